Source: an optimization exercise on an open RTL-to-GDS flow (aim: small area, a short achievable clock period and few clock cycles per item). Production flows keep margins and buffers that such runs may drop. RTL that was checked went through simulation tests only; none was proved equivalent to the original. The runs stand in the order in which they began. Some may have run side by side, so a run need not build on the results above it, and the first need not be the original design. Not every run is shown, and edits may drop behaviour that the tests do not exercise. Function not checked in runs 3, 4 and 12: the RTL went through the layout flow alone. Power figures rest on the tool's default switching activity, not on a simulated workload.

==> flow/config.mk <==
export PLATFORM = sky130hd
export DESIGN_NAME = err_estimat
export DESIGN_NICKNAME = err_estimat
export VERILOG_FILES = /design/flow/design.v
export SDC_FILE = /design/flow/constraint.sdc
export NUM_CORES = 4
export LEC_CHECK = 0
export CAP_MARGIN = 20
export CORE_MARGIN = 2
export CORE_UTILIZATION = 40
export PLACE_DENSITY = 0.6
export SLEW_MARGIN = 20
==> flow/constraint.sdc <==
create_clock -name core_clock -period 10.0 [get_ports {clk}]
set_input_delay 2.0000 -clock core_clock [delete_from_list [all_inputs] [get_ports {clk}]]
set_output_delay 2.0000 -clock core_clock [all_outputs]
set_load 0.01 [all_outputs]
==> flow/design.v <==
`timescale 1ns / 1ps
module qadd
#(
    parameter Q = 23,
    parameter N = 32
)
(
    input  wire         clk        ,
    input  wire         rst        ,
    input  wire         i_start    ,
    input  wire [N-1:0] addend     ,
    input  wire [N-1:0] adder      ,
    output wire [N-1:0] add_res    ,
    output wire         add_res_vld
);
reg [N-1:0] res;
reg         res_vld;
assign add_res = res;
assign add_res_vld = res_vld;
always @(posedge clk) begin
if(rst)begin
    res[N-1:0] <= {N{1'b0}};
    res_vld    <= 1'b0;
end else if(i_start) begin
    res_vld <= 1'b1;
    if(addend[N-1] == adder[N-1]) begin            
        res[N-2:0] = addend[N-2:0] + adder[N-2:0];
        res[N-1] = addend[N-1];
    end else if(addend[N-1] == 0 && adder[N-1] == 1) begin
        if( addend[N-2:0] > adder[N-2:0] ) begin
            res[N-2:0] = addend[N-2:0] - adder[N-2:0];
            res[N-1] = 0;
        end else begin
            res[N-2:0] = adder[N-2:0] - addend[N-2:0];
            if (res[N-2:0] == 0)
                res[N-1] = 0;
            else
                res[N-1] = 1;
        end
    end else begin
        if( addend[N-2:0] > adder[N-2:0] ) begin
            res[N-2:0] = addend[N-2:0] - adder[N-2:0];
            if (res[N-2:0] == 0)
              res[N-1] = 0;
            else
              res[N-1] = 1;
        end else begin
            res[N-2:0] = adder[N-2:0] - addend[N-2:0];
            res[N-1] = 0;
        end
    end
end else begin
    res[N-1:0] <= res[N-1:0]; 
    res_vld    <= 1'b0;
end end
endmodule
`timescale 1ns / 1ps
module qdiv
#(
    parameter Q = 23,
    parameter N = 32
)
(
    input  wire          i_clk         ,
    input  wire          i_rst         ,
    input  wire          i_start       ,
    input  wire  [N-1:0] i_dividend    ,
    input  wire  [N-1:0] i_divisor     ,
    output wire  [N-1:0] o_quotient_out,
    output wire          o_complete    ,
    output wire          o_overflow
);
reg [2*N+Q-3:0] reg_working_quotient;
reg [N-1:0]     reg_quotient;
reg [N-2+Q:0]   reg_working_dividend;
reg [2*N+Q-3:0] reg_working_divisor;
reg [N-1:0]     reg_count;
reg         reg_done;      
reg         reg_sign;      
reg         reg_overflow;    
assign o_quotient_out[N-2:0] = reg_quotient[N-2:0];  
assign o_quotient_out[N-1] = reg_sign;             
assign o_complete = reg_done;
assign o_overflow = reg_overflow;
always @( posedge i_clk ) begin
    if(i_rst)begin
        reg_done <= 1'b1;
        reg_count <= 0; 
        reg_working_quotient <= 0;
        reg_working_dividend <= 0;
        reg_working_divisor <= 0;
        reg_overflow <= 1'b0;
    end else if(   i_start ) begin                    
        reg_done <= 1'b0;
        reg_count <= N+Q-1;                      
        reg_working_quotient <= 0;
        reg_working_dividend <= 0;
        reg_working_divisor <= 0;
        reg_overflow <= 1'b0;
        reg_working_dividend[N+Q-2:Q] <= i_dividend[N-2:0];        
        reg_working_divisor[2*N+Q-3:N+Q-1] <= i_divisor[N-2:0];    
        reg_sign <= i_dividend[N-1] ^ i_divisor[N-1];    
    end else if(!reg_done) begin
        reg_working_divisor <= reg_working_divisor >> 1;   
        reg_count <= reg_count - 1;                
        if(reg_working_dividend >= reg_working_divisor) begin
            reg_working_quotient[reg_count] <= 1'b1;                     
            reg_working_dividend <= reg_working_dividend - reg_working_divisor;  
        end
        if(reg_count == 0) begin
            reg_done <= 1'b1;
            reg_quotient <= reg_working_quotient;
            if (reg_working_quotient[2*N+Q-3:N]>0)
                reg_overflow <= 1'b1;
        end else
            reg_count <= reg_count - 1;
    end
end
endmodule
`timescale 1ns / 1ns
module alt_cal_s1
#(
   parameter s1_coef1 = 32'b1_1100_1100_1101_0010_1010_0001_1110,  
   parameter s1_coef2 = 32'b101_0101_0101_0101_0111_0001,  
   parameter s1_coef3 = 32'b11_0001_0100_1101_0110_0101_0011_0110,  
   parameter recip_s1_amp = 6'd48,
   parameter s1_coef_amp = 6'd22
)
(
   input  wire [00:0] rst      ,
   input  wire [00:0] clk      ,
   input  wire [00:0] i_start  ,
   input wire  [20:0] i_nv     ,
   input wire  [24:0] i_nu     ,
   input wire  [20:0] i_no     ,
   output reg  [00:0] o_s1_busy,
   output reg  [31:0] o_s1     ,
   output reg  [00:0] o_s1_vld ,
   output reg  [00:0] o_s1_error
);
reg [50:0]  k0xnv;
reg [50:0]  k1xnu;
reg [50:0]  k2xno;
reg k0xnv_cpld,k1xnu_cpld,k2xno_cpld;
always@(posedge clk)
    if(rst) k0xnv <= 51'h0;
    else if(i_start) k0xnv[50:0] <= i_nv[20:0]*s1_coef1;
    else k0xnv[50:0] <= k0xnv[50:0];
always@(posedge clk)
    if(rst) k1xnu[50:0] <= 51'h0;
    else if(i_start) k1xnu[50:0] <= i_nu[24:0]*s1_coef2;
    else k1xnu[50:0] <= k1xnu[50:0];
always@(posedge clk)
    if(rst) k2xno[50:0] <= 51'h0;
    else if(i_start) k2xno[50:0] <= i_no[20:0]*s1_coef3;
    else k2xno[50:0] <= k2xno[50:0];
always@(posedge clk)
    if(rst) k0xnv_cpld <= 1'h0;
    else k0xnv_cpld <= i_start;
wire [51:0]add_res0,add_res1;
wire       add_res0_vld,add_res1_vld;
qadd #(.Q(1),.N(52))qadd_inst0
(
    .rst           (rst),
    .clk           (clk),
    .i_start       (k0xnv_cpld),
    .addend        ({1'b0,k0xnv}),
    .adder         ({1'b1,k1xnu}),
    .add_res       (add_res0),
    .add_res_vld   (add_res0_vld)
 );
qadd #(.Q(1),.N(52))qadd_inst1
(
    .rst           (rst),
    .clk           (clk),
    .i_start       (add_res0_vld),
    .addend        (add_res0),
    .adder         ({1'b1,k2xno}),
    .add_res       (add_res1),
    .add_res_vld   (add_res1_vld)
 );
reg [31:0] div,a;
reg        div_vld;
always@(posedge clk)
    if(rst)
        div <= 'h0;
    else if(add_res1_vld)
        div <=  add_res1[51:s1_coef_amp]; 
     else
         div <= div;
always@(posedge clk) div_vld <= add_res1_vld;
reg add_res1_vld_reg;
always@(posedge clk)
    if(rst)begin
    	  o_s1 <= 'h0;
    	  o_s1_vld <= 1'b0;
    end else if(add_res1[51])begin
    	  o_s1 <= 'h0;
    	  o_s1_vld <= div_vld;    	
    end else begin
    	  o_s1 <= div;
    	  o_s1_vld <= div_vld;     	
    end
always@(posedge clk)
    if(rst) o_s1_busy <= 1'b0;
    else if(i_start) o_s1_busy <= 1'b1;
    else if(add_res1_vld) o_s1_busy <= 1'b0;
    else  o_s1_busy <= o_s1_busy;
always@(posedge clk)
    if(rst) o_s1_error <= 1'b0;
    else if(i_start) o_s1_error <= 1'b0;
    else if( (add_res1_vld&&add_res1[51]) || (add_res0_vld&&add_res0[51]))
        o_s1_error <= 1'b1;
    else if(add_res0_vld&&add_res0[50:0]==0)
        o_s1_error <= 1'b1;
    else o_s1_error <= o_s1_error;
endmodule
 `timescale 1ns / 1ns
module alt_cal_e1
#(
    parameter e1_coef1 = 32'b101_1000_0110_1001_1110_0110_1000_0001,  
    parameter e1_coef2 = 33'b1010_0000_0000_0000_0000_0000_0000_0000,  
    parameter recip_s1_amp = 6'd48,
    parameter e1_coef_amp  = 5'd24
)
(
    input  wire [00:0] rst      ,
    input  wire [00:0] clk      ,
    input  wire [00:0] i_start  ,
    input  wire [20:0] i_mv     ,
    input  wire [20:0] i_mo     ,
    input  wire [31:0] i_s1     ,
    input  wire [00:0] i_s1_vld ,
    output reg  [00:0] o_e1_busy,
    output reg  [31:0] o_e1     ,
    output reg  [00:0] o_e1_vld ,
    output reg  [00:0] o_e1_error
);
wire [63:0] CONST0;
wire [63:0] CONST1;  
assign CONST0 = {1'b1 ,{recip_s1_amp{1'b0}}}; 
assign CONST1 = {1'b1 ,{e1_coef_amp{1'b0}}};
reg [52:0] k3xmv,k4xmo;
reg         k3xmv_cpld;
reg [52+recip_s1_amp:0]k3xmv_amp,k4xmo_amp;
reg k3xmv_cpld_amp;
reg [52+recip_s1_amp:0]k3xmv_amp_div,k4xmo_amp_div;
reg k3xmv_vld_amp_div;
always@(posedge clk)
    if(rst) k3xmv <= 53'h0;
    else if(i_start) k3xmv[52:0] <= i_mv[20:0]*e1_coef1;
    else k3xmv[52:0] <= k3xmv[52:0];
always@(posedge clk)
    if(rst) k4xmo[52:0] <= 53'h0;
    else if(i_start) k4xmo[52:0] <= i_mo[20:0]*e1_coef2;
    else k4xmo[52:0] <= k4xmo[52:0];
always@(posedge clk)
    if(rst) k3xmv_cpld <= 1'h0;
    else k3xmv_cpld <= i_start;
always@(posedge clk)
    if(rst) k3xmv_amp <= 'h0;
    else if(k3xmv_cpld) k3xmv_amp <= {k3xmv,{recip_s1_amp{1'b0}}};
    else k3xmv_amp <= k3xmv_amp;
always@(posedge clk)
    if(rst) k4xmo_amp <= 'h0;
    else if(k3xmv_cpld) k4xmo_amp <= {k4xmo,{recip_s1_amp{1'b0}}};
    else k4xmo_amp <= k4xmo_amp;
always@(posedge clk)
    if(rst) k3xmv_cpld_amp <= 1'h0;
    else k3xmv_cpld_amp <= k3xmv_cpld;
wire [53+recip_s1_amp:0]  add_res;
wire         add_res_vld;
qadd
#(
    .Q (0),
    .N (54+recip_s1_amp)
)
qadd_inst0
(
    .rst           (rst),
    .clk           (clk),
    .i_start       (k3xmv_cpld_amp),
    .addend        ({1'b0,k3xmv_amp}),
    .adder         ({1'b1,k4xmo_amp}),
    .add_res       (add_res),
    .add_res_vld   (add_res_vld)
 );
reg [31:0] div;
reg        div_vld;
wire [31:0] qdiv;
wire   qdiv_cpld;
reg    qdiv_cpld_reg;
wire qdiv_vld;
reg [53:0]i_1divs1;
reg i_1divs1_vld;
always@(posedge clk)
    if(rst)
        i_1divs1 <= 'h0;
    else if(i_s1_vld)
        i_1divs1 <= add_res[53+recip_s1_amp:recip_s1_amp];
    else
        i_1divs1 <= i_1divs1;
 always@(posedge clk)begin
     i_1divs1_vld <= i_s1_vld;
     div_vld <= i_1divs1_vld;
 end
qdiv #(.Q (0),.N (54))qdiv_int
(
    .i_clk             (clk),
    .i_rst             (rst),
    .i_start           (i_1divs1_vld),
    .i_dividend        (i_1divs1),
    .i_divisor         ({22'h0,i_s1}),
    .o_quotient_out    (qdiv),
    .o_complete        (qdiv_cpld),
    .o_overflow        ()
);
always@(posedge clk)
    if(rst) qdiv_cpld_reg <= 1'b1;
    else qdiv_cpld_reg <= qdiv_cpld;
assign qdiv_vld = !qdiv_cpld_reg&qdiv_cpld ? 1'b1 : 1'b0;
always@(posedge clk)
    if(rst) begin
         o_e1 <= 'h0;
         o_e1_vld <= 1'b0;
    end else if(i_s1==0)begin
         o_e1 <= 0;
         o_e1_vld <= qdiv_vld;   
    end else if(i_s1==0)begin
         o_e1 <= 0;
         o_e1_vld <= qdiv_vld;         
    end else if(add_res[53+recip_s1_amp])begin
         o_e1 <= 0;
         o_e1_vld <= qdiv_vld;    	
    end else begin
         o_e1 <= qdiv;
         o_e1_vld <= qdiv_vld;
    end
always@(posedge clk)
    if(rst) o_e1_busy <= 1'b0;
    else if(i_start) o_e1_busy <= 1'b1;
    else if(qdiv_vld) o_e1_busy <= 1'b0;
    else  o_e1_busy <= o_e1_busy;
always@(posedge clk)
    if(rst) o_e1_error <= 1'b0;
    else if(i_start) o_e1_error <= 1'b0;
    else if(add_res[53+recip_s1_amp]&&add_res_vld)o_e1_error <= 1'b1;
    else if(add_res[52+recip_s1_amp:0]==0&&add_res_vld)o_e1_error <= 1'b1;
    else if( o_e1_vld && (o_e1>CONST1) || (o_e1<0) )o_e1_error <= 1'b1;
    else o_e1_error <= o_e1_error;
endmodule
`timescale 1ns / 1ns
module err_estimat
#(
   parameter s1_coef1       = 32'b00111001_10011010_01010100_00111101,  
   parameter s1_coef2       = 32'b00000000_01001100_10000001_10010001,  
   parameter s1_coef3       = 32'b01100010_10011010_11001010_01101011,  
   parameter e1_coef1       = 32'b10110000_11010011_11001101_00000010,  
   parameter e1_coef2       = 33'b1_01000000_00000000_00000000_00000000,  
   parameter s1_coef_amp    = 6'd22,
   parameter recip_s1_amp   = 6'd48,
   parameter e1_coef_amp    = 5'd24
)
(
   input wire         clk,
   input wire         rst,
   input wire         i_start,
   input wire  [20:0] i_nv,
   input wire  [24:0] i_nu,
   input wire  [20:0] i_no,
   input wire  [20:0] i_mv,
   input wire  [20:0] i_mo,
   output reg  [31:0] o_s1,
   output reg  [31:0] o_e1,
   output reg         o_vld,
   output reg         o_error
);
reg  [20:0] i_nv_reg    ;
reg  [24:0] i_nu_reg    ;
reg  [20:0] i_no_reg    ;
reg  [20:0] i_mv_reg    ;
reg  [20:0] i_mo_reg    ;
reg         i_start_reg0;
reg         i_start_reg1;
reg         err_cal_start;
always@(posedge clk)i_start_reg0 <= i_start;
always@(posedge clk)i_start_reg1 <= i_start_reg0;
always@(posedge clk)
    if(rst) err_cal_start <= 1'b0;
    else if(~i_start_reg1 & i_start_reg0) err_cal_start <= 1'b1;
    else err_cal_start <= 1'b0;
always@(posedge clk)
    if(rst) begin
         i_nv_reg    <= 'h0;
         i_nu_reg    <= 'h0;
         i_no_reg    <= 'h0;
         i_mv_reg    <= 'h0;
         i_mo_reg    <= 'h0;
    end else if(~i_start_reg0 & i_start)begin
         i_nv_reg    <= i_nv;
         i_nu_reg    <= i_nu;
         i_no_reg    <= i_no;
         i_mv_reg    <= i_mv;
         i_mo_reg    <= i_mo;
    end
wire cal_s1_busy,cal_e1_busy,s1_error;
wire [31:0]s1;
wire       s1_vld;
alt_cal_s1
#(
    .s1_coef1          (s1_coef1),
    .s1_coef2          (s1_coef2),
    .s1_coef3          (s1_coef3),
    .recip_s1_amp      (recip_s1_amp),
    .s1_coef_amp       (s1_coef_amp)
)
cal_s1_inst
(
    .rst               (rst),
    .clk               (clk),
    .i_start           (err_cal_start),
    .i_nv              (i_nv_reg),
    .i_nu              (i_nu_reg),
    .i_no              (i_no_reg),
    .o_s1_busy         (cal_s1_busy),
    .o_s1              (s1),
    .o_s1_vld          (s1_vld),
    .o_s1_error        (s1_error)
);
wire [31:0]e1;
wire e1_vld;
wire e1_error;
alt_cal_e1
#(
    .e1_coef1          (e1_coef1),
    .e1_coef2          (e1_coef2),
    .recip_s1_amp      (recip_s1_amp),
    .e1_coef_amp       (e1_coef_amp)
)
cal_e1_inst
(
    .rst               (rst),
    .clk               (clk),
    .i_start           (err_cal_start),
    .i_mv              (i_mv_reg),
    .i_mo              (i_mo_reg),
    .i_s1              (s1),
    .i_s1_vld          (s1_vld),
    .o_e1_busy         (cal_e1_busy),
    .o_e1              (e1),
    .o_e1_vld          (e1_vld),
    .o_e1_error        (e1_error)
);
wire [31:0] CONST1 = 32'd1 << e1_coef_amp;
always@(posedge clk)
    if(rst) begin
         o_s1    <= 32'h0;
         o_e1    <= 32'h0;
         o_vld   <= 1'b0;
         o_error <= 1'b0;
    end else begin
         o_vld   <= e1_vld;
         if(e1_vld) begin
             o_s1    <= s1;
             o_e1    <= e1;
             o_error <= s1_error | e1_error | (e1 > CONST1);
         end
    end
endmodule
==> flow/run.sh <==
#!/bin/bash
# synth_recipe.tcl (not shown) runs the flow's synth.tcl, then flattens the netlist and writes it again
# the make line also repeats each setting of config.mk as NAME=value (left out here)
make -C /OpenROAD-flow-scripts/flow DESIGN_CONFIG=/design/flow/config.mk WORK_HOME=/design/flow/orfs CLKGATE_MAP_FILE= SYNTH_SCRIPT=/design/flow/synth_recipe.tcl finish
==> flow_summary.yaml, run 1 <==
outcome:
  status: "timing/DRC/antenna clean"
worst_hold_path:
  min_from: "cal_e1_inst.qdiv_cpld_reg"
  hold_class: "register to register"
  holdPathStages: 1
sta:
  slew_violations: 0
  worst_pin_slew_ps: 1090
  finalClockSkew_ps: 61.2
  whs_ps: 382
  hold_viol: 0
  fin_ws_ps: 1740
  tns_ps: 0
  period_needed_ps: 8260
  rsz0062_at_grt: "false"
  slew_headroom: 0.271
  setup_violations: 0
  fin_crit_sh: 0.826
  fmax_mhz: 121
floorplanning:
  core_um2: 240000
  dieArea_um2: 245000
  start_util: 0.401
  num_rows: 180
  die_w_um: 495
  die_h_um: 495
  ios: 178
global_routing:
  grt_overflow: 0
  grt_use_total: 0.257
  grt_max_degree: 136
  grt_pass1_wl_mm: 486
  grt_pass1_vias: 78000
  grt_antenna_before_repair: 7
power_and_ir_drop:
  ir_drop_mv: 0.166
  p_seq_frac: 0.225
  pwr_density_cell_nw_per_um2: 188
  p_switching_uw: 8910
  power_uw: 19800
  switching_share: 0.451
  pwr-share-comb: 0.534
  p_int_uw: 10900
  p_clk_frac: 0.241
  p_leak_uw: 0.0499
detailed_routing:
  wl_per_cell_um: 22.3
  first_pass_iters: 6
  highest_layer: "met4"
  wl_met2_mm: 142
  dr_wl_met3_mm: 16.2
  vias_per_cell: 5.49
  vias: 78300
  met1_length_mm: 153
  dr.first_iter.drc_count: 6309
  route.detailed.drc: 0
  wirelength_mm: 319
  ant_nets: 0
worst_setup_path:
  rrSetupSlack_ps: 1740
  critical_path_class: "register to register"
  cp-startpoint: "i_no_reg[19]"
  max_stage_delay_ps: 770
  path_delay_family: "adder cells"
  critPathSlowestCell: "a2111oi_0"
  cp_data_required_time_ps: 10610
  worst-path-stages: 25
  rr_startpoint: "i_no_reg[19]"
  cp_num_buf_inv: 5
  arrival_ps: 8870
  crit_path_end_kind: "register"
  critPathLaunchType: "register"
  worst_path_most_repeated_cell: "fa_1"
  cp_max_fo: 8
  rr_worst_depth: 25
clock_tree:
  insertion_delay_ps: 820
  h-tree-depth: 3
  cts.path.max_buffers: 3
  hold_buffers: 0
  cts_root_buffer: "clkbuf_16"
  clk_pin_slew_ps: 60
  numCtsBuffers: 121
  post-cts-setup-buffer-count: 0
  clock_sinks: 1020
  cts_resized: 0
  cts_tree: "built"
synthesis:
  synth-edff-count: 32
  avgSynthCellArea_um2: 8.68
  seq_area_frac_synth: 0.215
  synth_top_flop_cell: "dfxtp_1"
  ys_warn_count: 7
  syn_area_um2: 96200
  yosysUniqueCellTypes: 112
  netlist_instances: 11100
  ys_ff_latch: 1020
  async_flop_share: 0
finish:
  reg_top3: "cal_e1_inst.qdiv_int.reg_working_divisor: 83 flops, cal_e1_inst.qdiv_int.reg_count: 54 flops"
  largest_reg_flops: 83
  fillCellCount: 23800
  fin_cells: 14300
  layout-drive-gt1-share: 0.0385
  final-seq-area_um2: 20800
  largest_register: "cal_e1_inst.qdiv_int.reg_working_divisor"
  multiInputGateArea_um2: 68200
  nets: 13100
  syn2layout_area_growth_pct: 9.14
flow_run:
  drv_cap: 0
placed_design:
  place_ws_ps: 1870
  port_buffers: 175
  gp_congestion: 0.979
  dp_cells: 14000
  hpwl_mm: 262
## stage by stage
step	utilization	area, µm²
floorplan	-	96200
global placement	0.420	101000
detailed placement	0.420	101000
CTS	0.438	105000
global route	0.438	105000
finish	0.438	105000
## power by group through the flow
stage,clock (µW),sequential [µW],combinational [µW]
2_1_floorplan,0,4410,7160
3_3_place_gp,0,4540,10300
3_5_place_dp,0,4540,10300
4_1_cts,4890,4450,10400
5_1_grt,5050,4470,11500
6_report,4760,4460,10600
## cells by family (layout without fill, tap and decap cells)
logic type / after synthesis / in the layout / synth area share
fa+ha+maj: 2058 / 2058 / 0.323
buf+inv: 1946 / 1931 / 0.0768
compound gates: 2214 / 2214 / 0.149
other cells: 1 / 3 / 0.0000390
simple gates: 2844 / 2844 / 0.138
xor+xnor: 499 / 499 / 0.0454
flops: 1020 / 1020 / 0.215
mux: 504 / 504 / 0.0526
## cell usage after synthesis (all sizes together), types with 83 or more instances
master | number | area share
xnor2 | 311 | 0.028
a211oi | 153 | 0.012
ha | 1344 | 0.17
inv | 1462 | 0.057
clkbuf | 387 | 0.015
nor2 | 1055 | 0.041
o21bai | 107 | 0.0084
fa | 714 | 0.15
nor3 | 159 | 0.0086
a21o | 250 | 0.020
nand2 | 758 | 0.030
dfxtp | 988 | 0.21
a21oi | 730 | 0.038
xor2 | 188 | 0.017
nor4 | 117 | 0.0083
nor2b | 83 | 0.0054
nand3 | 146 | 0.0076
and2 | 93 | 0.0060
o21ai | 360 | 0.019
buf | 93 | 0.0045
nand4 | 122 | 0.0082
mux2i | 492 | 0.051
## cells in the final DEF, fill, tap and decap left out, types with 21 or more instances in the layout
cell type / count
buf_4: 59
inv_1: 1458
clkdlybuf4s50_1: 174
nor2b_1: 82
nand2_1: 754
xnor2_1: 311
o21ai_0: 345
o21a_1: 70
o21bai_1: 106
nor2_1: 1051
nand2b_1: 59
dfxtp_1: 980
a221oi_1: 29
clkbuf_16: 123
nand4_1: 119
xor2_1: 188
mux2i_1: 492
edfxtp_1: 32
nor3_1: 153
or2_2: 37
o22ai_1: 62
nand3_1: 146
or3_1: 49
clkinv_2: 21
a2111oi_0: 23
nor4_1: 109
a31oi_1: 58
a311oi_1: 57
and2_1: 93
ha_1: 1344
fa_1: 714
a21o_1: 250
and3_1: 60
and4_1: 23
a211oi_1: 151
o211ai_1: 40
o31ai_1: 44
a21oi_1: 729
## path summary, 6_finish.rpt
kind                           end
max          cal_s1_inst.k2xno[49]
max reg2reg  cal_s1_inst.k2xno[49]
min           cal_e1_inst.o_e1_vld
min reg2reg   cal_e1_inst.o_e1_vld
## worst reg2reg max path: stages (launching register included)
cell and delay [ps]:
dfxtp_1 540, inv_1 140, ha_1 340, inv_1 90, fa_1 530, inv_1 60, fa_1 600, fa_1 490
fa_1 530, inv_1 60, fa_1 440, fa_1 520, ha_1 420, a21o_1 220, a21o_1 190, a21o_1 190
a21o_1 180, a211o_1 310, a2111oi_0 770, buf_4 240, nor3_1 70, nor2_1 210, nor2_1 100, a2111oi_0 520
xor2_1 200, o22ai_1 80
## routing by layer
layer	vias up	track usage
li1	37500	-
met1	38300	0.370
met2	2130	0.409
met3	385	0.0280
met4	0	0.0635
met5	-	0
## final cells by class
| type | instances | area share |
|---|---|---|
| inverter | 1466 | 0.0524 |
| antenna | 1 | 0.0000238 |
| clock inverter | 80 | 0.00946 |
| timing repair buffer | 235 | 0.0211 |
| clock buffer | 150 | 0.0321 |
| tap | 3185 | 0.0379 |
| sequential | 1020 | 0.198 |
| multi-input combinational | 8121 | 0.649 |
Testbench counts, summed over its fixed seeds: cycles 78,000, items 1,200.
==> run 2: changes to the inputs <==
==> flow/design.v (replaced) <==
module err_estimat
(
   input wire         clk,
   input wire         rst,
   input wire         i_start,
   input wire  [20:0] i_nv,
   input wire  [24:0] i_nu,
   input wire  [20:0] i_no,
   input wire  [20:0] i_mv,
   input wire  [20:0] i_mo,
   output wire [31:0] o_s1,
   output wire [31:0] o_e1,
   output reg         o_vld,
   output wire        o_error
);
localparam [423:0] TT_l_nv = 424'he098543ec64a1894c64a1894c6da4c2a706cda6c5accaa00e09854fe3ec65accaa;
function [52:0] l_nv;
    input [2:0] d;
    integer j;
    for (j = 0; j < 53; j = j + 1) l_nv[j] = TT_l_nv[j*8 + d];
endfunction
localparam [423:0] TT_l_nu = 424'hfefefefefefefefefefefefefefefefefefefefefefefefefefefe7e8eb294c64a98540e3254fefefe3ec64a98540e3254fe1e66aa;
function [52:0] l_nu;
    input [2:0] d;
    integer j;
    for (j = 0; j < 53; j = j + 1) l_nu[j] = TT_l_nu[j*8 + d];
endfunction
localparam [423:0] TT_l_no = 424'hfefefefefefefefefefefefefefefefefefefe3ec64a98547e8e922492b4e62a706cda6c4a18d48e922492b4e62a706cda6c5accaa;
function [52:0] l_no;
    input [2:0] d;
    integer j;
    for (j = 0; j < 53; j = j + 1) l_no[j] = TT_l_no[j*8 + d];
endfunction
localparam [431:0] TT_l_mv = 432'hc0382492b466aa00e01894c6da6c4a9854fe3ec64a1894c65accaa00000000f0ccaa00;
function [53:0] l_mv;
    input [2:0] d;
    integer j;
    for (j = 0; j < 54; j = j + 1) l_mv[j] = TT_l_mv[j*8 + d];
endfunction
localparam [431:0] TT_l_mo = 432'hfefefefefefefefefefefefefefefefefefe7e8e92b466aa000000000000000000000000000000000000000000000000000000000000;
function [53:0] l_mo;
    input [2:0] d;
    integer j;
    for (j = 0; j < 54; j = j + 1) l_mo[j] = TT_l_mo[j*8 + d];
endfunction
localparam [847:0] TT_l_nutop = 848'hfffefffefffefffefffefffefffefffefffefffefffefffefffefffefffefffefffefffefffefffefffefffefffefffefffefffe3ffec07ec78ec9b2529418c6694a3398aa540f0e33325554fffefffe07fef83e18c6694a3398aa540f0e3332555401fe1e1e6666aaaa;
function [52:0] l_nutop;
    input [3:0] d;
    integer j;
    for (j = 0; j < 53; j = j + 1) l_nutop[j] = TT_l_nutop[j*16 + d];
endfunction
reg         sp;                  
reg         st_mul, st_div;
reg   [2:0] cnt;
reg   [5:0] rows;                
reg  [20:0] rnv, rnu, rno, rmv, rmo;
reg  [52:0] ax;
reg  [53:0] ay;
reg  [28:0] rr;                  
reg         wc, wq, noz, ylez;
wire start = ~rst & i_start & ~sp;
wire        xneg  = ax[52] ^ (ax[51] & wc);
wire        xtopz = wc ? (ax[52:51] == 2'b11) : (ax[52:51] == 2'b00);
wire        xzero = xtopz & (ax[50:0] == 51'd0);
wire        s1err = xneg | (xzero & noz);
wire [28:0] sd    = ax[50:22];
wire        s1z   = xneg | (sd == 29'd0);
wire        yneg  = ay[53] ^ wq;
wire        ylez_now = yneg | (ay[52:0] == 53'd0);
wire        first = st_div & (rows == 6'd52);
wire        ez_now = ylez_now | s1z;
wire        ylez_c = first ? ylez_now : ylez;
wire        ez    = ylez_c | s1z;
wire [52:0] yw = ay[52:0];
wire [30:0] t = {rr, yw[52:51]};
wire [31:0] c1 = {1'b0, t} - {3'b0, sd};
wire [31:0] c2 = {1'b0, t} - {2'b0, sd, 1'b0};
wire [31:0] c3 = {1'b0, t} - {3'b0, sd} - {2'b0, sd, 1'b0};
wire       g1 = ~c1[31], g2 = ~c2[31], g3 = ~c3[31];
wire       q1 = g2;
wire       q2 = g3 | (g1 & ~g2);
wire [28:0] rnext = g3 ? c3[28:0] : g2 ? c2[28:0] : g1 ? c1[28:0] : t[28:0];
wire [36:0] tm = {rr, yw[52:45]};
wire [36:0] hm;
genvar gi;
generate for (gi = 0; gi <= 36; gi = gi + 1) begin : g_hm
    if (gi >= 28) begin : g1
        assign hm[gi] = 1'b1;
    end else begin : g0
        assign hm[gi] = ~|sd[28:gi+1];
    end
end endgenerate
wire sk = (rows >= 6'd8) & ~|(tm & hm);
wire [52:0] ax_h = (ax << 3) + l_nv(rnv[20:18]) + l_nu(rnu[20:18]) + l_no(rno[20:18]);
wire [53:0] ay_h = (ay << 3) + l_mv(rmv[20:18]) + l_mo(rmo[20:18]);
wire last_mul = (cnt == 3'd6);
wire [5:0] rows_n = rows - (sk ? 6'd8 : 6'd2);
wire div_done = st_div & ((first & ez_now) | (rows_n == 6'd0));
always @(posedge clk) begin
    sp <= i_start;
    if (rst) begin
        st_mul <= 1'b0;
        st_div <= 1'b0;
        o_vld  <= 1'b0;
    end else begin
        o_vld  <= div_done & ~start;
        st_mul <= start | (st_mul & ~last_mul);
        st_div <= ~start & ((st_mul & last_mul) | (st_div & ~div_done));
    end
end
always @(posedge clk) begin
    cnt <= st_mul ? cnt + 3'd1 : 3'd0;
    if (st_mul) begin
        rnv <= rnv << 3;
        rnu <= rnu << 3;
        rno <= rno << 3;
        rmv <= rmv << 3;
        rmo <= rmo << 3;
    end else begin
        rnv <= i_nv;
        rnu <= i_nu[20:0];
        rno <= i_no;
        rmv <= i_mv;
        rmo <= i_mo;
    end
    if (st_mul & (cnt == 3'd0)) begin
        wc  <= (rno[20:0] > 21'd1361165);
        wq  <= (rmo[20:0] > 21'd1677721);
        noz <= (rno[20:0] == 21'd0);
    end
    if (st_mul)
        ax <= ax_h;
    else if (~st_div)
        ax <= l_nutop(i_nu[24:21]);
    rows <= st_div ? rows_n : 6'd52;
    if (st_div & first)
        ylez <= ylez_now;
    if (st_mul) begin
        ay <= ay_h;
    end else if (st_div) begin
        if (sk) begin
            ay[52:0] <= {yw[44:0], 8'd0};
        end else begin
            ay[52:0] <= {yw[50:0], q1, q2};
        end
    end else begin
        ay <= 54'd0;
    end
    if (st_div)
        rr <= sk ? tm[28:0] : rnext;
    else
        rr <= 29'd0;
end
wire [31:0] e1 = {ay[30:0], 1'b0};
wire        e1gt = (|e1[31:25]) | (e1[24] & (|e1[23:0]));
assign o_s1    = s1z ? 32'd0 : {3'd0, sd};
assign o_e1    = ez ? 32'd0 : e1;
assign o_error = s1err | ylez_c | (~ez & e1gt);
endmodule
==> flow_summary.yaml, run 2 <==
outcome:
  status: "timing/DRC/antenna clean"
synthesis:
  synth_area_leader_cell: "dfxtp_1"
  syn_area_um2: 24700
  seq_area_frac_synth: 0.232
  synth_top_flop_cell: "dfxtp_1"
  yosys-top-cells-count: "ha_1, inv_1, a21oi_1, dfxtp_1, nand2_1"
  async_flop_share: 0
  synthTopCellsByArea: "dfxtp_1, ha_1, fa_1"
  synth.most_common_cell: "ha_1"
  yosysUniqueCellTypes: 83
  netlist_instances: 2908
  ys_warn_count: 1
  ys_ff_latch: 257
  synth-edff-count: 58
  avgSynthCellArea_um2: 8.48
  synth.top_cell.area_share: 0.162
detailed_routing:
  wl_per_cell_um: 21.2
  first_pass_iters: 6
  vias_per_cell: 5.79
  dr.first_iter.drc_count: 1870
  route.detailed.drc: 0
  vias: 22200
  wirelength_mm: 81.4
  ant_nets: 0
worst_setup_path:
  cp_num_buf_inv: 2
  critPathLaunchType: "register"
  crit_path_end_kind: "register"
  crit_path_cell_trace: "inv_1 > ha_1 > nor2b_1 > o31a_1 > o311ai_0 > nand4_1 > a21o_1 > a21oi_1 > xnor2_1 > ha_1 > nand4_1 > nor2_1 > nand2_1 > o311a_1 > a21o_1 > o31ai_1 > a221oi_4 > xnor2_4 > buf_4 > nand2_1 > o22ai_1 > o221a_1"
  critical_path_class: "register to register"
  cp_data_required_time_ps: 10480
  critPathSlowestCell: "o311ai_0"
  arrival_ps: 7370
  cp_max_fo: 26
  max_stage_delay_ps: 830
  path_delay_family: "compound AO/OA/AOI/OAI gates"
floorplanning:
  num_rows: 91
  die_w_um: 252
  dieArea_um2: 63600
  start_util: 0.402
  die_h_um: 252
  ios: 178
  core_um2: 61400
placed_design:
  gp_congestion: 0.990
  hpwl_mm: 63.3
  port_buffers: 173
  place_ws_ps: 3220
finish:
  fillCellCount: 5923
  reg_top3: "ay: 54 flops, ax: 53 flops, rr: 29 flops"
  largest_register: "ay"
  layout_common_cells: "ha_1, inv_1, a21oi_1, dfxtp_1, nand2_1"
  syn2layout_area_growth_pct: 14.8
  nets: 3517
  postLayoutCoreUtil: 0.461
  layout-drive-gt1-share: 0.0662
  largest_reg_flops: 54
  layout_commonest_cell: "ha_1"
sta:
  slew_headroom: 0.274
  hold_viol: 0
  fmax_mhz: 145
  finalClockSkew_ps: 20.6
  worst_pin_slew_ps: 1090
  tns_ps: 0
  period_needed_ps: 6900
  fin_crit_sh: 0.690
  slew_violations: 0
  fin_ws_ps: 3100
  setup_violations: 0
  rsz0062_at_grt: "false"
clock_tree:
  numCtsBuffers: 34
  post-cts-setup-buffer-count: 0
  cts_tree: "built"
  clock_sinks: 257
  cts_resized: 0
  insertion_delay_ps: 550
  h-tree-depth: 2
  cts_root_buffer: "clkbuf_16"
  clk_pin_slew_ps: 60
  cts.path.max_buffers: 3
  hold_buffers: 0
global_routing:
  grt_pass1_vias: 21600
  grt_antenna_before_repair: 4
  grt_max_degree: 179
  grt_overflow: 0
  grt_pass1_wl_mm: 126
  grt_use_total: 0.252
power_and_ir_drop:
  p_leak_uw: 0.0129
  pwr_density_cell_nw_per_um2: 279
  power_uw: 7910
  ir_drop_mv: 0.180
flow_run:
  drv_cap: 0
worst_hold_path:
  hold_class: "register to register"
==> run 2: cell types whose count changed in the layout (fill, tap and decap cells not counted), moves of 174 or more <==
cell,delta
a21oi_1,-496
nor2_1,-889
xnor2_1,-211
fa_1,-624
dfxtp_1,-782
inv_1,-1184
o21ai_0,-174
nand2_1,-559
ha_1,-1058
mux2i_1,-432
==> run 2: kinds of logic (layout without fill, tap and decap cells) <==
logic type / Yosys count / after routing / synth area share
other: 1 / 5 / 0.000152
adders and majority gates: 376 / 376 / 0.218
buffers and inverters: 384 / 526 / 0.0594
muxes: 159 / 159 / 0.0702
and+or+nand+nor: 702 / 702 / 0.137
DFF: 257 / 257 / 0.232
AOI/OAI and AO/OA: 855 / 855 / 0.221
xor gates and xnor gates: 174 / 174 / 0.0621
==> run 2: final cells by class <==
cell class,count,area [µm²],area share
antenna,1,2.50,0.0000884
clock buffer,45,985,0.0348
clock inverter,15,146,0.00517
inverter,276,1040,0.0366
multi-input combinational,2270,17500,0.620
sequential,257,5730,0.202
tap,790,988,0.0349
timing repair buffer,190,1870,0.0661
==> run 2: path summary, 6_finish.rpt <==
kind              slack (ps)  endpoint  depth (start not counted)    start
setup / recovery        3100    rr[10]                         22   ax[23]
hold / removal           450   rnv[14]                          1  rnv[11]
setup reg to reg        3100    rr[10]                         22   ax[23]
hold reg to reg          450   rnv[14]                          1  rnv[11]
==> run 2: worst register-to-register path: cells and delay by family (launching register included) <==
family,cells,cell delay [ps]
AND/OR/NAND/NOR,6,1220
flip-flops,1,470
XOR/XNOR,2,650
AO/OA/AOI/OAI,10,3100
buffers and inverters,2,710
adder cells (fa/ha/maj),2,690
==> run 2: layer usage <==
metal	track usage	wire length, µm
met5	0	57
met1	0.337	36500
met2	0.416	37300
met3	0.0475	5450
met4	0.0673	2130
==> run 2: power by group <==
group / internal, µW / switching [µW]
clock: 749 / 523
combinational: 2120 / 3090
sequential: 1230 / 182
==> run 2: through the flow <==
step / std cells / hold slack (ps) / cell area (µm²)
2_1_floorplan: 2911 / 417 / 24700
3_3_place_gp: 3783 / 426 / 27200
3_5_place_dp: 3783 / 441 / 27200
4_1_cts: 3843 / 455 / 28300
5_1_grt: 3843 / 461 / 28300
6_report: 3844 / 453 / 28300
Testbench counts for the RTL of run 2, summed over its fixed seeds: cycles 26,307, items 1,200.
==> run 3: changes to the inputs <==
--- a/flow/design.v
+++ b/flow/design.v
@@ -75,7 +75,10 @@
 wire [30:0] t = {rr, yw[52:51]};
 wire [31:0] c1 = {1'b0, t} - {3'b0, sd};
 wire [31:0] c2 = {1'b0, t} - {2'b0, sd, 1'b0};
-wire [31:0] c3 = {1'b0, t} - {3'b0, sd} - {2'b0, sd, 1'b0};
+wire [31:0] na = ~{3'b0, sd}, nb = ~{2'b0, sd, 1'b0}, ta = {1'b0, t};
+wire [31:0] cs_s = ta ^ na ^ nb;
+wire [31:0] cs_c = (ta & na) | (ta & nb) | (na & nb);
+wire [31:0] c3 = cs_s + {cs_c[30:0], 1'b0} + 32'd2;
 wire       g1 = ~c1[31], g2 = ~c2[31], g3 = ~c3[31];
 wire       q1 = g2;
 wire       q2 = g3 | (g1 & ~g2);
==> flow_summary.yaml, run 3 <==
worst_setup_path:
  critPathLaunchType: "register"
  max_stage_delay_ps: 590
  crit_path_end_kind: "register"
  cp_max_fo: 10
  rr_worst_depth: 19
  crit_path_cell_trace: "inv_1 > ha_1 > nand2b_1 > a21boi_0 > fa_1 > inv_1 > fa_1 > inv_1 > ha_1 > o211ai_1 > o211ai_1 > a41o_1 > nor4bb_1 > o21ai_1 > a21oi_1 > o21ai_1 > o21ai_1 > a21oi_1 > or4_1"
  cp_data_required_time_ps: 10270
  critPathSlowestCell: "dfxtp_1"
  arrival_ps: 6270
  rrSetupSlack_ps: 4000
  critical_path_class: "register to register"
  rr_startpoint: "rnv[18]"
  timing.rr.end: "ax[43]"
synthesis:
  synth-edff-count: 58
  async_flop_share: 0
  netlist_instances: 2959
  seq_area_frac_synth: 0.222
  ys_ff_latch: 257
  synthTopCellsByArea: "dfxtp_1, ha_1, fa_1"
  avgSynthCellArea_um2: 8.72
  synthAdderAreaFrac: 0.246
  yosys-top-cells-count: "ha_1, inv_1, a21oi_1, dfxtp_1, nand2_1"
  yosysUniqueCellTypes: 88
  synthXorXnorAreaFrac: 0.0563
  synth_area_leader_cell: "dfxtp_1"
  synth.top_cell.area_share: 0.154
  synth.most_common_cell: "ha_1"
  syn_area_um2: 25800
  synthSimpleGateAreaFrac: 0.131
  synth_mux_area_frac: 0.0642
  synth_top_flop_cell: "dfxtp_1"
  ys_warn_count: 1
  synth_compound_area_frac: 0.218
  synth_top_family_by_area: "adder cells"
global_routing:
  grt_pass1_vias: 23000
  grt_use_total: 0.249
  grt_max_degree: 86
  grt_antenna_before_repair: 1
  grt_pass1_wl_mm: 132
  grt_overflow: 0
sta:
  slew_headroom: 0.293
  fin_crit_sh: 0.600
  period_needed_ps: 6000
  finalClockSkew_ps: 28.3
  worst_pin_slew_ps: 1030
  setup_violations: 0
  rsz0062_at_grt: "false"
  tns_ps: 0
  hold_viol: 0
  fmax_mhz: 167
  slew_violations: 0
detailed_routing:
  wirelength_mm: 84.0
  dr.first_iter.drc_count: 1774
  vias: 22700
  vias_per_cell: 5.76
  wl_per_cell_um: 21.3
  route.detailed.drc: 0
  ant_nets: 0
  first_pass_iters: 7
floorplanning:
  dieArea_um2: 66500
  num_rows: 93
  ios: 178
  die_h_um: 258
  start_util: 0.402
  die_w_um: 258
  core_um2: 64100
placed_design:
  hpwl_mm: 65.1
  gp_congestion: 0.950
  port_buffers: 173
finish:
  largest_register: "ay"
  largest_reg_flops: 54
  reg_top3: "ay: 54 flops, ax: 53 flops, rr: 29 flops"
  nets: 3615
  postLayoutCoreUtil: 0.460
  layout_commonest_cell: "ha_1"
  syn2layout_area_growth_pct: 14.2
  num_antenna_cells: 0
  layout_common_cells: "ha_1, inv_1, a21oi_1, dfxtp_1, nand2_1"
  layout-drive-gt1-share: 0.0708
clock_tree:
  hold_buffers: 0
  cts_root_buffer: "clkbuf_16"
  clock_sinks: 257
  post-cts-setup-buffer-count: 0
  clk_pin_slew_ps: 70
  h-tree-depth: 2
  cts_resized: 0
  insertion_delay_ps: 560
  numCtsBuffers: 34
  cts_tree: "built"
  cts.path.max_buffers: 3
power_and_ir_drop:
  pwr_density_cell_nw_per_um2: 275
  ir_drop_mv: 0.159
  p_leak_uw: 0.0135
outcome:
  status: "timing/DRC/antenna clean"
worst_hold_path:
  hold_end: "cnt[0]"
  hold_class: "register to register"
  holdPathStages: 1
  min_from: "cnt[0]"
flow_run:
  drv_cap: 0
-- run 3: area by class of cell --
class,count,area [µm²]
multi-input combinational,2287,18500
sequential,257,5730
inverter,293,1100
clock inverter,20,285
fill,6255,34700
tap,855,1070
clock buffer,41,888
timing repair buffer,194,1890
-- run 3: per-layer routing --
layer / track usage / wire length (µm)
met4: 0.0776 / 2490
met1: 0.329 / 37000
met2: 0.416 / 39000
met3: 0.0404 / 5440
met5: 0 / 0
-- run 3: cells by family (layout without fill, tap and decap cells) --
kind of cell             count (synthesis)  count (layout)
AO/OA/AOI/OAI                          851             851
AND/OR/NAND/NOR                        679             679
adder cells (fa/ha/maj)                436             436
buffers and inverters                  418             548
flip-flops                             257             257
XOR/XNOR                               165             165
multiplexers                           152             152
other                                    1               4
-- run 3: worst max path at each step --
stage,cells past startpoint,from,end
after global placement,17,rnu[18],ax[43]
after floorplan,19,rnu[18],ax[43]
final,19,rnv[18],ax[43]
after global routing,19,rnv[18],ax[43]
after detailed placement,19,rnv[18],ax[43]
after CTS,19,rnv[18],ax[43]
-- run 3: where the power goes --
| group | switching [µW] | total [µW] | internal [µW] |
|---|---|---|---|
| clock | 534 | 1310 | 778 |
| sequential | 206 | 1440 | 1240 |
| combinational | 3160 | 5340 | 2180 |
-- run 3: worst max-delay path, delay by kind of cell, from the launching register on --
kind                       cells  cell delay [ps]
AOI/OAI and AO/OA              9             2380
adders and majority gates      4             1410
buffers and inverters          3              370
DFF                            1              590
and+or+nand+nor                3              970
-- run 3: through the flow --
step,setup WS (ps),hold WS [ps],area (µm²),power (µW),cells
finish,4000,436,29500,8090,3947
floorplan,4590,402,25800,5250,2962
global route,3610,463,29500,8770,3947
global placement,4310,414,28300,6660,3886
detailed placement,4170,428,28300,6680,3886
CTS,4090,442,29500,8060,3947
==> run 4: changes to the inputs <==
--- a/flow/config.mk
+++ b/flow/config.mk
@@ -9,4 +9,5 @@
 export CORE_MARGIN = 2
 export CORE_UTILIZATION = 40
 export PLACE_DENSITY = 0.6
+export SETUP_SLACK_MARGIN = 5
 export SLEW_MARGIN = 20
==> flow_summary.yaml, run 4 <==
worst_setup_path:
  crit_path_end_kind: "primary output"
  rrSetupSlack_ps: 5100
  critPathLaunchType: "register"
  cp_data_required_time_ps: 8000
  timing.rr.end: "rr[13]"
  rr_startpoint: "ax[26]"
  critical_path_class: "register to primary output"
  rr_worst_depth: 17
  arrival_ps: 3160
  cp_max_fo: 8
synthesis:
  ys_ff_latch: 257
  synthTopCellsByArea: "dfxtp_1, ha_1, fa_1"
  synth-edff-count: 58
  synth_top_flop_cell: "dfxtp_1"
  async_flop_share: 0
  synth.most_common_cell: "ha_1"
  synth.top_cell.area_share: 0.154
  avgSynthCellArea_um2: 8.72
  netlist_instances: 2959
  syn_area_um2: 25800
  yosys-top-cells-count: "ha_1, inv_1, a21oi_1, dfxtp_1, nand2_1"
  yosysUniqueCellTypes: 88
  ys_warn_count: 1
  seq_area_frac_synth: 0.222
  synth_area_leader_cell: "dfxtp_1"
floorplanning:
  ios: 178
  die_h_um: 258
  core_um2: 64100
  die_w_um: 258
  num_rows: 93
  dieArea_um2: 66500
  start_util: 0.402
finish:
  reg_top3: "ay: 54 flops, ax: 53 flops, rr: 29 flops"
  largest_reg_flops: 54
  layout-drive-gt1-share: 0.125
  largest_register: "ay"
  num_antenna_cells: 0
  fillCellCount: 6104
  final-seq-area_um2: 5760
  nets: 3676
  multiInputGateArea_um2: 19100
  fin_cells: 4006
  layout_common_cells: "ha_1, inv_1, a21oi_1, nand2_1, dfxtp_1"
  syn2layout_area_growth_pct: 18.6
  layout_commonest_cell: "ha_1"
  final_area_um2: 30600
clock_tree:
  cts.path.max_buffers: 3
  cts_tree: "built"
  insertion_delay_ps: 570
  clk_pin_slew_ps: 60
  h-tree-depth: 2
  numCtsBuffers: 34
  cts_root_buffer: "clkbuf_16"
  hold_buffers: 0
  clock_sinks: 257
sta:
  finalClockSkew_ps: 32.9
  slew_headroom: 0.369
  setup_violations: 0
  worst_pin_slew_ps: 947
  rsz0062_at_grt: "true"
  hold_viol: 0
  fin_crit_sh: 0.516
  tns_ps: 0
  fin_ws_ps: 4840
  fmax_mhz: 194
  period_needed_ps: 5160
  slew_violations: 0
detailed_routing:
  vias: 23200
  route.detailed.drc: 0
  ant_nets: 0
  wirelength_mm: 84.5
  dr.first_iter.drc_count: 1786
  first_pass_iters: 5
  wl_per_cell_um: 21.1
  vias_per_cell: 5.78
power_and_ir_drop:
  pwr_density_cell_nw_per_um2: 281
  ir_drop_mv: 0.198
  p_leak_uw: 0.0143
global_routing:
  grt_use_total: 0.248
  grt_antenna_before_repair: 0
  grt_max_degree: 72
  grt_overflow: 0
  grt_pass1_vias: 23000
  grt_pass1_wl_mm: 131
outcome:
  status: "timing/DRC/antenna clean"
placed_design:
  hpwl_mm: 64.3
  placedInstanceArea_um2: 28300
  gp_congestion: 0.968
  place_ws_ps: 4140
  port_buffers: 173
  dp_cells: 3886
worst_hold_path:
  hold_class: "register to register"
  holdPathStages: 1
  min_from: "rmv[14]"
  hold_end: "rmv[17]"
flow_run:
  drv_cap: 0
==> run 4: layout make-up <==
cell class / count / area share
timing repair buffer: 254 / 0.0791
sequential: 257 / 0.188
tap: 855 / 0.0350
clock inverter: 13 / 0.00548
multi-input combinational: 2287 / 0.623
timing repair inverter: 1 / 0.000245
inverter: 293 / 0.0373
clock buffer: 46 / 0.0313
==> run 4: report_power, final <==
group          leakage (µW)  internal, µW  switching (µW)
clock              0.000547           730             519
combinational        0.0115          2490            3390
sequential          0.00223          1240             218
total                0.0143          4460            4130
==> run 4: worst max-delay path, cell delays in order, from the launching register on <==
cell	delay, ps
dfxtp_1	460
nor4_4	310
nand4_1	230
o41ai_4	430
mux2_4	250
nor3_2	80
buf_6	180
and2_1	180
clkdlybuf4s50_1	480
==> run 4: what timing repair did <==
item | CTS | global route
setup buffers | 25 | 33
pin swaps | 11 | 22
gates cloned | 1 | 2
gates resized for setup | 78 | 111
setup endpoints to repair | 119 | 104
==> run 4: cell families (layout without fill, tap and decap cells) <==
group           count (synthesis)  in the layout  synth area share
mux                           152            152            0.0642
fa+ha+maj                     436            436             0.246
compound gates                851            851             0.218
xor+xnor                      165            165            0.0563
buf+inv                       418            607            0.0632
flops                         257            257             0.222
other cells                     1              4          0.000145
simple gates                  679            679             0.131
==> run 4: worst max-delay path by stage <==
| stage | startpoint | endpoint | slack (ps) |
|---|---|---|---|
| floorplan | rnu[18] | ax[43] | 4980 |
| global placement | rnv[18] | ax[43] | 4290 |
| detailed placement | rnv[18] | ax[43] | 4140 |
| CTS | ay[50] | o_e1[5] | 4780 |
| global route | ax[36] | o_e1[4] | 4760 |
| finish | ay[46] | o_e1[4] | 4840 |
==> run 4: through the flow <==
| stage | util | power (µW) | hold WS [ps] |
|---|---|---|---|
| global route | 0.477 | 9280 | 466 |
| global placement | 0.441 | 6700 | 413 |
| floorplan | - | 5270 | 402 |
| finish | 0.477 | 8590 | 450 |
| CTS | 0.467 | 8230 | 453 |
| detailed placement | 0.441 | 6710 | 438 |
==> run 4: metal layers <==
layer  global-route usage  part of all wire
met3               0.0392             0.065
met2                0.409              0.46
met5                    0                 0
met4               0.0830             0.035
met1                0.331              0.44
==> run 5: changes to the inputs <==
==> flow/design.v (replaced) <==
module err_estimat
(
   input wire         clk,
   input wire         rst,
   input wire         i_start,
   input wire  [20:0] i_nv,
   input wire  [24:0] i_nu,
   input wire  [20:0] i_no,
   input wire  [20:0] i_mv,
   input wire  [20:0] i_mo,
   output wire [31:0] o_s1,
   output wire [31:0] o_e1,
   output reg         o_vld,
   output wire        o_error
);
localparam [3391:0] TT_l_x6 = 3392'hfe00000000000000fe00000000000000fe00000000000000fe00000000000000fe00000000000000fe00000000000000fe00000000000000fe00000000000000fe00000000000000fe00000000000000fe00000000000000fe00000000000000fe00000000000000fe00000000000000fe00000000000000fe00000000000000fe00000000000000fe00000000000000fe00000000000000feffffff00000000feff0000ffff0000fe00ff00ff00ff00fe000001fffffffffefffffe0000fffffe003ffe00ff003ffe00c0feff0700c0fe1fc07e03f81fc07ee1c78e1c78e1c78e26c9b26c9b26c9b24a5294a5294a5294e318c6318c6318c62d6b5ad6b4a5294a6739cc6319ce739854a5aa5295a94a541ef00f78c33ce10e66333399cccc6632aa5555aa5555aa54ffff00ffff00fffe00ff0f00ff3f00fe007ff001ffc007fe0f81f03e0fc1f83e738e31ce31c639c69496d652525a4a4a313363e6c6cc9c98ad2a52d5a5aa5a547887788ff00ff00e99999b9333333332aaaaa9b5555555540f7ffce000073ffef0873ce10f78c31e3399cc663399cc6655aa55aa55aa55aa;
function [52:0] l_x6;
    input [5:0] d;
    integer j;
    for (j = 0; j < 53; j = j + 1) l_x6[j] = TT_l_x6[j*64 + d];
endfunction
localparam [423:0] TT_l_no = 424'hfefefefefefefefefefefefefefefefefefefe3ec64a98547e8e922492b4e62a706cda6c4a18d48e922492b4e62a706cda6c5accaa;
function [52:0] l_no;
    input [2:0] d;
    integer j;
    for (j = 0; j < 53; j = j + 1) l_no[j] = TT_l_no[j*8 + d];
endfunction
localparam [3455:0] TT_l_y6 = 3456'hf0f0f8f8fcfcfefef0f0f8f8fcfcfefef0f0f8f8fcfcfefef0f0f8f8fcfcfefef0f0f8f8fcfcfefef0f0f8f8fcfcfefef0f0f8f8fcfcfefef0f0f8f8fcfcfefef0f0f8f8fcfcfefef0f0f8f8fcfcfefef0f0f8f8fcfcfefef0f0f8f8fcfcfefef0f0f8f8fcfcfefef0f0f8f8fcfcfefef0f0f8f8fcfcfefef0f0f8f8fcfcfefef0f0f8f8fcfcfefef0f0f8f8fcfcfefef0f0f8f8fcfc7e7ef17138381c1c8e8e3692dbc96d24b6925ab4695ab469d2b43366cc3366cc996655aa5555aa55aaaa00ffff0000ffff00ff00ff00ff00ff000000000000000000ffffff0000000000000000ffff000000ff0000ff00ff0000ffff000000ffff00ffff00ffff00ff0000ffff00ffff000000ff0000ff00ff00ff0000ffff00000000ff00ff00ff0000ffffffffffffff000000ffffffffff00ffff000000ffff0000ff0000ff00ff00000000ffff000000ff0000ff00ff0000ffff000000ffff0000ff00ffff00ff00ffff0000ffff0000ff00ff00ff00ff000000000000000000000000000000000000000000000000000000000000000000ffffffff00000000ffff0000ffff0000ff00ff00ff00ff000000000000000000;
function [53:0] l_y6;
    input [5:0] d;
    integer j;
    for (j = 0; j < 54; j = j + 1) l_y6[j] = TT_l_y6[j*64 + d];
endfunction
localparam [847:0] TT_l_nutop = 848'hfffefffefffefffefffefffefffefffefffefffefffefffefffefffefffefffefffefffefffefffefffefffefffefffefffefffe3ffec07ec78ec9b2529418c6694a3398aa540f0e33325554fffefffe07fef83e18c6694a3398aa540f0e3332555401fe1e1e6666aaaa;
function [52:0] l_nutop;
    input [3:0] d;
    integer j;
    for (j = 0; j < 53; j = j + 1) l_nutop[j] = TT_l_nutop[j*16 + d];
endfunction
reg         sp;                  
reg         st_mul, st_div, dfirst;
reg   [2:0] cnt;
reg   [5:0] rows;                
reg  [20:0] rnv, rnu, rno, rmv, rmo;
reg  [52:0] ax;
reg  [53:0] ay;
reg  [28:0] rr;                  
reg         wc, wq, noz;
reg         f_ylez, f_ez, f_s1z, f_s1err;
wire start = ~rst & i_start & ~sp;
wire [52:0] ox  = ax << 3;
wire [52:0] lx1 = l_x6({rnv[20:18], rnu[20:18]});
wire [52:0] lx2 = l_no(rno[20:18]);
wire [52:0] xa  = ox ^ lx1 ^ lx2;
wire [52:0] xb  = {(ox[51:0] & lx1[51:0]) | (ox[51:0] & lx2[51:0]) | (lx1[51:0] & lx2[51:0]), 1'b0};
wire [52:0] ax_h = xa + xb;
wire [53:0] ay_h = (ay << 3) + l_y6({rmv[20:18], rmo[20:18]});
wire last_mul = (cnt == 3'd6);
wire        xneg  = ax[52] ^ (ax[51] & wc);
wire        xtopz = wc ? (ax[52:51] == 2'b11) : (ax[52:51] == 2'b00);
wire        xzero = xtopz & (ax[50:0] == 51'd0);
wire [28:0] sd    = ax[50:22];
wire        s1z   = xneg | (sd == 29'd0);
wire        yneg  = ay[53] ^ wq;
wire        ylez  = yneg | (ay[52:0] == 53'd0);
wire        ez    = ylez | s1z;
wire [52:0] yw = ay[52:0];
wire [30:0] t  = {rr, yw[52:51]};
wire [31:0] c1 = {1'b0, t} - {3'b0, sd};
wire [31:0] c2 = {1'b0, t} - {2'b0, sd, 1'b0};
wire [31:0] ua = ~{1'b0, t}, ub = {3'b0, sd}, uc = {2'b0, sd, 1'b0};
wire [31:0] us = ua ^ ub ^ uc;
wire [31:0] uk = {(ua[30:0] & ub[30:0]) | (ua[30:0] & uc[30:0]) | (ub[30:0] & uc[30:0]), 1'b0};
wire [31:0] c3 = ~(us + uk);
wire        g1 = ~c1[31], g2 = ~c2[31], g3 = ~c3[31];
wire        q1 = g2;
wire        q0 = g3 | (g1 & ~g2);
wire [28:0] rnext = g3 ? c3[28:0] : g2 ? c2[28:0] : g1 ? c1[28:0] : t[28:0];
wire [44:0] tm = {rr, yw[52:37]};
wire [44:0] hm;
genvar gi;
generate for (gi = 0; gi <= 44; gi = gi + 1) begin : g_hm
    if (gi >= 28) begin : g1
        assign hm[gi] = 1'b1;
    end else begin : g0
        assign hm[gi] = ~|sd[28:gi+1];
    end
end endgenerate
wire sk = (rows >= 6'd16) & ~|(tm & hm);
wire [5:0] rows_n = rows - (sk ? 6'd16 : 6'd2);
wire div_done = st_div & ((dfirst & ez) | (rows_n == 6'd0));
always @(posedge clk) begin
    sp <= i_start;
    if (rst) begin
        st_mul <= 1'b0;
        st_div <= 1'b0;
        o_vld  <= 1'b0;
    end else begin
        o_vld  <= div_done & ~start;
        st_mul <= start | (st_mul & ~last_mul);
        st_div <= ~start & ((st_mul & last_mul) | (st_div & ~div_done));
    end
end
always @(posedge clk) begin
    dfirst <= st_mul & last_mul;
    cnt <= st_mul ? cnt + 3'd1 : 3'd0;
    if (st_mul) begin
        rnv <= rnv << 3;
        rnu <= rnu << 3;
        rno <= rno << 3;
        rmv <= rmv << 3;
        rmo <= rmo << 3;
    end else begin
        rnv <= i_nv;
        rnu <= i_nu[20:0];
        rno <= i_no;
        rmv <= i_mv;
        rmo <= i_mo;
    end
    if (st_mul & (cnt == 3'd0)) begin
        wc  <= (rno > 21'd1361165);
        wq  <= (rmo > 21'd1677721);
        noz <= (rno == 21'd0);
    end
    if (dfirst) begin
        f_ylez  <= ylez;
        f_ez    <= ez;
        f_s1z   <= s1z;
        f_s1err <= xneg | (xzero & noz);
    end
    if (st_mul)
        ax <= ax_h;
    else if (~st_div)
        ax <= l_nutop(i_nu[24:21]);
    if (st_mul) begin
        ay <= ay_h;
    end else if (st_div) begin
        if (sk)
            ay[52:0] <= {yw[36:0], 16'd0};
        else
            ay[52:0] <= {yw[50:0], q1, q0};
    end else begin
        ay <= 54'd0;
    end
    rows <= st_div ? rows_n : 6'd52;
    rr <= ~st_div ? 29'd0 : sk ? tm[28:0] : rnext;
end
wire [31:0] e1   = {ay[30:0], 1'b0};
wire        e1gt = (|e1[31:25]) | (e1[24] & (|e1[23:0]));
assign o_s1    = f_s1z ? 32'd0 : {3'd0, sd};
assign o_e1    = f_ez ? 32'd0 : e1;
assign o_error = f_s1err | f_ylez | (~f_ez & e1gt);
endmodule
==> flow_summary.yaml, run 5 <==
finish:
  syn2layout_area_growth_pct: 16.4
  largest_register: "ay"
  layout-drive-gt1-share: 0.0975
  layout_common_cells: "a21oi_1, nand2_1, nor2_1, inv_1, ha_1"
  nets: 3845
  multiInputGateArea_um2: 19600
  layout_commonest_cell: "a21oi_1"
  reg_top3: "ay: 54 flops, ax: 53 flops, rr: 29 flops"
  fillCellCount: 6545
  postLayoutCoreUtil: 0.469
  final-seq-area_um2: 5850
  largest_reg_flops: 54
  num_antenna_cells: 0
detailed_routing:
  ant_nets: 0
  vias: 25700
  dr.first_iter.drc_count: 2446
  first_pass_iters: 6
  route.detailed.drc: 0
  wl_per_cell_um: 20.9
  wirelength_mm: 90.2
  vias_per_cell: 5.96
global_routing:
  grt.met2_usage: 0.416
  grt.busiest_layer: "met2"
  grt_use_total: 0.254
  grtUsageMet3: 0.0373
  met1_usage: 0.344
  grt_pass1_wl_mm: 138
  grt_overflow: 0
  grt_max_degree: 86
  grt_pass1_vias: 24100
  grt_antenna_before_repair: 1
synthesis:
  ys_warn_count: 1
  synthTopCellsByArea: "dfxtp_1, ha_1, edfxtp_1"
  synth-edff-count: 61
  synth.top_cell.area_share: 0.151
  yosys-top-cells-count: "a21oi_1, nand2_1, nor2_1, inv_1, ha_1"
  netlist_instances: 3321
  synth_top_flop_cell: "dfxtp_1"
  yosysUniqueCellTypes: 93
  async_flop_share: 0
  avgSynthCellArea_um2: 7.99
  seq_area_frac_synth: 0.220
  syn_area_um2: 26500
  ys_ff_latch: 261
  synth.most_common_cell: "a21oi_1"
  synth_area_leader_cell: "dfxtp_1"
placed_design:
  port_buffers: 173
  gp_congestion: 0.989
  hpwl_mm: 66.2
sta:
  hold_viol: 0
  period_needed_ps: 4920
  worst_pin_slew_ps: 1030
  setup_violations: 0
  finalClockSkew_ps: 22.7
  fmax_mhz: 203
  slew_violations: 0
  tns_ps: 0
  fin_crit_sh: 0.492
  rsz0062_at_grt: "true"
  slew_headroom: 0.311
clock_tree:
  h-tree-depth: 1
  numCtsBuffers: 30
  clock_sinks: 261
  cts_root_buffer: "clkbuf_16"
  cts.path.max_buffers: 3
  clk_pin_slew_ps: 60
  insertion_delay_ps: 600
  cts_tree: "built"
worst_setup_path:
  cp_max_fo: 50
  critPathLaunchType: "register"
  path_delay_family: "compound AO/OA/AOI/OAI gates"
  arrival_ps: 5250
  rrSetupSlack_ps: 5080
  critPathSlowestCell: "nor2_1"
  cp_data_required_time_ps: 10330
  crit_path_cell_trace: "buf_4 > nor2_1 > a22o_1 > a21oi_2 > fa_1 > ha_4 > nand2_1 > or3_1 > o21bai_4 > a311oi_4 > o2111a_2 > o2111ai_4 > a2111o_1 > a311o_1"
  critical_path_class: "register to register"
  max_stage_delay_ps: 670
  cp_num_buf_inv: 1
  crit_path_end_kind: "register"
flow_run:
  drv_cap: 0
power_and_ir_drop:
  ir_drop_mv: 0.162
  p_leak_uw: 0.0127
  p_switching_uw: 2930
  p_clk_frac: 0.180
  p_int_uw: 3500
  pwr_density_cell_nw_per_um2: 208
  pwr-share-comb: 0.606
  switching_share: 0.456
  p_seq_frac: 0.214
floorplanning:
  start_util: 0.403
  ios: 178
  core_um2: 65700
  num_rows: 94
  die_w_um: 261
  dieArea_um2: 68400
  die_h_um: 261
outcome:
  status: "timing/DRC/antenna clean"
worst_hold_path:
  hold_class: "register to register"
==> run 5: logic make-up after synthesis <==
family	Yosys count	synth area share
flops	261	0.220
fa+ha+maj	309	0.169
compound gates	1103	0.269
simple gates	927	0.166
other cells	1	0.000141
mux	152	0.0643
xor+xnor	154	0.0509
buf+inv	414	0.0611
==> run 5: layout make-up <==
| class | count | area share |
|---|---|---|
| Multi-Input combinational cell | 2650 | 0.634 |
| Clock buffer | 40 | 0.0276 |
| Timing Repair inverter | 2 | 0.000486 |
| Timing Repair Buffer | 240 | 0.0782 |
| Tap cell | 864 | 0.0350 |
| Inverter | 239 | 0.0298 |
| Clock inverter | 14 | 0.00568 |
| Sequential cell | 261 | 0.190 |
==> run 5: per-layer routing <==
metal / up-vias / routed length (µm) / part of all wire
li1: 12300 / - / -
met1: 12100 / 39500 / 0.44
met2: 1060 / 41000 / 0.45
met3: 195 / 6580 / 0.073
met4: 2 / 3090 / 0.034
met5: - / 13 / 0.00014
==> run 5: worst reg2reg max path, delay by kind of cell, from the launching register on <==
kind | cells | cell delay (ps)
AND/OR/NAND/NOR | 3 | 1180
flip-flops | 1 | 300
adder cells (fa/ha/maj) | 2 | 850
buffers and inverters | 1 | 290
AO/OA/AOI/OAI | 8 | 2040
==> run 5: repair_timing <==
item / in CTS / in global routing
setup buffers: 27 / 12
pin swaps: 11 / 24
hold endpoints to repair: 0 / 0
resized for setup: 61 / 70
endpoints found under the setup margin: 53 / 38
hold buffers: 0 / 0
cloned: 5 / 2
==> run 5: metrics by stage <==
| stage | cell area [µm²] | hold slack (ps) | setup slack, ps | total power [µW] | cells |
|---|---|---|---|---|---|
| 2_1_floorplan | 26500 | 402 | 5030 | 3980 | 3324 |
| 3_3_place_gp | 28800 | 416 | 3840 | 4900 | 4208 |
| 3_5_place_dp | 28800 | 426 | 3850 | 4890 | 4209 |
| 4_1_cts | 30400 | 439 | 4990 | 6180 | 4295 |
| 5_1_grt | 30900 | 457 | 4940 | 6880 | 4310 |
| 6_report | 30900 | 433 | 5080 | 6430 | 4310 |
==> run 5: path summary, 6_finish.rpt <==
kind	startpoint	end	cells past startpoint
max	rnv[20]	ax[52]	14
min	cnt[0]	cnt[0]	1
max reg2reg	rnv[20]	ax[52]	14
min reg2reg	cnt[0]	cnt[0]	1
==> run 5: power groups by stage <==
stage                     logic [µW]  clock network, µW  registers [µW]
after global placement          3500                  0            1400
after global routing            4280               1210            1390
after detailed placement        3490                  0            1400
final                           3900               1160            1380
after CTS                       3630               1180            1370
after floorplan                 2670                  0            1310
Testbench counts for the RTL of run 5, summed over its fixed seeds: cycles 24,000, items 1,200.
==> run 6: changes to the inputs <==
--- a/flow/design.v
+++ b/flow/design.v
@@ -53,8 +53,10 @@
 wire [52:0] lx2 = l_no(rno[20:18]);
 wire [52:0] xa  = ox ^ lx1 ^ lx2;
 wire [52:0] xb  = {(ox[51:0] & lx1[51:0]) | (ox[51:0] & lx2[51:0]) | (lx1[51:0] & lx2[51:0]), 1'b0};
-wire [52:0] ax_h = xa + xb;
-wire [53:0] ay_h = (ay << 3) + l_y6({rmv[20:18], rmo[20:18]});
+wire [52:0] ax_h;
+add53 u_ax (.a(xa), .b(xb), .s(ax_h));
+wire [53:0] ay_h;
+add54 u_ay (.a(ay << 3), .b(l_y6({rmv[20:18], rmo[20:18]})), .s(ay_h));
 wire last_mul = (cnt == 3'd6);
 wire        xneg  = ax[52] ^ (ax[51] & wc);
 wire        xtopz = wc ? (ax[52:51] == 2'b11) : (ax[52:51] == 2'b00);
@@ -66,12 +68,14 @@
 wire        ez    = ylez | s1z;
 wire [52:0] yw = ay[52:0];
 wire [30:0] t  = {rr, yw[52:51]};
-wire [31:0] c1 = {1'b0, t} - {3'b0, sd};
-wire [31:0] c2 = {1'b0, t} - {2'b0, sd, 1'b0};
+wire [31:0] c1, c2, c3x;
+sub32 u_c1 (.a({1'b0, t}), .b(~{3'b0, sd}), .s(c1));
+sub32 u_c2 (.a({1'b0, t}), .b(~{2'b0, sd, 1'b0}), .s(c2));
 wire [31:0] ua = ~{1'b0, t}, ub = {3'b0, sd}, uc = {2'b0, sd, 1'b0};
 wire [31:0] us = ua ^ ub ^ uc;
 wire [31:0] uk = {(ua[30:0] & ub[30:0]) | (ua[30:0] & uc[30:0]) | (ub[30:0] & uc[30:0]), 1'b0};
-wire [31:0] c3 = ~(us + uk);
+add32 u_c3 (.a(us), .b(uk), .s(c3x));
+wire [31:0] c3 = ~c3x;
 wire        g1 = ~c1[31], g2 = ~c2[31], g3 = ~c3[31];
 wire        q1 = g2;
 wire        q0 = g3 | (g1 & ~g2);
@@ -151,3 +155,477 @@
 assign o_e1    = f_ez ? 32'd0 : e1;
 assign o_error = f_s1err | f_ylez | (~f_ez & e1gt);
 endmodule
+module add53 (input wire [52:0] a, input wire [52:0] b, output wire [52:0] s);
+wire [52:0] p = a ^ b;
+wire [52:0] g = a & b;
+wire g_0 = g[1] | (p[1] & g[0]);
+wire g_1 = g[3] | (p[3] & g[2]), p_1 = p[3] & p[2];
+wire g_2 = g[5] | (p[5] & g[4]), p_2 = p[5] & p[4];
+wire g_3 = g[7] | (p[7] & g[6]), p_3 = p[7] & p[6];
+wire g_4 = g[9] | (p[9] & g[8]), p_4 = p[9] & p[8];
+wire g_5 = g[11] | (p[11] & g[10]), p_5 = p[11] & p[10];
+wire g_6 = g[13] | (p[13] & g[12]), p_6 = p[13] & p[12];
+wire g_7 = g[15] | (p[15] & g[14]), p_7 = p[15] & p[14];
+wire g_8 = g[17] | (p[17] & g[16]), p_8 = p[17] & p[16];
+wire g_9 = g[19] | (p[19] & g[18]), p_9 = p[19] & p[18];
+wire g_10 = g[21] | (p[21] & g[20]), p_10 = p[21] & p[20];
+wire g_11 = g[23] | (p[23] & g[22]), p_11 = p[23] & p[22];
+wire g_12 = g[25] | (p[25] & g[24]), p_12 = p[25] & p[24];
+wire g_13 = g[27] | (p[27] & g[26]), p_13 = p[27] & p[26];
+wire g_14 = g[29] | (p[29] & g[28]), p_14 = p[29] & p[28];
+wire g_15 = g[31] | (p[31] & g[30]), p_15 = p[31] & p[30];
+wire g_16 = g[33] | (p[33] & g[32]), p_16 = p[33] & p[32];
+wire g_17 = g[35] | (p[35] & g[34]), p_17 = p[35] & p[34];
+wire g_18 = g[37] | (p[37] & g[36]), p_18 = p[37] & p[36];
+wire g_19 = g[39] | (p[39] & g[38]), p_19 = p[39] & p[38];
+wire g_20 = g[41] | (p[41] & g[40]), p_20 = p[41] & p[40];
+wire g_21 = g[43] | (p[43] & g[42]), p_21 = p[43] & p[42];
+wire g_22 = g[45] | (p[45] & g[44]), p_22 = p[45] & p[44];
+wire g_23 = g[47] | (p[47] & g[46]), p_23 = p[47] & p[46];
+wire g_24 = g[49] | (p[49] & g[48]), p_24 = p[49] & p[48];
+wire g_25 = g[51] | (p[51] & g[50]), p_25 = p[51] & p[50];
+wire g_26 = g[2] | (p[2] & g_0);
+wire g_27 = g_1 | (p_1 & g_0);
+wire g_28 = g[6] | (p[6] & g_2), p_28 = p[6] & p_2;
+wire g_29 = g_3 | (p_3 & g_2), p_29 = p_3 & p_2;
+wire g_30 = g[10] | (p[10] & g_4), p_30 = p[10] & p_4;
+wire g_31 = g_5 | (p_5 & g_4), p_31 = p_5 & p_4;
+wire g_32 = g[14] | (p[14] & g_6), p_32 = p[14] & p_6;
+wire g_33 = g_7 | (p_7 & g_6), p_33 = p_7 & p_6;
+wire g_34 = g[18] | (p[18] & g_8), p_34 = p[18] & p_8;
+wire g_35 = g_9 | (p_9 & g_8), p_35 = p_9 & p_8;
+wire g_36 = g[22] | (p[22] & g_10), p_36 = p[22] & p_10;
+wire g_37 = g_11 | (p_11 & g_10), p_37 = p_11 & p_10;
+wire g_38 = g[26] | (p[26] & g_12), p_38 = p[26] & p_12;
+wire g_39 = g_13 | (p_13 & g_12), p_39 = p_13 & p_12;
+wire g_40 = g[30] | (p[30] & g_14), p_40 = p[30] & p_14;
+wire g_41 = g_15 | (p_15 & g_14), p_41 = p_15 & p_14;
+wire g_42 = g[34] | (p[34] & g_16), p_42 = p[34] & p_16;
+wire g_43 = g_17 | (p_17 & g_16), p_43 = p_17 & p_16;
+wire g_44 = g[38] | (p[38] & g_18), p_44 = p[38] & p_18;
+wire g_45 = g_19 | (p_19 & g_18), p_45 = p_19 & p_18;
+wire g_46 = g[42] | (p[42] & g_20), p_46 = p[42] & p_20;
+wire g_47 = g_21 | (p_21 & g_20), p_47 = p_21 & p_20;
+wire g_48 = g[46] | (p[46] & g_22), p_48 = p[46] & p_22;
+wire g_49 = g_23 | (p_23 & g_22), p_49 = p_23 & p_22;
+wire g_50 = g[50] | (p[50] & g_24), p_50 = p[50] & p_24;
+wire g_51 = g_25 | (p_25 & g_24), p_51 = p_25 & p_24;
+wire g_52 = g[4] | (p[4] & g_27);
+wire g_53 = g_2 | (p_2 & g_27);
+wire g_54 = g_28 | (p_28 & g_27);
+wire g_55 = g_29 | (p_29 & g_27);
+wire g_56 = g[12] | (p[12] & g_31), p_56 = p[12] & p_31;
+wire g_57 = g_6 | (p_6 & g_31), p_57 = p_6 & p_31;
+wire g_58 = g_32 | (p_32 & g_31), p_58 = p_32 & p_31;
+wire g_59 = g_33 | (p_33 & g_31), p_59 = p_33 & p_31;
+wire g_60 = g[20] | (p[20] & g_35), p_60 = p[20] & p_35;
+wire g_61 = g_10 | (p_10 & g_35), p_61 = p_10 & p_35;
+wire g_62 = g_36 | (p_36 & g_35), p_62 = p_36 & p_35;
+wire g_63 = g_37 | (p_37 & g_35), p_63 = p_37 & p_35;
+wire g_64 = g[28] | (p[28] & g_39), p_64 = p[28] & p_39;
+wire g_65 = g_14 | (p_14 & g_39), p_65 = p_14 & p_39;
+wire g_66 = g_40 | (p_40 & g_39), p_66 = p_40 & p_39;
+wire g_67 = g_41 | (p_41 & g_39), p_67 = p_41 & p_39;
+wire g_68 = g[36] | (p[36] & g_43), p_68 = p[36] & p_43;
+wire g_69 = g_18 | (p_18 & g_43), p_69 = p_18 & p_43;
+wire g_70 = g_44 | (p_44 & g_43), p_70 = p_44 & p_43;
+wire g_71 = g_45 | (p_45 & g_43), p_71 = p_45 & p_43;
+wire g_72 = g[44] | (p[44] & g_47), p_72 = p[44] & p_47;
+wire g_73 = g_22 | (p_22 & g_47), p_73 = p_22 & p_47;
+wire g_74 = g_48 | (p_48 & g_47), p_74 = p_48 & p_47;
+wire g_75 = g_49 | (p_49 & g_47), p_75 = p_49 & p_47;
+wire g_76 = g[52] | (p[52] & g_51), p_76 = p[52] & p_51;
+wire g_77 = g[8] | (p[8] & g_55);
+wire g_78 = g_4 | (p_4 & g_55);
+wire g_79 = g_30 | (p_30 & g_55);
+wire g_80 = g_31 | (p_31 & g_55);
+wire g_81 = g_56 | (p_56 & g_55);
+wire g_82 = g_57 | (p_57 & g_55);
+wire g_83 = g_58 | (p_58 & g_55);
+wire g_84 = g_59 | (p_59 & g_55);
+wire g_85 = g[24] | (p[24] & g_63), p_85 = p[24] & p_63;
+wire g_86 = g_12 | (p_12 & g_63), p_86 = p_12 & p_63;
+wire g_87 = g_38 | (p_38 & g_63), p_87 = p_38 & p_63;
+wire g_88 = g_39 | (p_39 & g_63), p_88 = p_39 & p_63;
+wire g_89 = g_64 | (p_64 & g_63), p_89 = p_64 & p_63;
+wire g_90 = g_65 | (p_65 & g_63), p_90 = p_65 & p_63;
+wire g_91 = g_66 | (p_66 & g_63), p_91 = p_66 & p_63;
+wire g_92 = g_67 | (p_67 & g_63), p_92 = p_67 & p_63;
+wire g_93 = g[40] | (p[40] & g_71), p_93 = p[40] & p_71;
+wire g_94 = g_20 | (p_20 & g_71), p_94 = p_20 & p_71;
+wire g_95 = g_46 | (p_46 & g_71), p_95 = p_46 & p_71;
+wire g_96 = g_47 | (p_47 & g_71), p_96 = p_47 & p_71;
+wire g_97 = g_72 | (p_72 & g_71), p_97 = p_72 & p_71;
+wire g_98 = g_73 | (p_73 & g_71), p_98 = p_73 & p_71;
+wire g_99 = g_74 | (p_74 & g_71), p_99 = p_74 & p_71;
+wire g_100 = g_75 | (p_75 & g_71), p_100 = p_75 & p_71;
+wire g_101 = g[16] | (p[16] & g_84);
+wire g_102 = g_8 | (p_8 & g_84);
+wire g_103 = g_34 | (p_34 & g_84);
+wire g_104 = g_35 | (p_35 & g_84);
+wire g_105 = g_60 | (p_60 & g_84);
+wire g_106 = g_61 | (p_61 & g_84);
+wire g_107 = g_62 | (p_62 & g_84);
+wire g_108 = g_63 | (p_63 & g_84);
+wire g_109 = g_85 | (p_85 & g_84);
+wire g_110 = g_86 | (p_86 & g_84);
+wire g_111 = g_87 | (p_87 & g_84);
+wire g_112 = g_88 | (p_88 & g_84);
+wire g_113 = g_89 | (p_89 & g_84);
+wire g_114 = g_90 | (p_90 & g_84);
+wire g_115 = g_91 | (p_91 & g_84);
+wire g_116 = g_92 | (p_92 & g_84);
+wire g_117 = g[48] | (p[48] & g_100), p_117 = p[48] & p_100;
+wire g_118 = g_24 | (p_24 & g_100), p_118 = p_24 & p_100;
+wire g_119 = g_50 | (p_50 & g_100), p_119 = p_50 & p_100;
+wire g_120 = g_51 | (p_51 & g_100), p_120 = p_51 & p_100;
+wire g_121 = g_76 | (p_76 & g_100), p_121 = p_76 & p_100;
+wire g_122 = g[32] | (p[32] & g_116);
+wire g_123 = g_16 | (p_16 & g_116);
+wire g_124 = g_42 | (p_42 & g_116);
+wire g_125 = g_43 | (p_43 & g_116);
+wire g_126 = g_68 | (p_68 & g_116);
+wire g_127 = g_69 | (p_69 & g_116);
+wire g_128 = g_70 | (p_70 & g_116);
+wire g_129 = g_71 | (p_71 & g_116);
+wire g_130 = g_93 | (p_93 & g_116);
+wire g_131 = g_94 | (p_94 & g_116);
+wire g_132 = g_95 | (p_95 & g_116);
+wire g_133 = g_96 | (p_96 & g_116);
+wire g_134 = g_97 | (p_97 & g_116);
+wire g_135 = g_98 | (p_98 & g_116);
+wire g_136 = g_99 | (p_99 & g_116);
+wire g_137 = g_100 | (p_100 & g_116);
+wire g_138 = g_117 | (p_117 & g_116);
+wire g_139 = g_118 | (p_118 & g_116);
+wire g_140 = g_119 | (p_119 & g_116);
+wire g_141 = g_120 | (p_120 & g_116);
+wire g_142 = g_121 | (p_121 & g_116);
+wire [52:0] c = {g_141, g_140, g_139, g_138, g_137, g_136, g_135, g_134, g_133, g_132, g_131, g_130, g_129, g_128, g_127, g_126, g_125, g_124, g_123, g_122, g_116, g_115, g_114, g_113, g_112, g_111, g_110, g_109, g_108, g_107, g_106, g_105, g_104, g_103, g_102, g_101, g_84, g_83, g_82, g_81, g_80, g_79, g_78, g_77, g_55, g_54, g_53, g_52, g_27, g_26, g_0, g[0], 1'b0};
+assign s = p ^ c;
+endmodule
+module add54 (input wire [53:0] a, input wire [53:0] b, output wire [53:0] s);
+wire [53:0] p = a ^ b;
+wire [53:0] g = a & b;
+wire g_0 = g[1] | (p[1] & g[0]);
+wire g_1 = g[3] | (p[3] & g[2]), p_1 = p[3] & p[2];
+wire g_2 = g[5] | (p[5] & g[4]), p_2 = p[5] & p[4];
+wire g_3 = g[7] | (p[7] & g[6]), p_3 = p[7] & p[6];
+wire g_4 = g[9] | (p[9] & g[8]), p_4 = p[9] & p[8];
+wire g_5 = g[11] | (p[11] & g[10]), p_5 = p[11] & p[10];
+wire g_6 = g[13] | (p[13] & g[12]), p_6 = p[13] & p[12];
+wire g_7 = g[15] | (p[15] & g[14]), p_7 = p[15] & p[14];
+wire g_8 = g[17] | (p[17] & g[16]), p_8 = p[17] & p[16];
+wire g_9 = g[19] | (p[19] & g[18]), p_9 = p[19] & p[18];
+wire g_10 = g[21] | (p[21] & g[20]), p_10 = p[21] & p[20];
+wire g_11 = g[23] | (p[23] & g[22]), p_11 = p[23] & p[22];
+wire g_12 = g[25] | (p[25] & g[24]), p_12 = p[25] & p[24];
+wire g_13 = g[27] | (p[27] & g[26]), p_13 = p[27] & p[26];
+wire g_14 = g[29] | (p[29] & g[28]), p_14 = p[29] & p[28];
+wire g_15 = g[31] | (p[31] & g[30]), p_15 = p[31] & p[30];
+wire g_16 = g[33] | (p[33] & g[32]), p_16 = p[33] & p[32];
+wire g_17 = g[35] | (p[35] & g[34]), p_17 = p[35] & p[34];
+wire g_18 = g[37] | (p[37] & g[36]), p_18 = p[37] & p[36];
+wire g_19 = g[39] | (p[39] & g[38]), p_19 = p[39] & p[38];
+wire g_20 = g[41] | (p[41] & g[40]), p_20 = p[41] & p[40];
+wire g_21 = g[43] | (p[43] & g[42]), p_21 = p[43] & p[42];
+wire g_22 = g[45] | (p[45] & g[44]), p_22 = p[45] & p[44];
+wire g_23 = g[47] | (p[47] & g[46]), p_23 = p[47] & p[46];
+wire g_24 = g[49] | (p[49] & g[48]), p_24 = p[49] & p[48];
+wire g_25 = g[51] | (p[51] & g[50]), p_25 = p[51] & p[50];
+wire g_26 = g[53] | (p[53] & g[52]), p_26 = p[53] & p[52];
+wire g_27 = g[2] | (p[2] & g_0);
+wire g_28 = g_1 | (p_1 & g_0);
+wire g_29 = g[6] | (p[6] & g_2), p_29 = p[6] & p_2;
+wire g_30 = g_3 | (p_3 & g_2), p_30 = p_3 & p_2;
+wire g_31 = g[10] | (p[10] & g_4), p_31 = p[10] & p_4;
+wire g_32 = g_5 | (p_5 & g_4), p_32 = p_5 & p_4;
+wire g_33 = g[14] | (p[14] & g_6), p_33 = p[14] & p_6;
+wire g_34 = g_7 | (p_7 & g_6), p_34 = p_7 & p_6;
+wire g_35 = g[18] | (p[18] & g_8), p_35 = p[18] & p_8;
+wire g_36 = g_9 | (p_9 & g_8), p_36 = p_9 & p_8;
+wire g_37 = g[22] | (p[22] & g_10), p_37 = p[22] & p_10;
+wire g_38 = g_11 | (p_11 & g_10), p_38 = p_11 & p_10;
+wire g_39 = g[26] | (p[26] & g_12), p_39 = p[26] & p_12;
+wire g_40 = g_13 | (p_13 & g_12), p_40 = p_13 & p_12;
+wire g_41 = g[30] | (p[30] & g_14), p_41 = p[30] & p_14;
+wire g_42 = g_15 | (p_15 & g_14), p_42 = p_15 & p_14;
+wire g_43 = g[34] | (p[34] & g_16), p_43 = p[34] & p_16;
+wire g_44 = g_17 | (p_17 & g_16), p_44 = p_17 & p_16;
+wire g_45 = g[38] | (p[38] & g_18), p_45 = p[38] & p_18;
+wire g_46 = g_19 | (p_19 & g_18), p_46 = p_19 & p_18;
+wire g_47 = g[42] | (p[42] & g_20), p_47 = p[42] & p_20;
+wire g_48 = g_21 | (p_21 & g_20), p_48 = p_21 & p_20;
+wire g_49 = g[46] | (p[46] & g_22), p_49 = p[46] & p_22;
+wire g_50 = g_23 | (p_23 & g_22), p_50 = p_23 & p_22;
+wire g_51 = g[50] | (p[50] & g_24), p_51 = p[50] & p_24;
+wire g_52 = g_25 | (p_25 & g_24), p_52 = p_25 & p_24;
+wire g_53 = g[4] | (p[4] & g_28);
+wire g_54 = g_2 | (p_2 & g_28);
+wire g_55 = g_29 | (p_29 & g_28);
+wire g_56 = g_30 | (p_30 & g_28);
+wire g_57 = g[12] | (p[12] & g_32), p_57 = p[12] & p_32;
+wire g_58 = g_6 | (p_6 & g_32), p_58 = p_6 & p_32;
+wire g_59 = g_33 | (p_33 & g_32), p_59 = p_33 & p_32;
+wire g_60 = g_34 | (p_34 & g_32), p_60 = p_34 & p_32;
+wire g_61 = g[20] | (p[20] & g_36), p_61 = p[20] & p_36;
+wire g_62 = g_10 | (p_10 & g_36), p_62 = p_10 & p_36;
+wire g_63 = g_37 | (p_37 & g_36), p_63 = p_37 & p_36;
+wire g_64 = g_38 | (p_38 & g_36), p_64 = p_38 & p_36;
+wire g_65 = g[28] | (p[28] & g_40), p_65 = p[28] & p_40;
+wire g_66 = g_14 | (p_14 & g_40), p_66 = p_14 & p_40;
+wire g_67 = g_41 | (p_41 & g_40), p_67 = p_41 & p_40;
+wire g_68 = g_42 | (p_42 & g_40), p_68 = p_42 & p_40;
+wire g_69 = g[36] | (p[36] & g_44), p_69 = p[36] & p_44;
+wire g_70 = g_18 | (p_18 & g_44), p_70 = p_18 & p_44;
+wire g_71 = g_45 | (p_45 & g_44), p_71 = p_45 & p_44;
+wire g_72 = g_46 | (p_46 & g_44), p_72 = p_46 & p_44;
+wire g_73 = g[44] | (p[44] & g_48), p_73 = p[44] & p_48;
+wire g_74 = g_22 | (p_22 & g_48), p_74 = p_22 & p_48;
+wire g_75 = g_49 | (p_49 & g_48), p_75 = p_49 & p_48;
+wire g_76 = g_50 | (p_50 & g_48), p_76 = p_50 & p_48;
+wire g_77 = g[52] | (p[52] & g_52), p_77 = p[52] & p_52;
+wire g_78 = g_26 | (p_26 & g_52), p_78 = p_26 & p_52;
+wire g_79 = g[8] | (p[8] & g_56);
+wire g_80 = g_4 | (p_4 & g_56);
+wire g_81 = g_31 | (p_31 & g_56);
+wire g_82 = g_32 | (p_32 & g_56);
+wire g_83 = g_57 | (p_57 & g_56);
+wire g_84 = g_58 | (p_58 & g_56);
+wire g_85 = g_59 | (p_59 & g_56);
+wire g_86 = g_60 | (p_60 & g_56);
+wire g_87 = g[24] | (p[24] & g_64), p_87 = p[24] & p_64;
+wire g_88 = g_12 | (p_12 & g_64), p_88 = p_12 & p_64;
+wire g_89 = g_39 | (p_39 & g_64), p_89 = p_39 & p_64;
+wire g_90 = g_40 | (p_40 & g_64), p_90 = p_40 & p_64;
+wire g_91 = g_65 | (p_65 & g_64), p_91 = p_65 & p_64;
+wire g_92 = g_66 | (p_66 & g_64), p_92 = p_66 & p_64;
+wire g_93 = g_67 | (p_67 & g_64), p_93 = p_67 & p_64;
+wire g_94 = g_68 | (p_68 & g_64), p_94 = p_68 & p_64;
+wire g_95 = g[40] | (p[40] & g_72), p_95 = p[40] & p_72;
+wire g_96 = g_20 | (p_20 & g_72), p_96 = p_20 & p_72;
+wire g_97 = g_47 | (p_47 & g_72), p_97 = p_47 & p_72;
+wire g_98 = g_48 | (p_48 & g_72), p_98 = p_48 & p_72;
+wire g_99 = g_73 | (p_73 & g_72), p_99 = p_73 & p_72;
+wire g_100 = g_74 | (p_74 & g_72), p_100 = p_74 & p_72;
+wire g_101 = g_75 | (p_75 & g_72), p_101 = p_75 & p_72;
+wire g_102 = g_76 | (p_76 & g_72), p_102 = p_76 & p_72;
+wire g_103 = g[16] | (p[16] & g_86);
+wire g_104 = g_8 | (p_8 & g_86);
+wire g_105 = g_35 | (p_35 & g_86);
+wire g_106 = g_36 | (p_36 & g_86);
+wire g_107 = g_61 | (p_61 & g_86);
+wire g_108 = g_62 | (p_62 & g_86);
+wire g_109 = g_63 | (p_63 & g_86);
+wire g_110 = g_64 | (p_64 & g_86);
+wire g_111 = g_87 | (p_87 & g_86);
+wire g_112 = g_88 | (p_88 & g_86);
+wire g_113 = g_89 | (p_89 & g_86);
+wire g_114 = g_90 | (p_90 & g_86);
+wire g_115 = g_91 | (p_91 & g_86);
+wire g_116 = g_92 | (p_92 & g_86);
+wire g_117 = g_93 | (p_93 & g_86);
+wire g_118 = g_94 | (p_94 & g_86);
+wire g_119 = g[48] | (p[48] & g_102), p_119 = p[48] & p_102;
+wire g_120 = g_24 | (p_24 & g_102), p_120 = p_24 & p_102;
+wire g_121 = g_51 | (p_51 & g_102), p_121 = p_51 & p_102;
+wire g_122 = g_52 | (p_52 & g_102), p_122 = p_52 & p_102;
+wire g_123 = g_77 | (p_77 & g_102), p_123 = p_77 & p_102;
+wire g_124 = g_78 | (p_78 & g_102), p_124 = p_78 & p_102;
+wire g_125 = g[32] | (p[32] & g_118);
+wire g_126 = g_16 | (p_16 & g_118);
+wire g_127 = g_43 | (p_43 & g_118);
+wire g_128 = g_44 | (p_44 & g_118);
+wire g_129 = g_69 | (p_69 & g_118);
+wire g_130 = g_70 | (p_70 & g_118);
+wire g_131 = g_71 | (p_71 & g_118);
+wire g_132 = g_72 | (p_72 & g_118);
+wire g_133 = g_95 | (p_95 & g_118);
+wire g_134 = g_96 | (p_96 & g_118);
+wire g_135 = g_97 | (p_97 & g_118);
+wire g_136 = g_98 | (p_98 & g_118);
+wire g_137 = g_99 | (p_99 & g_118);
+wire g_138 = g_100 | (p_100 & g_118);
+wire g_139 = g_101 | (p_101 & g_118);
+wire g_140 = g_102 | (p_102 & g_118);
+wire g_141 = g_119 | (p_119 & g_118);
+wire g_142 = g_120 | (p_120 & g_118);
+wire g_143 = g_121 | (p_121 & g_118);
+wire g_144 = g_122 | (p_122 & g_118);
+wire g_145 = g_123 | (p_123 & g_118);
+wire g_146 = g_124 | (p_124 & g_118);
+wire [53:0] c = {g_145, g_144, g_143, g_142, g_141, g_140, g_139, g_138, g_137, g_136, g_135, g_134, g_133, g_132, g_131, g_130, g_129, g_128, g_127, g_126, g_125, g_118, g_117, g_116, g_115, g_114, g_113, g_112, g_111, g_110, g_109, g_108, g_107, g_106, g_105, g_104, g_103, g_86, g_85, g_84, g_83, g_82, g_81, g_80, g_79, g_56, g_55, g_54, g_53, g_28, g_27, g_0, g[0], 1'b0};
+assign s = p ^ c;
+endmodule
+module add32 (input wire [31:0] a, input wire [31:0] b, output wire [31:0] s);
+wire [31:0] p = a ^ b;
+wire [31:0] g = a & b;
+wire g_0 = g[1] | (p[1] & g[0]);
+wire g_1 = g[3] | (p[3] & g[2]), p_1 = p[3] & p[2];
+wire g_2 = g[5] | (p[5] & g[4]), p_2 = p[5] & p[4];
+wire g_3 = g[7] | (p[7] & g[6]), p_3 = p[7] & p[6];
+wire g_4 = g[9] | (p[9] & g[8]), p_4 = p[9] & p[8];
+wire g_5 = g[11] | (p[11] & g[10]), p_5 = p[11] & p[10];
+wire g_6 = g[13] | (p[13] & g[12]), p_6 = p[13] & p[12];
+wire g_7 = g[15] | (p[15] & g[14]), p_7 = p[15] & p[14];
+wire g_8 = g[17] | (p[17] & g[16]), p_8 = p[17] & p[16];
+wire g_9 = g[19] | (p[19] & g[18]), p_9 = p[19] & p[18];
+wire g_10 = g[21] | (p[21] & g[20]), p_10 = p[21] & p[20];
+wire g_11 = g[23] | (p[23] & g[22]), p_11 = p[23] & p[22];
+wire g_12 = g[25] | (p[25] & g[24]), p_12 = p[25] & p[24];
+wire g_13 = g[27] | (p[27] & g[26]), p_13 = p[27] & p[26];
+wire g_14 = g[29] | (p[29] & g[28]), p_14 = p[29] & p[28];
+wire g_15 = g[31] | (p[31] & g[30]), p_15 = p[31] & p[30];
+wire g_16 = g[2] | (p[2] & g_0);
+wire g_17 = g_1 | (p_1 & g_0);
+wire g_18 = g[6] | (p[6] & g_2), p_18 = p[6] & p_2;
+wire g_19 = g_3 | (p_3 & g_2), p_19 = p_3 & p_2;
+wire g_20 = g[10] | (p[10] & g_4), p_20 = p[10] & p_4;
+wire g_21 = g_5 | (p_5 & g_4), p_21 = p_5 & p_4;
+wire g_22 = g[14] | (p[14] & g_6), p_22 = p[14] & p_6;
+wire g_23 = g_7 | (p_7 & g_6), p_23 = p_7 & p_6;
+wire g_24 = g[18] | (p[18] & g_8), p_24 = p[18] & p_8;
+wire g_25 = g_9 | (p_9 & g_8), p_25 = p_9 & p_8;
+wire g_26 = g[22] | (p[22] & g_10), p_26 = p[22] & p_10;
+wire g_27 = g_11 | (p_11 & g_10), p_27 = p_11 & p_10;
+wire g_28 = g[26] | (p[26] & g_12), p_28 = p[26] & p_12;
+wire g_29 = g_13 | (p_13 & g_12), p_29 = p_13 & p_12;
+wire g_30 = g[30] | (p[30] & g_14), p_30 = p[30] & p_14;
+wire g_31 = g_15 | (p_15 & g_14), p_31 = p_15 & p_14;
+wire g_32 = g[4] | (p[4] & g_17);
+wire g_33 = g_2 | (p_2 & g_17);
+wire g_34 = g_18 | (p_18 & g_17);
+wire g_35 = g_19 | (p_19 & g_17);
+wire g_36 = g[12] | (p[12] & g_21), p_36 = p[12] & p_21;
+wire g_37 = g_6 | (p_6 & g_21), p_37 = p_6 & p_21;
+wire g_38 = g_22 | (p_22 & g_21), p_38 = p_22 & p_21;
+wire g_39 = g_23 | (p_23 & g_21), p_39 = p_23 & p_21;
+wire g_40 = g[20] | (p[20] & g_25), p_40 = p[20] & p_25;
+wire g_41 = g_10 | (p_10 & g_25), p_41 = p_10 & p_25;
+wire g_42 = g_26 | (p_26 & g_25), p_42 = p_26 & p_25;
+wire g_43 = g_27 | (p_27 & g_25), p_43 = p_27 & p_25;
+wire g_44 = g[28] | (p[28] & g_29), p_44 = p[28] & p_29;
+wire g_45 = g_14 | (p_14 & g_29), p_45 = p_14 & p_29;
+wire g_46 = g_30 | (p_30 & g_29), p_46 = p_30 & p_29;
+wire g_47 = g_31 | (p_31 & g_29), p_47 = p_31 & p_29;
+wire g_48 = g[8] | (p[8] & g_35);
+wire g_49 = g_4 | (p_4 & g_35);
+wire g_50 = g_20 | (p_20 & g_35);
+wire g_51 = g_21 | (p_21 & g_35);
+wire g_52 = g_36 | (p_36 & g_35);
+wire g_53 = g_37 | (p_37 & g_35);
+wire g_54 = g_38 | (p_38 & g_35);
+wire g_55 = g_39 | (p_39 & g_35);
+wire g_56 = g[24] | (p[24] & g_43), p_56 = p[24] & p_43;
+wire g_57 = g_12 | (p_12 & g_43), p_57 = p_12 & p_43;
+wire g_58 = g_28 | (p_28 & g_43), p_58 = p_28 & p_43;
+wire g_59 = g_29 | (p_29 & g_43), p_59 = p_29 & p_43;
+wire g_60 = g_44 | (p_44 & g_43), p_60 = p_44 & p_43;
+wire g_61 = g_45 | (p_45 & g_43), p_61 = p_45 & p_43;
+wire g_62 = g_46 | (p_46 & g_43), p_62 = p_46 & p_43;
+wire g_63 = g_47 | (p_47 & g_43), p_63 = p_47 & p_43;
+wire g_64 = g[16] | (p[16] & g_55);
+wire g_65 = g_8 | (p_8 & g_55);
+wire g_66 = g_24 | (p_24 & g_55);
+wire g_67 = g_25 | (p_25 & g_55);
+wire g_68 = g_40 | (p_40 & g_55);
+wire g_69 = g_41 | (p_41 & g_55);
+wire g_70 = g_42 | (p_42 & g_55);
+wire g_71 = g_43 | (p_43 & g_55);
+wire g_72 = g_56 | (p_56 & g_55);
+wire g_73 = g_57 | (p_57 & g_55);
+wire g_74 = g_58 | (p_58 & g_55);
+wire g_75 = g_59 | (p_59 & g_55);
+wire g_76 = g_60 | (p_60 & g_55);
+wire g_77 = g_61 | (p_61 & g_55);
+wire g_78 = g_62 | (p_62 & g_55);
+wire g_79 = g_63 | (p_63 & g_55);
+wire [31:0] c = {g_78, g_77, g_76, g_75, g_74, g_73, g_72, g_71, g_70, g_69, g_68, g_67, g_66, g_65, g_64, g_55, g_54, g_53, g_52, g_51, g_50, g_49, g_48, g_35, g_34, g_33, g_32, g_17, g_16, g_0, g[0], 1'b0};
+assign s = p ^ c;
+endmodule
+module sub32 (input wire [31:0] a, input wire [31:0] b, output wire [31:0] s);
+wire [31:0] p = a ^ b;
+wire [31:0] g = {a[31:1] & b[31:1], a[0] | b[0]};
+wire g_0 = g[1] | (p[1] & g[0]);
+wire g_1 = g[3] | (p[3] & g[2]), p_1 = p[3] & p[2];
+wire g_2 = g[5] | (p[5] & g[4]), p_2 = p[5] & p[4];
+wire g_3 = g[7] | (p[7] & g[6]), p_3 = p[7] & p[6];
+wire g_4 = g[9] | (p[9] & g[8]), p_4 = p[9] & p[8];
+wire g_5 = g[11] | (p[11] & g[10]), p_5 = p[11] & p[10];
+wire g_6 = g[13] | (p[13] & g[12]), p_6 = p[13] & p[12];
+wire g_7 = g[15] | (p[15] & g[14]), p_7 = p[15] & p[14];
+wire g_8 = g[17] | (p[17] & g[16]), p_8 = p[17] & p[16];
+wire g_9 = g[19] | (p[19] & g[18]), p_9 = p[19] & p[18];
+wire g_10 = g[21] | (p[21] & g[20]), p_10 = p[21] & p[20];
+wire g_11 = g[23] | (p[23] & g[22]), p_11 = p[23] & p[22];
+wire g_12 = g[25] | (p[25] & g[24]), p_12 = p[25] & p[24];
+wire g_13 = g[27] | (p[27] & g[26]), p_13 = p[27] & p[26];
+wire g_14 = g[29] | (p[29] & g[28]), p_14 = p[29] & p[28];
+wire g_15 = g[31] | (p[31] & g[30]), p_15 = p[31] & p[30];
+wire g_16 = g[2] | (p[2] & g_0);
+wire g_17 = g_1 | (p_1 & g_0);
+wire g_18 = g[6] | (p[6] & g_2), p_18 = p[6] & p_2;
+wire g_19 = g_3 | (p_3 & g_2), p_19 = p_3 & p_2;
+wire g_20 = g[10] | (p[10] & g_4), p_20 = p[10] & p_4;
+wire g_21 = g_5 | (p_5 & g_4), p_21 = p_5 & p_4;
+wire g_22 = g[14] | (p[14] & g_6), p_22 = p[14] & p_6;
+wire g_23 = g_7 | (p_7 & g_6), p_23 = p_7 & p_6;
+wire g_24 = g[18] | (p[18] & g_8), p_24 = p[18] & p_8;
+wire g_25 = g_9 | (p_9 & g_8), p_25 = p_9 & p_8;
+wire g_26 = g[22] | (p[22] & g_10), p_26 = p[22] & p_10;
+wire g_27 = g_11 | (p_11 & g_10), p_27 = p_11 & p_10;
+wire g_28 = g[26] | (p[26] & g_12), p_28 = p[26] & p_12;
+wire g_29 = g_13 | (p_13 & g_12), p_29 = p_13 & p_12;
+wire g_30 = g[30] | (p[30] & g_14), p_30 = p[30] & p_14;
+wire g_31 = g_15 | (p_15 & g_14), p_31 = p_15 & p_14;
+wire g_32 = g[4] | (p[4] & g_17);
+wire g_33 = g_2 | (p_2 & g_17);
+wire g_34 = g_18 | (p_18 & g_17);
+wire g_35 = g_19 | (p_19 & g_17);
+wire g_36 = g[12] | (p[12] & g_21), p_36 = p[12] & p_21;
+wire g_37 = g_6 | (p_6 & g_21), p_37 = p_6 & p_21;
+wire g_38 = g_22 | (p_22 & g_21), p_38 = p_22 & p_21;
+wire g_39 = g_23 | (p_23 & g_21), p_39 = p_23 & p_21;
+wire g_40 = g[20] | (p[20] & g_25), p_40 = p[20] & p_25;
+wire g_41 = g_10 | (p_10 & g_25), p_41 = p_10 & p_25;
+wire g_42 = g_26 | (p_26 & g_25), p_42 = p_26 & p_25;
+wire g_43 = g_27 | (p_27 & g_25), p_43 = p_27 & p_25;
+wire g_44 = g[28] | (p[28] & g_29), p_44 = p[28] & p_29;
+wire g_45 = g_14 | (p_14 & g_29), p_45 = p_14 & p_29;
+wire g_46 = g_30 | (p_30 & g_29), p_46 = p_30 & p_29;
+wire g_47 = g_31 | (p_31 & g_29), p_47 = p_31 & p_29;
+wire g_48 = g[8] | (p[8] & g_35);
+wire g_49 = g_4 | (p_4 & g_35);
+wire g_50 = g_20 | (p_20 & g_35);
+wire g_51 = g_21 | (p_21 & g_35);
+wire g_52 = g_36 | (p_36 & g_35);
+wire g_53 = g_37 | (p_37 & g_35);
+wire g_54 = g_38 | (p_38 & g_35);
+wire g_55 = g_39 | (p_39 & g_35);
+wire g_56 = g[24] | (p[24] & g_43), p_56 = p[24] & p_43;
+wire g_57 = g_12 | (p_12 & g_43), p_57 = p_12 & p_43;
+wire g_58 = g_28 | (p_28 & g_43), p_58 = p_28 & p_43;
+wire g_59 = g_29 | (p_29 & g_43), p_59 = p_29 & p_43;
+wire g_60 = g_44 | (p_44 & g_43), p_60 = p_44 & p_43;
+wire g_61 = g_45 | (p_45 & g_43), p_61 = p_45 & p_43;
+wire g_62 = g_46 | (p_46 & g_43), p_62 = p_46 & p_43;
+wire g_63 = g_47 | (p_47 & g_43), p_63 = p_47 & p_43;
+wire g_64 = g[16] | (p[16] & g_55);
+wire g_65 = g_8 | (p_8 & g_55);
+wire g_66 = g_24 | (p_24 & g_55);
+wire g_67 = g_25 | (p_25 & g_55);
+wire g_68 = g_40 | (p_40 & g_55);
+wire g_69 = g_41 | (p_41 & g_55);
+wire g_70 = g_42 | (p_42 & g_55);
+wire g_71 = g_43 | (p_43 & g_55);
+wire g_72 = g_56 | (p_56 & g_55);
+wire g_73 = g_57 | (p_57 & g_55);
+wire g_74 = g_58 | (p_58 & g_55);
+wire g_75 = g_59 | (p_59 & g_55);
+wire g_76 = g_60 | (p_60 & g_55);
+wire g_77 = g_61 | (p_61 & g_55);
+wire g_78 = g_62 | (p_62 & g_55);
+wire g_79 = g_63 | (p_63 & g_55);
+wire [31:0] c = {g_78, g_77, g_76, g_75, g_74, g_73, g_72, g_71, g_70, g_69, g_68, g_67, g_66, g_65, g_64, g_55, g_54, g_53, g_52, g_51, g_50, g_49, g_48, g_35, g_34, g_33, g_32, g_17, g_16, g_0, g[0], 1'b1};
+assign s = {p[31:1] ^ c[31:1], ~p[0]};
+endmodule
==> flow_summary.yaml, run 6 <==
placed_design:
  gp_congestion: 0.948
  port_buffers: 173
  hpwl_mm: 54.6
synthesis:
  avgSynthCellArea_um2: 8.66
  synth_area_leader_cell: "dfxtp_1"
  syn_area_um2: 23500
  synth.top_cell.area_share: 0.170
  yosys-top-cells-count: "ha_1, a21oi_1, inv_1, dfxtp_1, nor2_1"
  yosysUniqueCellTypes: 95
  synth.most_common_cell: "ha_1"
  seq_area_frac_synth: 0.248
  async_flop_share: 0
  synthTopCellsByArea: "dfxtp_1, ha_1, fa_1"
  synth-edff-count: 61
  ys_ff_latch: 261
  ys_warn_count: 1
  synth_top_flop_cell: "dfxtp_1"
  netlist_instances: 2715
finish:
  multiInputGateArea_um2: 16800
  fillCellCount: 5582
  num_antenna_cells: 0
  syn2layout_area_growth_pct: 18.6
  largest_register: "ay"
  largest_reg_flops: 54
  layout_commonest_cell: "a21oi_1"
  layout-drive-gt1-share: 0.120
  final-seq-area_um2: 5850
  layout_common_cells: "a21oi_1, ha_1, inv_1, dfxtp_1, nor2_1"
  reg_top3: "ay: 54 flops, ax: 53 flops, rr: 29 flops"
  nets: 3294
floorplanning:
  num_rows: 88
  die_w_um: 247
  start_util: 0.406
  dieArea_um2: 60800
  die_h_um: 247
  core_um2: 57900
  ios: 178
worst_setup_path:
  rrSetupSlack_ps: 5080
  max_stage_delay_ps: 640
  rr_startpoint: "rnu[19]"
  arrival_ps: 5250
  timing.rr.end: "ax[27]"
  cp_max_fo: 8
  crit_path_cell_trace: "buf_6 > clkinvlp_4 > ha_4 > buf_6 > nor3_2 > o21ai_1 > o221a_2 > o21ai_4 > fa_2 > ha_4 > o211a_1 > a211o_1 > a211o_4 > a21boi_4 > o21ai_4 > a2111oi_4 > nor2_2 > a21o_1 > xor2_1 > a21o_1"
  rr_worst_depth: 20
  cp_num_buf_inv: 3
  crit_path_end_kind: "register"
  critical_path_class: "register to register"
  critPathSlowestCell: "fa_2"
  path_delay_family: "compound AO/OA/AOI/OAI gates"
  critPathLaunchType: "register"
  cp_data_required_time_ps: 10330
sta:
  slew_violations: 0
  tns_ps: 0
  hold_viol: 0
  period_needed_ps: 4920
  worst_pin_slew_ps: 1080
  finalClockSkew_ps: 45.9
  fmax_mhz: 203
  slew_headroom: 0.282
  rsz0062_at_grt: "true"
  fin_crit_sh: 0.492
  whs_ps: 447
  setup_violations: 0
clock_tree:
  numCtsBuffers: 31
  insertion_delay_ps: 610
  cts.path.max_buffers: 3
  cts_tree: "built"
  h-tree-depth: 1
  clock_sinks: 261
  cts_root_buffer: "clkbuf_16"
  clk_pin_slew_ps: 60
  hold_buffers: 0
global_routing:
  grt_max_degree: 93
  grt_pass1_wl_mm: 116
  grt_antenna_before_repair: 1
  grt_overflow: 0
  grt_pass1_vias: 21100
  grt_use_total: 0.239
power_and_ir_drop:
  ir_drop_mv: 0.144
  p_seq_frac: 0.247
  p_clk_frac: 0.213
  power_uw: 5570
  p_int_uw: 3260
  p_switching_uw: 2320
  p_leak_uw: 0.0118
  switching_share: 0.415
  pwr_density_cell_nw_per_um2: 200
  pwr-share-comb: 0.540
worst_hold_path:
  min_from: "cnt[0]"
  hold_class: "register to register"
  holdPathStages: 1
  hold_end: "cnt[0]"
detailed_routing:
  vias: 21200
  first_pass_iters: 6
  ant_nets: 0
  vias_per_cell: 5.81
  wirelength_mm: 74.7
  route.detailed.drc: 0
  wl_per_cell_um: 20.5
  dr.first_iter.drc_count: 1474
flow_run:
  drv_cap: 0
outcome:
  status: "timing/DRC/antenna clean"
## run 6: per-stage QoR
stage                     worst slack (ps)   util  cell area, µm²  std cells
after floorplan                       5040      -           23500       2718
after global placement                3850  0.447           25900       3548
after detailed placement              3830  0.447           25900       3548
after CTS                             5000  0.472           27300       3628
after global routing                  4910  0.482           27900       3648
final                                 5080  0.482           27900       3648
## run 6: logic make-up after synthesis
| logic type | Yosys count | share of synthesized area |
|---|---|---|
| AO/OA/AOI/OAI | 782 | 0.216 |
| other | 1 | 0.000159 |
| flip-flops | 261 | 0.248 |
| XOR/XNOR | 172 | 0.0640 |
| AND/OR/NAND/NOR | 674 | 0.137 |
| adder cells (fa/ha/maj) | 324 | 0.204 |
| multiplexers | 155 | 0.0737 |
| buffers and inverters | 346 | 0.0573 |
## run 6: timing repair
action	CTS	global route
cloned	5	1
pin swaps	4	36
setup buffers	17	18
gates resized for setup	47	87
endpoints found under the setup margin	44	26
## run 6: metal layers
layer	global-route usage	up-vias	share of wire	routed length [µm]
met5	0	-	0.00017	13
met4	0.0730	2	0.030	2210
met3	0.0383	157	0.072	5350
met2	0.404	779	0.47	34900
met1	0.313	10200	0.43	32100
li1	-	10000	-	-
## run 6: worst max-delay path by stage
stage / start / endpoint / slack, ps / depth (start not counted)
after global placement: rnv[19] / ax[52] / 3850 / 19
after CTS: rnu[19] / ax[39] / 5000 / 20
after global routing: rnu[19] / ax[29] / 4910 / 21
after detailed placement: rnv[19] / ax[52] / 3830 / 19
final: rnu[19] / ax[27] / 5080 / 20
after floorplan: rnu[20] / ax[27] / 5040 / 19
## run 6: power by group through the flow
stage / combinational, µW / clock, µW / sequential [µW]
floorplan: 2070 / 0 / 1310
global placement: 2670 / 0 / 1390
detailed placement: 2710 / 0 / 1400
CTS: 2790 / 1210 / 1370
global route: 3330 / 1250 / 1390
finish: 3010 / 1190 / 1370
## run 6: final cells by class
type | instances | share of cell area
multi-input combinational | 2111 | 0.603
sequential | 261 | 0.210
timing repair buffer | 236 | 0.0848
tap | 765 | 0.0343
clock buffer | 42 | 0.0327
inverter | 215 | 0.0298
clock inverter | 16 | 0.00533
timing repair inverter | 2 | 0.000538
Testbench counts for the RTL of run 6, summed over its fixed seeds: cycles 24,000, items 1,200.
==> run 7: changes to the inputs <==
--- a/flow/design.v
+++ b/flow/design.v
@@ -25,11 +25,11 @@
     integer j;
     for (j = 0; j < 53; j = j + 1) l_no[j] = TT_l_no[j*8 + d];
 endfunction
-localparam [3455:0] TT_l_y6 = 3456'hf0f0f8f8fcfcfefef0f0f8f8fcfcfefef0f0f8f8fcfcfefef0f0f8f8fcfcfefef0f0f8f8fcfcfefef0f0f8f8fcfcfefef0f0f8f8fcfcfefef0f0f8f8fcfcfefef0f0f8f8fcfcfefef0f0f8f8fcfcfefef0f0f8f8fcfcfefef0f0f8f8fcfcfefef0f0f8f8fcfcfefef0f0f8f8fcfcfefef0f0f8f8fcfcfefef0f0f8f8fcfcfefef0f0f8f8fcfcfefef0f0f8f8fcfcfefef0f0f8f8fcfc7e7ef17138381c1c8e8e3692dbc96d24b6925ab4695ab469d2b43366cc3366cc996655aa5555aa55aaaa00ffff0000ffff00ff00ff00ff00ff000000000000000000ffffff0000000000000000ffff000000ff0000ff00ff0000ffff000000ffff00ffff00ffff00ff0000ffff00ffff000000ff0000ff00ff00ff0000ffff00000000ff00ff00ff0000ffffffffffffff000000ffffffffff00ffff000000ffff0000ff0000ff00ff00000000ffff000000ff0000ff00ff0000ffff000000ffff0000ff00ffff00ff00ffff0000ffff0000ff00ff00ff00ff000000000000000000000000000000000000000000000000000000000000000000ffffffff00000000ffff0000ffff0000ff00ff00ff00ff000000000000000000;
-function [53:0] l_y6;
+localparam [2367:0] TT_l_y6 = 2368'hf0f0f8f8fcfcfefef0f0f8f8fcfc7e7ef17138381c1c8e8e3692dbc96d24b6925ab4695ab469d2b43366cc3366cc996655aa5555aa55aaaa00ffff0000ffff00ff00ff00ff00ff000000000000000000ffffff0000000000000000ffff000000ff0000ff00ff0000ffff000000ffff00ffff00ffff00ff0000ffff00ffff000000ff0000ff00ff00ff0000ffff00000000ff00ff00ff0000ffffffffffffff000000ffffffffff00ffff000000ffff0000ff0000ff00ff00000000ffff000000ff0000ff00ff0000ffff000000ffff0000ff00ffff00ff00ffff0000ffff0000ff00ff00ff00ff000000000000000000000000000000000000000000000000000000000000000000ffffffff00000000ffff0000ffff0000ff00ff00ff00ff000000000000000000;
+function [36:0] l_y6;
     input [5:0] d;
     integer j;
-    for (j = 0; j < 54; j = j + 1) l_y6[j] = TT_l_y6[j*64 + d];
+    for (j = 0; j < 37; j = j + 1) l_y6[j] = TT_l_y6[j*64 + d];
 endfunction
 localparam [847:0] TT_l_nutop = 848'hfffefffefffefffefffefffefffefffefffefffefffefffefffefffefffefffefffefffefffefffefffefffefffefffefffefffe3ffec07ec78ec9b2529418c6694a3398aa540f0e33325554fffefffe07fef83e18c6694a3398aa540f0e3332555401fe1e1e6666aaaa;
 function [52:0] l_nutop;
@@ -43,7 +43,7 @@
 reg   [5:0] rows;                
 reg  [20:0] rnv, rnu, rno, rmv, rmo;
 reg  [52:0] ax;
-reg  [53:0] ay;
+reg  [33:0] hy;
 reg  [28:0] rr;                  
 reg         wc, wq, noz;
 reg         f_ylez, f_ez, f_s1z, f_s1err;
@@ -55,18 +55,19 @@
 wire [52:0] xb  = {(ox[51:0] & lx1[51:0]) | (ox[51:0] & lx2[51:0]) | (lx1[51:0] & lx2[51:0]), 1'b0};
 wire [52:0] ax_h;
 add53 u_ax (.a(xa), .b(xb), .s(ax_h));
-wire [53:0] ay_h;
-add54 u_ay (.a(ay << 3), .b(l_y6({rmv[20:18], rmo[20:18]})), .s(ay_h));
+wire [36:0] ly = l_y6({rmv[2:0], rmo[2:0]});
+wire [36:0] sy;
+add37 u_sy (.a({{3{hy[33]}}, hy}), .b(ly), .s(sy));
 wire last_mul = (cnt == 3'd6);
 wire        xneg  = ax[52] ^ (ax[51] & wc);
 wire        xtopz = wc ? (ax[52:51] == 2'b11) : (ax[52:51] == 2'b00);
 wire        xzero = xtopz & (ax[50:0] == 51'd0);
 wire [28:0] sd    = ax[50:22];
 wire        s1z   = xneg | (sd == 29'd0);
-wire        yneg  = ay[53] ^ wq;
-wire        ylez  = yneg | (ay[52:0] == 53'd0);
+wire [52:0] yw = {hy[31:0], rmv};
+wire        yneg  = hy[32] ^ wq;
+wire        ylez  = yneg | (yw == 53'd0);
 wire        ez    = ylez | s1z;
-wire [52:0] yw = ay[52:0];
 wire [30:0] t  = {rr, yw[52:51]};
 wire [31:0] c1, c2, c3x;
 sub32 u_c1 (.a({1'b0, t}), .b(~{3'b0, sd}), .s(c1));
@@ -80,18 +81,18 @@
 wire        q1 = g2;
 wire        q0 = g3 | (g1 & ~g2);
 wire [28:0] rnext = g3 ? c3[28:0] : g2 ? c2[28:0] : g1 ? c1[28:0] : t[28:0];
-wire [44:0] tm = {rr, yw[52:37]};
-wire [44:0] hm;
+wire [31:0] tm = yw[52:21];
+wire [31:0] hm;
 genvar gi;
-generate for (gi = 0; gi <= 44; gi = gi + 1) begin : g_hm
+generate for (gi = 0; gi <= 31; gi = gi + 1) begin : g_hm
     if (gi >= 28) begin : g1
         assign hm[gi] = 1'b1;
     end else begin : g0
         assign hm[gi] = ~|sd[28:gi+1];
     end
 end endgenerate
-wire sk = (rows >= 6'd16) & ~|(tm & hm);
-wire [5:0] rows_n = rows - (sk ? 6'd16 : 6'd2);
+wire sk = dfirst & ~|(tm & hm);
+wire [5:0] rows_n = rows - (sk ? 6'd32 : 6'd2);
 wire div_done = st_div & ((dfirst & ez) | (rows_n == 6'd0));
 always @(posedge clk) begin
     sp <= i_start;
@@ -112,13 +113,11 @@
         rnv <= rnv << 3;
         rnu <= rnu << 3;
         rno <= rno << 3;
-        rmv <= rmv << 3;
-        rmo <= rmo << 3;
+        rmo <= rmo >> 3;
     end else begin
         rnv <= i_nv;
         rnu <= i_nu[20:0];
         rno <= i_no;
-        rmv <= i_mv;
         rmo <= i_mo;
     end
     if (st_mul & (cnt == 3'd0)) begin
@@ -137,19 +136,21 @@
     else if (~st_div)
         ax <= l_nutop(i_nu[24:21]);
     if (st_mul) begin
-        ay <= ay_h;
+        hy  <= sy[36:3];
+        rmv <= {sy[2:0], rmv[20:3]};
     end else if (st_div) begin
         if (sk)
-            ay[52:0] <= {yw[36:0], 16'd0};
+            {hy[31:0], rmv} <= {yw[20:0], 32'd0};
         else
-            ay[52:0] <= {yw[50:0], q1, q0};
+            {hy[31:0], rmv} <= {yw[50:0], q1, q0};
     end else begin
-        ay <= 54'd0;
+        hy  <= 34'd0;
+        rmv <= i_mv;
     end
     rows <= st_div ? rows_n : 6'd52;
     rr <= ~st_div ? 29'd0 : sk ? tm[28:0] : rnext;
 end
-wire [31:0] e1   = {ay[30:0], 1'b0};
+wire [31:0] e1   = {yw[30:0], 1'b0};
 wire        e1gt = (|e1[31:25]) | (e1[24] & (|e1[23:0]));
 assign o_s1    = f_s1z ? 32'd0 : {3'd0, sd};
 assign o_e1    = f_ez ? 32'd0 : e1;
@@ -304,9 +305,9 @@
 wire [52:0] c = {g_141, g_140, g_139, g_138, g_137, g_136, g_135, g_134, g_133, g_132, g_131, g_130, g_129, g_128, g_127, g_126, g_125, g_124, g_123, g_122, g_116, g_115, g_114, g_113, g_112, g_111, g_110, g_109, g_108, g_107, g_106, g_105, g_104, g_103, g_102, g_101, g_84, g_83, g_82, g_81, g_80, g_79, g_78, g_77, g_55, g_54, g_53, g_52, g_27, g_26, g_0, g[0], 1'b0};
 assign s = p ^ c;
 endmodule
-module add54 (input wire [53:0] a, input wire [53:0] b, output wire [53:0] s);
-wire [53:0] p = a ^ b;
-wire [53:0] g = a & b;
+module add37 (input wire [36:0] a, input wire [36:0] b, output wire [36:0] s);
+wire [36:0] p = a ^ b;
+wire [36:0] g = a & b;
 wire g_0 = g[1] | (p[1] & g[0]);
 wire g_1 = g[3] | (p[3] & g[2]), p_1 = p[3] & p[2];
 wire g_2 = g[5] | (p[5] & g[4]), p_2 = p[5] & p[4];
@@ -325,136 +326,79 @@
 wire g_15 = g[31] | (p[31] & g[30]), p_15 = p[31] & p[30];
 wire g_16 = g[33] | (p[33] & g[32]), p_16 = p[33] & p[32];
 wire g_17 = g[35] | (p[35] & g[34]), p_17 = p[35] & p[34];
-wire g_18 = g[37] | (p[37] & g[36]), p_18 = p[37] & p[36];
-wire g_19 = g[39] | (p[39] & g[38]), p_19 = p[39] & p[38];
-wire g_20 = g[41] | (p[41] & g[40]), p_20 = p[41] & p[40];
-wire g_21 = g[43] | (p[43] & g[42]), p_21 = p[43] & p[42];
-wire g_22 = g[45] | (p[45] & g[44]), p_22 = p[45] & p[44];
-wire g_23 = g[47] | (p[47] & g[46]), p_23 = p[47] & p[46];
-wire g_24 = g[49] | (p[49] & g[48]), p_24 = p[49] & p[48];
-wire g_25 = g[51] | (p[51] & g[50]), p_25 = p[51] & p[50];
-wire g_26 = g[53] | (p[53] & g[52]), p_26 = p[53] & p[52];
-wire g_27 = g[2] | (p[2] & g_0);
-wire g_28 = g_1 | (p_1 & g_0);
-wire g_29 = g[6] | (p[6] & g_2), p_29 = p[6] & p_2;
-wire g_30 = g_3 | (p_3 & g_2), p_30 = p_3 & p_2;
-wire g_31 = g[10] | (p[10] & g_4), p_31 = p[10] & p_4;
-wire g_32 = g_5 | (p_5 & g_4), p_32 = p_5 & p_4;
-wire g_33 = g[14] | (p[14] & g_6), p_33 = p[14] & p_6;
-wire g_34 = g_7 | (p_7 & g_6), p_34 = p_7 & p_6;
-wire g_35 = g[18] | (p[18] & g_8), p_35 = p[18] & p_8;
-wire g_36 = g_9 | (p_9 & g_8), p_36 = p_9 & p_8;
-wire g_37 = g[22] | (p[22] & g_10), p_37 = p[22] & p_10;
-wire g_38 = g_11 | (p_11 & g_10), p_38 = p_11 & p_10;
-wire g_39 = g[26] | (p[26] & g_12), p_39 = p[26] & p_12;
-wire g_40 = g_13 | (p_13 & g_12), p_40 = p_13 & p_12;
-wire g_41 = g[30] | (p[30] & g_14), p_41 = p[30] & p_14;
-wire g_42 = g_15 | (p_15 & g_14), p_42 = p_15 & p_14;
-wire g_43 = g[34] | (p[34] & g_16), p_43 = p[34] & p_16;
-wire g_44 = g_17 | (p_17 & g_16), p_44 = p_17 & p_16;
-wire g_45 = g[38] | (p[38] & g_18), p_45 = p[38] & p_18;
-wire g_46 = g_19 | (p_19 & g_18), p_46 = p_19 & p_18;
-wire g_47 = g[42] | (p[42] & g_20), p_47 = p[42] & p_20;
-wire g_48 = g_21 | (p_21 & g_20), p_48 = p_21 & p_20;
-wire g_49 = g[46] | (p[46] & g_22), p_49 = p[46] & p_22;
-wire g_50 = g_23 | (p_23 & g_22), p_50 = p_23 & p_22;
-wire g_51 = g[50] | (p[50] & g_24), p_51 = p[50] & p_24;
-wire g_52 = g_25 | (p_25 & g_24), p_52 = p_25 & p_24;
-wire g_53 = g[4] | (p[4] & g_28);
-wire g_54 = g_2 | (p_2 & g_28);
-wire g_55 = g_29 | (p_29 & g_28);
-wire g_56 = g_30 | (p_30 & g_28);
-wire g_57 = g[12] | (p[12] & g_32), p_57 = p[12] & p_32;
-wire g_58 = g_6 | (p_6 & g_32), p_58 = p_6 & p_32;
-wire g_59 = g_33 | (p_33 & g_32), p_59 = p_33 & p_32;
-wire g_60 = g_34 | (p_34 & g_32), p_60 = p_34 & p_32;
-wire g_61 = g[20] | (p[20] & g_36), p_61 = p[20] & p_36;
-wire g_62 = g_10 | (p_10 & g_36), p_62 = p_10 & p_36;
-wire g_63 = g_37 | (p_37 & g_36), p_63 = p_37 & p_36;
-wire g_64 = g_38 | (p_38 & g_36), p_64 = p_38 & p_36;
-wire g_65 = g[28] | (p[28] & g_40), p_65 = p[28] & p_40;
-wire g_66 = g_14 | (p_14 & g_40), p_66 = p_14 & p_40;
-wire g_67 = g_41 | (p_41 & g_40), p_67 = p_41 & p_40;
-wire g_68 = g_42 | (p_42 & g_40), p_68 = p_42 & p_40;
-wire g_69 = g[36] | (p[36] & g_44), p_69 = p[36] & p_44;
-wire g_70 = g_18 | (p_18 & g_44), p_70 = p_18 & p_44;
-wire g_71 = g_45 | (p_45 & g_44), p_71 = p_45 & p_44;
-wire g_72 = g_46 | (p_46 & g_44), p_72 = p_46 & p_44;
-wire g_73 = g[44] | (p[44] & g_48), p_73 = p[44] & p_48;
-wire g_74 = g_22 | (p_22 & g_48), p_74 = p_22 & p_48;
-wire g_75 = g_49 | (p_49 & g_48), p_75 = p_49 & p_48;
-wire g_76 = g_50 | (p_50 & g_48), p_76 = p_50 & p_48;
-wire g_77 = g[52] | (p[52] & g_52), p_77 = p[52] & p_52;
-wire g_78 = g_26 | (p_26 & g_52), p_78 = p_26 & p_52;
-wire g_79 = g[8] | (p[8] & g_56);
-wire g_80 = g_4 | (p_4 & g_56);
-wire g_81 = g_31 | (p_31 & g_56);
-wire g_82 = g_32 | (p_32 & g_56);
-wire g_83 = g_57 | (p_57 & g_56);
-wire g_84 = g_58 | (p_58 & g_56);
-wire g_85 = g_59 | (p_59 & g_56);
-wire g_86 = g_60 | (p_60 & g_56);
-wire g_87 = g[24] | (p[24] & g_64), p_87 = p[24] & p_64;
-wire g_88 = g_12 | (p_12 & g_64), p_88 = p_12 & p_64;
-wire g_89 = g_39 | (p_39 & g_64), p_89 = p_39 & p_64;
-wire g_90 = g_40 | (p_40 & g_64), p_90 = p_40 & p_64;
-wire g_91 = g_65 | (p_65 & g_64), p_91 = p_65 & p_64;
-wire g_92 = g_66 | (p_66 & g_64), p_92 = p_66 & p_64;
-wire g_93 = g_67 | (p_67 & g_64), p_93 = p_67 & p_64;
-wire g_94 = g_68 | (p_68 & g_64), p_94 = p_68 & p_64;
-wire g_95 = g[40] | (p[40] & g_72), p_95 = p[40] & p_72;
-wire g_96 = g_20 | (p_20 & g_72), p_96 = p_20 & p_72;
-wire g_97 = g_47 | (p_47 & g_72), p_97 = p_47 & p_72;
-wire g_98 = g_48 | (p_48 & g_72), p_98 = p_48 & p_72;
-wire g_99 = g_73 | (p_73 & g_72), p_99 = p_73 & p_72;
-wire g_100 = g_74 | (p_74 & g_72), p_100 = p_74 & p_72;
-wire g_101 = g_75 | (p_75 & g_72), p_101 = p_75 & p_72;
-wire g_102 = g_76 | (p_76 & g_72), p_102 = p_76 & p_72;
-wire g_103 = g[16] | (p[16] & g_86);
-wire g_104 = g_8 | (p_8 & g_86);
-wire g_105 = g_35 | (p_35 & g_86);
-wire g_106 = g_36 | (p_36 & g_86);
-wire g_107 = g_61 | (p_61 & g_86);
-wire g_108 = g_62 | (p_62 & g_86);
-wire g_109 = g_63 | (p_63 & g_86);
-wire g_110 = g_64 | (p_64 & g_86);
-wire g_111 = g_87 | (p_87 & g_86);
-wire g_112 = g_88 | (p_88 & g_86);
-wire g_113 = g_89 | (p_89 & g_86);
-wire g_114 = g_90 | (p_90 & g_86);
-wire g_115 = g_91 | (p_91 & g_86);
-wire g_116 = g_92 | (p_92 & g_86);
-wire g_117 = g_93 | (p_93 & g_86);
-wire g_118 = g_94 | (p_94 & g_86);
-wire g_119 = g[48] | (p[48] & g_102), p_119 = p[48] & p_102;
-wire g_120 = g_24 | (p_24 & g_102), p_120 = p_24 & p_102;
-wire g_121 = g_51 | (p_51 & g_102), p_121 = p_51 & p_102;
-wire g_122 = g_52 | (p_52 & g_102), p_122 = p_52 & p_102;
-wire g_123 = g_77 | (p_77 & g_102), p_123 = p_77 & p_102;
-wire g_124 = g_78 | (p_78 & g_102), p_124 = p_78 & p_102;
-wire g_125 = g[32] | (p[32] & g_118);
-wire g_126 = g_16 | (p_16 & g_118);
-wire g_127 = g_43 | (p_43 & g_118);
-wire g_128 = g_44 | (p_44 & g_118);
-wire g_129 = g_69 | (p_69 & g_118);
-wire g_130 = g_70 | (p_70 & g_118);
-wire g_131 = g_71 | (p_71 & g_118);
-wire g_132 = g_72 | (p_72 & g_118);
-wire g_133 = g_95 | (p_95 & g_118);
-wire g_134 = g_96 | (p_96 & g_118);
-wire g_135 = g_97 | (p_97 & g_118);
-wire g_136 = g_98 | (p_98 & g_118);
-wire g_137 = g_99 | (p_99 & g_118);
-wire g_138 = g_100 | (p_100 & g_118);
-wire g_139 = g_101 | (p_101 & g_118);
-wire g_140 = g_102 | (p_102 & g_118);
-wire g_141 = g_119 | (p_119 & g_118);
-wire g_142 = g_120 | (p_120 & g_118);
-wire g_143 = g_121 | (p_121 & g_118);
-wire g_144 = g_122 | (p_122 & g_118);
-wire g_145 = g_123 | (p_123 & g_118);
-wire g_146 = g_124 | (p_124 & g_118);
-wire [53:0] c = {g_145, g_144, g_143, g_142, g_141, g_140, g_139, g_138, g_137, g_136, g_135, g_134, g_133, g_132, g_131, g_130, g_129, g_128, g_127, g_126, g_125, g_118, g_117, g_116, g_115, g_114, g_113, g_112, g_111, g_110, g_109, g_108, g_107, g_106, g_105, g_104, g_103, g_86, g_85, g_84, g_83, g_82, g_81, g_80, g_79, g_56, g_55, g_54, g_53, g_28, g_27, g_0, g[0], 1'b0};
+wire g_18 = g[2] | (p[2] & g_0);
+wire g_19 = g_1 | (p_1 & g_0);
+wire g_20 = g[6] | (p[6] & g_2), p_20 = p[6] & p_2;
+wire g_21 = g_3 | (p_3 & g_2), p_21 = p_3 & p_2;
+wire g_22 = g[10] | (p[10] & g_4), p_22 = p[10] & p_4;
+wire g_23 = g_5 | (p_5 & g_4), p_23 = p_5 & p_4;
+wire g_24 = g[14] | (p[14] & g_6), p_24 = p[14] & p_6;
+wire g_25 = g_7 | (p_7 & g_6), p_25 = p_7 & p_6;
+wire g_26 = g[18] | (p[18] & g_8), p_26 = p[18] & p_8;
+wire g_27 = g_9 | (p_9 & g_8), p_27 = p_9 & p_8;
+wire g_28 = g[22] | (p[22] & g_10), p_28 = p[22] & p_10;
+wire g_29 = g_11 | (p_11 & g_10), p_29 = p_11 & p_10;
+wire g_30 = g[26] | (p[26] & g_12), p_30 = p[26] & p_12;
+wire g_31 = g_13 | (p_13 & g_12), p_31 = p_13 & p_12;
+wire g_32 = g[30] | (p[30] & g_14), p_32 = p[30] & p_14;
+wire g_33 = g_15 | (p_15 & g_14), p_33 = p_15 & p_14;
+wire g_34 = g[34] | (p[34] & g_16), p_34 = p[34] & p_16;
+wire g_35 = g_17 | (p_17 & g_16), p_35 = p_17 & p_16;
+wire g_36 = g[4] | (p[4] & g_19);
+wire g_37 = g_2 | (p_2 & g_19);
+wire g_38 = g_20 | (p_20 & g_19);
+wire g_39 = g_21 | (p_21 & g_19);
+wire g_40 = g[12] | (p[12] & g_23), p_40 = p[12] & p_23;
+wire g_41 = g_6 | (p_6 & g_23), p_41 = p_6 & p_23;
+wire g_42 = g_24 | (p_24 & g_23), p_42 = p_24 & p_23;
+wire g_43 = g_25 | (p_25 & g_23), p_43 = p_25 & p_23;
+wire g_44 = g[20] | (p[20] & g_27), p_44 = p[20] & p_27;
+wire g_45 = g_10 | (p_10 & g_27), p_45 = p_10 & p_27;
+wire g_46 = g_28 | (p_28 & g_27), p_46 = p_28 & p_27;
+wire g_47 = g_29 | (p_29 & g_27), p_47 = p_29 & p_27;
+wire g_48 = g[28] | (p[28] & g_31), p_48 = p[28] & p_31;
+wire g_49 = g_14 | (p_14 & g_31), p_49 = p_14 & p_31;
+wire g_50 = g_32 | (p_32 & g_31), p_50 = p_32 & p_31;
+wire g_51 = g_33 | (p_33 & g_31), p_51 = p_33 & p_31;
+wire g_52 = g[36] | (p[36] & g_35), p_52 = p[36] & p_35;
+wire g_53 = g[8] | (p[8] & g_39);
+wire g_54 = g_4 | (p_4 & g_39);
+wire g_55 = g_22 | (p_22 & g_39);
+wire g_56 = g_23 | (p_23 & g_39);
+wire g_57 = g_40 | (p_40 & g_39);
+wire g_58 = g_41 | (p_41 & g_39);
+wire g_59 = g_42 | (p_42 & g_39);
+wire g_60 = g_43 | (p_43 & g_39);
+wire g_61 = g[24] | (p[24] & g_47), p_61 = p[24] & p_47;
+wire g_62 = g_12 | (p_12 & g_47), p_62 = p_12 & p_47;
+wire g_63 = g_30 | (p_30 & g_47), p_63 = p_30 & p_47;
+wire g_64 = g_31 | (p_31 & g_47), p_64 = p_31 & p_47;
+wire g_65 = g_48 | (p_48 & g_47), p_65 = p_48 & p_47;
+wire g_66 = g_49 | (p_49 & g_47), p_66 = p_49 & p_47;
+wire g_67 = g_50 | (p_50 & g_47), p_67 = p_50 & p_47;
+wire g_68 = g_51 | (p_51 & g_47), p_68 = p_51 & p_47;
+wire g_69 = g[16] | (p[16] & g_60);
+wire g_70 = g_8 | (p_8 & g_60);
+wire g_71 = g_26 | (p_26 & g_60);
+wire g_72 = g_27 | (p_27 & g_60);
+wire g_73 = g_44 | (p_44 & g_60);
+wire g_74 = g_45 | (p_45 & g_60);
+wire g_75 = g_46 | (p_46 & g_60);
+wire g_76 = g_47 | (p_47 & g_60);
+wire g_77 = g_61 | (p_61 & g_60);
+wire g_78 = g_62 | (p_62 & g_60);
+wire g_79 = g_63 | (p_63 & g_60);
+wire g_80 = g_64 | (p_64 & g_60);
+wire g_81 = g_65 | (p_65 & g_60);
+wire g_82 = g_66 | (p_66 & g_60);
+wire g_83 = g_67 | (p_67 & g_60);
+wire g_84 = g_68 | (p_68 & g_60);
+wire g_85 = g[32] | (p[32] & g_84);
+wire g_86 = g_16 | (p_16 & g_84);
+wire g_87 = g_34 | (p_34 & g_84);
+wire g_88 = g_35 | (p_35 & g_84);
+wire g_89 = g_52 | (p_52 & g_84);
+wire [36:0] c = {g_88, g_87, g_86, g_85, g_84, g_83, g_82, g_81, g_80, g_79, g_78, g_77, g_76, g_75, g_74, g_73, g_72, g_71, g_70, g_69, g_60, g_59, g_58, g_57, g_56, g_55, g_54, g_53, g_39, g_38, g_37, g_36, g_19, g_18, g_0, g[0], 1'b0};
 assign s = p ^ c;
 endmodule
 module add32 (input wire [31:0] a, input wire [31:0] b, output wire [31:0] s);
==> flow_summary.yaml, run 7 <==
outcome:
  status: "timing/DRC/antenna clean"
synthesis:
  async_flop_share: 0
  synth_compound_area_frac: 0.221
  ys_warn_count: 1
  synthSimpleGateAreaFrac: 0.148
  synth.most_common_cell: "nand2_1"
  synth.top_cell.area_share: 0.161
  netlist_instances: 2632
  synthXorXnorAreaFrac: 0.0602
  seq_area_frac_synth: 0.244
  synthAdderAreaFrac: 0.207
  syn_area_um2: 22300
  yosys-top-cells-count: "nand2_1, ha_1, inv_1, a21oi_1, nor2_1"
  synth-edff-count: 62
  synth_top_flop_cell: "dfxtp_1"
  synth_mux_area_frac: 0.0564
  ys_ff_latch: 241
  avgSynthCellArea_um2: 8.46
  synthTopCellsByArea: "dfxtp_1, ha_1, fa_1"
  yosysUniqueCellTypes: 90
  synth_top_family_by_area: "compound AO/OA/AOI/OAI gates"
  synth_area_leader_cell: "dfxtp_1"
sta:
  period_needed_ps: 5080
  rsz0062_at_grt: "true"
  fin_crit_sh: 0.508
  finalClockSkew_ps: 16.2
  hold_viol: 0
  fin_ws_ps: 4920
  slew_violations: 0
  whs_ps: 438
  worst_pin_slew_ps: 1090
  slew_headroom: 0.270
  fmax_mhz: 197
  setup_violations: 0
  tns_ps: 0
detailed_routing:
  vias_per_cell: 5.76
  ant_nets: 0
  first_pass_iters: 6
  route.detailed.drc: 0
  dr.first_iter.drc_count: 1543
  vias: 20500
  wirelength_mm: 73.8
  wl_per_cell_um: 20.8
global_routing:
  grt.busiest_layer: "met2"
  grt_use_total: 0.247
  grt_pass1_wl_mm: 112
  grt.met2_usage: 0.428
  met1_usage: 0.313
  grt_overflow: 0
  grtUsageMet3: 0.0292
  grt_max_degree: 69
  grt_antenna_before_repair: 0
  grt_pass1_vias: 20200
placed_design:
  gp_congestion: 0.943
  place_ws_ps: 3240
  port_buffers: 173
  hpwl_mm: 54.0
  dp_cells: 3442
finish:
  syn2layout_area_growth_pct: 20.2
  fin_cells: 3555
  multiInputGateArea_um2: 15900
  reg_top3: "ax: 53 flops, hy: 34 flops, rr: 29 flops"
  largest_register: "ax"
  fillCellCount: 5290
  final-seq-area_um2: 5460
  layout_common_cells: "nand2_1, inv_1, a21oi_1, ha_1, nor2_1"
  layout_commonest_cell: "nand2_1"
  num_antenna_cells: 0
  layout-drive-gt1-share: 0.119
  nets: 3207
  largest_reg_flops: 53
flow_run:
  drv_cap: 0
floorplanning:
  ios: 178
  core_um2: 55100
  die_w_um: 240
  dieArea_um2: 57600
  num_rows: 86
  start_util: 0.404
  die_h_um: 240
clock_tree:
  cts_tree: "built"
  insertion_delay_ps: 580
  h-tree-depth: 1
  clock_sinks: 241
  numCtsBuffers: 29
  cts_root_buffer: "clkbuf_16"
  cts.path.max_buffers: 3
  clk_pin_slew_ps: 60
power_and_ir_drop:
  p_int_uw: 3090
  ir_drop_mv: 0.134
  p_clk_frac: 0.208
  p_leak_uw: 0.0112
  p_seq_frac: 0.241
  p_switching_uw: 2220
  switching_share: 0.418
  power_uw: 5310
  pwr-share-comb: 0.551
  pwr_density_cell_nw_per_um2: 198
worst_setup_path:
  cp_max_fo: 5
  cp_data_required_time_ps: 10340
  critical_path_class: "register to register"
  crit_path_end_kind: "register"
  rrSetupSlack_ps: 4920
  arrival_ps: 5420
  critPathLaunchType: "register"
worst_hold_path:
  hold_class: "register to register"
==> run 7: final timing paths <==
kind | start | endpoint | cells after the start
worst min register to register | cnt[0] | cnt[0] | 1
worst min-delay path | cnt[0] | cnt[0] | 1
worst max-delay path | rnu[19] | ax[42] | 20
worst max register to register | rnu[19] | ax[42] | 20
==> run 7: area by class of cell <==
type | instances | share of cell area
Clock buffer | 47 | 0.0342
Inverter | 217 | 0.0323
Clock inverter | 5 | 0.00308
Sequential cell | 241 | 0.204
Multi-Input combinational cell | 2041 | 0.594
Timing Repair Buffer | 254 | 0.0967
Timing Repair inverter | 2 | 0.000561
Tap cell | 748 | 0.0350
==> run 7: power groups by stage <==
stage                     clock network (µW)  logic (µW)  registers (µW)
after global routing                    1170        3210            1290
after floorplan                            0        1950            1210
after global placement                     0        2510            1300
after detailed placement                   0        2570            1300
final                                   1110        2930            1280
after CTS                               1130        2700            1280
==> run 7: worst max-delay path: stages (launching register included) <==
cell and delay [ps]:
dfxtp_4 430, clkinv_8 90, ha_4 320, nand2b_4 160
o21ai_4 60, mux4_2 520, a21oi_2 190, fa_1 460
ha_4 290, a211oi_4 280, o21ai_1 80, o211ai_1 250
nand3b_1 170, o221ai_4 260, o21bai_4 90, a221o_1 430
buf_4 160, a21o_1 180, a21oi_2 150, xnor2_1 80
a21o_1 170
==> run 7: cell families (layout without fill, tap and decap cells) <==
| family | after synthesis | count (layout) |
|---|---|---|
| AO/OA/AOI/OAI | 759 | 759 |
| XOR/XNOR | 153 | 153 |
| adder cells (fa/ha/maj) | 310 | 310 |
| buffers and inverters | 353 | 525 |
| flip-flops | 241 | 241 |
| multiplexers | 112 | 112 |
| other | 1 | 4 |
| AND/OR/NAND/NOR | 703 | 703 |
==> run 7: routing by layer <==
layer  vias to the layer above  wire (µm)
met4                         0       3070
li1                       9684          -
met1                      9911      30900
met2                       705      35900
met3                       173       3900
met5                         -          0
==> run 7: metrics by stage <==
stage	cell area [µm²]	utilization
global placement	24600	0.447
global route	26800	0.486
CTS	26100	0.474
finish	26800	0.486
floorplan	22400	-
detailed placement	24600	0.447
==> run 7: timing repair <==
action,4_1_cts,5_1_grt
hold buffers,0,0
cloned,4,3
gates resized for setup,63,62
hold endpoints to repair,0,0
pin swaps,7,31
endpoints found under the setup margin,49,37
buffers inserted,20,32
Testbench counts for the RTL of run 7, summed over its fixed seeds: cycles 22,800, items 1,200.
==> run 8: changes to the inputs <==
--- a/flow/design.v
+++ b/flow/design.v
@@ -13,17 +13,17 @@
    output reg         o_vld,
    output wire        o_error
 );
-localparam [3391:0] TT_l_x6 = 3392'hfe00000000000000fe00000000000000fe00000000000000fe00000000000000fe00000000000000fe00000000000000fe00000000000000fe00000000000000fe00000000000000fe00000000000000fe00000000000000fe00000000000000fe00000000000000fe00000000000000fe00000000000000fe00000000000000fe00000000000000fe00000000000000fe00000000000000feffffff00000000feff0000ffff0000fe00ff00ff00ff00fe000001fffffffffefffffe0000fffffe003ffe00ff003ffe00c0feff0700c0fe1fc07e03f81fc07ee1c78e1c78e1c78e26c9b26c9b26c9b24a5294a5294a5294e318c6318c6318c62d6b5ad6b4a5294a6739cc6319ce739854a5aa5295a94a541ef00f78c33ce10e66333399cccc6632aa5555aa5555aa54ffff00ffff00fffe00ff0f00ff3f00fe007ff001ffc007fe0f81f03e0fc1f83e738e31ce31c639c69496d652525a4a4a313363e6c6cc9c98ad2a52d5a5aa5a547887788ff00ff00e99999b9333333332aaaaa9b5555555540f7ffce000073ffef0873ce10f78c31e3399cc663399cc6655aa55aa55aa55aa;
-function [52:0] l_x6;
+localparam [2239:0] TT_l_x6 = 2240'hfe00000000000000feffff7f00000000fe1f0080ffff0000fee03f80ff00ff00fee0c08103071f3f7ee1c78e1c78e1c78e26c9b26c9b26c9b24a5294a5294a52946318c6318c6318c6a5294a5294a5294acc6398e631cc63982a5a5495a92a5a548ff01ec33c87f00e933366cccc993332a555aa5555aa5554f0ff0000ff7f00fef000ff00ff800ffef0ff7f0f0080f0fef01f83f01f83f03e31e79c31e79c31c6526ba5d26ba5d64ae6318c6739cc639895a94a54b5ab5a54c33ce31ee11ef10ecc4c6c666666363255d5a5aaaaaa5a540780f0ff0f00f0fe7887f00ff00ff01e9999333333333366aaaa5555555555aaffff000000ffff0000ff00ffff00ff00ffff0000ffff0000ff00ff00ff00ff00;
+function [34:0] l_x6;
     input [5:0] d;
     integer j;
-    for (j = 0; j < 53; j = j + 1) l_x6[j] = TT_l_x6[j*64 + d];
+    for (j = 0; j < 35; j = j + 1) l_x6[j] = TT_l_x6[j*64 + d];
 endfunction
-localparam [423:0] TT_l_no = 424'hfefefefefefefefefefefefefefefefefefefe3ec64a98547e8e922492b4e62a706cda6c4a18d48e922492b4e62a706cda6c5accaa;
-function [52:0] l_no;
+localparam [279:0] TT_l_no = 280'hfe3ec64a98547e8e922492b4e62a706cda6c4a18d48e922492b4e62a706cda6c5accaa;
+function [34:0] l_no;
     input [2:0] d;
     integer j;
-    for (j = 0; j < 53; j = j + 1) l_no[j] = TT_l_no[j*8 + d];
+    for (j = 0; j < 35; j = j + 1) l_no[j] = TT_l_no[j*8 + d];
 endfunction
 localparam [2367:0] TT_l_y6 = 2368'hf0f0f8f8fcfcfefef0f0f8f8fcfc7e7ef17138381c1c8e8e3692dbc96d24b6925ab4695ab469d2b43366cc3366cc996655aa5555aa55aaaa00ffff0000ffff00ff00ff00ff00ff000000000000000000ffffff0000000000000000ffff000000ff0000ff00ff0000ffff000000ffff00ffff00ffff00ff0000ffff00ffff000000ff0000ff00ff00ff0000ffff00000000ff00ff00ff0000ffffffffffffff000000ffffffffff00ffff000000ffff0000ff0000ff00ff00000000ffff000000ff0000ff00ff0000ffff000000ffff0000ff00ffff00ff00ffff0000ffff0000ff00ff00ff00ff000000000000000000000000000000000000000000000000000000000000000000ffffffff00000000ffff0000ffff0000ff00ff00ff00ff000000000000000000;
 function [36:0] l_y6;
@@ -31,38 +31,39 @@
     integer j;
     for (j = 0; j < 37; j = j + 1) l_y6[j] = TT_l_y6[j*64 + d];
 endfunction
-localparam [847:0] TT_l_nutop = 848'hfffefffefffefffefffefffefffefffefffefffefffefffefffefffefffefffefffefffefffefffefffefffefffefffefffefffe3ffec07ec78ec9b2529418c6694a3398aa540f0e33325554fffefffe07fef83e18c6694a3398aa540f0e3332555401fe1e1e6666aaaa;
-function [52:0] l_nutop;
+localparam [511:0] TT_l_nulo = 512'hfffefffefffefffefffe3ffec07ec78ec9b2529418c6694a3398aa540f0e33325554fffefffe07fef83e18c6694a3398aa540f0e3332555401fe1e1e6666aaaa;
+function [31:0] l_nulo;
     input [3:0] d;
     integer j;
-    for (j = 0; j < 53; j = j + 1) l_nutop[j] = TT_l_nutop[j*16 + d];
+    for (j = 0; j < 32; j = j + 1) l_nulo[j] = TT_l_nulo[j*16 + d];
 endfunction
 reg         sp;                  
 reg         st_mul, st_div, dfirst;
 reg   [2:0] cnt;
 reg   [5:0] rows;                
 reg  [20:0] rnv, rnu, rno, rmv, rmo;
-reg  [52:0] ax;
+reg  [31:0] hx;
+reg         xlz;
 reg  [33:0] hy;
 reg  [28:0] rr;                  
 reg         wc, wq, noz;
 reg         f_ylez, f_ez, f_s1z, f_s1err;
 wire start = ~rst & i_start & ~sp;
-wire [52:0] ox  = ax << 3;
-wire [52:0] lx1 = l_x6({rnv[20:18], rnu[20:18]});
-wire [52:0] lx2 = l_no(rno[20:18]);
-wire [52:0] xa  = ox ^ lx1 ^ lx2;
-wire [52:0] xb  = {(ox[51:0] & lx1[51:0]) | (ox[51:0] & lx2[51:0]) | (lx1[51:0] & lx2[51:0]), 1'b0};
-wire [52:0] ax_h;
-add53 u_ax (.a(xa), .b(xb), .s(ax_h));
+wire [34:0] ox  = {{3{hx[31]}}, hx};
+wire [34:0] lx1 = l_x6({rnv[2:0], rnu[2:0]});
+wire [34:0] lx2 = l_no(rno[2:0]);
+wire [34:0] xa  = ox ^ lx1 ^ lx2;
+wire [34:0] xb  = {(ox[33:0] & lx1[33:0]) | (ox[33:0] & lx2[33:0]) | (lx1[33:0] & lx2[33:0]), 1'b0};
+wire [34:0] sx;
+add35 u_sx (.a(xa), .b(xb), .s(sx));
 wire [36:0] ly = l_y6({rmv[2:0], rmo[2:0]});
 wire [36:0] sy;
 add37 u_sy (.a({{3{hy[33]}}, hy}), .b(ly), .s(sy));
 wire last_mul = (cnt == 3'd6);
-wire        xneg  = ax[52] ^ (ax[51] & wc);
-wire        xtopz = wc ? (ax[52:51] == 2'b11) : (ax[52:51] == 2'b00);
-wire        xzero = xtopz & (ax[50:0] == 51'd0);
-wire [28:0] sd    = ax[50:22];
+wire        xneg  = hx[31] ^ (hx[30] & wc);
+wire        xtopz = wc ? (hx[31:30] == 2'b11) : (hx[31:30] == 2'b00);
+wire        xzero = xtopz & (hx[29:0] == 30'd0) & xlz;
+wire [28:0] sd    = hx[29:1];
 wire        s1z   = xneg | (sd == 29'd0);
 wire [52:0] yw = {hy[31:0], rmv};
 wire        yneg  = hy[32] ^ wq;
@@ -110,13 +111,13 @@
     dfirst <= st_mul & last_mul;
     cnt <= st_mul ? cnt + 3'd1 : 3'd0;
     if (st_mul) begin
-        rnv <= rnv << 3;
-        rnu <= rnu << 3;
-        rno <= rno << 3;
+        rnv <= rnv >> 3;
+        rnu <= rnu >> 3;
+        rno <= rno >> 3;
         rmo <= rmo >> 3;
     end else begin
         rnv <= i_nv;
-        rnu <= i_nu[20:0];
+        rnu <= i_nu[24:4];
         rno <= i_no;
         rmo <= i_mo;
     end
@@ -132,9 +133,15 @@
         f_s1err <= xneg | (xzero & noz);
     end
     if (st_mul)
-        ax <= ax_h;
+    begin
+        hx  <= sx[34:3];
+        xlz <= xlz & (sx[2:0] == 3'd0);
+    end
     else if (~st_div)
-        ax <= l_nutop(i_nu[24:21]);
+    begin
+        hx  <= l_nulo(i_nu[3:0]);
+        xlz <= 1'b1;
+    end
     if (st_mul) begin
         hy  <= sy[36:3];
         rmv <= {sy[2:0], rmv[20:3]};
@@ -156,9 +163,9 @@
 assign o_e1    = f_ez ? 32'd0 : e1;
 assign o_error = f_s1err | f_ylez | (~f_ez & e1gt);
 endmodule
-module add53 (input wire [52:0] a, input wire [52:0] b, output wire [52:0] s);
-wire [52:0] p = a ^ b;
-wire [52:0] g = a & b;
+module add35 (input wire [34:0] a, input wire [34:0] b, output wire [34:0] s);
+wire [34:0] p = a ^ b;
+wire [34:0] g = a & b;
 wire g_0 = g[1] | (p[1] & g[0]);
 wire g_1 = g[3] | (p[3] & g[2]), p_1 = p[3] & p[2];
 wire g_2 = g[5] | (p[5] & g[4]), p_2 = p[5] & p[4];
@@ -176,133 +183,75 @@
 wire g_14 = g[29] | (p[29] & g[28]), p_14 = p[29] & p[28];
 wire g_15 = g[31] | (p[31] & g[30]), p_15 = p[31] & p[30];
 wire g_16 = g[33] | (p[33] & g[32]), p_16 = p[33] & p[32];
-wire g_17 = g[35] | (p[35] & g[34]), p_17 = p[35] & p[34];
-wire g_18 = g[37] | (p[37] & g[36]), p_18 = p[37] & p[36];
-wire g_19 = g[39] | (p[39] & g[38]), p_19 = p[39] & p[38];
-wire g_20 = g[41] | (p[41] & g[40]), p_20 = p[41] & p[40];
-wire g_21 = g[43] | (p[43] & g[42]), p_21 = p[43] & p[42];
-wire g_22 = g[45] | (p[45] & g[44]), p_22 = p[45] & p[44];
-wire g_23 = g[47] | (p[47] & g[46]), p_23 = p[47] & p[46];
-wire g_24 = g[49] | (p[49] & g[48]), p_24 = p[49] & p[48];
-wire g_25 = g[51] | (p[51] & g[50]), p_25 = p[51] & p[50];
-wire g_26 = g[2] | (p[2] & g_0);
-wire g_27 = g_1 | (p_1 & g_0);
-wire g_28 = g[6] | (p[6] & g_2), p_28 = p[6] & p_2;
-wire g_29 = g_3 | (p_3 & g_2), p_29 = p_3 & p_2;
-wire g_30 = g[10] | (p[10] & g_4), p_30 = p[10] & p_4;
-wire g_31 = g_5 | (p_5 & g_4), p_31 = p_5 & p_4;
-wire g_32 = g[14] | (p[14] & g_6), p_32 = p[14] & p_6;
-wire g_33 = g_7 | (p_7 & g_6), p_33 = p_7 & p_6;
-wire g_34 = g[18] | (p[18] & g_8), p_34 = p[18] & p_8;
-wire g_35 = g_9 | (p_9 & g_8), p_35 = p_9 & p_8;
-wire g_36 = g[22] | (p[22] & g_10), p_36 = p[22] & p_10;
-wire g_37 = g_11 | (p_11 & g_10), p_37 = p_11 & p_10;
-wire g_38 = g[26] | (p[26] & g_12), p_38 = p[26] & p_12;
-wire g_39 = g_13 | (p_13 & g_12), p_39 = p_13 & p_12;
-wire g_40 = g[30] | (p[30] & g_14), p_40 = p[30] & p_14;
-wire g_41 = g_15 | (p_15 & g_14), p_41 = p_15 & p_14;
-wire g_42 = g[34] | (p[34] & g_16), p_42 = p[34] & p_16;
-wire g_43 = g_17 | (p_17 & g_16), p_43 = p_17 & p_16;
-wire g_44 = g[38] | (p[38] & g_18), p_44 = p[38] & p_18;
-wire g_45 = g_19 | (p_19 & g_18), p_45 = p_19 & p_18;
-wire g_46 = g[42] | (p[42] & g_20), p_46 = p[42] & p_20;
-wire g_47 = g_21 | (p_21 & g_20), p_47 = p_21 & p_20;
-wire g_48 = g[46] | (p[46] & g_22), p_48 = p[46] & p_22;
-wire g_49 = g_23 | (p_23 & g_22), p_49 = p_23 & p_22;
-wire g_50 = g[50] | (p[50] & g_24), p_50 = p[50] & p_24;
-wire g_51 = g_25 | (p_25 & g_24), p_51 = p_25 & p_24;
-wire g_52 = g[4] | (p[4] & g_27);
-wire g_53 = g_2 | (p_2 & g_27);
-wire g_54 = g_28 | (p_28 & g_27);
-wire g_55 = g_29 | (p_29 & g_27);
-wire g_56 = g[12] | (p[12] & g_31), p_56 = p[12] & p_31;
-wire g_57 = g_6 | (p_6 & g_31), p_57 = p_6 & p_31;
-wire g_58 = g_32 | (p_32 & g_31), p_58 = p_32 & p_31;
-wire g_59 = g_33 | (p_33 & g_31), p_59 = p_33 & p_31;
-wire g_60 = g[20] | (p[20] & g_35), p_60 = p[20] & p_35;
-wire g_61 = g_10 | (p_10 & g_35), p_61 = p_10 & p_35;
-wire g_62 = g_36 | (p_36 & g_35), p_62 = p_36 & p_35;
-wire g_63 = g_37 | (p_37 & g_35), p_63 = p_37 & p_35;
-wire g_64 = g[28] | (p[28] & g_39), p_64 = p[28] & p_39;
-wire g_65 = g_14 | (p_14 & g_39), p_65 = p_14 & p_39;
-wire g_66 = g_40 | (p_40 & g_39), p_66 = p_40 & p_39;
-wire g_67 = g_41 | (p_41 & g_39), p_67 = p_41 & p_39;
-wire g_68 = g[36] | (p[36] & g_43), p_68 = p[36] & p_43;
-wire g_69 = g_18 | (p_18 & g_43), p_69 = p_18 & p_43;
-wire g_70 = g_44 | (p_44 & g_43), p_70 = p_44 & p_43;
-wire g_71 = g_45 | (p_45 & g_43), p_71 = p_45 & p_43;
-wire g_72 = g[44] | (p[44] & g_47), p_72 = p[44] & p_47;
-wire g_73 = g_22 | (p_22 & g_47), p_73 = p_22 & p_47;
-wire g_74 = g_48 | (p_48 & g_47), p_74 = p_48 & p_47;
-wire g_75 = g_49 | (p_49 & g_47), p_75 = p_49 & p_47;
-wire g_76 = g[52] | (p[52] & g_51), p_76 = p[52] & p_51;
-wire g_77 = g[8] | (p[8] & g_55);
-wire g_78 = g_4 | (p_4 & g_55);
-wire g_79 = g_30 | (p_30 & g_55);
-wire g_80 = g_31 | (p_31 & g_55);
-wire g_81 = g_56 | (p_56 & g_55);
-wire g_82 = g_57 | (p_57 & g_55);
-wire g_83 = g_58 | (p_58 & g_55);
-wire g_84 = g_59 | (p_59 & g_55);
-wire g_85 = g[24] | (p[24] & g_63), p_85 = p[24] & p_63;
-wire g_86 = g_12 | (p_12 & g_63), p_86 = p_12 & p_63;
-wire g_87 = g_38 | (p_38 & g_63), p_87 = p_38 & p_63;
-wire g_88 = g_39 | (p_39 & g_63), p_88 = p_39 & p_63;
-wire g_89 = g_64 | (p_64 & g_63), p_89 = p_64 & p_63;
-wire g_90 = g_65 | (p_65 & g_63), p_90 = p_65 & p_63;
-wire g_91 = g_66 | (p_66 & g_63), p_91 = p_66 & p_63;
-wire g_92 = g_67 | (p_67 & g_63), p_92 = p_67 & p_63;
-wire g_93 = g[40] | (p[40] & g_71), p_93 = p[40] & p_71;
-wire g_94 = g_20 | (p_20 & g_71), p_94 = p_20 & p_71;
-wire g_95 = g_46 | (p_46 & g_71), p_95 = p_46 & p_71;
-wire g_96 = g_47 | (p_47 & g_71), p_96 = p_47 & p_71;
-wire g_97 = g_72 | (p_72 & g_71), p_97 = p_72 & p_71;
-wire g_98 = g_73 | (p_73 & g_71), p_98 = p_73 & p_71;
-wire g_99 = g_74 | (p_74 & g_71), p_99 = p_74 & p_71;
-wire g_100 = g_75 | (p_75 & g_71), p_100 = p_75 & p_71;
-wire g_101 = g[16] | (p[16] & g_84);
-wire g_102 = g_8 | (p_8 & g_84);
-wire g_103 = g_34 | (p_34 & g_84);
-wire g_104 = g_35 | (p_35 & g_84);
-wire g_105 = g_60 | (p_60 & g_84);
-wire g_106 = g_61 | (p_61 & g_84);
-wire g_107 = g_62 | (p_62 & g_84);
-wire g_108 = g_63 | (p_63 & g_84);
-wire g_109 = g_85 | (p_85 & g_84);
-wire g_110 = g_86 | (p_86 & g_84);
-wire g_111 = g_87 | (p_87 & g_84);
-wire g_112 = g_88 | (p_88 & g_84);
-wire g_113 = g_89 | (p_89 & g_84);
-wire g_114 = g_90 | (p_90 & g_84);
-wire g_115 = g_91 | (p_91 & g_84);
-wire g_116 = g_92 | (p_92 & g_84);
-wire g_117 = g[48] | (p[48] & g_100), p_117 = p[48] & p_100;
-wire g_118 = g_24 | (p_24 & g_100), p_118 = p_24 & p_100;
-wire g_119 = g_50 | (p_50 & g_100), p_119 = p_50 & p_100;
-wire g_120 = g_51 | (p_51 & g_100), p_120 = p_51 & p_100;
-wire g_121 = g_76 | (p_76 & g_100), p_121 = p_76 & p_100;
-wire g_122 = g[32] | (p[32] & g_116);
-wire g_123 = g_16 | (p_16 & g_116);
-wire g_124 = g_42 | (p_42 & g_116);
-wire g_125 = g_43 | (p_43 & g_116);
-wire g_126 = g_68 | (p_68 & g_116);
-wire g_127 = g_69 | (p_69 & g_116);
-wire g_128 = g_70 | (p_70 & g_116);
-wire g_129 = g_71 | (p_71 & g_116);
-wire g_130 = g_93 | (p_93 & g_116);
-wire g_131 = g_94 | (p_94 & g_116);
-wire g_132 = g_95 | (p_95 & g_116);
-wire g_133 = g_96 | (p_96 & g_116);
-wire g_134 = g_97 | (p_97 & g_116);
-wire g_135 = g_98 | (p_98 & g_116);
-wire g_136 = g_99 | (p_99 & g_116);
-wire g_137 = g_100 | (p_100 & g_116);
-wire g_138 = g_117 | (p_117 & g_116);
-wire g_139 = g_118 | (p_118 & g_116);
-wire g_140 = g_119 | (p_119 & g_116);
-wire g_141 = g_120 | (p_120 & g_116);
-wire g_142 = g_121 | (p_121 & g_116);
-wire [52:0] c = {g_141, g_140, g_139, g_138, g_137, g_136, g_135, g_134, g_133, g_132, g_131, g_130, g_129, g_128, g_127, g_126, g_125, g_124, g_123, g_122, g_116, g_115, g_114, g_113, g_112, g_111, g_110, g_109, g_108, g_107, g_106, g_105, g_104, g_103, g_102, g_101, g_84, g_83, g_82, g_81, g_80, g_79, g_78, g_77, g_55, g_54, g_53, g_52, g_27, g_26, g_0, g[0], 1'b0};
+wire g_17 = g[2] | (p[2] & g_0);
+wire g_18 = g_1 | (p_1 & g_0);
+wire g_19 = g[6] | (p[6] & g_2), p_19 = p[6] & p_2;
+wire g_20 = g_3 | (p_3 & g_2), p_20 = p_3 & p_2;
+wire g_21 = g[10] | (p[10] & g_4), p_21 = p[10] & p_4;
+wire g_22 = g_5 | (p_5 & g_4), p_22 = p_5 & p_4;
+wire g_23 = g[14] | (p[14] & g_6), p_23 = p[14] & p_6;
+wire g_24 = g_7 | (p_7 & g_6), p_24 = p_7 & p_6;
+wire g_25 = g[18] | (p[18] & g_8), p_25 = p[18] & p_8;
+wire g_26 = g_9 | (p_9 & g_8), p_26 = p_9 & p_8;
+wire g_27 = g[22] | (p[22] & g_10), p_27 = p[22] & p_10;
+wire g_28 = g_11 | (p_11 & g_10), p_28 = p_11 & p_10;
+wire g_29 = g[26] | (p[26] & g_12), p_29 = p[26] & p_12;
+wire g_30 = g_13 | (p_13 & g_12), p_30 = p_13 & p_12;
+wire g_31 = g[30] | (p[30] & g_14), p_31 = p[30] & p_14;
+wire g_32 = g_15 | (p_15 & g_14), p_32 = p_15 & p_14;
+wire g_33 = g[34] | (p[34] & g_16), p_33 = p[34] & p_16;
+wire g_34 = g[4] | (p[4] & g_18);
+wire g_35 = g_2 | (p_2 & g_18);
+wire g_36 = g_19 | (p_19 & g_18);
+wire g_37 = g_20 | (p_20 & g_18);
+wire g_38 = g[12] | (p[12] & g_22), p_38 = p[12] & p_22;
+wire g_39 = g_6 | (p_6 & g_22), p_39 = p_6 & p_22;
+wire g_40 = g_23 | (p_23 & g_22), p_40 = p_23 & p_22;
+wire g_41 = g_24 | (p_24 & g_22), p_41 = p_24 & p_22;
+wire g_42 = g[20] | (p[20] & g_26), p_42 = p[20] & p_26;
+wire g_43 = g_10 | (p_10 & g_26), p_43 = p_10 & p_26;
+wire g_44 = g_27 | (p_27 & g_26), p_44 = p_27 & p_26;
+wire g_45 = g_28 | (p_28 & g_26), p_45 = p_28 & p_26;
+wire g_46 = g[28] | (p[28] & g_30), p_46 = p[28] & p_30;
+wire g_47 = g_14 | (p_14 & g_30), p_47 = p_14 & p_30;
+wire g_48 = g_31 | (p_31 & g_30), p_48 = p_31 & p_30;
+wire g_49 = g_32 | (p_32 & g_30), p_49 = p_32 & p_30;
+wire g_50 = g[8] | (p[8] & g_37);
+wire g_51 = g_4 | (p_4 & g_37);
+wire g_52 = g_21 | (p_21 & g_37);
+wire g_53 = g_22 | (p_22 & g_37);
+wire g_54 = g_38 | (p_38 & g_37);
+wire g_55 = g_39 | (p_39 & g_37);
+wire g_56 = g_40 | (p_40 & g_37);
+wire g_57 = g_41 | (p_41 & g_37);
+wire g_58 = g[24] | (p[24] & g_45), p_58 = p[24] & p_45;
+wire g_59 = g_12 | (p_12 & g_45), p_59 = p_12 & p_45;
+wire g_60 = g_29 | (p_29 & g_45), p_60 = p_29 & p_45;
+wire g_61 = g_30 | (p_30 & g_45), p_61 = p_30 & p_45;
+wire g_62 = g_46 | (p_46 & g_45), p_62 = p_46 & p_45;
+wire g_63 = g_47 | (p_47 & g_45), p_63 = p_47 & p_45;
+wire g_64 = g_48 | (p_48 & g_45), p_64 = p_48 & p_45;
+wire g_65 = g_49 | (p_49 & g_45), p_65 = p_49 & p_45;
+wire g_66 = g[16] | (p[16] & g_57);
+wire g_67 = g_8 | (p_8 & g_57);
+wire g_68 = g_25 | (p_25 & g_57);
+wire g_69 = g_26 | (p_26 & g_57);
+wire g_70 = g_42 | (p_42 & g_57);
+wire g_71 = g_43 | (p_43 & g_57);
+wire g_72 = g_44 | (p_44 & g_57);
+wire g_73 = g_45 | (p_45 & g_57);
+wire g_74 = g_58 | (p_58 & g_57);
+wire g_75 = g_59 | (p_59 & g_57);
+wire g_76 = g_60 | (p_60 & g_57);
+wire g_77 = g_61 | (p_61 & g_57);
+wire g_78 = g_62 | (p_62 & g_57);
+wire g_79 = g_63 | (p_63 & g_57);
+wire g_80 = g_64 | (p_64 & g_57);
+wire g_81 = g_65 | (p_65 & g_57);
+wire g_82 = g[32] | (p[32] & g_81);
+wire g_83 = g_16 | (p_16 & g_81);
+wire g_84 = g_33 | (p_33 & g_81);
+wire [34:0] c = {g_83, g_82, g_81, g_80, g_79, g_78, g_77, g_76, g_75, g_74, g_73, g_72, g_71, g_70, g_69, g_68, g_67, g_66, g_57, g_56, g_55, g_54, g_53, g_52, g_51, g_50, g_37, g_36, g_35, g_34, g_18, g_17, g_0, g[0], 1'b0};
 assign s = p ^ c;
 endmodule
 module add37 (input wire [36:0] a, input wire [36:0] b, output wire [36:0] s);
==> flow_summary.yaml, run 8 <==
outcome:
  status: "timing/DRC/antenna clean"
clock_tree:
  hold_buffers: 0
  numCtsBuffers: 26
  clk_pin_slew_ps: 70
  cts_tree: "built"
  clock_sinks: 221
  insertion_delay_ps: 560
  cts.path.max_buffers: 3
  h-tree-depth: 1
  cts_root_buffer: "clkbuf_16"
floorplanning:
  start_util: 0.404
  core_um2: 50000
  die_h_um: 229
  dieArea_um2: 52300
  ios: 178
  die_w_um: 229
  num_rows: 82
finish:
  nets: 2940
  reg_top3: "hy: 34 flops, hx: 32 flops, rr: 29 flops"
  layout-drive-gt1-share: 0.0974
  largest_register: "hy"
  syn2layout_area_growth_pct: 18.0
  largest_reg_flops: 34
  fillCellCount: 4780
  num_antenna_cells: 0
  layout_common_cells: "a21oi_1, nand2_1, o21ai_0, ha_1, nor2_1"
  layout_commonest_cell: "a21oi_1"
  final_area_um2: 23800
sta:
  hold_viol: 0
  worst_pin_slew_ps: 1200
  slew_violations: 0
  rsz0062_at_grt: "true"
  fin_crit_sh: 0.488
  setup_violations: 0
  slew_headroom: 0.197
  period_needed_ps: 4880
  fmax_mhz: 205
  tns_ps: 0
  finalClockSkew_ps: 9.57
worst_setup_path:
  cp_max_fo: 52
  path_delay_family: "compound AO/OA/AOI/OAI gates"
  crit_path_cell_trace: "buf_6 > clkinvlp_4 > buf_4 > nor2_1 > nor3_1 > a21oi_1 > fa_1 > ha_1 > a21oi_1 > nand2_1 > o211ai_1 > o21ai_4 > a22oi_2 > o21ai_2 > a31oi_4 > o21bai_1 > fa_1 > xor2_1 > a21o_1"
  cp_num_buf_inv: 3
  max_stage_delay_ps: 480
  arrival_ps: 5200
  crit_path_end_kind: "register"
  critical_path_class: "register to register"
  critPathSlowestCell: "fa_1"
  critPathLaunchType: "register"
  cp_data_required_time_ps: 10320
detailed_routing:
  vias_per_cell: 5.82
  ant_nets: 0
  dr.first_iter.drc_count: 1816
  first_pass_iters: 6
  wl_per_cell_um: 20.7
  wirelength_mm: 67.1
  route.detailed.drc: 0
  vias: 18900
synthesis:
  async_flop_share: 0
  netlist_instances: 2431
  synth-edff-count: 42
  yosysUniqueCellTypes: 78
  avgSynthCellArea_um2: 8.30
  synth_top_flop_cell: "dfxtp_1"
  seq_area_frac_synth: 0.240
  synth.top_cell.area_share: 0.178
  yosys-top-cells-count: "a21oi_1, nand2_1, o21ai_0, ha_1, dfxtp_1"
  syn_area_um2: 20200
  ys_ff_latch: 221
  synth_area_leader_cell: "dfxtp_1"
  synth.most_common_cell: "a21oi_1"
  synthTopCellsByArea: "dfxtp_1, ha_1, fa_1"
  ys_warn_count: 1
power_and_ir_drop:
  p_seq_frac: 0.222
  switching_share: 0.447
  p_clk_frac: 0.188
  pwr_density_cell_nw_per_um2: 229
  pwr-share-comb: 0.590
  p_int_uw: 3010
  p_switching_uw: 2440
  p_leak_uw: 0.00990
  ir_drop_mv: 0.156
global_routing:
  grt_max_degree: 94
  grt_use_total: 0.246
  grt_antenna_before_repair: 0
  grt_pass1_vias: 17900
  grt_overflow: 0
  grt_pass1_wl_mm: 103
placed_design:
  gp_congestion: 0.976
  port_buffers: 173
  hpwl_mm: 49.9
  placedInstanceArea_um2: 22400
worst_hold_path:
  hold_class: "register to register"
flow_run:
  drv_cap: 0
-- run 8: per-layer routing --
layer | track usage | up-vias | share of wire
met2 | 0.406 | 753 | 0.46
met1 | 0.333 | 9080 | 0.44
met3 | 0.0297 | 141 | 0.063
met5 | 0 | - | 0
li1 | - | 8927 | -
met4 | 0.0837 | 0 | 0.036
-- run 8: kinds of logic (layout without fill, tap and decap cells) --
logic type | count (synthesis) | in the layout | synth area share
simple gates | 661 | 661 | 0.155
other cells | 1 | 4 | 0.000186
mux | 110 | 110 | 0.0631
xor+xnor | 131 | 131 | 0.0569
flops | 221 | 221 | 0.240
buf+inv | 301 | 443 | 0.0589
fa+ha+maj | 272 | 272 | 0.200
compound gates | 734 | 734 | 0.226
-- run 8: metrics by stage --
stage	std cells	util	total power [µW]	hold WS [ps]	worst slack, ps
final	3248	0.476	5450	438	5120
after global routing	3248	0.476	5870	464	4860
after CTS	3237	0.472	5370	445	4930
after detailed placement	3168	0.448	4280	420	3580
after global placement	3168	0.448	4220	417	3670
after floorplan	2434	-	3430	402	5050
-- run 8: power by group through the flow --
| stage | clock [µW] | sequential, µW | combinational, µW |
|---|---|---|---|
| after floorplan | 0 | 1120 | 2300 |
| after global placement | 0 | 1220 | 3000 |
| after CTS | 1050 | 1200 | 3120 |
| after global routing | 1080 | 1220 | 3570 |
| after detailed placement | 0 | 1220 | 3050 |
| final | 1030 | 1210 | 3220 |
-- run 8: final cells by class --
type | count | area, µm² | share of cell area
Clock inverter | 13 | 168 | 0.00704
Timing Repair inverter | 2 | 12.5 | 0.000526
Timing Repair Buffer | 222 | 2190 | 0.0919
Clock buffer | 35 | 766 | 0.0322
Tap cell | 672 | 841 | 0.0353
Inverter | 171 | 671 | 0.0282
Multi-Input combinational cell | 1912 | 14300 | 0.601
Sequential cell | 221 | 4860 | 0.204
-- run 8: final timing paths --
path / cells after the start / to / startpoint / slack, ps
hold reg to reg: 1 / cnt[0] / cnt[0] / 440
setup reg to reg: 19 / hx[30] / rnv[2] / 5120
hold / removal: 1 / cnt[0] / cnt[0] / 440
setup / recovery: 19 / hx[30] / rnv[2] / 5120
-- run 8: what timing repair did --
| item | in CTS | in global routing |
|---|---|---|
| cloned | 2 | 2 |
| setup endpoints to repair | 49 | 33 |
| gates resized for setup | 40 | 26 |
| setup buffers | 19 | 8 |
| pin swaps | 2 | 5 |
Testbench counts for the RTL of run 8, summed over its fixed seeds: cycles 22,800, items 1,200.
==> run 9: changes to the inputs <==
--- a/flow/design.v
+++ b/flow/design.v
@@ -40,11 +40,12 @@
 reg         sp;                  
 reg         st_mul, st_div, dfirst;
 reg   [2:0] cnt;
-reg   [5:0] rows;                
+reg   [4:0] steps;               
+reg         pha;
 reg  [20:0] rnv, rnu, rno, rmv, rmo;
 reg  [31:0] hx;
 reg         xlz;
-reg  [33:0] hy;
+reg   [4:0] hy;
 reg  [28:0] rr;                  
 reg         wc, wq, noz;
 reg         f_ylez, f_ez, f_s1z, f_s1err;
@@ -58,18 +59,19 @@
 add35 u_sx (.a(xa), .b(xb), .s(sx));
 wire [36:0] ly = l_y6({rmv[2:0], rmo[2:0]});
 wire [36:0] sy;
-add37 u_sy (.a({{3{hy[33]}}, hy}), .b(ly), .s(sy));
+add37 u_sy (.a({{3{hy[4]}}, hy, rr}), .b(ly), .s(sy));
 wire last_mul = (cnt == 3'd6);
 wire        xneg  = hx[31] ^ (hx[30] & wc);
 wire        xtopz = wc ? (hx[31:30] == 2'b11) : (hx[31:30] == 2'b00);
 wire        xzero = xtopz & (hx[29:0] == 30'd0) & xlz;
 wire [28:0] sd    = hx[29:1];
 wire        s1z   = xneg | (sd == 29'd0);
-wire [52:0] yw = {hy[31:0], rmv};
-wire        yneg  = hy[32] ^ wq;
+wire [52:0] yw = {hy[2:0], rr, rmv};
+wire        yneg  = hy[3] ^ wq;
 wire        ylez  = yneg | (yw == 53'd0);
 wire        ez    = ylez | s1z;
-wire [30:0] t  = {rr, yw[52:51]};
+wire [31:0] qa = {rnv, rnu[20:10]};
+wire [30:0] t  = {rr, pha ? qa[31:30] : rmv[20:19]};
 wire [31:0] c1, c2, c3x;
 sub32 u_c1 (.a({1'b0, t}), .b(~{3'b0, sd}), .s(c1));
 sub32 u_c2 (.a({1'b0, t}), .b(~{2'b0, sd, 1'b0}), .s(c2));
@@ -82,7 +84,6 @@
 wire        q1 = g2;
 wire        q0 = g3 | (g1 & ~g2);
 wire [28:0] rnext = g3 ? c3[28:0] : g2 ? c2[28:0] : g1 ? c1[28:0] : t[28:0];
-wire [31:0] tm = yw[52:21];
 wire [31:0] hm;
 genvar gi;
 generate for (gi = 0; gi <= 31; gi = gi + 1) begin : g_hm
@@ -92,9 +93,10 @@
         assign hm[gi] = ~|sd[28:gi+1];
     end
 end endgenerate
-wire sk = dfirst & ~|(tm & hm);
-wire [5:0] rows_n = rows - (sk ? 6'd32 : 6'd2);
-wire div_done = st_div & ((dfirst & ez) | (rows_n == 6'd0));
+wire yhsmall = ~|(yw[52:21] & hm);
+wire bstep    = st_div & ~pha & (~dfirst | yhsmall);    
+wire to_pha   = dfirst & ~ez & ~yhsmall;
+wire div_done = st_div & ((dfirst & ez) | (bstep & (steps == 5'd1)));
 always @(posedge clk) begin
     sp <= i_start;
     if (rst) begin
@@ -106,6 +108,7 @@
         st_mul <= start | (st_mul & ~last_mul);
         st_div <= ~start & ((st_mul & last_mul) | (st_div & ~div_done));
     end
+    pha <= st_div & ~start & (to_pha | (pha & (steps != 5'd1)));
 end
 always @(posedge clk) begin
     dfirst <= st_mul & last_mul;
@@ -115,6 +118,11 @@
         rnu <= rnu >> 3;
         rno <= rno >> 3;
         rmo <= rmo >> 3;
+    end else if (st_div) begin
+        if (to_pha)
+            {rnv, rnu[20:10]} <= yw[52:21];
+        else if (pha)
+            {rnv, rnu[20:10]} <= {qa[29:0], q1, q0};
     end else begin
         rnv <= i_nv;
         rnu <= i_nu[24:4];
@@ -143,21 +151,22 @@
         xlz <= 1'b1;
     end
     if (st_mul) begin
-        hy  <= sy[36:3];
+        {hy, rr} <= sy[36:3];
         rmv <= {sy[2:0], rmv[20:3]};
     end else if (st_div) begin
-        if (sk)
-            {hy[31:0], rmv} <= {yw[20:0], 32'd0};
-        else
-            {hy[31:0], rmv} <= {yw[50:0], q1, q0};
+        if (to_pha)
+            rr <= 29'd0;
+        else if (pha | bstep)
+            rr <= rnext;
+        if (bstep)
+            rmv <= {rmv[18:0], q1, q0};
     end else begin
-        hy  <= 34'd0;
+        {hy, rr} <= 34'd0;
         rmv <= i_mv;
     end
-    rows <= st_div ? rows_n : 6'd52;
-    rr <= ~st_div ? 29'd0 : sk ? tm[28:0] : rnext;
+    steps <= ~st_div ? 5'd10 : to_pha ? 5'd16 : (pha & (steps == 5'd1)) ? 5'd10 : (pha | bstep) ? steps - 5'd1 : steps;
 end
-wire [31:0] e1   = {yw[30:0], 1'b0};
+wire [31:0] e1   = {rnu[20:10], rmv[19:0], 1'b0};
 wire        e1gt = (|e1[31:25]) | (e1[24] & (|e1[23:0]));
 assign o_s1    = f_s1z ? 32'd0 : {3'd0, sd};
 assign o_e1    = f_ez ? 32'd0 : e1;
==> flow_summary.yaml, run 9 <==
clock_tree:
  cts.path.max_buffers: 2
  h-tree-depth: 4
  clock_sinks: 193
  cts_tree: "built"
  insertion_delay_ps: 470
  cts_root_buffer: "clkbuf_16"
  hold_buffers: 0
  clk_pin_slew_ps: 80
  numCtsBuffers: 17
sta:
  setup_violations: 0
  hold_viol: 0
  rsz0062_at_grt: "true"
  finalClockSkew_ps: 12.0
  worst_pin_slew_ps: 1170
  whs_ps: 480
  fmax_mhz: 196
  period_needed_ps: 5110
  tns_ps: 0
  slew_headroom: 0.218
  fin_crit_sh: 0.511
  slew_violations: 0
outcome:
  status: "timing/DRC/antenna clean"
synthesis:
  async_flop_share: 0
  synthTopCellsByArea: "edfxtp_1, ha_1, fa_1"
  seq_area_frac_synth: 0.257
  synth.most_common_cell: "nor2_1"
  ys_ff_latch: 193
  synth-edff-count: 167
  synth_top_flop_cell: "edfxtp_1"
  synth_area_leader_cell: "edfxtp_1"
  yosys-top-cells-count: "nor2_1, a21oi_1, ha_1, inv_1, nand2_1"
  netlist_instances: 2470
  synth.top_cell.area_share: 0.233
  avgSynthCellArea_um2: 8.73
  yosysUniqueCellTypes: 92
  ys_warn_count: 1
  syn_area_um2: 21600
worst_setup_path:
  critPathLaunchType: "register"
  rr_startpoint: "rnu[1]"
  rrSetupSlack_ps: 4890
  timing.rr.end: "hx[30]"
  rr_worst_depth: 22
  crit_path_end_kind: "register"
  cp_max_fo: 5
  arrival_ps: 5330
  critical_path_class: "register to register"
  cp_data_required_time_ps: 10230
floorplanning:
  core_um2: 53500
  dieArea_um2: 55800
  ios: 178
  num_rows: 85
  start_util: 0.403
  die_h_um: 236
  die_w_um: 236
global_routing:
  grt_antenna_before_repair: 1
  grt_pass1_wl_mm: 117
  grt_overflow: 0
  grt_pass1_vias: 19200
  grt_max_degree: 103
  grt_use_total: 0.272
finish:
  layout_commonest_cell: "nor2_1"
  largest_register: "hx"
  layout_common_cells: "nor2_1, ha_1, a21oi_1, inv_1, nand2_1"
  syn2layout_area_growth_pct: 18.3
  reg_top3: "hx: 32 flops, rr: 29 flops"
  nets: 3030
  largest_reg_flops: 32
  layout-drive-gt1-share: 0.109
detailed_routing:
  vias: 20300
  dr.first_iter.drc_count: 2148
  route.detailed.drc: 0
  first_pass_iters: 6
  wl_per_cell_um: 23.2
  vias_per_cell: 6.05
  wirelength_mm: 77.7
  ant_nets: 0
power_and_ir_drop:
  ir_drop_mv: 0.160
  pwr_density_cell_nw_per_um2: 234
  p_leak_uw: 0.0108
worst_hold_path:
  min_from: "cnt[0]"
  holdPathStages: 1
  hold_end: "cnt[0]"
  hold_class: "register to register"
flow_run:
  drv_cap: 0
placed_design:
  gp_congestion: 0.927
  hpwl_mm: 57.8
  port_buffers: 173
[run 9: cell count changes in the layout (fill, tap and decap cells not counted), moves of 22 or more]
cell | before | now
a211oi_1 | 24 | 68
a21o_1 | 49 | 87
a21oi_1 | 215 | 184
buf_4 | 40 | 89
dfxtp_1 | 171 | 23
edfxtp_1 | 42 | 167
mux2i_1 | 27 | 73
nand2_1 | 210 | 177
nor2_1 | 173 | 219
o211ai_1 | 51 | 23
o21ai_0 | 188 | 166
[run 9: critical path, cell delays in order, from the launching register on]
cell and delay, ps:
edfxtp_1 430, buf_12 180, ha_4 170, buf_4 150, buf_4 150, nor2_4 170
nor2_1 60, a211oi_1 270, o21ai_0 130, nand3_1 90, nand2_1 160, fa_1 480
ha_1 350, and3_1 210, a221oi_1 230, o21ai_1 130, a21o_1 190, nand3_1 130
a21oi_2 100, or3_4 380, fa_2 360, xor2_1 150, a21o_1 180
[run 9: how the worst max path moves through the flow]
stage           start      to
2_1_floorplan  rnu[1]  hx[30]
3_3_place_gp   rnu[1]  hx[30]
3_5_place_dp   rnu[1]  hx[30]
4_1_cts        rnu[1]  hx[30]
5_1_grt        rnu[1]  hx[30]
6_report       rnu[1]  hx[30]
[run 9: layout make-up]
type                    instances  area (µm²)
diodes                          1        2.50
multi-input cells            1963       15100
clock buffers                  19         433
fillers                      5111       28000
repair buffers                276        2690
well taps                     696         871
clock inverters                13         135
flip-flops and latches        193        5540
repair inverters                2        18.8
inverters                     188         753
[run 9: cell families after synthesis]
family	share of synthesized area
multiplexers	0.0698
AND/OR/NAND/NOR	0.147
XOR/XNOR	0.0475
other	0.000174
buffers and inverters	0.0597
AO/OA/AOI/OAI	0.229
flip-flops	0.257
adder cells (fa/ha/maj)	0.190
[run 9: what timing repair did]
| item | 4_1_cts | 5_1_grt |
|---|---|---|
| gates resized for setup | 79 | 19 |
| pin swaps | 18 | 20 |
| gates cloned | 5 | 1 |
| setup endpoints to repair | 45 | 23 |
| setup buffers | 41 | 34 |
[run 9: per-layer routing]
layer	GRT usage	vias up	share of wire
li1	-	9353	-
met1	0.385	9858	0.45
met2	0.416	913	0.44
met3	0.0516	135	0.083
met4	0.0919	0	0.034
met5	0	-	0
[run 9: through the flow]
step,cells,area [µm²],util,setup WS (ps),power [µW]
floorplan,2473,21700,-,5000,3900
global placement,3237,23900,0.446,3920,4930
detailed placement,3237,23900,0.446,3900,4990
CTS,3315,25200,0.470,4910,5830
global route,3350,25500,0.477,4730,6410
finish,3351,25500,0.477,4890,5970
[run 9: power by group]
group | internal [µW] | switching (µW)
Combinational | 1680 | 2360
Clock | 334 | 367
Sequential | 1010 | 213
Testbench counts for the RTL of run 9, summed over its fixed seeds: cycles 21,600, items 1,200.
==> run 10: changes to the inputs <==
--- a/flow/config.mk
+++ b/flow/config.mk
@@ -7,7 +7,7 @@
 export LEC_CHECK = 0
 export CAP_MARGIN = 20
 export CORE_MARGIN = 2
-export CORE_UTILIZATION = 40
-export PLACE_DENSITY = 0.6
+export CORE_UTILIZATION = 65
+export PLACE_DENSITY = 0.75
 export SETUP_SLACK_MARGIN = 5
 export SLEW_MARGIN = 20
==> flow_summary.yaml, run 10 <==
clock_tree:
  clk_pin_slew_ps: 90
  insertion_delay_ps: 460
  numCtsBuffers: 17
  clock_sinks: 193
  cts_root_buffer: "clkbuf_16"
  cts.path.max_buffers: 2
  cts_tree: "built"
  h-tree-depth: 4
worst_setup_path:
  critPathSlowestCell: "edfxtp_1"
  rrSetupSlack_ps: 4830
  critical_path_class: "register to register"
  cp_data_required_time_ps: 10220
  max_stage_delay_ps: 500
  critPathLaunchType: "register"
  rr_worst_depth: 20
  rr_startpoint: "rnu[0]"
  cp_max_fo: 6
  crit_path_end_kind: "register"
  timing.rr.end: "hx[30]"
  arrival_ps: 5390
  worst_path_most_repeated_cell: "a21o_1"
  crit_path_cell_trace: "inv_4 > ha_4 > or2_4 > buf_4 > buf_4 > o21ai_0 > mux4_2 > mux2i_2 > fa_1 > ha_1 > inv_1 > o21bai_1 > a21o_1 > a21o_1 > a21o_1 > a22o_1 > or3_4 > fa_2 > xor2_2 > a21o_1"
detailed_routing:
  route.detailed.drc: 0
  first_pass_iters: 8
  wl_per_cell_um: 24.1
  vias: 21200
  ant_nets: 0
  dr.first_iter.drc_count: 2720
  vias_per_cell: 6.87
  wirelength_mm: 74.6
synthesis:
  ys_warn_count: 1
  synthTopCellsByArea: "edfxtp_1, ha_1, fa_1"
  synth-edff-count: 167
  syn_area_um2: 21600
  async_flop_share: 0
  netlist_instances: 2470
  ys_ff_latch: 193
  synth.top_cell.area_share: 0.233
  avgSynthCellArea_um2: 8.73
  seq_area_frac_synth: 0.257
  synth.most_common_cell: "nor2_1"
  synth_top_flop_cell: "edfxtp_1"
  yosys-top-cells-count: "nor2_1, a21oi_1, ha_1, inv_1, nand2_1"
  yosysUniqueCellTypes: 92
  synth_area_leader_cell: "edfxtp_1"
power_and_ir_drop:
  pwr_density_cell_nw_per_um2: 241
  p_int_uw: 3060
  p_switching_uw: 3030
  switching_share: 0.497
  pwr-share-comb: 0.674
  p_seq_frac: 0.197
  p_clk_frac: 0.129
  ir_drop_mv: 0.199
  p_leak_uw: 0.0108
flow_run:
  drv_cap: 0
finish:
  reg_top3: "hx: 32 flops, rr: 29 flops"
  layout_commonest_cell: "nor2_1"
  layout_common_cells: "nor2_1, a21oi_1, ha_1, nand2_1, inv_1"
  syn2layout_area_growth_pct: 17.3
  nets: 3028
  layout-drive-gt1-share: 0.109
  largest_reg_flops: 32
  largest_register: "hx"
  num_antenna_cells: 0
sta:
  rsz0062_at_grt: "true"
  fin_crit_sh: 0.517
  setup_violations: 0
  worst_pin_slew_ps: 1160
  slew_headroom: 0.226
  slew_violations: 0
  fmax_mhz: 193
  hold_viol: 0
  finalClockSkew_ps: 15.4
  whs_ps: 467
  tns_ps: 0
  period_needed_ps: 5170
worst_hold_path:
  hold_end: "cnt[0]"
  min_from: "cnt[0]"
  holdPathStages: 1
  hold_class: "register to register"
placed_design:
  gp_congestion: 0.997
  hpwl_mm: 52.5
  port_buffers: 173
global_routing:
  grt_antenna_before_repair: 1
  grt_use_total: 0.424
  grt_pass1_wl_mm: 112
  grt_pass1_vias: 19700
  grt_max_degree: 113
  grt_overflow: 0
floorplanning:
  start_util: 0.661
  dieArea_um2: 34600
  die_w_um: 186
  ios: 178
  core_um2: 32600
  num_rows: 66
  die_h_um: 186
outcome:
  status: "timing/DRC/antenna clean"
[run 10: cell counts after synthesis]
Identical to the previous run, type by type.
[run 10: worst max-delay path by stage]
| stage | slack (ps) | cells after the start | end | from |
|---|---|---|---|---|
| after floorplan | 5000 | 23 | hx[30] | rnu[1] |
| after global placement | 4040 | 20 | hx[30] | rnu[1] |
| after detailed placement | 3910 | 17 | hx[30] | rnu[2] |
| after CTS | 4880 | 22 | hx[30] | rnu[1] |
| after global routing | 4590 | 21 | hx[30] | rnu[0] |
| final | 4830 | 20 | hx[30] | rnu[0] |
[run 10: cells by family after synthesis]
family | synth area share
flip-flops | 0.257
adder cells (fa/ha/maj) | 0.190
other | 0.000174
XOR/XNOR | 0.0475
AND/OR/NAND/NOR | 0.147
AO/OA/AOI/OAI | 0.229
multiplexers | 0.0698
buffers and inverters | 0.0597
[run 10: repair_timing]
item	CTS	global route
pin swaps	12	23
setup buffers	31	42
hold buffers	0	0
endpoints found under the setup margin	40	61
gates cloned	6	2
resized for setup	46	56
endpoints found under the hold margin	0	0
[run 10: layout make-up]
| class | instances | area, µm² |
|---|---|---|
| timing repair buffer | 273 | 2670 |
| inverter | 188 | 741 |
| clock inverter | 15 | 246 |
| sequential | 193 | 5540 |
| tap | 442 | 553 |
| timing repair inverter | 3 | 22.5 |
| multi-input combinational | 1963 | 15100 |
| fill | 2272 | 7340 |
| clock buffer | 17 | 425 |
[run 10: metrics by stage]
step | std cells | setup WS, ps | utilization | area, µm² | power (µW)
after floorplan | 2473 | 5000 | - | 21700 | 3900
after global placement | 2980 | 4040 | 0.721 | 23500 | 4810
after detailed placement | 2980 | 3910 | 0.721 | 23500 | 4940
after CTS | 3049 | 4880 | 0.757 | 24700 | 5820
after global routing | 3094 | 4590 | 0.775 | 25300 | 6480
final | 3094 | 4830 | 0.775 | 25300 | 6090
[run 10: worst max-delay path, delay by kind of cell, from the launching register on]
kind / cells / cell delay [ps]
adder cells (fa/ha/maj): 4 / 1440
flip-flops: 1 / 500
multiplexers: 2 / 740
AO/OA/AOI/OAI: 7 / 1120
XOR/XNOR: 1 / 150
buffers and inverters: 4 / 480
AND/OR/NAND/NOR: 2 / 500
[run 10: routing by layer]
layer	global-route usage	vias up	wire, µm
met4	0.211	2	4460
met5	0	-	13
met3	0.119	372	9980
met2	0.640	1610	32000
met1	0.559	9908	28200
li1	-	9349	-
[run 10: power by group through the flow]
| stage | Sequential, µW | Combinational [µW] | Clock [µW] |
|---|---|---|---|
| floorplan | 1110 | 2780 | 0 |
| global placement | 1210 | 3600 | 0 |
| detailed placement | 1210 | 3730 | 0 |
| CTS | 1190 | 3850 | 780 |
| global route | 1200 | 4470 | 810 |
| finish | 1200 | 4100 | 785 |
==> run 11: changes to the inputs <==
--- a/flow/design.v
+++ b/flow/design.v
@@ -13,11 +13,17 @@
    output reg         o_vld,
    output wire        o_error
 );
-localparam [2239:0] TT_l_x6 = 2240'hfe00000000000000feffff7f00000000fe1f0080ffff0000fee03f80ff00ff00fee0c08103071f3f7ee1c78e1c78e1c78e26c9b26c9b26c9b24a5294a5294a52946318c6318c6318c6a5294a5294a5294acc6398e631cc63982a5a5495a92a5a548ff01ec33c87f00e933366cccc993332a555aa5555aa5554f0ff0000ff7f00fef000ff00ff800ffef0ff7f0f0080f0fef01f83f01f83f03e31e79c31e79c31c6526ba5d26ba5d64ae6318c6739cc639895a94a54b5ab5a54c33ce31ee11ef10ecc4c6c666666363255d5a5aaaaaa5a540780f0ff0f00f0fe7887f00ff00ff01e9999333333333366aaaa5555555555aaffff000000ffff0000ff00ffff00ff00ffff0000ffff0000ff00ff00ff00ff00;
-function [34:0] l_x6;
-    input [5:0] d;
+localparam [279:0] TT_l_nv = 280'he098543ec64a1894c64a1894c6da4c2a706cda6c5accaa00e09854fe3ec65accaa;
+function [34:0] l_nv;
+    input [2:0] d;
+    integer j;
+    for (j = 0; j < 35; j = j + 1) l_nv[j] = TT_l_nv[j*8 + d];
+endfunction
+localparam [279:0] TT_l_nu = 280'hfefefefefe7e8eb294c64a98540e3254fefefe3ec64a98540e3254fe1e66aa00000000;
+function [34:0] l_nu;
+    input [2:0] d;
     integer j;
-    for (j = 0; j < 35; j = j + 1) l_x6[j] = TT_l_x6[j*64 + d];
+    for (j = 0; j < 35; j = j + 1) l_nu[j] = TT_l_nu[j*8 + d];
 endfunction
 localparam [279:0] TT_l_no = 280'hfe3ec64a98547e8e922492b4e62a706cda6c4a18d48e922492b4e62a706cda6c5accaa;
 function [34:0] l_no;
@@ -51,10 +57,13 @@
 reg         f_ylez, f_ez, f_s1z, f_s1err;
 wire start = ~rst & i_start & ~sp;
 wire [34:0] ox  = {{3{hx[31]}}, hx};
-wire [34:0] lx1 = l_x6({rnv[2:0], rnu[2:0]});
-wire [34:0] lx2 = l_no(rno[2:0]);
-wire [34:0] xa  = ox ^ lx1 ^ lx2;
-wire [34:0] xb  = {(ox[33:0] & lx1[33:0]) | (ox[33:0] & lx2[33:0]) | (lx1[33:0] & lx2[33:0]), 1'b0};
+wire [34:0] lx1 = l_nv(rnv[2:0]);
+wire [34:0] lx2 = l_nu(rnu[2:0]);
+wire [34:0] lx3 = l_no(rno[2:0]);
+wire [34:0] xa0 = lx1 ^ lx2 ^ lx3;
+wire [34:0] xb0 = {(lx1[33:0] & lx2[33:0]) | (lx1[33:0] & lx3[33:0]) | (lx2[33:0] & lx3[33:0]), 1'b0};
+wire [34:0] xa  = ox ^ xa0 ^ xb0;
+wire [34:0] xb  = {(ox[33:0] & xa0[33:0]) | (ox[33:0] & xb0[33:0]) | (xa0[33:0] & xb0[33:0]), 1'b0};
 wire [34:0] sx;
 add35 u_sx (.a(xa), .b(xb), .s(sx));
 wire [36:0] ly = l_y6({rmv[2:0], rmo[2:0]});
@@ -113,21 +122,19 @@
 always @(posedge clk) begin
     dfirst <= st_mul & last_mul;
     cnt <= st_mul ? cnt + 3'd1 : 3'd0;
+    rno <= st_mul ? rno >> 3 : i_no;
+    rmo <= st_mul ? rmo >> 3 : i_mo;
     if (st_mul) begin
         rnv <= rnv >> 3;
         rnu <= rnu >> 3;
-        rno <= rno >> 3;
-        rmo <= rmo >> 3;
-    end else if (st_div) begin
-        if (to_pha)
-            {rnv, rnu[20:10]} <= yw[52:21];
-        else if (pha)
-            {rnv, rnu[20:10]} <= {qa[29:0], q1, q0};
+    end else if (st_div & (to_pha | pha)) begin
+        {rnv, rnu[20:10]} <= to_pha ? yw[52:21] : {qa[29:0], q1, q0};
+        rnu[9:0] <= i_nu[13:4];
     end else begin
         rnv <= i_nv;
-        rnu <= i_nu[24:4];
-        rno <= i_no;
-        rmo <= i_mo;
+        rnu[9:0] <= i_nu[13:4];
+        if (~st_div)
+            rnu[20:10] <= i_nu[24:14];
     end
     if (st_mul & (cnt == 3'd0)) begin
         wc  <= (rno > 21'd1361165);
@@ -141,29 +148,18 @@
         f_s1err <= xneg | (xzero & noz);
     end
     if (st_mul)
-    begin
-        hx  <= sx[34:3];
-        xlz <= xlz & (sx[2:0] == 3'd0);
-    end
+        hx <= sx[34:3];
     else if (~st_div)
-    begin
-        hx  <= l_nulo(i_nu[3:0]);
-        xlz <= 1'b1;
-    end
-    if (st_mul) begin
-        {hy, rr} <= sy[36:3];
+        hx <= l_nulo(i_nu[3:0]);
+    xlz <= st_mul ? xlz & (sx[2:0] == 3'd0) : 1'b1;
+    hy <= st_mul ? sy[36:32] : 5'd0;
+    rr <= st_mul ? sy[31:3] : (st_div & ~to_pha) ? rnext : 29'd0;
+    if (st_mul)
         rmv <= {sy[2:0], rmv[20:3]};
-    end else if (st_div) begin
-        if (to_pha)
-            rr <= 29'd0;
-        else if (pha | bstep)
-            rr <= rnext;
-        if (bstep)
-            rmv <= {rmv[18:0], q1, q0};
-    end else begin
-        {hy, rr} <= 34'd0;
+    else if (~st_div)
         rmv <= i_mv;
-    end
+    else if (bstep)
+        rmv <= {rmv[18:0], q1, q0};
     steps <= ~st_div ? 5'd10 : to_pha ? 5'd16 : (pha & (steps == 5'd1)) ? 5'd10 : (pha | bstep) ? steps - 5'd1 : steps;
 end
 wire [31:0] e1   = {rnu[20:10], rmv[19:0], 1'b0};
--- a/flow/config.mk
+++ b/flow/config.mk
@@ -7,7 +7,7 @@
 export LEC_CHECK = 0
 export CAP_MARGIN = 20
 export CORE_MARGIN = 2
-export CORE_UTILIZATION = 65
-export PLACE_DENSITY = 0.75
+export CORE_UTILIZATION = 40
+export PLACE_DENSITY = 0.6
 export SETUP_SLACK_MARGIN = 5
 export SLEW_MARGIN = 20
==> flow_summary.yaml, run 11 <==
finish:
  largest_register: "hx"
  layout_common_cells: "inv_1, ha_1, clkdlybuf4s50_1, nand2_1, a21oi_1"
  layout_commonest_cell: "inv_1"
  largest_reg_flops: 32
  fin_cells: 2998
  final_area_um2: 23200
  nets: 2782
  reg_top3: "hx: 32 flops, rr: 29 flops"
  final-seq-area_um2: 4580
  fillCellCount: 4727
  syn2layout_area_growth_pct: 18.5
  layout-drive-gt1-share: 0.103
  multiInputGateArea_um2: 14300
power_and_ir_drop:
  pwr-share-comb: 0.701
  pwr_density_cell_nw_per_um2: 280
  p_switching_uw: 3220
  ir_drop_mv: 0.149
  p_int_uw: 3270
  p_seq_frac: 0.182
  p_leak_uw: 0.00971
  p_clk_frac: 0.117
  switching_share: 0.496
detailed_routing:
  ant_nets: 0
  wl_per_cell_um: 22.7
  vias_per_cell: 5.78
  wirelength_mm: 68.0
  vias: 17300
  first_pass_iters: 6
  route.detailed.drc: 0
  dr.first_iter.drc_count: 1323
synthesis:
  synth_area_leader_cell: "ha_1"
  ys_warn_count: 1
  yosysUniqueCellTypes: 85
  seq_area_frac_synth: 0.232
  avgSynthCellArea_um2: 8.88
  ys_ff_latch: 193
  yosys-top-cells-count: "inv_1, ha_1, nand2_1, a21oi_1, o21ai_0"
  netlist_instances: 2202
  synth.most_common_cell: "inv_1"
  synthTopCellsByArea: "ha_1, dfxtp_1, fa_1"
  synth-edff-count: 68
  synth_top_flop_cell: "dfxtp_1"
  syn_area_um2: 19600
  synth.top_cell.area_share: 0.129
  async_flop_share: 0
clock_tree:
  clock_sinks: 193
  cts.path.max_buffers: 2
  clk_pin_slew_ps: 80
  h-tree-depth: 4
  cts_root_buffer: "clkbuf_16"
  cts_tree: "built"
  numCtsBuffers: 17
  insertion_delay_ps: 470
sta:
  period_needed_ps: 5000
  worst_pin_slew_ps: 1010
  setup_violations: 0
  hold_viol: 0
  finalClockSkew_ps: 15.9
  rsz0062_at_grt: "true"
  fmax_mhz: 200
  slew_violations: 0
  slew_headroom: 0.321
  fin_crit_sh: 0.500
  tns_ps: 0
worst_hold_path:
  hold_class: "register to register"
  holdPathStages: 1
worst_setup_path:
  critPathLaunchType: "register"
  crit_path_end_kind: "register"
  rr_worst_depth: 18
  cp_data_required_time_ps: 10230
  critical_path_class: "register to register"
  cp_max_fo: 9
  arrival_ps: 5230
outcome:
  status: "timing/DRC/antenna clean"
floorplanning:
  start_util: 0.402
  die_w_um: 225
  core_um2: 48600
  dieArea_um2: 50700
  die_h_um: 225
  num_rows: 81
  ios: 178
placed_design:
  placedInstanceArea_um2: 21900
  port_buffers: 173
  dp_cells: 2938
  hpwl_mm: 53.4
  gp_congestion: 0.937
flow_run:
  drv_cap: 0
global_routing:
  grt_use_total: 0.266
  grt_overflow: 0
  grt_pass1_wl_mm: 101
  grt_antenna_before_repair: 1
  grt_max_degree: 88
  grt_pass1_vias: 17100
## run 11: path summary, 6_finish.rpt
kind | endpoint | slack [ps] | startpoint
max reg2reg | hx[30] | 5000 | rnu[0]
min reg2reg | cnt[0] | 440 | cnt[0]
max | hx[30] | 5000 | rnu[0]
min | cnt[0] | 440 | cnt[0]
## run 11: timing repair
| action | in CTS | in global routing |
|---|---|---|
| hold endpoints to repair | 0 | 0 |
| resized for setup | 59 | 44 |
| endpoints found under the setup margin | 31 | 28 |
| hold buffers | 0 | 0 |
| buffers inserted | 7 | 18 |
| pin swaps | 2 | 14 |
## run 11: cell families (layout without fill, tap and decap cells)
logic type / Yosys count / count (layout) / share of synthesized area
flip-flops: 193 / 193 / 0.232
other: 1 / 5 / 0.000192
XOR/XNOR: 127 / 127 / 0.0576
buffers and inverters: 296 / 466 / 0.0604
multiplexers: 164 / 164 / 0.0896
AND/OR/NAND/NOR: 542 / 542 / 0.135
adder cells (fa/ha/maj): 310 / 310 / 0.239
AO/OA/AOI/OAI: 569 / 569 / 0.186
## run 11: stage by stage
stage | hold WS [ps] | util | setup WS, ps | total power, µW
after global placement | 416 | 0.450 | 4260 | 5350
after floorplan | 402 | - | 5010 | 4180
after global routing | 474 | 0.476 | 4890 | 7030
after detailed placement | 431 | 0.450 | 4100 | 5430
final | 442 | 0.476 | 5000 | 6490
after CTS | 449 | 0.468 | 4910 | 6310
## run 11: power by group through the flow
| stage | Combinational, µW | Clock, µW | Sequential [µW] |
|---|---|---|---|
| after global routing | 5040 | 793 | 1200 |
| after detailed placement | 4240 | 0 | 1190 |
| after floorplan | 3120 | 0 | 1060 |
| final | 4550 | 757 | 1180 |
| after CTS | 4370 | 765 | 1170 |
| after global placement | 4150 | 0 | 1190 |
## run 11: area by class of cell
cell class,count,share of cell area
Antenna cell,1,0.000108
Clock buffer,21,0.0222
Clock inverter,11,0.00534
Inverter,218,0.0360
Multi-Input combinational cell,1716,0.616
Sequential cell,193,0.198
Tap cell,622,0.0336
Timing Repair Buffer,216,0.0893
## run 11: critical path, stage by stage, from the launching register on
cell,delay [ps]
dfxtp_4,390
clkinvlp_4,170
ha_4,240
nand2_8,130
clkinvlp_4,150
fa_1,600
inv_1,100
fa_1,460
ha_1,360
a21o_1,200
a21o_1,190
a21oi_2,200
nand4_1,220
a32oi_2,320
nand2b_1,130
a21o_1,190
fa_1,380
xor2_1,150
a21o_1,180
## run 11: metal layers
metal | vias up | GRT usage | share of wire
met5 | - | 0 | 0
met2 | 644 | 0.444 | 0.48
li1 | 8124 | - | -
met3 | 132 | 0.0404 | 0.062
met4 | 0 | 0.103 | 0.038
met1 | 8419 | 0.347 | 0.42
Testbench counts for the RTL of run 11, summed over its fixed seeds: cycles 21,600, items 1,200.
==> run 12: changes to the inputs <==
--- a/flow/design.v
+++ b/flow/design.v
@@ -55,6 +55,7 @@
 reg  [28:0] rr;                  
 reg         wc, wq, noz;
 reg         f_ylez, f_ez, f_s1z, f_s1err;
+reg         qlo;                 
 wire start = ~rst & i_start & ~sp;
 wire [34:0] ox  = {{3{hx[31]}}, hx};
 wire [34:0] lx1 = l_nv(rnv[2:0]);
@@ -160,10 +161,11 @@
         rmv <= i_mv;
     else if (bstep)
         rmv <= {rmv[18:0], q1, q0};
+    qlo <= st_div & (qlo | (bstep & (q1 | q0)));
     steps <= ~st_div ? 5'd10 : to_pha ? 5'd16 : (pha & (steps == 5'd1)) ? 5'd10 : (pha | bstep) ? steps - 5'd1 : steps;
 end
 wire [31:0] e1   = {rnu[20:10], rmv[19:0], 1'b0};
-wire        e1gt = (|e1[31:25]) | (e1[24] & (|e1[23:0]));
+wire        e1gt = (|e1[31:25]) | (e1[24] & ((|e1[23:21]) | qlo));
 assign o_s1    = f_s1z ? 32'd0 : {3'd0, sd};
 assign o_e1    = f_ez ? 32'd0 : e1;
 assign o_error = f_s1err | f_ylez | (~f_ez & e1gt);
--- a/flow/config.mk
+++ b/flow/config.mk
@@ -8,6 +8,6 @@
 export CAP_MARGIN = 20
 export CORE_MARGIN = 2
 export CORE_UTILIZATION = 40
-export PLACE_DENSITY = 0.6
+export PLACE_DENSITY = 0.75
 export SETUP_SLACK_MARGIN = 5
 export SLEW_MARGIN = 20
==> flow_summary.yaml, run 12 <==
outcome:
  status: "timing/DRC/antenna clean"
placed_design:
  port_buffers: 173
  dp_cells: 2954
  hpwl_mm: 52.1
  gp_congestion: 0.963
floorplanning:
  start_util: 0.403
  ios: 178
  core_um2: 48600
  die_w_um: 225
  num_rows: 81
  dieArea_um2: 50800
  die_h_um: 225
synthesis:
  synth_top_family_by_area: "adder cells"
  synth_compound_area_frac: 0.198
  synthXorXnorAreaFrac: 0.0549
  synth_area_leader_cell: "dfxtp_1"
  avgSynthCellArea_um2: 8.85
  synthTopCellsByArea: "dfxtp_1, ha_1, fa_1"
  yosys-top-cells-count: "inv_1, ha_1, nand2_1, a21oi_1, nor2_1"
  synthAdderAreaFrac: 0.238
  syn_area_um2: 19600
  async_flop_share: 0
  synth.top_cell.area_share: 0.129
  yosysUniqueCellTypes: 90
  seq_area_frac_synth: 0.233
  synthSimpleGateAreaFrac: 0.133
  ys_warn_count: 1
  synth-edff-count: 68
  ys_ff_latch: 194
  netlist_instances: 2217
  synth_top_flop_cell: "dfxtp_1"
  synth_mux_area_frac: 0.0828
  synth.most_common_cell: "inv_1"
finish:
  layout_commonest_cell: "inv_1"
  reg_top3: "hx: 32 flops, rr: 29 flops"
  layout_common_cells: "inv_1, ha_1, clkdlybuf4s50_1, nand2_1, a21oi_1"
  syn2layout_area_growth_pct: 16.2
  largest_reg_flops: 32
  postLayoutCoreUtil: 0.469
  fillCellCount: 4577
  layout-drive-gt1-share: 0.0853
  largest_register: "hx"
  nets: 2776
  fin_cells: 2992
detailed_routing:
  vias: 17600
  vias_per_cell: 5.87
  dr.first_iter.drc_count: 1593
  ant_nets: 0
  route.detailed.drc: 0
  wl_per_cell_um: 21.8
  wirelength_mm: 65.3
  first_pass_iters: 7
sta:
  period_needed_ps: 4880
  finalClockSkew_ps: 17.7
  worst_pin_slew_ps: 1170
  slew_headroom: 0.214
  fmax_mhz: 205
  tns_ps: 0
  fin_crit_sh: 0.488
  setup_violations: 0
  hold_viol: 0
  rsz0062_at_grt: "false"
  slew_violations: 0
worst_hold_path:
  hold_class: "register to register"
worst_setup_path:
  arrival_ps: 5230
  critical_path_class: "register to register"
  cp_max_fo: 8
  critPathLaunchType: "register"
  crit_path_end_kind: "register"
  cp_data_required_time_ps: 10350
clock_tree:
  cts_root_buffer: "clkbuf_16"
  h-tree-depth: 4
  hold_buffers: 0
  cts.path.max_buffers: 2
  numCtsBuffers: 17
  clock_sinks: 194
  insertion_delay_ps: 480
  cts_tree: "built"
  clk_pin_slew_ps: 90
power_and_ir_drop:
  p_clk_frac: 0.114
  p_seq_frac: 0.181
  p_leak_uw: 0.00960
  switching_share: 0.498
  ir_drop_mv: 0.178
  p_int_uw: 3220
  pwr-share-comb: 0.705
  pwr_density_cell_nw_per_um2: 282
  p_switching_uw: 3200
global_routing:
  grt_overflow: 0
  grt_use_total: 0.257
  grt_pass1_vias: 17400
  grt_pass1_wl_mm: 99.7
  grt_antenna_before_repair: 1
  grt_max_degree: 94
flow_run:
  drv_cap: 0
[run 12: changes by cell type after synthesis, moves of 9 or more]
cell,previous run,this run
nor2_1,131,151
o21ai_0,133,117
xor2_1,61,45
mux2i_1,85,70
xnor2_1,65,78
o21ai_1,26,15
a21oi_1,149,159
o21a_1,15,24
[run 12: path summary, 6_finish.rpt]
kind                from       to  slack [ps]  depth (start not counted)
setup reg to reg   hx[9]  rnu[10]        5120                         13
hold / removal    cnt[0]   cnt[0]         450                          1
setup / recovery   hx[9]  rnu[10]        5120                         13
hold reg to reg   cnt[0]   cnt[0]         450                          1
[run 12: stage by stage]
stage	setup WS [ps]	cell area, µm²	hold slack, ps	total power, µW
after floorplan	5060	19600	402	4330
after global placement	4350	22000	412	5330
after detailed placement	4320	22000	442	5470
after CTS	4970	22600	456	6280
after global routing	4960	22800	477	6960
final	5120	22800	451	6420
[run 12: power by group through the flow]
stage               Sequential, µW  Clock, µW  Combinational [µW]
detailed placement            1170          0                4300
global route                  1180        771                5010
floorplan                     1080          0                3260
finish                        1160        733                4520
global placement              1170          0                4160
CTS                           1160        741                4390
[run 12: layer usage]
| metal | GRT usage | routed length, µm | up-vias |
|---|---|---|---|
| met1 | 0.318 | 26500 | 8515 |
| met4 | 0.126 | 3250 | 2 |
| met5 | 0 | 12 | - |
| li1 | - | - | 8165 |
| met3 | 0.0424 | 4410 | 170 |
| met2 | 0.433 | 31100 | 725 |
[run 12: cell families after synthesis]
| family | after synthesis |
|---|---|
| other | 1 |
| xor gates and xnor gates | 123 |
| AOI/OAI and AO/OA | 592 |
| and+or+nand+nor | 546 |
| buffers and inverters | 302 |
| DFF | 194 |
| adders and majority gates | 309 |
| muxes | 150 |
[run 12: repair_timing]
item / in CTS / in global routing
pin swaps: 1 / 4
endpoints found under the setup margin: 13 / 22
buffers inserted: 1 / 4
gates resized for setup: 23 / 36
[run 12: area by class of cell]
cell class              count  area, µm²  area share
clock buffers              17        425      0.0187
inverters                 221        830      0.0364
well taps                 622        778      0.0341
multi-input cells        1724      14100       0.617
diodes                      1       2.50    0.000110
flip-flops and latches    194       4590       0.202
clock inverters            15        188     0.00823
repair buffers            198       1920      0.0842
[run 12: worst max-delay path, stage by stage (launching register included)]
cell	delay [ps]
edfxtp_1	570
inv_1	260
fa_1	610
inv_1	50
ha_1	350
a21o_1	210
a21o_1	200
a32oi_1	370
a41oi_2	300
o21ai_2	390
o41a_1	490
a21oi_2	150
a2111oi_1	600
a211o_1	180
==> run 13: changes to the inputs <==
--- a/flow/design.v
+++ b/flow/design.v
@@ -138,7 +138,7 @@
             rnu[20:10] <= i_nu[24:14];
     end
     if (st_mul & (cnt == 3'd0)) begin
-        wc  <= (rno > 21'd1361165);
+        wc  <= (rno > 21'd1361170);
         wq  <= (rmo > 21'd1677721);
         noz <= (rno == 21'd0);
     end
--- a/flow/config.mk
+++ b/flow/config.mk
@@ -8,6 +8,6 @@
 export CAP_MARGIN = 20
 export CORE_MARGIN = 2
 export CORE_UTILIZATION = 40
-export PLACE_DENSITY = 0.75
+export PLACE_DENSITY = 0.6
 export SETUP_SLACK_MARGIN = 5
 export SLEW_MARGIN = 20
==> flow_summary.yaml, run 13 <==
outcome:
  status: "timing/DRC/antenna clean"
sta:
  finalClockSkew_ps: 23.6
  worst_pin_slew_ps: 1120
  setup_violations: 0
  period_needed_ps: 4940
  hold_viol: 0
  rsz0062_at_grt: "true"
  slew_headroom: 0.254
  slew_violations: 0
  fmax_mhz: 202
  fin_crit_sh: 0.494
  tns_ps: 0
synthesis:
  seq_area_frac_synth: 0.228
  synth_top_flop_cell: "dfxtp_1"
  synthTopCellsByArea: "ha_1, dfxtp_1, fa_1"
  synth_area_leader_cell: "ha_1"
  syn_area_um2: 20000
  synth.most_common_cell: "inv_1"
  avgSynthCellArea_um2: 8.71
  async_flop_share: 0
  yosys-top-cells-count: "inv_1, ha_1, nand2_1, nor2_1, a21oi_1"
  ys_warn_count: 1
  synth.top_cell.area_share: 0.127
  synth-edff-count: 68
  netlist_instances: 2302
  yosysUniqueCellTypes: 98
  ys_ff_latch: 194
detailed_routing:
  vias: 17900
  dr.first_iter.drc_count: 1516
  ant_nets: 0
  route.detailed.drc: 0
  vias_per_cell: 5.71
  wirelength_mm: 70.5
  wl_per_cell_um: 22.5
  first_pass_iters: 5
power_and_ir_drop:
  pwr_density_cell_nw_per_um2: 277
  p_leak_uw: 0.00996
  ir_drop_mv: 0.216
floorplanning:
  core_um2: 49800
  die_w_um: 228
  ios: 178
  dieArea_um2: 51900
  start_util: 0.403
  num_rows: 82
  die_h_um: 228
clock_tree:
  cts.path.max_buffers: 2
  h-tree-depth: 4
  numCtsBuffers: 17
  clock_sinks: 194
  hold_buffers: 0
  clk_pin_slew_ps: 80
  cts_root_buffer: "clkbuf_16"
  cts_tree: "built"
  insertion_delay_ps: 490
placed_design:
  gp_congestion: 0.955
  placedInstanceArea_um2: 22400
  port_buffers: 173
  hpwl_mm: 55.7
worst_setup_path:
  critPathSlowestCell: "fa_1"
  max_stage_delay_ps: 530
  rrSetupSlack_ps: 5060
  critPathLaunchType: "register"
  cp-startpoint: "rnv[1]"
  cp_data_required_time_ps: 10220
  crit_path_end_kind: "register"
  rr_worst_depth: 20
  crit_path_cell_trace: "inv_4 > ha_1 > nor2_2 > a21o_1 > inv_1 > fa_1 > fa_1 > inv_1 > ha_1 > a21o_1 > a21o_1 > a21oi_2 > nor2_1 > a2111oi_4 > a21boi_2 > o21ai_0 > nand2b_1 > fa_1 > xnor2_1 > o21ai_0"
  arrival_ps: 5160
  cp_max_fo: 9
  crit_path_end: "hx[30]"
  critical_path_class: "register to register"
  timing.rr.end: "hx[30]"
  rr_startpoint: "rnv[1]"
global_routing:
  grt_overflow: 0
  grt_pass1_vias: 17800
  grt_pass1_wl_mm: 106
  grt_use_total: 0.265
  grt_max_degree: 97
  grt_antenna_before_repair: 2
finish:
  nets: 2866
  syn2layout_area_growth_pct: 16.4
  reg_top3: "hx: 32 flops, rr: 29 flops"
  final_area_um2: 23300
  layout-drive-gt1-share: 0.0980
  largest_reg_flops: 32
  layout_common_cells: "inv_1, ha_1, nand2_1, clkdlybuf4s50_1, nor2_1"
  largest_register: "hx"
  layout_commonest_cell: "inv_1"
flow_run:
  drv_cap: 0
worst_hold_path:
  hold_class: "register to register"
  holdPathStages: 1
==> run 13: cell count changes in the layout (fill, tap and decap cells not counted), moves of 7 or more <==
| cell | before | now |
|---|---|---|
| nand2_1 | 161 | 191 |
| xnor2_1 | 78 | 65 |
| o21ai_0 | 110 | 131 |
| inv_1 | 215 | 243 |
| mux2i_1 | 67 | 53 |
| and3_1 | 9 | 21 |
| buf_4 | 25 | 32 |
| o211ai_1 | 23 | 12 |
| a21oi_1 | 154 | 139 |
| o21ai_1 | 18 | 9 |
| nor2_1 | 149 | 170 |
| a311oi_1 | 3 | 12 |
==> run 13: critical path, delay by kind of cell (launching register included) <==
| family | cells | cell delay [ps] |
|---|---|---|
| simple gates | 3 | 340 |
| xor+xnor | 1 | 150 |
| compound gates | 8 | 1440 |
| buf+inv | 3 | 170 |
| flops | 1 | 440 |
| fa+ha+maj | 5 | 2140 |
==> run 13: cell type report <==
class	instances	area (µm²)
tap	672	841
timing repair buffer	206	1990
clock inverter	11	93.8
inverter	253	963
sequential	194	4590
antenna	1	2.50
fill	4855	26400
multi-input combinational	1773	14400
clock buffer	21	460
==> run 13: kinds of logic after synthesis <==
group,Yosys count,synth area share
multiplexers,136,0.0740
AND/OR/NAND/NOR,611,0.144
flip-flops,194,0.228
XOR/XNOR,115,0.0503
AO/OA/AOI/OAI,598,0.205
buffers and inverters,338,0.0668
adder cells (fa/ha/maj),309,0.232
other,1,0.000187
==> run 13: report_power, final <==
| group | internal [µW] | switching, µW | leakage [µW] |
|---|---|---|---|
| clock network | 339 | 363 | 0.000278 |
| registers | 951 | 186 | 0.00176 |
| logic | 1890 | 2730 | 0.00792 |
| total | 3180 | 3280 | 0.00996 |
==> run 13: timing repair <==
item,4_1_cts,5_1_grt
setup endpoints to repair,15,16
hold endpoints to repair,0,0
pin swaps,1,5
setup buffers,1,13
gates resized for setup,34,31
==> run 13: how the worst min path moves through the flow <==
| stage | start | to | slack [ps] |
|---|---|---|---|
| floorplan | cnt[0] | cnt[0] | 400 |
| detailed placement | cnt[0] | cnt[0] | 430 |
| global route | cnt[0] | cnt[0] | 460 |
| global placement | cnt[0] | cnt[0] | 410 |
| finish | cnt[0] | cnt[0] | 440 |
| CTS | cnt[0] | cnt[0] | 450 |
==> run 13: per-layer routing <==
metal | global-route usage | wire (µm) | vias to the layer above
met4 | 0.0946 | 2600 | 0
met1 | 0.336 | 29600 | 8718
met5 | 0 | 0 | -
met3 | 0.0328 | 3560 | 136
met2 | 0.464 | 34700 | 599
li1 | - | - | 8411
==> run 13: through the flow <==
| stage | std cells | hold WS (ps) | power, µW | util | setup WS [ps] |
|---|---|---|---|---|---|
| 2_1_floorplan | 2305 | 402 | 4310 | - | 5020 |
| 3_3_place_gp | 3084 | 414 | 5490 | 0.450 | 4440 |
| 3_5_place_dp | 3084 | 432 | 5580 | 0.450 | 4230 |
| 4_1_cts | 3117 | 451 | 6340 | 0.463 | 4990 |
| 5_1_grt | 3131 | 463 | 6980 | 0.469 | 4900 |
| 6_report | 3131 | 443 | 6460 | 0.469 | 5060 |
Testbench counts for the RTL of run 13, summed over its fixed seeds: cycles 21,600, items 1,200.
==> run 14: changes to the inputs <==
--- a/flow/config.mk
+++ b/flow/config.mk
@@ -8,6 +8,6 @@
 export CAP_MARGIN = 20
 export CORE_MARGIN = 2
 export CORE_UTILIZATION = 40
-export PLACE_DENSITY = 0.6
+export PLACE_DENSITY = 0.75
 export SETUP_SLACK_MARGIN = 5
 export SLEW_MARGIN = 20
==> flow_summary.yaml, run 14 <==
synthesis:
  synth_mux_area_frac: 0.0740
  synthXorXnorAreaFrac: 0.0503
  synth-edff-count: 68
  avgSynthCellArea_um2: 8.71
  synthSimpleGateAreaFrac: 0.144
  ys_ff_latch: 194
  yosysUniqueCellTypes: 98
  synthTopCellsByArea: "ha_1, dfxtp_1, fa_1"
  netlist_instances: 2302
  synth_area_leader_cell: "ha_1"
  yosys-top-cells-count: "inv_1, ha_1, nand2_1, nor2_1, a21oi_1"
  synth.most_common_cell: "inv_1"
  synth_top_family_by_area: "adder cells"
  synth.top_cell.area_share: 0.127
  async_flop_share: 0
  syn_area_um2: 20000
  synth_top_flop_cell: "dfxtp_1"
  synth_compound_area_frac: 0.205
  ys_warn_count: 1
  seq_area_frac_synth: 0.228
  synthAdderAreaFrac: 0.232
clock_tree:
  insertion_delay_ps: 480
  cts_root_buffer: "clkbuf_16"
  numCtsBuffers: 17
  h-tree-depth: 4
  hold_buffers: 0
  cts.path.max_buffers: 2
  clock_sinks: 194
  cts_tree: "built"
  clk_pin_slew_ps: 80
worst_setup_path:
  arrival_ps: 5100
  critPathSlowestCell: "or4_4"
  cp_max_fo: 7
  critical_path_class: "register to register"
  critPathLaunchType: "register"
  cp_data_required_time_ps: 10210
  crit_path_end_kind: "register"
  max_stage_delay_ps: 560
  crit_path_cell_trace: "inv_1 > ha_1 > nand2_2 > o21a_4 > inv_1 > fa_1 > inv_1 > fa_1 > ha_1 > nand4_1 > or4_4 > a31oi_4 > o2111ai_4 > a21boi_2 > o21ai_1 > nand2b_1 > fa_1 > nand2_1 > nand2_1"
finish:
  largest_register: "hx"
  layout_common_cells: "inv_1, ha_1, nand2_1, clkdlybuf4s50_1, nor2_1"
  largest_reg_flops: 32
  final_area_um2: 23400
  reg_top3: "hx: 32 flops, rr: 29 flops"
  syn2layout_area_growth_pct: 16.9
  layout-drive-gt1-share: 0.0998
  layout_commonest_cell: "inv_1"
  nets: 2862
placed_design:
  gp_congestion: 0.949
  place_ws_ps: 4080
  placedInstanceArea_um2: 22400
  port_buffers: 173
  hpwl_mm: 53.2
floorplanning:
  die_h_um: 228
  ios: 178
  core_um2: 49800
  die_w_um: 228
  dieArea_um2: 51900
  start_util: 0.403
  num_rows: 82
detailed_routing:
  wl_per_cell_um: 21.6
  vias: 18400
  dr.first_iter.drc_count: 1784
  wirelength_mm: 67.6
  first_pass_iters: 6
  ant_nets: 0
  vias_per_cell: 5.88
  route.detailed.drc: 0
sta:
  hold_viol: 0
  fin_crit_sh: 0.488
  slew_headroom: 0.230
  tns_ps: 0
  fin_ws_ps: 5120
  worst_pin_slew_ps: 1150
  finalClockSkew_ps: 9.75
  setup_violations: 0
  slew_violations: 0
  whs_ps: 453
  period_needed_ps: 4880
  rsz0062_at_grt: "true"
  fmax_mhz: 205
power_and_ir_drop:
  ir_drop_mv: 0.198
  power_uw: 6510
  pwr_density_cell_nw_per_um2: 278
  p_leak_uw: 0.00998
worst_hold_path:
  hold_class: "register to register"
global_routing:
  grt_pass1_vias: 18100
  grt_antenna_before_repair: 5
  grt_max_degree: 88
  grt_overflow: 0
  grt_use_total: 0.254
  grt_pass1_wl_mm: 103
outcome:
  status: "timing/DRC/antenna clean"
flow_run:
  drv_cap: 0
run 14: cell count changes in the layout (fill, tap and decap cells not counted), moves of 2 or more:
cell,change
clkinv_8,+5
buf_4,-4
a21oi_1,-2
a21oi_2,+2
bufinv_16,+2
clkbuf_1,-2
clkbuf_8,-2
clkinv_2,-2
ha_1,-2
ha_2,+2
nor2_2,-2
nor2_4,+2
run 14: logic make-up (layout without fill, tap and decap cells):
group	count (synthesis)	after routing
AO/OA/AOI/OAI	598	598
adder cells (fa/ha/maj)	309	309
buffers and inverters	338	487
other	1	6
flip-flops	194	194
AND/OR/NAND/NOR	611	611
multiplexers	136	136
XOR/XNOR	115	115
run 14: path summary, 6_finish.rpt:
check / slack, ps / startpoint / to / cells past startpoint
hold reg to reg: 450 / cnt[0] / cnt[0] / 1
setup reg to reg: 5120 / rno[0] / hx[29] / 19
setup / recovery: 5120 / rno[0] / hx[29] / 19
hold / removal: 450 / cnt[0] / cnt[0] / 1
run 14: layer usage:
metal | wire length (µm) | vias to the layer above | global-route usage
met3 | 5190 | 170 | 0.0350
met1 | 27000 | 8987 | 0.321
met2 | 32500 | 834 | 0.431
met4 | 2910 | 0 | 0.114
li1 | - | 8415 | -
met5 | 0 | - | 0
run 14: metrics by stage:
step	utilization	std cells
after detailed placement	0.450	3079
after global placement	0.450	3079
after CTS	0.465	3113
after floorplan	-	2305
after global routing	0.471	3128
final	0.471	3128
run 14: critical path, delay by kind of cell (launching register included):
kind	cells	cell delay [ps]
flip-flops	1	390
AND/OR/NAND/NOR	6	1030
buffers and inverters	3	230
adder cells (fa/ha/maj)	5	2090
AO/OA/AOI/OAI	5	860
run 14: power by group:
| part | switching, µW | internal [µW] |
|---|---|---|
| sequential | 195 | 951 |
| clock | 370 | 387 |
| combinational | 2710 | 1900 |
| total | 3280 | 3240 |
run 14: cell type report:
cell class / count / area [µm²]
inverters: 253 / 960
multi-input cells: 1773 / 14400
fillers: 4681 / 26300
repair buffers: 202 / 1950
clock inverters: 15 / 219
well taps: 672 / 841
flip-flops and latches: 194 / 4590
diodes: 2 / 5.00
clock buffers: 17 / 425
run 14: what timing repair did:
action	CTS	global route
setup buffers	2	13
pin swaps	1	6
gates cloned	0	0
resized for setup	30	48
setup endpoints to repair	17	27
==> run 15: changes to the inputs <==
--- a/flow/config.mk
+++ b/flow/config.mk
@@ -8,6 +8,6 @@
 export CAP_MARGIN = 20
 export CORE_MARGIN = 2
 export CORE_UTILIZATION = 40
-export PLACE_DENSITY = 0.75
+export PLACE_DENSITY = 0.9
 export SETUP_SLACK_MARGIN = 5
 export SLEW_MARGIN = 20
==> flow_summary.yaml, run 15 <==
outcome:
  status: "timing/DRC/antenna clean"
synthesis:
  yosys-top-cells-count: "inv_1, ha_1, nand2_1, nor2_1, a21oi_1"
  async_flop_share: 0
  yosysUniqueCellTypes: 98
  synth_area_leader_cell: "ha_1"
  netlist_instances: 2302
  synth_top_flop_cell: "dfxtp_1"
  ys_warn_count: 1
  ys_ff_latch: 194
  avgSynthCellArea_um2: 8.71
  synth.top_cell.area_share: 0.127
  synth-edff-count: 68
  seq_area_frac_synth: 0.228
  synthTopCellsByArea: "ha_1, dfxtp_1, fa_1"
  syn_area_um2: 20000
  synth.most_common_cell: "inv_1"
clock_tree:
  hold_buffers: 0
  cts.path.max_buffers: 2
  clock_sinks: 194
  cts_tree: "built"
  insertion_delay_ps: 480
  clk_pin_slew_ps: 80
  cts_root_buffer: "clkbuf_16"
  numCtsBuffers: 17
  h-tree-depth: 4
finish:
  fin_cells: 3133
  layout_common_cells: "inv_1, ha_1, nand2_1, clkdlybuf4s50_1, nor2_1"
  largest_register: "hx"
  nets: 2868
  syn2layout_area_growth_pct: 17.4
  largest_reg_flops: 32
  layout_commonest_cell: "inv_1"
  layout-drive-gt1-share: 0.102
  reg_top3: "hx: 32 flops, rr: 29 flops"
  fillCellCount: 4487
worst_setup_path:
  cp_data_required_time_ps: 10380
  path_delay_family: "compound AO/OA/AOI/OAI gates"
  critPathSlowestCell: "nor2_1"
  arrival_ps: 5260
  cp_max_fo: 11
  crit_path_end_kind: "register"
  crit_path_cell_trace: "mux2_2 > fa_1 > inv_1 > ha_1 > a21o_1 > a41oi_1 > a21o_1 > a21oi_2 > o21ai_2 > a21oi_2 > nor2_1 > nand2_1 > o221ai_1"
  critPathLaunchType: "register"
  critical_path_class: "register to register"
  max_stage_delay_ps: 660
  cp_num_buf_inv: 1
power_and_ir_drop:
  pwr_density_cell_nw_per_um2: 282
  ir_drop_mv: 0.218
  p_leak_uw: 0.0100
global_routing:
  grt_pass1_wl_mm: 103
  grt_overflow: 0
  grt_max_degree: 100
  grt_use_total: 0.252
  grt_pass1_vias: 18400
  grt_antenna_before_repair: 2
floorplanning:
  dieArea_um2: 51900
  die_h_um: 228
  die_w_um: 228
  start_util: 0.403
  num_rows: 82
  core_um2: 49800
  ios: 178
sta:
  fin_crit_sh: 0.488
  finalClockSkew_ps: 9.73
  worst_pin_slew_ps: 1130
  setup_violations: 0
  period_needed_ps: 4880
  slew_violations: 0
  fin_ws_ps: 5120
  slew_headroom: 0.244
  fmax_mhz: 205
  whs_ps: 448
  tns_ps: 0
  rsz0062_at_grt: "false"
  hold_viol: 0
detailed_routing:
  route.detailed.drc: 0
  dr.first_iter.drc_count: 1910
  vias: 18700
  ant_nets: 0
  wl_per_cell_um: 21.6
  wirelength_mm: 67.7
  first_pass_iters: 6
  vias_per_cell: 5.98
worst_hold_path:
  hold_class: "register to register"
placed_design:
  port_buffers: 173
  hpwl_mm: 51.3
  gp_congestion: 0.982
  place_ws_ps: 4270
  dp_cells: 3078
flow_run:
  drv_cap: 0
run 15: cell counts after synthesis:
No cell type changed its count.
run 15: final cells by class:
type                    instances  area [µm²]  area share
well taps                     672         841      0.0358
repair buffers                208        2000      0.0850
inverters                     253         965      0.0410
flip-flops and latches        194        4600       0.195
clock inverters                13         158     0.00670
clock buffers                  19         475      0.0202
multi-input cells            1773       14500       0.616
diodes                          1        2.50    0.000106
run 15: stage by stage:
stage / util / cell area, µm² / power, µW
floorplan: - / 20100 / 4310
detailed placement: 0.449 / 22400 / 5520
global route: 0.473 / 23500 / 7090
global placement: 0.449 / 22400 / 5390
CTS: 0.464 / 23100 / 6320
finish: 0.473 / 23500 / 6640
run 15: logic make-up after synthesis:
family                     share of synthesized area
and+or+nand+nor                                0.144
AOI/OAI and AO/OA                              0.205
buffers and inverters                         0.0668
adders and majority gates                      0.232
DFF                                            0.228
muxes                                         0.0740
xor gates and xnor gates                      0.0503
other                                       0.000187
run 15: what timing repair did:
| action | in CTS | in global routing |
|---|---|---|
| resized for setup | 26 | 47 |
| buffers inserted | 2 | 20 |
| pin swaps | 2 | 11 |
| setup endpoints to repair | 14 | 9 |
run 15: routing by layer:
metal	global-route usage	part of all wire
met1	0.298	0.36
met4	0.148	0.064
met3	0.0656	0.11
met2	0.413	0.46
met5	0	0
run 15: worst register-to-register path, delay by kind of cell (launching register included):
family	cells	cell delay (ps)
compound gates	7	1880
simple gates	2	1100
fa+ha+maj	2	650
flops	1	630
mux	1	450
buf+inv	1	90
run 15: worst paths after layout:
path	from	to	slack (ps)	depth (start not counted)
worst min-delay path	cnt[0]	cnt[0]	450	1
worst max register to register	pha	rr[24]	5120	13
worst max-delay path	pha	rr[24]	5120	13
worst min register to register	cnt[0]	cnt[0]	450	1
run 15: power by group:
part	switching (µW)	leakage, µW	total [µW]	internal [µW]
sequential	206	0.00176	1160	951
combinational	2770	0.00793	4740	1970
clock	370	0.000305	736	367
==> run 16: changes to the inputs <==
--- a/flow/config.mk
+++ b/flow/config.mk
@@ -8,6 +8,8 @@
 export CAP_MARGIN = 20
 export CORE_MARGIN = 2
 export CORE_UTILIZATION = 40
-export PLACE_DENSITY = 0.9
+export CTS_CLUSTER_DIAMETER = 120
+export CTS_CLUSTER_SIZE = 40
+export PLACE_DENSITY = 0.75
 export SETUP_SLACK_MARGIN = 5
 export SLEW_MARGIN = 20
==> flow_summary.yaml, run 16 <==
detailed_routing:
  first_pass_iters: 6
  route.detailed.drc: 0
  wirelength_mm: 67.6
  wl_per_cell_um: 21.6
  ant_nets: 0
  dr.first_iter.drc_count: 1784
  vias: 18400
  vias_per_cell: 5.88
synthesis:
  seq_area_frac_synth: 0.228
  synth_area_leader_cell: "ha_1"
  synth.top_cell.area_share: 0.127
  netlist_instances: 2302
  ys_warn_count: 1
  synth.most_common_cell: "inv_1"
  avgSynthCellArea_um2: 8.71
  synth-edff-count: 68
  yosys-top-cells-count: "inv_1, ha_1, nand2_1, nor2_1, a21oi_1"
  synthTopCellsByArea: "ha_1, dfxtp_1, fa_1"
  async_flop_share: 0
  ys_ff_latch: 194
  synth_top_flop_cell: "dfxtp_1"
  yosysUniqueCellTypes: 98
  syn_area_um2: 20000
placed_design:
  dp_cells: 3079
  gp_congestion: 0.949
  hpwl_mm: 53.2
  port_buffers: 173
  place_ws_ps: 4080
clock_tree:
  cts_root_buffer: "clkbuf_16"
  h-tree-depth: 4
  numCtsBuffers: 17
  cts_tree: "built"
  clk_pin_slew_ps: 80
  insertion_delay_ps: 480
  clock_sinks: 194
  cts.path.max_buffers: 2
global_routing:
  grt_use_total: 0.254
  grt_pass1_wl_mm: 103
  grtUsageMet3: 0.0350
  grt.met2_usage: 0.431
  grt_pass1_vias: 18100
  met1_usage: 0.321
  grt.busiest_layer: "met2"
  grt_antenna_before_repair: 5
  grt_max_degree: 88
  grt_overflow: 0
worst_setup_path:
  cp_num_buf_inv: 3
  crit_path_cell_trace: "inv_1 > ha_1 > nand2_2 > o21a_4 > inv_1 > fa_1 > inv_1 > fa_1 > ha_1 > nand4_1 > or4_4 > a31oi_4 > o2111ai_4 > a21boi_2 > o21ai_1 > nand2b_1 > fa_1 > nand2_1 > nand2_1"
  path_delay_family: "adder cells"
  rr_startpoint: "rno[0]"
  rrSetupSlack_ps: 5120
  crit_path_end_kind: "register"
  critPathSlowestCell: "or4_4"
  cp-startpoint: "rno[0]"
  cp_data_required_time_ps: 10210
  rr_worst_depth: 19
  timing.rr.end: "hx[29]"
  cp_max_fo: 7
  max_stage_delay_ps: 560
  arrival_ps: 5100
  worst-path-stages: 19
  critPathLaunchType: "register"
  critical_path_class: "register to register"
  crit_path_end: "hx[29]"
power_and_ir_drop:
  ir_drop_mv: 0.198
  pwr_density_cell_nw_per_um2: 278
  p_leak_uw: 0.00998
finish:
  fillCellCount: 4681
  fin_cells: 3128
  layout-drive-gt1-share: 0.0998
  largest_reg_flops: 32
  reg_top3: "hx: 32 flops, rr: 29 flops"
  layout_common_cells: "inv_1, ha_1, nand2_1, clkdlybuf4s50_1, nor2_1"
  postLayoutCoreUtil: 0.471
  nets: 2862
  layout_commonest_cell: "inv_1"
  syn2layout_area_growth_pct: 16.9
  largest_register: "hx"
outcome:
  status: "timing/DRC/antenna clean"
floorplanning:
  dieArea_um2: 51900
  num_rows: 82
  core_um2: 49800
  start_util: 0.403
  ios: 178
  die_w_um: 228
  die_h_um: 228
sta:
  rsz0062_at_grt: "true"
  period_needed_ps: 4880
  slew_violations: 0
  fin_crit_sh: 0.488
  fin_ws_ps: 5120
  hold_viol: 0
  slew_headroom: 0.230
  worst_pin_slew_ps: 1150
  setup_violations: 0
  tns_ps: 0
  fmax_mhz: 205
  finalClockSkew_ps: 9.75
worst_hold_path:
  hold_class: "register to register"
flow_run:
  drv_cap: 0
run 16: cell counts after synthesis:
No cell type changed its count.
run 16: logic make-up (layout without fill, tap and decap cells):
group / after synthesis / count (layout) / share of synthesized area
AOI/OAI and AO/OA: 598 / 598 / 0.205
other: 1 / 6 / 0.000187
muxes: 136 / 136 / 0.0740
DFF: 194 / 194 / 0.228
adders and majority gates: 309 / 309 / 0.232
xor gates and xnor gates: 115 / 115 / 0.0503
buffers and inverters: 338 / 487 / 0.0668
and+or+nand+nor: 611 / 611 / 0.144
run 16: per-layer routing:
layer	wire length, µm	share of wire
met2	32500	0.48
met1	27000	0.40
met4	2910	0.043
met3	5190	0.077
met5	0	0
run 16: worst min-delay path by stage:
stage / start / endpoint / slack (ps) / depth (start not counted)
detailed placement: cnt[0] / cnt[0] / 440 / 1
global route: cnt[0] / cnt[0] / 470 / 1
floorplan: cnt[0] / cnt[0] / 400 / 1
CTS: rnu[8] / rnu[5] / 460 / 1
finish: cnt[0] / cnt[0] / 450 / 1
global placement: cnt[0] / cnt[0] / 410 / 1
run 16: cell type report:
| type | instances | area (µm²) | share of cell area |
|---|---|---|---|
| antenna | 2 | 5.00 | 0.000214 |
| multi-input combinational | 1773 | 14400 | 0.616 |
| timing repair buffer | 202 | 1950 | 0.0834 |
| clock inverter | 15 | 219 | 0.00935 |
| clock buffer | 17 | 425 | 0.0182 |
| inverter | 253 | 960 | 0.0410 |
| sequential | 194 | 4590 | 0.196 |
| tap | 672 | 841 | 0.0359 |
run 16: worst reg2reg max path: stages (launching register included):
cell	delay (ps)
dfxtp_4	390
inv_1	100
ha_1	360
nand2_2	110
o21a_4	160
inv_1	80
fa_1	490
inv_1	50
fa_1	470
ha_1	360
nand4_1	120
or4_4	570
a31oi_4	260
o2111ai_4	150
a21boi_2	200
o21ai_1	90
nand2b_1	100
fa_1	410
nand2_1	80
nand2_1	70
run 16: per-stage QoR:
stage                     hold slack [ps]  total power, µW  area [µm²]
after floorplan                       402             4310       20100
after global placement                414             5350       22400
after detailed placement              445             5500       22400
after CTS                             462             6340       23100
after global routing                  467             7010       23400
final                                 453             6510       23400
run 16: what timing repair did:
action                     CTS  global route
resized for setup           30            48
setup buffers                2            13
setup endpoints to repair   17            27
pin swaps                    1             6
hold buffers                 0             0
run 16: where the power goes:
part	leakage [µW]	internal, µW	switching (µW)	total (µW)
registers	0.00176	951	195	1150
clock network	0.000312	387	370	757
logic	0.00790	1900	2710	4610
==> run 17: changes to the inputs <==
--- a/flow/design.v
+++ b/flow/design.v
@@ -82,18 +82,19 @@
 wire        ez    = ylez | s1z;
 wire [31:0] qa = {rnv, rnu[20:10]};
 wire [30:0] t  = {rr, pha ? qa[31:30] : rmv[20:19]};
-wire [31:0] c1, c2, c3x;
+wire [31:0] c1, c2;
 sub32 u_c1 (.a({1'b0, t}), .b(~{3'b0, sd}), .s(c1));
 sub32 u_c2 (.a({1'b0, t}), .b(~{2'b0, sd, 1'b0}), .s(c2));
-wire [31:0] ua = ~{1'b0, t}, ub = {3'b0, sd}, uc = {2'b0, sd, 1'b0};
+wire [31:0] ua = {1'b0, t}, ub = ~{3'b0, sd}, uc = ~{2'b0, sd, 1'b0};
 wire [31:0] us = ua ^ ub ^ uc;
-wire [31:0] uk = {(ua[30:0] & ub[30:0]) | (ua[30:0] & uc[30:0]) | (ub[30:0] & uc[30:0]), 1'b0};
-add32 u_c3 (.a(us), .b(uk), .s(c3x));
-wire [31:0] c3 = ~c3x;
+wire [30:0] uk = (ua[30:0] & ub[30:0]) | (ua[30:0] & uc[30:0]) | (ub[30:0] & uc[30:0]);
+wire [31:0] c3;
+sub32 u_c3 (.a(us), .b({uk, 1'b1}), .s(c3));
 wire        g1 = ~c1[31], g2 = ~c2[31], g3 = ~c3[31];
 wire        q1 = g2;
 wire        q0 = g3 | (g1 & ~g2);
-wire [28:0] rnext = g3 ? c3[28:0] : g2 ? c2[28:0] : g1 ? c1[28:0] : t[28:0];
+wire        e3 = g3, e2 = g2 & ~g3, e1s = g1 & ~g2, e0 = ~g1;
+wire [28:0] rnext = ({29{e3}} & c3[28:0]) | ({29{e2}} & c2[28:0]) | ({29{e1s}} & c1[28:0]) | ({29{e0}} & t[28:0]);
 wire [31:0] hm;
 genvar gi;
 generate for (gi = 0; gi <= 31; gi = gi + 1) begin : g_hm
@@ -357,92 +358,6 @@
 wire [36:0] c = {g_88, g_87, g_86, g_85, g_84, g_83, g_82, g_81, g_80, g_79, g_78, g_77, g_76, g_75, g_74, g_73, g_72, g_71, g_70, g_69, g_60, g_59, g_58, g_57, g_56, g_55, g_54, g_53, g_39, g_38, g_37, g_36, g_19, g_18, g_0, g[0], 1'b0};
 assign s = p ^ c;
 endmodule
-module add32 (input wire [31:0] a, input wire [31:0] b, output wire [31:0] s);
-wire [31:0] p = a ^ b;
-wire [31:0] g = a & b;
-wire g_0 = g[1] | (p[1] & g[0]);
-wire g_1 = g[3] | (p[3] & g[2]), p_1 = p[3] & p[2];
-wire g_2 = g[5] | (p[5] & g[4]), p_2 = p[5] & p[4];
-wire g_3 = g[7] | (p[7] & g[6]), p_3 = p[7] & p[6];
-wire g_4 = g[9] | (p[9] & g[8]), p_4 = p[9] & p[8];
-wire g_5 = g[11] | (p[11] & g[10]), p_5 = p[11] & p[10];
-wire g_6 = g[13] | (p[13] & g[12]), p_6 = p[13] & p[12];
-wire g_7 = g[15] | (p[15] & g[14]), p_7 = p[15] & p[14];
-wire g_8 = g[17] | (p[17] & g[16]), p_8 = p[17] & p[16];
-wire g_9 = g[19] | (p[19] & g[18]), p_9 = p[19] & p[18];
-wire g_10 = g[21] | (p[21] & g[20]), p_10 = p[21] & p[20];
-wire g_11 = g[23] | (p[23] & g[22]), p_11 = p[23] & p[22];
-wire g_12 = g[25] | (p[25] & g[24]), p_12 = p[25] & p[24];
-wire g_13 = g[27] | (p[27] & g[26]), p_13 = p[27] & p[26];
-wire g_14 = g[29] | (p[29] & g[28]), p_14 = p[29] & p[28];
-wire g_15 = g[31] | (p[31] & g[30]), p_15 = p[31] & p[30];
-wire g_16 = g[2] | (p[2] & g_0);
-wire g_17 = g_1 | (p_1 & g_0);
-wire g_18 = g[6] | (p[6] & g_2), p_18 = p[6] & p_2;
-wire g_19 = g_3 | (p_3 & g_2), p_19 = p_3 & p_2;
-wire g_20 = g[10] | (p[10] & g_4), p_20 = p[10] & p_4;
-wire g_21 = g_5 | (p_5 & g_4), p_21 = p_5 & p_4;
-wire g_22 = g[14] | (p[14] & g_6), p_22 = p[14] & p_6;
-wire g_23 = g_7 | (p_7 & g_6), p_23 = p_7 & p_6;
-wire g_24 = g[18] | (p[18] & g_8), p_24 = p[18] & p_8;
-wire g_25 = g_9 | (p_9 & g_8), p_25 = p_9 & p_8;
-wire g_26 = g[22] | (p[22] & g_10), p_26 = p[22] & p_10;
-wire g_27 = g_11 | (p_11 & g_10), p_27 = p_11 & p_10;
-wire g_28 = g[26] | (p[26] & g_12), p_28 = p[26] & p_12;
-wire g_29 = g_13 | (p_13 & g_12), p_29 = p_13 & p_12;
-wire g_30 = g[30] | (p[30] & g_14), p_30 = p[30] & p_14;
-wire g_31 = g_15 | (p_15 & g_14), p_31 = p_15 & p_14;
-wire g_32 = g[4] | (p[4] & g_17);
-wire g_33 = g_2 | (p_2 & g_17);
-wire g_34 = g_18 | (p_18 & g_17);
-wire g_35 = g_19 | (p_19 & g_17);
-wire g_36 = g[12] | (p[12] & g_21), p_36 = p[12] & p_21;
-wire g_37 = g_6 | (p_6 & g_21), p_37 = p_6 & p_21;
-wire g_38 = g_22 | (p_22 & g_21), p_38 = p_22 & p_21;
-wire g_39 = g_23 | (p_23 & g_21), p_39 = p_23 & p_21;
-wire g_40 = g[20] | (p[20] & g_25), p_40 = p[20] & p_25;
-wire g_41 = g_10 | (p_10 & g_25), p_41 = p_10 & p_25;
-wire g_42 = g_26 | (p_26 & g_25), p_42 = p_26 & p_25;
-wire g_43 = g_27 | (p_27 & g_25), p_43 = p_27 & p_25;
-wire g_44 = g[28] | (p[28] & g_29), p_44 = p[28] & p_29;
-wire g_45 = g_14 | (p_14 & g_29), p_45 = p_14 & p_29;
-wire g_46 = g_30 | (p_30 & g_29), p_46 = p_30 & p_29;
-wire g_47 = g_31 | (p_31 & g_29), p_47 = p_31 & p_29;
-wire g_48 = g[8] | (p[8] & g_35);
-wire g_49 = g_4 | (p_4 & g_35);
-wire g_50 = g_20 | (p_20 & g_35);
-wire g_51 = g_21 | (p_21 & g_35);
-wire g_52 = g_36 | (p_36 & g_35);
-wire g_53 = g_37 | (p_37 & g_35);
-wire g_54 = g_38 | (p_38 & g_35);
-wire g_55 = g_39 | (p_39 & g_35);
-wire g_56 = g[24] | (p[24] & g_43), p_56 = p[24] & p_43;
-wire g_57 = g_12 | (p_12 & g_43), p_57 = p_12 & p_43;
-wire g_58 = g_28 | (p_28 & g_43), p_58 = p_28 & p_43;
-wire g_59 = g_29 | (p_29 & g_43), p_59 = p_29 & p_43;
-wire g_60 = g_44 | (p_44 & g_43), p_60 = p_44 & p_43;
-wire g_61 = g_45 | (p_45 & g_43), p_61 = p_45 & p_43;
-wire g_62 = g_46 | (p_46 & g_43), p_62 = p_46 & p_43;
-wire g_63 = g_47 | (p_47 & g_43), p_63 = p_47 & p_43;
-wire g_64 = g[16] | (p[16] & g_55);
-wire g_65 = g_8 | (p_8 & g_55);
-wire g_66 = g_24 | (p_24 & g_55);
-wire g_67 = g_25 | (p_25 & g_55);
-wire g_68 = g_40 | (p_40 & g_55);
-wire g_69 = g_41 | (p_41 & g_55);
-wire g_70 = g_42 | (p_42 & g_55);
-wire g_71 = g_43 | (p_43 & g_55);
-wire g_72 = g_56 | (p_56 & g_55);
-wire g_73 = g_57 | (p_57 & g_55);
-wire g_74 = g_58 | (p_58 & g_55);
-wire g_75 = g_59 | (p_59 & g_55);
-wire g_76 = g_60 | (p_60 & g_55);
-wire g_77 = g_61 | (p_61 & g_55);
-wire g_78 = g_62 | (p_62 & g_55);
-wire g_79 = g_63 | (p_63 & g_55);
-wire [31:0] c = {g_78, g_77, g_76, g_75, g_74, g_73, g_72, g_71, g_70, g_69, g_68, g_67, g_66, g_65, g_64, g_55, g_54, g_53, g_52, g_51, g_50, g_49, g_48, g_35, g_34, g_33, g_32, g_17, g_16, g_0, g[0], 1'b0};
-assign s = p ^ c;
-endmodule
 module sub32 (input wire [31:0] a, input wire [31:0] b, output wire [31:0] s);
 wire [31:0] p = a ^ b;
 wire [31:0] g = {a[31:1] & b[31:1], a[0] | b[0]};
--- a/flow/config.mk
+++ b/flow/config.mk
@@ -8,8 +8,6 @@
 export CAP_MARGIN = 20
 export CORE_MARGIN = 2
 export CORE_UTILIZATION = 40
-export CTS_CLUSTER_DIAMETER = 120
-export CTS_CLUSTER_SIZE = 40
 export PLACE_DENSITY = 0.75
 export SETUP_SLACK_MARGIN = 5
 export SLEW_MARGIN = 20
==> flow_summary.yaml, run 17 <==
finish:
  syn2layout_area_growth_pct: 17.7
  multiInputGateArea_um2: 13700
  layout-drive-gt1-share: 0.0843
  largest_reg_flops: 32
  layout_common_cells: "ha_1, clkdlybuf4s50_1, inv_1, nand2_1, nor2_1"
  nets: 2704
  final-seq-area_um2: 4600
  layout_commonest_cell: "ha_1"
  fillCellCount: 4387
  largest_register: "hx"
  reg_top3: "hx: 32 flops, rr: 29 flops"
clock_tree:
  cts_tree: "built"
  cts.path.max_buffers: 2
  hold_buffers: 0
  clock_sinks: 194
  insertion_delay_ps: 470
  h-tree-depth: 4
  cts_root_buffer: "clkbuf_16"
  numCtsBuffers: 17
  clk_pin_slew_ps: 90
sta:
  tns_ps: 0
  worst_pin_slew_ps: 944
  hold_viol: 0
  slew_violations: 0
  finalClockSkew_ps: 17.2
  fin_crit_sh: 0.492
  rsz0062_at_grt: "true"
  setup_violations: 0
  fmax_mhz: 203
  period_needed_ps: 4920
  slew_headroom: 0.369
global_routing:
  grt_pass1_wl_mm: 97.8
  grt_pass1_vias: 17500
  grt_overflow: 0
  grt_antenna_before_repair: 3
  grt_max_degree: 156
  grt_use_total: 0.254
floorplanning:
  dieArea_um2: 49200
  ios: 178
  core_um2: 46700
  die_w_um: 222
  start_util: 0.407
  num_rows: 79
  die_h_um: 222
worst_hold_path:
  hold_class: "register to register"
synthesis:
  ys_warn_count: 1
  synth.most_common_cell: "ha_1"
  avgSynthCellArea_um2: 8.85
  syn_area_um2: 19000
  ys_ff_latch: 194
  yosys-top-cells-count: "ha_1, inv_1, nand2_1, a21oi_1, nor2_1"
  netlist_instances: 2144
  synth_area_leader_cell: "dfxtp_1"
  synthTopCellsByArea: "dfxtp_1, ha_1, fa_1"
  synth.top_cell.area_share: 0.133
  yosysUniqueCellTypes: 83
  synth-edff-count: 68
  seq_area_frac_synth: 0.241
  async_flop_share: 0
  synth_top_flop_cell: "dfxtp_1"
detailed_routing:
  vias_per_cell: 5.95
  vias: 17300
  wirelength_mm: 63.3
  ant_nets: 0
  dr.first_iter.drc_count: 1648
  route.detailed.drc: 0
  first_pass_iters: 18
  wl_per_cell_um: 21.8
worst_setup_path:
  arrival_ps: 5140
  cp_num_buf_inv: 1
  max_stage_delay_ps: 550
  worst_path_most_repeated_cell: "fa_1"
  critPathSlowestCell: "fa_1"
  crit_path_end_kind: "register"
  critical_path_class: "register to register"
  crit_path_cell_trace: "clkinvlp_4 > ha_4 > or2_4 > nand2_2 > fa_1 > fa_1 > ha_4 > o21a_1 > o2111ai_2 > o21ai_2 > a221oi_2 > o21ai_2 > o2bb2ai_4 > a211o_1 > a21o_1 > fa_1 > xor2_1 > a21o_1"
  cp_data_required_time_ps: 10220
  cp_max_fo: 5
  critPathLaunchType: "register"
  path_delay_family: "compound AO/OA/AOI/OAI gates"
power_and_ir_drop:
  pwr_density_cell_nw_per_um2: 276
  ir_drop_mv: 0.149
  power_uw: 6150
  p_leak_uw: 0.00965
placed_design:
  hpwl_mm: 49.4
  gp_congestion: 0.950
  port_buffers: 173
flow_run:
  drv_cap: 0
outcome:
  status: "timing/DRC/antenna clean"
-- run 17: cell families after synthesis --
| kind of cell | Yosys count | share of synthesized area |
|---|---|---|
| AOI/OAI and AO/OA | 596 | 0.204 |
| and+or+nand+nor | 530 | 0.130 |
| adders and majority gates | 308 | 0.244 |
| buffers and inverters | 267 | 0.0553 |
| DFF | 194 | 0.241 |
| xor gates and xnor gates | 140 | 0.0646 |
| muxes | 108 | 0.0608 |
| other | 1 | 0.000198 |
-- run 17: repair_timing --
item	in CTS	in global routing
setup endpoints to repair	31	45
hold endpoints to repair	0	0
setup buffers	8	17
resized for setup	34	45
pin swaps	3	17
cloned	0	0
-- run 17: final cells by class --
type,count,area share
Multi-Input combinational cell,1686,0.611
Sequential cell,194,0.206
Timing Repair Buffer,209,0.0904
Clock buffer,17,0.0191
Tap cell,607,0.0340
Inverter,180,0.0312
Clock inverter,15,0.00779
Antenna cell,1,0.000112
-- run 17: path summary, 6_finish.rpt --
check / startpoint / cells past startpoint / endpoint / slack, ps
max: rnu[0] / 18 / hx[30] / 5080
min: cnt[0] / 1 / cnt[0] / 460
max reg2reg: rnu[0] / 18 / hx[30] / 5080
min reg2reg: cnt[0] / 1 / cnt[0] / 460
-- run 17: power breakdown --
group / total, µW / leakage, µW / switching, µW / internal [µW]
combinational: 4260 / 0.00759 / 2400 / 1850
sequential: 1180 / 0.00176 / 226 / 951
clock: 719 / 0.000295 / 363 / 357
total: 6150 / 0.00965 / 2990 / 3160
-- run 17: per-layer routing --
metal / GRT usage / part of all wire / vias up
met5: 0 / 0.00043 / -
met4: 0.103 / 0.040 / 4
met3: 0.0440 / 0.084 / 171
met2: 0.428 / 0.48 / 811
met1: 0.322 / 0.40 / 8382
li1: - / - / 7930
-- run 17: stage by stage --
stage           util  cells  hold WS, ps  cell area [µm²]  setup slack, ps
2_1_floorplan      -   2147          402            19000             5000
3_3_place_gp   0.455   2851          415            21200             4420
3_5_place_dp   0.455   2851          432            21200             4290
4_1_cts        0.471   2891          451            22000             4930
5_1_grt        0.479   2909          471            22300             4870
6_report       0.479   2909          457            22300             5080
Testbench counts for the RTL of run 17, summed over its fixed seeds: cycles 21,600, items 1,200.

[what the ideal ports hide]
The flow's constraints put no driver on any port. The routed layouts listed below were extracted and timed again, unchanged, in two steps.
Step 1 (the two cells are an assumption about what drives the block):
set clk [get_ports {clk}]
set_driving_cell -lib_cell sky130_fd_sc_hd__clkbuf_16 $clk
set_driving_cell -lib_cell sky130_fd_sc_hd__buf_2 [delete_from_list [all_inputs] $clk]
Step 2 moves the port delays by t, midway between the first and last clock arrival at a register: inputs arrive t later, outputs are due t later. That takes back most of the time a late clock gives input paths.
a / b / c = no drivers / after step 1 / after step 2; a / b = the first two.
run | t, ns | setup WS [ns] | slew at the worst register clock pin (ns) | cell pins on the clock port's net
run 1 | 0.891 | 1.743 / 1.743 / 1.743 | 0.07 / 0.07 | 1
run 2 | 0.597 | 3.102 / 3.102 / 3.102 | 0.06 / 0.06 | 1
run 3 | 0.607 | 4.003 / 4.003 / 4.003 | 0.07 / 0.07 | 1
run 4 | 0.616 | 4.844 / 4.783 / 5.098 | 0.06 / 0.06 | 1
run 5 | 0.649 | 5.080 / 5.080 / 5.080 | 0.07 / 0.07 | 1
run 6 | 0.644 | 5.080 / 5.080 / 5.080 | 0.07 / 0.07 | 1
run 7 | 0.631 | 4.925 / 4.925 / 4.925 | 0.06 / 0.06 | 1
run 8 | 0.613 | 5.123 / 5.123 / 5.123 | 0.07 / 0.07 | 1
run 9 | 0.520 | 4.892 / 4.892 / 4.892 | 0.08 / 0.08 | 1
run 10 | 0.506 | 4.827 / 4.827 / 4.827 | 0.10 / 0.10 | 1
run 11 | 0.520 | 5.000 / 5.000 / 5.000 | 0.08 / 0.08 | 1
run 12 | 0.518 | 5.123 / 5.123 / 5.123 | 0.09 / 0.09 | 1
run 13 | 0.534 | 5.058 / 5.058 / 5.058 | 0.10 / 0.10 | 1
run 14 | 0.528 | 5.116 / 5.116 / 5.116 | 0.08 / 0.08 | 1
run 15 | 0.522 | 5.118 / 5.118 / 5.118 | 0.08 / 0.08 | 1
run 16 | 0.528 | 5.116 / 5.116 / 5.116 | 0.08 / 0.08 | 1
run 17 | 0.512 | 5.083 / 5.083 / 5.083 | 0.09 / 0.09 | 1
After both steps setup and hold are still met in every run listed.
